From an optimization exercise on the open Yosys and OpenROAD flow, aimed at small area, a short achievable clock period and few clock cycles; shortcuts taken in it are not production practice. Where RTL was checked, it was by simulation tests only, not by an equivalence proof against the original. The runs stand in the order in which they began. Some may have run side by side, so a run need not build on the results above it, and the first need not be the original design. Some runs may be left out. An edit can pass the tests and still lose a function that they never use. The RTL of runs 6, 7 and 12 was laid out without a check of its function.

$ cat flow/design.v
`timescale 1ns / 1ps
module alu(res, opra, oprb, cin, cout, zout, sout, parity, auxcar, sel);
   input  [7:0] opra;    
   input  [7:0] oprb;    
   input        cin;     
   output       cout;    
   output       zout;    
   output       sout;    
   output       parity;  
   output       auxcar;  
   input  [2:0] sel;     
   output [7:0] res;     
   reg       cout;    
   reg       zout;    
   reg       sout;    
   reg       parity;  
   reg       auxcar;  
   reg [7:0] resi;    
   reg [7:0] res;     
   always @(opra, oprb, cin, sel, res, resi) begin
      case (sel)
         3'b000: begin  
            { cout, resi } = opra+oprb;  
            auxcar = (((opra[3:0]+oprb[3:0]) >> 4) & 1'b1) ? 1'b1 : 1'b0 ;  
         end
         3'b001: begin  
            { cout, resi } = opra+oprb+cin;  
            auxcar = (((opra[3:0]+oprb[3:0]+cin) >> 4) & 1'b1) ? 1'b1 : 1'b0;  
         end
         3'b010, 3'b111: begin  
            { cout, resi } = opra-oprb;  
            auxcar = (((opra[3:0]-oprb[3:0]) >> 4) & 1'b1) ? 1'b1 : 1'b0;  
         end
         3'b011: begin  
            { cout, resi } = opra-oprb-cin;  
            auxcar = (((opra[3:0]-oprb[3:0]-cin >> 4)) & 1'b1) ? 1'b1 : 1'b0;  
         end
         3'b100: begin  
            { cout, resi } = {1'b0, opra&oprb};  
            auxcar = 1'b0;  
          end
         3'b101: begin  
            { cout, resi } = {1'b0, opra^oprb};  
            auxcar = 1'b0;  
         end
         3'b110:  begin  
            { cout, resi } = {1'b0, opra|oprb};  
            auxcar = 1'b0;  
         end
      endcase
      if (sel != 3'b111) res = resi; else res = opra;
      zout <= ~|resi;  
      sout <= resi[7];  
      parity <= ~^resi;  
   end
endmodule
`timescale 1ns / 1ps
module cpu8080(addr,      
               din,       
               dout,      
               readmem,   
               writemem,  
               readio,    
               writeio,   
               intr,      
               inta,      
               waitr,     
               reset,     
               clock);    
   output [15:0] addr;
   input  [7:0] din;
   output [7:0] dout;
   output readmem;
   output writemem;
   output readio;
   output writeio;
   input  intr;
   output inta;
   input  waitr;
   input  reset;
   input  clock;
   reg           readmem;
   reg           writemem;
   reg    [15:0] pc;
   reg    [15:0] addr;
   reg           readio;
   reg           writeio;
   reg           inta;
   reg    [15:0] sp;
   reg    [5:0]  state;        
   reg    [2:0]  regd;         
   reg    [7:0]  datao;        
   reg           dataeno;      
   reg    [15:0] waddrhold;    
   reg    [15:0] raddrhold;    
   reg    [7:0]  wdatahold;    
   reg    [7:0]  wdatahold2;   
   reg    [7:0]  rdatahold;    
   reg    [7:0]  rdatahold2;   
   reg    [1:0]  popdes;       
   reg    [5:0]  statesel;     
   reg    [5:0]  nextstate;    
   reg           eienb;        
   reg    [7:0]  opcode;       
   reg    [7:0]  regfil[0:7];
   reg           carry;  
   reg           auxcar;  
   reg           sign;  
   reg           zero;  
   reg           parity;  
   reg           ei;  
   reg           intcyc;  
   wire   [7:0]  alures;   
   reg    [7:0]  aluopra;  
   reg    [7:0]  aluoprb;  
   reg           alucin;   
   wire          alucout;  
   wire          alupar;   
   wire          aluaxc;   
   reg    [2:0]  alusel;   
   alu alu(alures, aluopra, aluoprb, alucin, alucout, aluzout, alusout, alupar,
           aluaxc, alusel);
   always @(posedge clock)
      if (reset) begin  
      state    <= 6'h01;  
      pc       <= 0;  
      dataeno  <= 0;  
      readmem  <= 0;  
      writemem <= 0;
      readio   <= 0;
      writeio  <= 0;
      inta     <= 0;
      intcyc   <= 0;
      ei       <= 1;  
      eienb    <= 0;
   end else case (state)
      6'h01: begin  
         if (intr&&ei) begin
            intcyc <= 1;  
            inta   <= 1;  
            ei     <= 0;  
         end else begin
            intcyc  <= 0;  
            readmem <= 1;  
         end
         addr <= pc;  
         if (eienb) ei <=1;  
         eienb <=0;  
         state <= 6'h02;  
      end
      6'h02: begin  
         state <= 6'h03;  
       end
      6'h03: begin  
         if (!waitr) 
            begin  
            opcode <= din;  
            readmem <= 0;  
            inta <= 0;  
            state <= 6'h04;  
         end
      end
      6'h04: begin  
         case (opcode[7:6])  
            2'b00: begin  
               case (opcode[5:0])  
                  6'b000000: begin  
                     state <= 6'h01;  
                     pc <= pc+16'h1;  
                  end
                  6'b110111: begin  
                     carry <= 1;  
                     state <= 6'h01;  
                     pc <= pc+16'h1;  
                  end
                  6'b111111: begin  
                     carry <= ~carry;  
                     state <= 6'h01;  
                     pc <= pc+16'h1;  
                  end
                  6'b101111: begin  
                     regfil[3'b111] <= ~regfil[3'b111];  
                     state <= 6'h01;  
                     pc <= pc+16'h1;  
                  end
                  6'b100111: begin  
                     if (regfil[3'b111][3:0] > 9 || auxcar)
                        { auxcar, regfil[3'b111] } <= regfil[3'b111]+8'h06;
                     state <= 6'h22;  
                     pc <= pc+16'h1;  
                  end
                  6'b000100, 6'b001100, 6'b010100, 6'b011100, 6'b100100, 
                  6'b101100, 6'b110100, 6'b111100, 6'b000101, 6'b001101, 
                  6'b010101, 6'b011101, 6'b100101, 6'b101101, 6'b110101, 
                  6'b111101: begin  
                     regd <= opcode[5:3];  
                     aluopra <= regfil[opcode[5:3]];  
                     aluoprb <= 1;  
                     if (opcode[0]) alusel <= 3'b010;  
                     else alusel <= 3'b000;  
                     if (opcode[5:3] == 3'b110) begin
                        raddrhold <= regfil[3'b100]<<8|regfil[3'b101];
                        statesel <= 60;  
                        state <= 6'h12;  
                     end else state <= 6'h07;  
                     pc <= pc+16'h1;  
                  end
                  6'b000010, 6'b010010: begin  
                     wdatahold <= regfil[3'b111];  
                     if (opcode[4])  
                        waddrhold <= regfil[3'b010]<<8|regfil[3'b011];
                     else  
                        waddrhold <= regfil[3'b000] << 8|regfil[3'b001];
                     statesel <= 1;  
                     state <= 6'h0e;
                     pc <= pc+16'h1;  
                  end
                  6'b001010, 6'b011010: begin  
                     regd <= 3'b111;  
                     if (opcode[4])  
                        raddrhold <= regfil[3'b010]<<8|regfil[3'b011];
                     else  
                        raddrhold <= regfil[3'b000]<<8|regfil[3'b001];
                     statesel <= 2;  
                     state <= 6'h12;
                     pc <= pc+16'h1;  
                  end
                  6'b000111: begin  
                     { carry, regfil[3'b111] } <= 
                        (regfil[3'b111] << 1)+regfil[3'b111][7];
                     state <= 6'h01;  
                     pc <= pc+16'h1;  
                  end
                  6'b010111: begin  
                     { carry, regfil[3'b111] } <= (regfil[3'b111] << 1)+carry;
                     state <= 6'h01;  
                     pc <= pc+16'h1;  
                  end
                  6'b001111: begin  
                     regfil[3'b111] <= 
                        (regfil[3'b111] >> 1)+(regfil[3'b111][0] << 7);
                     carry <= regfil[3'b111][0];
                     state <= 6'h01;  
                     pc <= pc+16'h1;  
                  end
                  6'b011111: begin  
                     regfil[3'b111] <= (regfil[3'b111] >> 1)+(carry << 7);
                     carry <= regfil[3'b111][0];
                     state <= 6'h01;  
                     pc <= pc+16'h1;  
                  end
                  6'b001001: begin  
                     { carry, regfil[3'b100], regfil[3'b101] } <= 
                        (regfil[3'b100] << 8)+regfil[3'b101]+
                        (regfil[3'b000] << 8)+regfil[3'b001];
                     state <= 6'h01;  
                     pc <= pc+16'h1;  
                  end
                  6'b011001: begin  
                     { carry, regfil[3'b100], regfil[3'b101] } <= 
                        (regfil[3'b100] << 8)+regfil[3'b101]+
                        (regfil[3'b010] << 8)+regfil[3'b011];
                     state <= 6'h01;  
                     pc <= pc+16'h1;  
                  end
                  6'b101001: begin  
                     { carry, regfil[3'b100], regfil[3'b101] } <= 
                        (regfil[3'b100] << 8)+regfil[3'b101]+
                        (regfil[3'b100] << 8)+regfil[3'b101];
                     state <= 6'h01;  
                     pc <= pc+16'h1;  
                  end
                  6'b111001: begin  
                     { carry, regfil[3'b100], regfil[3'b101] } <= 
                        (regfil[3'b100] << 8)+regfil[3'b101]+sp;
                     state <= 6'h01;  
                     pc <= pc+16'h1;  
                  end
                  6'b000011: begin  
                     regfil[3'b000] <= 
                        (((regfil[3'b000] << 8)+regfil[3'b001])+16'h1)>>8;
                     regfil[3'b001] <= 
                        ((regfil[3'b000] << 8)+regfil[3'b001])+16'h1;
                     state <= 6'h01;  
                     pc <= pc+16'h1;  
                  end
                  6'b010011: begin  
                     regfil[3'b010] <= 
                        (((regfil[3'b010] << 8)+regfil[3'b011])+16'h1)>>8;
                     regfil[3'b011] <= 
                        ((regfil[3'b010] << 8)+regfil[3'b011])+16'h1;
                     state <= 6'h01;  
                     pc <= pc+16'h1;  
                  end
                  6'b100011: begin  
                     regfil[3'b100] <= 
                        (((regfil[3'b100] << 8)+regfil[3'b101])+16'h1)>>8;
                     regfil[3'b101] <= 
                        ((regfil[3'b100] << 8)+regfil[3'b101])+16'h1;
                     state <= 6'h01;  
                     pc <= pc+16'h1;  
                  end
                  6'b110011: begin  
                     sp <= sp + 16'b1;
                     state <= 6'h01;  
                     pc <= pc+16'h1;  
                  end
                  6'b001011: begin  
                     regfil[3'b000] <= 
                        (((regfil[3'b000] << 8)+regfil[3'b001])-16'h1)>>8;
                     regfil[3'b001] <= 
                        ((regfil[3'b000] << 8)+regfil[3'b001])-16'h1;
                     state <= 6'h01;  
                     pc <= pc+16'h1;  
                  end
                  6'b011011: begin  
                     regfil[3'b010] <= 
                        (((regfil[3'b010] << 8)+regfil[3'b011])-16'h1)>>8;
                     regfil[3'b011] <= 
                        ((regfil[3'b010] << 8)+regfil[3'b011])-16'h1;
                     state <= 6'h01;  
                     pc <= pc+16'h1;  
                  end
                  6'b101011: begin  
                     regfil[3'b100] <= 
                        (((regfil[3'b100] << 8)+regfil[3'b101])-16'h1)>>8;
                     regfil[3'b101] <= 
                        ((regfil[3'b100] << 8)+regfil[3'b101])-16'h1;
                     state <= 6'h01;  
                     pc <= pc+1'h1;  
                  end
                  6'b111011: begin  
                     sp <= sp-16'b1;
                     state <= 6'h01;  
                     pc <= pc+16'h1;  
                  end
                  6'b000001: begin  
                     raddrhold <= pc+16'h1;  
                     statesel <= 4;  
                     state <= 6'h12;
                     pc <= pc+16'h3;  
                  end
                  6'b010001: begin  
                     raddrhold <= pc+16'h1;  
                     statesel <= 6;  
                     state <= 6'h12;
                     pc <= pc+16'h3;  
                  end
                  6'b100001: begin  
                     raddrhold <= pc+16'h1;  
                     statesel <= 8;  
                     state <= 6'h12;
                     pc <= pc+16'h3;  
                  end
                  6'b110001: begin  
                     raddrhold <= pc+16'h1;  
                     statesel <= 10;  
                     state <= 6'h12;
                     pc <= pc+16'h3;  
                  end
                  6'b000110, 6'b001110, 6'b010110, 6'b011110, 6'b100110, 
                  6'b101110, 6'b110110, 6'b111110: begin  
                     regd <= opcode[5:3];  
                     raddrhold <= pc+16'h1;  
                     if (opcode[5:3] == 3'b110) begin  
                        regd <= opcode[5:3];  
                        waddrhold <= { regfil[3'b100], regfil[3'b101] };
                        statesel <= 12;  
                     end else 
                        statesel <= 15;  
                     state <= 6'h12;
                     pc <= pc+16'h2;  
                  end
                  6'b110010: begin  
                     wdatahold <= regfil[3'b111];  
                     raddrhold <= pc+16'h1;  
                     statesel <= 17;  
                     state <= 6'h12;
                     pc <= pc + 16'h3;  
                  end
                  6'b111010: begin  
                     raddrhold <= pc+16'h1;  
                     regd <= 3'b111;  
                     statesel <= 21;  
                     state <= 6'h12;
                     pc <= pc+16'h3;  
                  end
                  6'b100010: begin  
                     wdatahold <= regfil[3'b101];  
                     wdatahold2 <= regfil[3'b100];
                     raddrhold <= pc+16'h1;  
                     statesel <= 26;  
                     state <= 6'h12;
                     pc <= pc+16'h3;  
                  end
                  6'b101010: begin  
                     raddrhold <= pc+16'h1;  
                     statesel <= 31;  
                     state <= 6'h12;
                     pc <= pc+16'h3;  
                  end
                  6'b001000, 6'b010000, 6'b011000, 6'b100000, 6'b101000, 
                  6'b110000, 6'b110000: begin 
                     state <= 6'h01;  
                     pc <= pc+16'h1;  
                  end
               endcase
            end
            2'b01: begin  
               if (opcode == 8'b01110110) state <= 6'h05;
               else begin
                  if (opcode[2:0] == 3'b110) begin
                     raddrhold <= regfil[3'b100]<<8|regfil[3'b101];
                     regd <= opcode[5:3];  
                     statesel <= 2;  
                     state <= 6'h12;
                  end else if (opcode[5:3] == 3'b110) begin
                     waddrhold <= regfil[3'b100]<<8|regfil[3'b101];
                     wdatahold <= regfil[opcode[2:0]];  
                     statesel <= 1;  
                     state <= 6'h0e;
                  end else begin
                     regfil[opcode[5:3]] <= regfil[opcode[2:0]];
                     state <= 6'h01;  
                  end
               end
               pc <= pc+16'h1;  
            end
            2'b10: begin  
               aluopra <= regfil[3'b111];  
               aluoprb <= regfil[opcode[2:0]];  
               alusel <= opcode[5:3];  
               alucin <= carry;  
               if (opcode[2:0] == 3'b110) begin
                  raddrhold <= regfil[3'b100]<<8|regfil[3'b101];
                  statesel <= 58;  
                  state <= 6'h12;  
               end else
                  state <= 6'h06;  
               pc <= pc+16'h1;  
            end
            2'b11: begin  
               case (opcode[5:0])  
                  6'b000101, 6'b010101, 6'b100101, 6'b110101: begin  
                     waddrhold <= sp-16'h2;  
                     sp <= sp-16'h2;  
                     case (opcode[5:4])  
                        2'b00: { wdatahold2, wdatahold } <= 
                                  { regfil[3'b000], regfil[3'b001] };
                        2'b01: { wdatahold2, wdatahold } <= 
                                  { regfil[3'b010], regfil[3'b011] };
                        2'b10: { wdatahold2, wdatahold } <= 
                                  { regfil[3'b100], regfil[3'b101] };
                        2'b11: { wdatahold2, wdatahold } <= 
                                  { regfil[3'b111], sign, zero, 1'b0, auxcar, 
                                    1'b0, parity, 1'b1, carry };
                     endcase
                     statesel <= 37;  
                     state <= 6'h0e;
                     pc <= pc+16'h1;  
                  end
                  6'b000001, 6'b010001, 6'b100001, 6'b110001: begin  
                     popdes <= opcode[5:4];  
                     raddrhold <= sp;  
                     sp <= sp+16'h2;  
                     statesel <= 39;  
                     state <= 6'h12;
                     pc <= pc+16'h1;  
                  end
                  6'b101011: begin  
                     regfil[3'b010] <= regfil[3'b100];
                     regfil[3'b011] <= regfil[3'b101];
                     regfil[3'b100] <= regfil[3'b010];
                     regfil[3'b101] <= regfil[3'b011];
                     state <= 6'h01;  
                     pc <= pc+16'h1;  
                  end
                  6'b100011: begin  
                     raddrhold <= sp;  
                     waddrhold <= sp;  
                     wdatahold <= regfil[3'b101];  
                     wdatahold2 <= regfil[3'b100];
                     statesel <= 41;  
                     state <= 6'h12;
                     pc <= pc+16'h1;  
                  end
                  6'b111001: begin  
                     sp <= { regfil[3'b100], regfil[3'b101] };
                     state <= 6'h01;  
                     pc <= pc+16'h1;  
                  end
                  6'b000110, 6'b001110, 6'b010110, 6'b011110, 6'b100110, 
                  6'b101110, 6'b110110, 
                  6'b111110: begin  
                     aluopra <= regfil[3'b111];  
                     alusel <= opcode[5:3];  
                     alucin <= carry;  
                     raddrhold <= pc+16'h1;  
                     statesel <= 45;  
                     state <= 6'h12;
                     pc <= pc+16'h2;  
                  end
                  6'b101001: begin  
                     state <= 6'h01;  
                     pc <= { regfil[3'b100], regfil[3'b101] };
                  end
                  6'b000011: begin  
                     raddrhold <= pc+16'h1;  
                     statesel <= 46;  
                     state <= 6'h12;
                  end
                  6'b000010, 6'b001010, 6'b010010, 6'b011010, 6'b100010, 
                  6'b101010, 6'b110010, 6'b111010: begin  
                     raddrhold <= pc+16'h1;  
                     statesel <= 46;  
                     case (opcode[5:3])  
                        3'b000: if (zero) state <= 6'h01;
                                else state <= 6'h12;
                        3'b001: if (!zero) state <= 6'h01;
                                else state <= 6'h12;
                        3'b010: if (carry) state <= 6'h01;
                                else state <= 6'h12;
                        3'b011: if (!carry) state <= 6'h01;
                                else state <= 6'h12;
                        3'b100: if (parity) state <= 6'h01;
                                else state <= 6'h12;
                        3'b101: if (!parity) state <= 6'h01;
                                else state <= 6'h12;
                        3'b110: if (sign) state <= 6'h01;
                                else state <= 6'h12;
                        3'b111: if (!sign) state <= 6'h01;
                                else state <= 6'h12;
                     endcase
                     pc <= pc+16'h3;  
                  end
                  6'b001101: begin  
                     raddrhold <= pc+16'h1;  
                     waddrhold <= sp-16'h2;  
                     if (intcyc) { wdatahold2, wdatahold } <= pc;
                     else { wdatahold2, wdatahold } <= pc+16'h3;
                     statesel <= 48;  
                     state <= 6'h12;
                  end
                  6'b000100, 6'b001100, 6'b010100, 6'b011100, 6'b100100, 
                  6'b101100, 6'b110100, 6'b111100: begin  
                     raddrhold <= pc+16'h1;  
                     waddrhold <= sp-16'h2;  
                     { wdatahold2, wdatahold } <= pc + 16'h3;
                     statesel <= 48;  
                     case (opcode[5:3])  
                        3'b000: if (zero) state <= 6'h01; 
                                else state <= 6'h12;
                        3'b001: if (!zero) state <= 6'h01;
                                else state <= 6'h12;
                        3'b010: if (carry) state <= 6'h01;
                                else state <= 6'h12;
                        3'b011: if (!carry) state <= 6'h01;
                                else state <= 6'h12;
                        3'b100: if (parity) state <= 6'h01;
                                else state <= 6'h12;
                        3'b101: if (!parity) state <= 6'h01;
                                else state <= 6'h12;
                        3'b110: if (sign) state <= 6'h01;
                                else state <= 6'h12;
                        3'b111: if (!sign) state <= 6'h01;
                                else state <= 6'h12;
                     endcase
                     pc <= pc+16'h3;  
                  end
                  6'b001001: begin  
                     raddrhold <= sp;  
                     statesel <= 56;  
                     state <= 6'h12;
                  end
                  6'b000000, 6'b001000, 6'b010000, 6'b011000, 6'b100000, 
                  6'b101000, 6'b110000, 6'b111000: begin  
                     raddrhold <= sp;  
                     statesel <= 56;  
                     case (opcode[5:3])  
                        3'b000: if (zero) state <= 6'h01; 
                                else state <= 6'h12;
                        3'b001: if (!zero) state <= 6'h01;
                                else state <= 6'h12;
                        3'b010: if (carry) state <= 6'h01;
                                else state <= 6'h12;
                        3'b011: if (!carry) state <= 6'h01;
                                else state <= 6'h12;
                        3'b100: if (parity) state <= 6'h01;
                                else state <= 6'h12;
                        3'b101: if (!parity) state <= 6'h01;
                                else state <= 6'h12;
                        3'b110: if (sign) state <= 6'h01;
                                else state <= 6'h12;
                        3'b111: if (!sign) state <= 6'h01;
                                else state <= 6'h12;
                     endcase
                     pc <= pc+16'h1;  
                  end
                  6'b000111, 6'b001111, 6'b010111, 6'b011111, 6'b100111, 
                  6'b101111, 6'b110111, 6'b111111: begin  
                     pc <= opcode & 8'b00111000;  
                     waddrhold <= sp-16'h2;  
                     if (intcyc) { wdatahold2, wdatahold } <= pc;
                     else { wdatahold2, wdatahold } <= pc+16'h1;  
                     sp <= sp-16'h2;  
                     statesel <= 37;  
                     state <= 6'h0e;  
                  end
                  6'b111011: begin  
                     eienb <= 1'b1;  
                     state <= 6'h01;  
                     pc <= pc+16'h1;  
                  end
                  6'b110011: begin  
                     ei <= 1'b0;
                     state <= 6'h01;  
                     pc <= pc+16'h1;  
                  end
                  6'b011011: begin  
                     raddrhold <= pc+1;  
                     statesel <= 52;  
                     state <= 6'h12;
                     pc <= pc+16'h2;  
                  end
                  6'b010011: begin  
                     raddrhold <= pc+1;  
                     statesel <= 53;  
                     state <= 6'h12;
                     pc <= pc+16'h2;  
                  end
                  6'b001011, 6'b011001, 6'b011101, 6'b101101, 
                  6'b111101: begin
                     state <= 6'h01;  
                     pc <= pc+16'h1;  
                  end
               endcase
            end
         endcase
      end
      6'h0e: begin
         addr <= waddrhold;  
         waddrhold <= waddrhold + 1'b1;  
         datao <= wdatahold;  
         wdatahold <= wdatahold2;  
         dataeno <= 1;  
         state <= 6'h0f;  
      end
      6'h0f: begin  
         writemem <= 1;  
         state <= 6'h10;  
      end
      6'h10: begin  
         if (!waitr) 
            begin  
            writemem <= 0;  
            state <= 6'h11;  
         end
      end
      6'h11: begin  
         dataeno <= 0;  
         state <= nextstate;  
         statesel <= statesel+6'b1;  
      end
      6'h12: begin
         addr <= raddrhold;  
         raddrhold <= raddrhold + 16'h1;  
         if (intcyc) inta <= 1;  
         else readmem <= 1;  
         state <= 6'h13;  
      end
      6'h13: begin  
         state <= 6'h14;  
      end
      6'h14: begin  
         if (!waitr) 
            begin  
            rdatahold2 <= rdatahold;  
            rdatahold <= din;  
            readmem <= 0;  
            inta <= 0;  
            state <= nextstate;  
            statesel <= statesel+6'b1;  
         end
      end
      6'h15: begin  
         case (popdes)  
            2'b00: { regfil[3'b000], regfil[3'b001] } <= 
                      { rdatahold, rdatahold2 };
            2'b01: { regfil[3'b010], regfil[3'b011] } <= 
                      { rdatahold, rdatahold2 };
            2'b10: { regfil[3'b100], regfil[3'b101] } <= 
                      { rdatahold, rdatahold2 };
            2'b11: begin
               regfil[3'b111] <= rdatahold;
               sign   <= ((rdatahold2 >> 7)& 1'b1) ? 1'b1:1'b0;
               zero   <= ((rdatahold2 >> 6)& 1'b1) ? 1'b1:1'b0;
               auxcar <= ((rdatahold2 >> 4)& 1'b1) ? 1'b1:1'b0;
               parity <= ((rdatahold2 >> 2)& 1'b1) ? 1'b1:1'b0;
               carry  <= ((rdatahold2 >> 0)& 1'b1) ? 1'b1:1'b0;
            end
         endcase
         state <= 6'h01;  
      end
      6'h0d: begin  
         state <= 6'h01;  
         pc <= { rdatahold, rdatahold2 };
      end
      6'h23: begin  
         sp <= sp-16'h2;  
         state <= 6'h01;  
         pc <= { rdatahold, rdatahold2 };
      end
      6'h24: begin  
         sp <= sp+16'h2;  
         state <= 6'h01;  
         pc <= { rdatahold, rdatahold2 };
      end
      6'h16: begin  
         addr <= rdatahold;  
         readio <= 1;  
         state <= 6'h17;  
      end
      6'h17: begin  
         state <= 6'h18;  
      end
      6'h18: begin  
         if (!waitr) 
            begin  
            regfil[3'b111] <= din;  
            readio <= 0;  
            state <= 6'h01;  
         end
      end
      6'h19: begin  
         addr <= rdatahold;  
         datao <= regfil[3'b111];  
         dataeno <= 1;  
         state <= 6'h1a;  
      end
      6'h1a: begin  
         writeio <= 1;  
         state <= 6'h1b;  
      end
      6'h1b: begin  
         if (!waitr) 
            begin  
            writeio <= 0;  
            state <= 6'h1c;  
         end
      end
      6'h1c: begin  
         dataeno <= 0;  
         state <= 6'h01;  
      end
      6'h05: begin  
         if (intr&&ei) state <= 6'h01;  
         else state <= 6'h05;
      end
      6'h1d: begin  
         regfil[regd] <= rdatahold;  
         state <= nextstate;  
         statesel <= statesel+6'b1;  
      end
      6'h25: begin  
         aluopra <= rdatahold;  
         state <= nextstate;  
         statesel <= statesel+6'b1;  
      end
      6'h26: begin  
         aluoprb <= rdatahold;  
         state <= nextstate;  
         statesel <= statesel+6'b1;  
      end
      6'h06: begin  
         regfil[3'b111] <= alures;  
         carry <= alucout;  
         sign <= alusout;  
         zero <= aluzout;  
         parity <= alupar;  
         auxcar <= aluaxc;  
         state <= 6'h01;  
      end
      6'h07: begin  
         regfil[regd] <= alures;  
         sign <= alures[7];  
         zero <= aluzout;  
         parity <= alupar;  
         auxcar <= aluaxc;  
         state <= 6'h01;  
      end
      6'h27: begin  
         waddrhold <= regfil[3'b100]<<8|regfil[3'b101];  
         wdatahold <= alures;  
         sign <= alures[7];  
         zero <= aluzout;  
         parity <= alupar;  
         auxcar <= aluaxc;  
         state <= nextstate;  
         statesel <= statesel+6'b1;  
      end
      6'h08: begin  
         regfil[3'b000] <= rdatahold;  
         regfil[3'b001] <= rdatahold2;  
         state <= 6'h01;  
      end
      6'h09: begin  
         regfil[3'b010] <= rdatahold;  
         regfil[3'b011] <= rdatahold2;  
         state <= 6'h01;  
      end
      6'h0a: begin  
         regfil[3'b100] <= rdatahold;  
         regfil[3'b101] <= rdatahold2;  
         state <= 6'h01;  
      end
      6'h0b: begin  
         sp <= { rdatahold, rdatahold2 };  
         state <= 6'h01;  
      end
      6'h1e: begin  
         wdatahold <= rdatahold;  
         state <= nextstate;  
         statesel <= statesel+6'b1;  
      end
      6'h1f: begin  
         waddrhold <= { rdatahold, rdatahold2 };
         state <= nextstate;  
         statesel <= statesel+6'b1;  
      end
      6'h20: begin  
         raddrhold <= { rdatahold, rdatahold2 };
         state <= nextstate;  
         statesel <= statesel+6'b1;  
      end
      6'h0c: begin  
         regfil[3'b101] <= rdatahold2;  
         regfil[3'b100] <= rdatahold;  
         state <= nextstate;  
         statesel <= statesel+6'b1;  
      end
      6'h21: begin
         aluoprb <= rdatahold;  
         state <= 6'h06;  
      end
      6'h22: begin
         if (regfil[3'b111][7:4] > 9 || carry)
            { carry, regfil[3'b111] } <= regfil[3'b111]+8'h60;
         state <= 6'h01;  
      end
      default: state <= 5'bx;
   endcase
   assign dout = datao;
   always @(statesel) case (statesel)
       1: nextstate = 6'h01;  
       2: nextstate = 6'h1d;  
       3: nextstate = 6'h01;  
       4: nextstate = 6'h12;  
       5: nextstate = 6'h08;  
       6: nextstate = 6'h12;  
       7: nextstate = 6'h09;  
       8: nextstate = 6'h12;  
       9: nextstate = 6'h0a;  
      10: nextstate = 6'h12;  
      11: nextstate = 6'h0b;  
      12: nextstate = 6'h1e;  
      13: nextstate = 6'h0e;  
      14: nextstate = 6'h01;  
      15: nextstate = 6'h1d;  
      16: nextstate = 6'h01;  
      17: nextstate = 6'h12;  
      18: nextstate = 6'h1f;  
      19: nextstate = 6'h0e;  
      20: nextstate = 6'h01;  
      21: nextstate = 6'h12;  
      22: nextstate = 6'h20;  
      23: nextstate = 6'h12;  
      24: nextstate = 6'h1d;  
      25: nextstate = 6'h01;  
      26: nextstate = 6'h12;  
      27: nextstate = 6'h1f;  
      28: nextstate = 6'h0e;  
      29: nextstate = 6'h0e;  
      30: nextstate = 6'h01;  
      31: nextstate = 6'h12;  
      32: nextstate = 6'h20;  
      33: nextstate = 6'h12;  
      34: nextstate = 6'h12;  
      35: nextstate = 6'h0c;  
      36: nextstate = 6'h01;  
      37: nextstate = 6'h0e;  
      38: nextstate = 6'h01;  
      39: nextstate = 6'h12;  
      40: nextstate = 6'h15;  
      41: nextstate = 6'h12;  
      42: nextstate = 6'h0e;  
      43: nextstate = 6'h0e;  
      44: nextstate = 6'h0a;  
      45: nextstate = 6'h21;  
      46: nextstate = 6'h12;  
      47: nextstate = 6'h0d;  
      48: nextstate = 6'h12;  
      49: nextstate = 6'h0e;  
      50: nextstate = 6'h0e;  
      51: nextstate = 6'h23;  
      52: nextstate = 6'h16;  
      53: nextstate = 6'h19;  
      54: nextstate = 6'h0e;  
      55: nextstate = 6'h0d;  
      56: nextstate = 6'h12;  
      57: nextstate = 6'h24;  
      58: nextstate = 6'h26;  
      59: nextstate = 6'h06;  
      60: nextstate = 6'h25;  
      61: nextstate = 6'h27;  
      62: nextstate = 6'h0e;  
      63: nextstate = 6'h01;  
      default nextstate = 6'bx;  
   endcase
endmodule
$ cat flow/run.sh
#!/bin/bash
# synth_recipe.tcl (not shown) runs the flow's synth.tcl, then flattens the netlist and writes it again
# the make line also repeats each setting of config.mk as NAME=value (left out here)
make -C /OpenROAD-flow-scripts/flow DESIGN_CONFIG=/design/flow/config.mk WORK_HOME=/design/flow/orfs CLKGATE_MAP_FILE= SYNTH_SCRIPT=/design/flow/synth_recipe.tcl finish
$ cat flow/config.mk
export PLATFORM = sky130hd
export DESIGN_NAME = cpu8080
export DESIGN_NICKNAME = cpu8080
export VERILOG_FILES = /design/flow/design.v
export SDC_FILE = /design/flow/constraint.sdc
export NUM_CORES = 4
export LEC_CHECK = 0
export CAP_MARGIN = 20
export CORE_MARGIN = 2
export CORE_UTILIZATION = 40
export SLEW_MARGIN = 20
$ cat flow/constraint.sdc
create_clock -name core_clock -period 7.0 [get_ports {clock}]
set_input_delay 1.4000 -clock core_clock [delete_from_list [all_inputs] [get_ports {clock}]]
set_output_delay 1.4000 -clock core_clock [all_outputs]
set_load 0.01 [all_outputs]
==> impl_results.md, run 1 <==
- Synth area leaders: edfxtp_1 22%, ha_1 5.2%, nand2_1 4.7%
- Filler Cell Count: 7,399
- EDFF count, synth: 212
- Critical Path RT: 7520 ps
- Clock Tree Buf Depth: 3
- Flops & latches, synth: 254
- Post-CTS Hold Buffers: 0
- Clock root cell: clkbuf_16
- Die height: 275 um
- Placer Congestion: 1.11
- Gr usage total: 38.0%
- # H-tree levels: 2
- Final cell count without fillers: 4,561
- Minimum clock period after layout: 5120 ps
- IO buf count: 40
- Final hold vios: 0
- Reg with most FFs: regfil
- Horizontal die dimension: 275 um
- Design area: 31,800 sq um
- Max-Cap Viols: 0
- Reg clk slew, reported paths: 70 ps
- Vias in the first global route: 29,400
- Setup bufs post-CTS: 0
- Post-place setup slack: 1930 ps
- DRT antenna net count: 0
- Clk Latency, worst-skew pair: 580 ps
- Status: no timing/DRC/antenna violations
- Layout area overhead: 8.24%
- Post-synth top area share: 21.7%
- Mux contribution to synthesized area: 7.75%
- Die area: 75,500 sq um
- Max Slew Vio Count: 0
- Residual DRC count: 0
- Drt total wl: 147,000 um
- Number of flip-flops in the largest register: 64
- Final setup vio count: 0
- Mapped Avg Cell Area: 7.89 sq um
- Via Count: 32,600
- Clock buffers created by TritonCTS: 36
- Rel. slew slack: 16.0%
- Post-synth design cell area: 29,300 sq um
- Num rows: 99
- Simple-Gate Fraction of Synth Area: 20.2%
- Element type at the critical path start: register
- CTS tree: done
- Main combinational cell family by area after synthesis: compound AO/OA/AOI/OAI gates
- Syn Nets: 3,857
- # resized after CTS: 0
- Most frequent cells in the layout: 371 x nand2_1, 340 x nor2_1, 269 x o21ai_0
- Fmax achieved: 195 MHz
- Crit Path Category: reg -> reg
- Wire length of the first global-routing pass: 211,000 um
- Via-to-Cell Ratio: 7.14
- Area after DPL: 30,600 sq um
- Main flop type after synthesis: edfxtp_1
- Crit end category: register
- Worst-Margin Slew: 1260 ps
- Layout cells sized above 1: 9.45%
- Starting density of the core: 40.3%
- Grt ovf: 0
- Async set-reset flop share out of synthesis: 0%
- Layout Skew: 13.3 ps
- Total negative setup slack: 0 ps
- Area leader, netlist: edfxtp_1
- Adder-Cell Fraction of Synth Area: 5.61%
- Detailed placement HPWL: 106,000 um
- Placed Cells: 4,490
- Violation count after the first detailed-route iteration: 5,704
- Core area: 72,800 sq um
- First-pass DRT Iterations: 10
- Sink Count: 254
- Nets@finish: 3,709
- Per-cell routed wire length: 32.3 um
- Num ports: 41
- Antenna violations before repair: 7
- Compound-Gate Fraction of Synth Area: 29.4%
- Post-Syn Instances: 3,717
- Synth cell types: 99
- Synth Area in XOR/XNOR: 6.30%
- Unrepaired setup endpoints after global routing: false
- CP arrival: 5650 ps
- Largest net degree at the start of global routing: 60
- Min-delay worst type: reg -> reg
- Most common cell after layout, fill and taps aside: nand2_1
- CP max FO: 22
- Final Cycle Share: 73.2%
- Seq/Total Area, Yosys: 24.6%
- Final worst setup slack: 1880 ps
- Synth warnings: 4
-- logic make-up after synthesis --
logic type | count (synthesis)
flops | 254
simple gates | 1248
buf+inv | 460
xor+xnor | 211
fa+ha+maj | 128
compound gates | 1253
mux | 163
-- per-layer routing --
layer  up-vias  track usage (%)  wire length [um]
li1      13900                -                 -
met1     15400             48.9             55100
met2      2641             54.6             60000
met3       592             13.0             21200
met4        11             23.2             11000
met5         -                0               129
-- area by class of cell --
class,instances,area [sq um],share of cell area (%)
clock buffers,47,942,2.97
clock inverters,19,204,0.642
flip-flops and latches,254,7210,22.7
repair buffers,159,1290,4.06
multi-input cells,3003,20500,64.4
well taps,959,1200,3.78
diodes,5,12.5,0.0394
inverters,115,439,1.38
-- synthesized netlist by cell type, drive strengths merged (11+ instances only) --
library cell  instances
nand4                37
clkbuf              276
o211ai               46
a32oi                11
nand2b               40
o22ai                33
mux2i                78
nor2                344
inv                 112
nand3b               14
o21a                 25
o31ai                29
a22oi                38
a21o                 32
and2                 15
xnor2               127
a221oi              120
a221o                40
mux4                 47
nor2b                40
and3                 38
dfxtp                42
nor3                111
nand2               372
a31oi                32
o221ai               27
or2                  25
xor2                 84
o311ai               11
ha                  122
a222oi               36
a21oi               248
nor3b                14
a22o                 13
nor4                 26
or4                  11
edfxtp              212
nand3               100
a2111oi              17
buf                  69
a211oi               80
o21ai               294
mux2                 38
or3                  31
-- per-stage QoR --
stage	hold WS, ps	utilization, %
finish	469	43.6
global route	497	43.6
CTS	478	43.6
detailed placement	464	42.0
global placement	454	42.0
floorplan	447	-
-- critical path, stage by stage, from the launching register on --
cell,delay [ps]
edfxtp_1,510
inv_1,160
ha_1,160
buf_4,310
or2_2,410
nor3_1,170
a311oi_1,280
o21ai_0,200
or3_1,630
inv_8,240
mux2i_1,700
inv_1,250
ha_1,300
nor2_1,190
o21ai_0,120
a32oi_1,250
o211a_1,160
-- worst paths after layout --
path,startpoint,endpoint,slack [ps],cells past startpoint
worst max-delay path,opcode[7],nextstate[4],1880,16
worst min-delay path,inta,inta,470,1
worst max register to register,opcode[7],nextstate[4],1880,16
worst min register to register,inta,inta,470,1
Power of run 1 is not shown: the default activity estimate is doubtful for this run.
==> run 2: changes to the inputs <==
==> flow/design.v (replaced) <==
`timescale 1ns / 1ps
module alu(x, y, cin, op, res, cout);
   input  [7:0] x;
   input  [7:0] y;
   input        cin;
   input  [2:0] op;
   output [7:0] res;
   output       cout;
   reg    [7:0] res;
   wire         sub = (op == 3'd1);
   wire   [8:0] sum = {1'b0, x} + {1'b0, y ^ {8{sub}}} + {8'b0, cin ^ sub};
   assign cout = sum[8] ^ sub;
   always @(*)
      case (op)
         3'd0, 3'd1: res = sum[7:0];
         3'd2:       res = x & y;
         3'd3:       res = x ^ y;
         3'd4:       res = x | y;
         default:    res = y;
      endcase
endmodule
`timescale 1ns / 1ps
module cpu8080(addr, din, dout, readmem, writemem, readio, writeio, intr, inta,
               waitr, reset, clock);
   output [15:0] addr;
   input  [7:0]  din;
   output [7:0]  dout;
   output        readmem;
   output        writemem;
   output        readio;
   output        writeio;
   input         intr;
   output        inta;
   input         waitr;
   input         reset;
   input         clock;
   localparam B_NONE = 3'd0, B_MR = 3'd1, B_MW = 3'd2, B_IOR = 3'd3,
              B_IOW = 3'd4, B_F = 3'd5;
   localparam A_PC = 3'd0, A_SP = 3'd1, A_BC = 3'd2, A_DE = 3'd3, A_HL = 3'd4,
              A_WZ = 3'd5;
   localparam Y_REG = 3'd0, Y_Z = 3'd1, Y_W = 3'd2, Y_SPL = 3'd3, Y_SPH = 3'd4,
              Y_K = 3'd5;
   localparam D_REG = 3'd0, D_Z = 3'd1, D_FLAGS = 3'd2, D_PCL = 3'd3,
              D_PCH = 3'd4;
   localparam OP_ADD = 3'd0, OP_SUB = 3'd1, OP_AND = 3'd2, OP_XOR = 3'd3,
              OP_OR = 3'd4, OP_PASS = 3'd5;
   reg    [7:0]  ir;
   reg    [2:0]  step;       
   reg           intcyc;     
   reg           gap;        
   reg           take_q;     
   reg           ei;
   reg           eienb;
   reg           xs;         
   reg    [15:0] pc;
   reg    [15:0] sp;
   reg    [7:0]  W, Z;
   reg    [7:0]  rB, rC, rD, rE, rH, rL, rA;
   reg           fS, fZ, fAC, fP, fCY;
   function [2:0] rmap;
      input [2:0] i;
      input       s;
      rmap = (s && (i[2] ^ i[1])) ? {~i[2], ~i[1], i[0]} : i;
   endfunction
   function [7:0] rsel;
      input [2:0] p;
      case (p)
         3'd0: rsel = rB;
         3'd1: rsel = rC;
         3'd2: rsel = rD;
         3'd3: rsel = rE;
         3'd4: rsel = rH;
         3'd5: rsel = rL;
         default: rsel = rA;
      endcase
   endfunction
   wire [2:0] ddd = ir[5:3];
   wire [2:0] sss = ir[2:0];
   wire [1:0] rp  = ir[5:4];
   wire [15:0] bc = {rB, rC};
   wire [15:0] de = xs ? {rH, rL} : {rD, rE};
   wire [15:0] hl = xs ? {rD, rE} : {rH, rL};
   wire [7:0] flagbyte = {fS, fZ, 1'b0, fAC, 1'b0, fP, 1'b1, fCY};
   reg cond;
   always @(*)
      case (ddd)
         3'd0: cond = !fZ;
         3'd1: cond = fZ;
         3'd2: cond = !fCY;
         3'd3: cond = fCY;
         3'd4: cond = !fP;
         3'd5: cond = fP;
         3'd6: cond = !fS;
         default: cond = fS;
      endcase
   reg    [2:0]  bus;
   reg    [2:0]  asel;
   reg           idec;       
   reg    [2:0]  dsrc;
   reg    [2:0]  didx;
   reg           xz;         
   reg    [2:0]  xidx;
   reg    [2:0]  ysrc;
   reg    [2:0]  yidx;
   reg    [7:0]  ykon;
   reg    [2:0]  aop;
   reg           acin;
   reg           last;
   reg    [15:0] pc_n, sp_n;
   reg    [7:0]  W_n, Z_n;
   reg    [2:0]  step_n;
   reg           xs_n;
   reg           fS_n, fZ_n, fAC_n, fP_n, fCY_n;
   reg           we;         
   reg    [2:0]  widx;
   reg    [1:0]  wsrc;       
   reg           pwe;        
   reg    [1:0]  pidx;
   reg    [15:0] abus;
   always @(*)
      case (asel)
         A_SP:    abus = sp;
         A_BC:    abus = bc;
         A_DE:    abus = de;
         A_HL:    abus = hl;
         A_WZ:    abus = {W, Z};
         default: abus = pc;
      endcase
   wire [15:0] idu  = abus + (idec ? 16'hffff : 16'h0001);
   wire [15:0] spm2 = {sp[15:1] - 15'd1, sp[0]};
   wire [7:0] rX = rsel(rmap(xidx, xs));
   wire [7:0] rY = rsel(rmap(yidx, xs));
   wire [7:0] rD_ = rsel(rmap(didx, xs));
   reg  [7:0] aY;
   always @(*)
      case (ysrc)
         Y_Z:     aY = Z;
         Y_W:     aY = W;
         Y_SPL:   aY = sp[7:0];
         Y_SPH:   aY = sp[15:8];
         Y_K:     aY = ykon;
         default: aY = rY;
      endcase
   wire [7:0] aX = xz ? Z : rX;
   wire [7:0] ares;
   wire       acout;
   alu alu(.x(aX), .y(aY), .cin(acin), .op(aop), .res(ares), .cout(acout));
   wire aS = ares[7];
   wire aZ = ~|ares;
   wire aP = ~^ares;
   reg  [7:0] dbus;
   always @(*)
      case (dsrc)
         D_Z:     dbus = Z;
         D_FLAGS: dbus = flagbyte;
         D_PCL:   dbus = pc[7:0];
         D_PCH:   dbus = pc[15:8];
         default: dbus = rD_;
      endcase
   wire ackwait = intcyc && (bus == B_MR) && !gap;
   wire rdop = (bus == B_MR) || (bus == B_F);
   assign readmem  = (rdop && !(bus == B_F ? take_q : intcyc));
   assign inta     = rdop && (bus == B_F ? take_q : intcyc) && !ackwait;
   assign writemem = (bus == B_MW);
   assign readio   = (bus == B_IOR);
   assign writeio  = (bus == B_IOW);
   assign addr     = abus;
   assign dout     = dbus;
   wire busy  = readmem || writemem || readio || writeio || inta;
   wire stall = waitr && busy;
   wire [2:0] grpop = ir[5:3];
   wire din_push = (din[7:6] == 2'b11) && (din[3:0] == 4'b0101);
   wire din_rst  = (din[7:6] == 2'b11) && (din[2:0] == 3'b111);
   wire din_di   = (din == 8'hf3);
   wire din_ei   = (din == 8'hfb);
   reg  [7:0] ir_n;
   reg        intcyc_n, ei_n, eienb_n;
   always @(*) begin
      bus = B_NONE; asel = A_PC; idec = 1'b0;
      dsrc = D_REG; didx = 3'd7;
      xz = 1'b0; xidx = 3'd7; ysrc = Y_REG; yidx = sss; ykon = 8'h00;
      aop = OP_PASS; acin = 1'b0;
      last = 1'b0;
      pc_n = pc; sp_n = sp; W_n = W; Z_n = Z;
      step_n = step + 3'd1;
      xs_n = xs;
      fS_n = fS; fZ_n = fZ; fAC_n = fAC; fP_n = fP; fCY_n = fCY;
      we = 1'b0; widx = ddd; wsrc = 2'd0;
      pwe = 1'b0; pidx = rp;
      ir_n = ir; intcyc_n = intcyc; ei_n = ei; eienb_n = eienb;
      if (step == 3'd0) begin
         step_n = 3'd1;
      end else case (ir[7:6])
      2'b00: case (sss)
         3'b000: last = 1'b1;  
         3'b001: if (!ir[3]) begin  
            case (step)
               3'd1, 3'd2: begin
                  bus = B_MR; asel = A_PC;
                  if (!intcyc) pc_n = idu;
                  if (rp == 2'b11) begin
                     if (step == 3'd1) sp_n[7:0] = din;
                     else sp_n[15:8] = din;
                  end else begin
                     we = 1'b1; wsrc = 2'd1;
                     widx = {rp, (step == 3'd1)};
                  end
               end
               default: last = 1'b1;
            endcase
         end else begin  
            xidx = (step == 3'd1) ? 3'd5 : 3'd4;
            aop = OP_ADD;
            acin = (step == 3'd1) ? 1'b0 : fCY;
            if (rp == 2'b11) ysrc = (step == 3'd1) ? Y_SPL : Y_SPH;
            else yidx = {rp, (step == 3'd1)};
            we = 1'b1; widx = xidx;
            fCY_n = acout;
            if (step != 3'd1) last = 1'b1;
         end
         3'b010: case (ddd)
            3'd0, 3'd2:  
               if (step == 3'd1) begin
                  bus = B_MW; asel = ddd[1] ? A_DE : A_BC;
                  dsrc = D_REG; didx = 3'd7;
               end else last = 1'b1;
            3'd1, 3'd3:  
               if (step == 3'd1) begin
                  bus = B_MR; asel = ddd[1] ? A_DE : A_BC;
                  we = 1'b1; widx = 3'd7; wsrc = 2'd1;
               end else last = 1'b1;
            default:  
               case (step)
                  3'd1: begin
                     bus = B_MR; asel = A_PC;
                     if (!intcyc) pc_n = idu;
                     Z_n = din;
                  end
                  3'd2: begin
                     bus = B_MR; asel = A_PC;
                     if (!intcyc) pc_n = idu;
                     W_n = din;
                  end
                  3'd3: begin
                     asel = A_WZ;
                     {W_n, Z_n} = idu;
                     if (ddd[0]) begin  
                        bus = B_MR;
                        we = 1'b1; wsrc = 2'd1;
                        widx = ddd[1] ? 3'd7 : 3'd5;
                     end else begin
                        bus = B_MW;
                        dsrc = D_REG; didx = ddd[1] ? 3'd7 : 3'd5;
                     end
                     if (ddd[1]) step_n = 3'd5;
                  end
                  3'd4: begin
                     asel = A_WZ;
                     if (ddd[0]) begin
                        bus = B_MR;
                        we = 1'b1; wsrc = 2'd1; widx = 3'd4;
                     end else begin
                        bus = B_MW;
                        dsrc = D_REG; didx = 3'd4;
                     end
                  end
                  default: last = 1'b1;
               endcase
         endcase
         3'b011:  
            if (step == 3'd1) begin
               idec = ir[3];
               case (rp)
                  2'd0: asel = A_BC;
                  2'd1: asel = A_DE;
                  2'd2: asel = A_HL;
                  default: asel = A_SP;
               endcase
               if (rp == 2'b11) sp_n = idu;
               else pwe = 1'b1;
            end else last = 1'b1;
         3'b100, 3'b101:  
            if (ddd != 3'd6) begin
               xidx = ddd; ysrc = Y_K; ykon = 8'h00; acin = 1'b1;
               aop = ir[0] ? OP_SUB : OP_ADD;
               we = 1'b1; widx = ddd;
               fS_n = aS; fZ_n = aZ; fP_n = aP; fAC_n = 1'b0;
               last = 1'b1;
            end else case (step)
               3'd1: begin
                  bus = B_MR; asel = A_HL;
                  Z_n = din;
               end
               3'd2: begin
                  xz = 1'b1; ysrc = Y_K; ykon = 8'h00; acin = 1'b1;
                  aop = ir[0] ? OP_SUB : OP_ADD;
                  Z_n = ares;
                  fS_n = aS; fZ_n = aZ; fP_n = aP; fAC_n = 1'b0;
               end
               3'd3: begin
                  bus = B_MW; asel = A_HL; dsrc = D_Z;
               end
               default: last = 1'b1;
            endcase
         3'b110:  
            if (ddd != 3'd6) begin
               if (step == 3'd1) begin
                  bus = B_MR; asel = A_PC;
                  if (!intcyc) pc_n = idu;
                  we = 1'b1; wsrc = 2'd1; widx = ddd;
               end else last = 1'b1;
            end else case (step)
               3'd1: begin
                  bus = B_MR; asel = A_PC;
                  if (!intcyc) pc_n = idu;
                  Z_n = din;
               end
               3'd2: begin
                  bus = B_MW; asel = A_HL; dsrc = D_Z;
               end
               default: last = 1'b1;
            endcase
         default: case (ddd)  
            3'd0: begin  
               fCY_n = rA[7]; xidx = 3'd7; ysrc = Y_K; ykon = {rA[6:0], rA[7]};
               we = 1'b1; widx = 3'd7; last = 1'b1;
            end
            3'd1: begin  
               fCY_n = rA[0]; ysrc = Y_K; ykon = {rA[0], rA[7:1]};
               we = 1'b1; widx = 3'd7; last = 1'b1;
            end
            3'd2: begin  
               fCY_n = rA[7]; ysrc = Y_K; ykon = {rA[6:0], fCY};
               we = 1'b1; widx = 3'd7; last = 1'b1;
            end
            3'd3: begin  
               fCY_n = rA[0]; ysrc = Y_K; ykon = {fCY, rA[7:1]};
               we = 1'b1; widx = 3'd7; last = 1'b1;
            end
            3'd4: begin  
               xidx = 3'd7; ysrc = Y_K; aop = OP_ADD; acin = 1'b0;
               widx = 3'd7;
               if (step == 3'd1) begin
                  ykon = 8'h06;
                  if (rA[3:0] > 4'd9 || fAC) begin
                     we = 1'b1; fAC_n = acout;
                  end
               end else begin
                  ykon = 8'h60;
                  if (rA[7:4] > 4'd9 || fCY) begin
                     we = 1'b1; fCY_n = acout;
                  end
                  last = 1'b1;
               end
            end
            3'd5: begin  
               ysrc = Y_K; ykon = ~rA;
               we = 1'b1; widx = 3'd7; last = 1'b1;
            end
            3'd6: begin  
               fCY_n = 1'b1; last = 1'b1;
            end
            default: begin  
               fCY_n = !fCY; last = 1'b1;
            end
         endcase
      endcase
      2'b01:
         if (ir[5:0] == 6'b110110) begin  
            if (step == 3'd1) begin
               if (!(intr && ei)) step_n = 3'd1;
            end else last = 1'b1;
         end else if (sss == 3'd6) begin  
            if (step == 3'd1) begin
               bus = B_MR; asel = A_HL;
               we = 1'b1; wsrc = 2'd1; widx = ddd;
            end else last = 1'b1;
         end else if (ddd == 3'd6) begin  
            if (step == 3'd1) begin
               bus = B_MW; asel = A_HL; dsrc = D_REG; didx = sss;
            end else last = 1'b1;
         end else begin  
            yidx = sss; aop = OP_PASS;
            we = 1'b1; widx = ddd;
            last = 1'b1;
         end
      2'b10:  
         if (sss == 3'd6 && step == 3'd1) begin
            bus = B_MR; asel = A_HL;
            Z_n = din;
         end else begin
            xidx = 3'd7;
            ysrc = (sss == 3'd6) ? Y_Z : Y_REG; yidx = sss;
            case (grpop)
               3'd0: begin aop = OP_ADD; acin = 1'b0; end
               3'd1: begin aop = OP_ADD; acin = fCY; end
               3'd2: begin aop = OP_SUB; acin = 1'b0; end
               3'd3: begin aop = OP_SUB; acin = fCY; end
               3'd4: aop = OP_AND;
               3'd5: aop = OP_XOR;
               3'd6: aop = OP_OR;
               default: begin aop = OP_SUB; acin = 1'b0; end
            endcase
            we = (grpop != 3'd7); widx = 3'd7;
            fS_n = aS; fZ_n = aZ; fP_n = aP; fAC_n = 1'b0;
            fCY_n = (grpop[2] && grpop != 3'd7) ? 1'b0 : acout;
            last = 1'b1;
         end
      default: case (sss)  
         3'b000, 3'b001:  
            if (sss == 3'b001 && ir[3] && rp[1]) begin  
               if (step == 3'd1) begin
                  if (rp[0]) sp_n = hl;
                  else pc_n = hl;
               end else last = 1'b1;
            end else if (sss == 3'b001 && !ir[3]) begin  
               case (step)
                  3'd1: begin
                     bus = B_MR; asel = A_SP; sp_n = idu;
                     if (rp == 2'b11) begin
                        fS_n = din[7]; fZ_n = din[6]; fAC_n = din[4];
                        fP_n = din[2]; fCY_n = din[0];
                     end else begin
                        we = 1'b1; wsrc = 2'd1; widx = {rp, 1'b1};
                     end
                  end
                  3'd2: begin
                     bus = B_MR; asel = A_SP; sp_n = idu;
                     we = 1'b1; wsrc = 2'd1;
                     widx = (rp == 2'b11) ? 3'd7 : {rp, 1'b0};
                  end
                  default: last = 1'b1;
               endcase
            end else begin  
               case (step)
                  3'd1: if (sss == 3'b001 || cond) begin
                     bus = B_MR; asel = A_SP; sp_n = idu;
                     Z_n = din;
                  end else last = 1'b1;
                  3'd2: begin
                     bus = B_MR; asel = A_SP; sp_n = idu;
                     pc_n = {din, Z};
                  end
                  default: last = 1'b1;
               endcase
            end
         3'b010:  
            case (step)
               3'd1: begin
                  bus = B_MR; asel = A_PC;
                  if (!intcyc) pc_n = idu;
                  Z_n = din;
               end
               3'd2: begin
                  bus = B_MR; asel = A_PC;
                  if (cond) pc_n = {din, Z};
                  else if (!intcyc) pc_n = idu;
               end
               default: last = 1'b1;
            endcase
         3'b011: case (ddd)
            3'd0, 3'd1:  
               case (step)
                  3'd1: begin
                     bus = B_MR; asel = A_PC;
                     if (!intcyc) pc_n = idu;
                     Z_n = din;
                  end
                  3'd2: begin
                     bus = B_MR; asel = A_PC;
                     pc_n = {din, Z};
                  end
                  default: last = 1'b1;
               endcase
            3'd2, 3'd3:  
               case (step)
                  3'd1: begin
                     bus = B_MR; asel = A_PC;
                     if (!intcyc) pc_n = idu;
                     Z_n = din;
                  end
                  3'd2: begin
                     asel = A_WZ;
                     if (ddd[0]) begin
                        bus = B_IOR;
                        we = 1'b1; wsrc = 2'd1; widx = 3'd7;
                     end else begin
                        bus = B_IOW; dsrc = D_REG; didx = 3'd7;
                     end
                  end
                  default: last = 1'b1;
               endcase
            3'd4:  
               case (step)
                  3'd1: begin
                     bus = B_MR; asel = A_SP; sp_n = idu;
                     Z_n = din;
                  end
                  3'd2: begin
                     bus = B_MR; asel = A_SP; idec = 1'b1; sp_n = idu;
                     W_n = din;
                  end
                  3'd3: begin
                     bus = B_MW; asel = A_SP; sp_n = idu;
                     dsrc = D_REG; didx = 3'd5;
                     ysrc = Y_Z; aop = OP_PASS;
                     we = 1'b1; widx = 3'd5;
                  end
                  3'd4: begin
                     bus = B_MW; asel = A_SP; idec = 1'b1; sp_n = idu;
                     dsrc = D_REG; didx = 3'd4;
                     ysrc = Y_W; aop = OP_PASS;
                     we = 1'b1; widx = 3'd4;
                  end
                  default: last = 1'b1;
               endcase
            3'd5: begin  
               xs_n = !xs; last = 1'b1;
            end
            default: last = 1'b1;  
         endcase
         3'b100, 3'b101:  
            if (sss == 3'b101 && !ir[3]) begin  
               case (step)
                  3'd1: begin
                     bus = B_MW; asel = A_SP; sp_n = idu;
                     if (rp == 2'b11) dsrc = D_FLAGS;
                     else begin dsrc = D_REG; didx = {rp, 1'b1}; end
                  end
                  3'd2: begin
                     bus = B_MW; asel = A_SP; idec = 1'b1; sp_n = idu;
                     dsrc = D_REG;
                     didx = (rp == 2'b11) ? 3'd7 : {rp, 1'b0};
                  end
                  default: last = 1'b1;
               endcase
            end else begin  
               case (step)
                  3'd1: begin
                     bus = B_MR; asel = A_PC;
                     if (!intcyc) pc_n = idu;
                     Z_n = din;
                  end
                  3'd2: begin
                     bus = B_MR; asel = A_PC;
                     if (!intcyc) pc_n = idu;
                     W_n = din;
                     if (sss == 3'b101 || cond) sp_n = spm2;
                     else step_n = 3'd5;
                  end
                  3'd3: begin
                     bus = B_MW; asel = A_SP; sp_n = idu;
                     dsrc = D_PCL;
                  end
                  3'd4: begin
                     bus = B_MW; asel = A_SP; idec = 1'b1; sp_n = idu;
                     dsrc = D_PCH;
                     pc_n = {W, Z};
                  end
                  default: last = 1'b1;
               endcase
            end
         3'b110:  
            if (step == 3'd1) begin
               bus = B_MR; asel = A_PC;
               if (!intcyc) pc_n = idu;
               Z_n = din;
            end else begin
               xidx = 3'd7; ysrc = Y_Z;
               case (grpop)
                  3'd0: begin aop = OP_ADD; acin = 1'b0; end
                  3'd1: begin aop = OP_ADD; acin = fCY; end
                  3'd2: begin aop = OP_SUB; acin = 1'b0; end
                  3'd3: begin aop = OP_SUB; acin = fCY; end
                  3'd4: aop = OP_AND;
                  3'd5: aop = OP_XOR;
                  3'd6: aop = OP_OR;
                  default: begin aop = OP_SUB; acin = 1'b0; end
               endcase
               we = (grpop != 3'd7); widx = 3'd7;
               fS_n = aS; fZ_n = aZ; fP_n = aP; fAC_n = 1'b0;
               fCY_n = (grpop[2] && grpop != 3'd7) ? 1'b0 : acout;
               last = 1'b1;
            end
         default:  
            case (step)
               3'd1: begin
                  bus = B_MW; asel = A_SP; sp_n = idu;
                  dsrc = D_PCL;
               end
               3'd2: begin
                  bus = B_MW; asel = A_SP; idec = 1'b1; sp_n = idu;
                  dsrc = D_PCH;
                  pc_n = {10'b0, ddd, 3'b000};
               end
               default: last = 1'b1;
            endcase
      endcase
      endcase
      if (last) begin
         bus = B_F; asel = A_PC; idec = 1'b0;
         ir_n = din; step_n = 3'd1; intcyc_n = take_q;
         if (!take_q) pc_n = idu;
         if (din_push || din_rst) sp_n = spm2;
         ei_n = (eienb || (ei && !take_q)) && !din_di;
         eienb_n = din_ei;
      end
   end
   wire [2:0] wphys = rmap(widx, xs);
   wire [7:0] wdata = wsrc[0] ? din : ares;
   wire [1:0] pphys = (xs && (pidx == 2'd1 || pidx == 2'd2)) ? ~pidx : pidx;
   always @(posedge clock) begin
      if (reset) begin
         step   <= 3'd0;
         ir     <= 8'h00;
         pc     <= 16'h0000;
         intcyc <= 1'b0;
         gap    <= 1'b0;
         take_q <= 1'b0;
         ei     <= 1'b1;
         eienb  <= 1'b0;
         xs     <= 1'b0;
      end else if (!stall) begin
         if (ackwait) gap <= 1'b1;
         else begin
            gap    <= 1'b0;
            take_q <= intr && ei_n;
            ir     <= ir_n;
            step   <= step_n;
            intcyc <= intcyc_n;
            ei     <= ei_n;
            eienb  <= eienb_n;
            xs     <= xs_n;
            pc     <= pc_n;
            sp     <= sp_n;
            W      <= W_n;
            Z      <= Z_n;
            fS     <= fS_n;
            fZ     <= fZ_n;
            fAC    <= fAC_n;
            fP     <= fP_n;
            fCY    <= fCY_n;
            if (we)
               case (wphys)
                  3'd0: rB <= wdata;
                  3'd1: rC <= wdata;
                  3'd2: rD <= wdata;
                  3'd3: rE <= wdata;
                  3'd4: rH <= wdata;
                  3'd5: rL <= wdata;
                  3'd7: rA <= wdata;
                  default: ;
               endcase
            if (pwe)
               case (pphys)
                  2'd0: {rB, rC} <= idu;
                  2'd1: {rD, rE} <= idu;
                  default: {rH, rL} <= idu;
               endcase
         end
      end
   end
endmodule
==> run 2 against run 1 <==
Net effect: still clean on timing, DRC and antenna; design area is 27% lower; die area is 31% lower; via count is 13% lower; fmax decreased by 25%; cell count is 20% lower; global-route usage up 14 points; critical path depth fell by 2; critical endpoint is now dout[5].
==> impl_results.md, run 2 <==
- Sink Count: 126 (was 254)
- Seq/Total Area, Yosys: 17.1% (was 24.6%)
- Synth Area in XOR/XNOR: 1.63% (was 6.30%)
- Min-delay worst type: reg -> reg (unchanged)
- Most instantiated library cell after synthesis: o21ai_0 (was nand2_1)
- R2r startpoint: ir[2] (was opcode[7])
- Most frequent cells in the layout: 325 x o21ai_0, 317 x nand2_1, 297 x nor2_1 (was 371 x nand2_1, 340 x nor2_1, 269 x o21ai_0)
- Core area: 50,000 sq um (was 72,800 sq um)
- Top flop regs: pc (16), sp (16)
- CP arrival: 5440 ps (was 5650 ps)
- Area leader, netlist: edfxtp_1 (unchanged)
- Reg-to-reg endpoint: pc[8] (was nextstate[4])
- Final Cycle Share: 97.7% (was 73.2%)
- CP Launch Point: ir[0] (was opcode[7])
- # H-tree levels: 4 (was 2)
- Status: no timing/DRC/antenna violations (unchanged)
- Clk Latency, worst-skew pair: 520 ps (was 580 ps)
- Most common cell after layout, fill and taps aside: o21ai_0 (was nand2_1)
- Per-cell routed wire length: 38.4 um (was 32.3 um)
- Crit end category: output port (was register)
- Slowest cell on crit path: clkdlybuf4s50_1 (was mux2i_1)
- CP max FO: 30 (was 22)
- Max-Cap Viols: 0 (unchanged)
- Synth warnings: 2 (was 4)
- Detailed placement HPWL: 103,000 um (was 106,000 um)
- Main combinational cell family by area after synthesis: compound AO/OA/AOI/OAI gates (unchanged)
- Via-to-Cell Ratio: 7.75 (was 7.14)
- Post-synth design cell area: 20,200 sq um (was 29,300 sq um)
- Minimum clock period after layout: 6840 ps (was 5120 ps)
- Vias in the first global route: 25,800 (was 29,400)
- Post-Syn Instances: 2,951 (was 3,717)
- Via Count: 28,400 (was 32,600)
- Clock buffers created by TritonCTS: 17 (was 36)
- Min-delay src: eienb (was inta)
- Adder-Cell Fraction of Synth Area: 3.52% (was 5.61%)
- Clock root cell: clkbuf_16 (unchanged)
- Layout area overhead: 14.1% (was 8.24%)
- Rel. slew slack: 15.6% (was 16.0%)
- Grt ovf: 0 (unchanged)
- Layout cells sized above 1: 12.9% (was 9.45%)
- Antenna violations before repair: 9 (was 7)
- Element type at the critical path start: register (unchanged)
- Design area: 23,100 sq um (was 31,800 sq um)
- Fmax achieved: 146 MHz (was 195 MHz)
- Endpoint, Worst Hold: eienb (was inta)
- Starting density of the core: 40.4% (was 40.3%)
- Mapped Avg Cell Area: 6.85 sq um (was 7.89 sq um)
- Critical Path RT: 5600 ps (was 7520 ps)
- Async set-reset flop share out of synthesis: 0% (unchanged)
- Syn Nets: 3,018 (was 3,857)
- Horizontal die dimension: 229 um (was 275 um)
- IO buf count: 40 (unchanged)
- Wire length of the first global-routing pass: 195,000 um (was 211,000 um)
- Slowest stage delay, CP: 660 ps (was 700 ps)
- Synth area leaders: edfxtp_1 14%, o21ai_0 8.1%, a21oi_1 7.1% (was edfxtp_1 22%, ha_1 5.2%, nand2_1 4.7%)
- Gr usage total: 51.8% (was 38.0%)
- Die height: 229 um (was 275 um)
- Die area: 52,300 sq um (was 75,500 sq um)
- Worst-Margin Slew: 1230 ps (was 1260 ps)
- Largest net degree at the start of global routing: 49 (was 60)
- R2R setup slack: 170 ps (was 1880 ps)
- Residual DRC count: 0 (unchanged)
- Simple-Gate Fraction of Synth Area: 21.1% (was 20.2%)
- Compound-Gate Fraction of Synth Area: 42.3% (was 29.4%)
- Critical Path, Cell by Cell: buf_4 -> and2b_1 -> nand3_1 -> buf_12 -> nor2_1 -> a32oi_1 -> o21ai_0 -> o21a_1 -> and2_1 -> a22oi_1 -> nor2_1 -> nor3_1 -> nor2_1 -> clkdlybuf4s50_1 (was inv_1 -> ha_1 -> buf_4 -> or2_2 -> nor3_1 -> a311oi_1 -> o21ai_0 -> or3_1 -> inv_8 -> mux2i_1 -> inv_1 -> ha_1 -> nor2_1 -> o21ai_0 -> a32oi_1 -> o211a_1)
- CTS tree: done (unchanged)
- DRT antenna net count: 0 (unchanged)
- Placer Congestion: 1.17 (was 1.11)
- Drt total wl: 141,000 um (was 147,000 um)
- Reg clk slew, reported paths: 70 ps (about the same)
- Main flop type after synthesis: edfxtp_1 (unchanged)
- Unrepaired setup endpoints after global routing: true (was false)
- Flops & latches, synth: 126 (was 254)
- Depth of the worst hold-timing path: 2 (was 1)
- Max Slew Vio Count: 0 (unchanged)
- Cells on worst reg2reg path: 24 (was 16)
- Area after DPL: 22,300 sq um (was 30,600 sq um)
- Num ports: 41 (unchanged)
- CP most frequent cell: nor2_1
- Violation count after the first detailed-route iteration: 6,017 (was 5,704)
- First-pass DRT Iterations: 10 (unchanged)
- Post-synth top area share: 13.8% (was 21.7%)
- Mux contribution to synthesized area: 7.20% (was 7.75%)
- Layout Skew: 16.8 ps (was 13.3 ps)
- Final hold vios: 0 (unchanged)
- Num rows: 82 (was 99)
- EDFF count, synth: 93 (was 212)
- Final setup vio count: 0 (unchanged)
- Synth top cells by count: 327 x o21ai_0, 317 x nand2_1, 298 x nor2_1 (was 371 x nand2_1, 344 x nor2_1, 275 x clkbuf_1)
- Nets@finish: 3,036 (was 3,709)
- Synth cell types: 99 (unchanged)
- Crit Path Category: reg -> out (was reg -> reg)
- Clock Tree Buf Depth: 2 (was 3)
-- run 2: cell types whose count changed in the layout (fill, tap and decap cells not counted), moves of 40 or more --
cell / delta
a21oi_1: +40
ha_1: -69
buf_4: +127
o21ai_0: +56
xor2_1: -75
mux2i_1: +40
xnor2_1: -103
edfxtp_1: -119
mux4_2: -46
nand2_1: -54
nor2_1: -43
-- run 2: layer usage --
layer / track usage [%] / share of wire (%) / vias up
met2: 70.9 / 39 / 2897
met3: 23.5 / 17 / 779
li1: - / - / 11300
met5: 0 / 0.023 / -
met4: 35.6 / 8.7 / 2
met1: 64.3 / 36 / 13400
-- run 2: per-stage QoR --
| stage | hold slack (ps) | instances | utilization (%) | setup slack [ps] | TNS (ps) |
|---|---|---|---|---|---|
| 2_1_floorplan | 448 | 2951 | - | 734 | 0 |
| 3_3_place_gp | 459 | 3617 | 44.6 | 258 | 0 |
| 3_5_place_dp | 466 | 3617 | 44.6 | 191 | 0 |
| 4_1_cts | 476 | 3649 | 45.8 | 143 | 0 |
| 5_1_grt | 534 | 3654 | 46.1 | -29.3 | -29.3 |
| 6_report | 479 | 3665 | 46.1 | 161 | 0 |
-- run 2: kinds of logic (layout without fill, tap and decap cells) --
logic type      Yosys count  in the layout
fa+ha+maj                55             55
other cells               0             11
buf+inv                 368            399
mux                     141            141
compound gates         1284           1284
xor+xnor                 36             36
simple gates            941            941
flops                   126            126
-- run 2: cell type report --
class / count / area [sq um]
fillers: 5219 / 26900
repair buffers: 291 / 2330
clock buffers: 17 / 425
flip-flops and latches: 126 / 3460
multi-input cells: 2457 / 15500
clock inverters: 15 / 189
well taps: 672 / 841
diodes: 11 / 27.5
inverters: 76 / 285
-- run 2: worst max path at each step --
| stage | to | slack, ps | cells past startpoint |
|---|---|---|---|
| 6_report | dout[5] | 160 | 14 |
| 5_1_grt | fP | -30 | 30 |
| 4_1_cts | sp[12] | 140 | 25 |
| 3_5_place_dp | sp[14] | 190 | 27 |
| 3_3_place_gp | sp[14] | 260 | 27 |
| 2_1_floorplan | sp[10] | 730 | 29 |
-- run 2: critical path, delay by kind of cell, from the launching register on --
family | cells | cell delay, ps
compound gates | 4 | 1390
buf+inv | 3 | 1270
flops | 1 | 390
simple gates | 7 | 1860
-- run 2: timing repair --
| action | in CTS | in global routing |
|---|---|---|
| buffers inserted | 0 | 2 |
| gates resized for setup | 0 | 16 |
| setup endpoints to repair | 0 | 45 |
| hold buffers | 0 | 0 |
Testbench counts for the RTL of run 2, summed over its fixed seeds: cycles 198,545.
Power of run 2 is not shown: the default activity estimate is doubtful for this run.
==> run 3: changes to the inputs <==
==> flow/design.v (replaced) <==
`timescale 1ns / 1ps
module alu(x, y, cin, op, res, cout);
   input  [7:0] x;
   input  [7:0] y;
   input        cin;
   input  [2:0] op;
   output [7:0] res;
   output       cout;
   reg    [7:0] res;
   wire         sub = (op == 3'd1);
   wire   [7:0] yy  = y ^ {8{sub}};
   wire   [7:0] g   = x & yy;
   wire   [7:0] p   = x ^ yy;
   wire         c0  = cin ^ sub;
   wire gl = g[3] | p[3] & g[2] | p[3] & p[2] & g[1] | p[3] & p[2] & p[1] & g[0];
   wire pl = &p[3:0];
   wire gh = g[7] | p[7] & g[6] | p[7] & p[6] & g[5] | p[7] & p[6] & p[5] & g[4];
   wire ph = &p[7:4];
   wire c4 = gl | pl & c0;
   wire [8:0] c;
   assign c[0] = c0;
   assign c[1] = g[0] | p[0] & c0;
   assign c[2] = g[1] | p[1] & g[0] | p[1] & p[0] & c0;
   assign c[3] = g[2] | p[2] & g[1] | p[2] & p[1] & g[0] | p[2] & p[1] & p[0] & c0;
   assign c[4] = c4;
   assign c[5] = g[4] | p[4] & c4;
   assign c[6] = g[5] | p[5] & g[4] | p[5] & p[4] & c4;
   assign c[7] = g[6] | p[6] & g[5] | p[6] & p[5] & g[4] | p[6] & p[5] & p[4] & c4;
   assign c[8] = gh | ph & gl | ph & pl & c0;
   assign cout = c[8] ^ sub;
   always @(*)
      case (op)
         3'd0, 3'd1: res = p ^ c[7:0];
         3'd2:       res = g;
         3'd3:       res = p;
         3'd4:       res = p | g;
         default:    res = y;
      endcase
endmodule
`timescale 1ns / 1ps
module cpu8080(addr, din, dout, readmem, writemem, readio, writeio, intr, inta,
               waitr, reset, clock);
   output [15:0] addr;
   input  [7:0]  din;
   output [7:0]  dout;
   output        readmem;
   output        writemem;
   output        readio;
   output        writeio;
   input         intr;
   output        inta;
   input         waitr;
   input         reset;
   input         clock;
   reg    [7:0]  ir;
   reg    [2:0]  step;       
   reg           intcyc;     
   reg           gap;        
   reg           take_q;     
   reg           ei;
   reg           eienb;
   reg           xs;         
   reg    [15:0] pc;
   reg    [15:0] sp;
   reg    [7:0]  W, Z;
   reg    [7:0]  rB, rC, rD, rE, rH, rL, rA;
   reg           fS, fAC, fCY;
   reg    [7:0]  fr;
   reg           fm, pZ, pP;
   wire          fZ = fm ? pZ : ~|fr;
   wire          fP = fm ? pP : ~^fr;
   reg           tc;         
   function [2:0] rmap;
      input [2:0] i;
      input       s;
      rmap = (s && (i[2] ^ i[1])) ? {~i[2], ~i[1], i[0]} : i;
   endfunction
   function [7:0] rsel;
      input [2:0] p;
      case (p)
         3'd0: rsel = rB;
         3'd1: rsel = rC;
         3'd2: rsel = rD;
         3'd3: rsel = rE;
         3'd4: rsel = rH;
         3'd5: rsel = rL;
         default: rsel = rA;
      endcase
   endfunction
   wire [2:0] ddd = ir[5:3];
   wire [7:0] flagbyte = {fS, fZ, 1'b0, fAC, 1'b0, fP, 1'b1, fCY};
   reg cond;
   always @(*)
      case (ddd)
         3'd0: cond = !fZ;
         3'd1: cond = fZ;
         3'd2: cond = !fCY;
         3'd3: cond = fCY;
         3'd4: cond = !fP;
         3'd5: cond = fP;
         3'd6: cond = !fS;
         default: cond = fS;
      endcase
   wire [2:0] nxt, alt;
   wire       usecond, hlt, pc_we, sp_we, sp_we_c, sp_m2, z_we, w_we, w_src;
   wire [1:0] z_src;
   wire       we, wdin, tc_we, daa, szp_alu, szp_din, xs_t;
   wire [2:0] widx, cy_sel;
   wire [1:0] ac_sel;
   cpu8080_ctl cur(.ir(ir), .step(step),
      .bus(), .asel(), .isel(), .dsrc(), .xz(), .xidx(), .ysrc(), .yidx(),
      .ksel(), .aop(), .acin(), .last(),
      .nxt(nxt), .alt(alt), .usecond(usecond), .hlt(hlt),
      .pc_we(pc_we), .sp_we(sp_we), .sp_we_c(sp_we_c), .sp_m2(sp_m2),
      .z_we(z_we), .w_we(w_we), .z_src(z_src), .w_src(w_src),
      .we(we), .widx(widx), .wdin(wdin), .tc_we(tc_we), .daa(daa),
      .szp_alu(szp_alu), .szp_din(szp_din), .ac_sel(ac_sel), .cy_sel(cy_sel),
      .xs_t(xs_t));
   reg    [2:0]  bus;
   reg    [2:0]  asel;       
   reg    [1:0]  isel;
   reg    [2:0]  dsrc;
   reg           xz;
   reg    [2:0]  xphys, yphys;
   reg    [2:0]  ysrc;
   reg    [2:0]  ksel;
   reg    [2:0]  aop;
   reg    [1:0]  acin;
   reg           last;
   wire ackwait = intcyc && (bus == 3'd1) && !gap;
   wire rdop = (bus == 3'd1) || (bus == 3'd5);
   wire ack  = (bus == 3'd5) ? take_q : intcyc;
   assign readmem  = rdop && !ack;
   assign inta     = rdop && ack && !ackwait;
   assign writemem = (bus == 3'd2);
   assign readio   = (bus == 3'd3);
   assign writeio  = (bus == 3'd4);
   wire busy  = readmem || writemem || readio || writeio || inta;
   wire stall = waitr && busy;
   wire hold  = stall || ackwait;
   wire [7:0] ir_n   = last ? din : ir;
   wire [2:0] step_n = last ? 3'd1 :
                       (hlt && !(intr && ei)) ? step :
                       (usecond && !cond) ? alt : nxt;
   wire       xs_n   = xs ^ xs_t;
   wire [7:0] nir   = reset ? 8'h00 : ir_n;
   wire [2:0] nstep = reset ? 3'd0 : step_n;
   wire       nxs   = reset ? 1'b0 : xs_n;
   wire [2:0] n_bus, n_asel, n_dsrc, n_xidx, n_ysrc, n_yidx, n_ksel, n_aop;
   wire [1:0] n_isel, n_acin;
   wire       n_xz, n_last;
   cpu8080_ctl nx(.ir(nir), .step(nstep),
      .bus(n_bus), .asel(n_asel), .isel(n_isel), .dsrc(n_dsrc), .xz(n_xz),
      .xidx(n_xidx), .ysrc(n_ysrc), .yidx(n_yidx), .ksel(n_ksel), .aop(n_aop),
      .acin(n_acin), .last(n_last),
      .nxt(), .alt(), .usecond(), .hlt(), .pc_we(), .sp_we(), .sp_we_c(),
      .sp_m2(), .z_we(), .w_we(), .z_src(), .w_src(), .we(), .widx(),
      .wdin(), .tc_we(), .daa(), .szp_alu(), .szp_din(), .ac_sel(),
      .cy_sel(), .xs_t());
   always @(posedge clock)
      if (reset || !hold) begin
         bus   <= n_bus;
         asel  <= (nxs && n_asel == 3'd3) ? 3'd4 :
                  (nxs && n_asel == 3'd4) ? 3'd3 : n_asel;
         isel  <= n_isel;
         dsrc  <= n_dsrc;
         xz    <= n_xz;
         xphys <= rmap(n_xidx, nxs);
         yphys <= rmap(n_yidx, nxs);
         ysrc  <= n_ysrc;
         ksel  <= n_ksel;
         aop   <= n_aop;
         acin  <= n_acin;
         last  <= n_last;
      end
   reg    [15:0] abus;
   always @(*)
      case (asel)
         3'd1:   abus = sp;
         3'd2:   abus = {rB, rC};
         3'd3:   abus = {rD, rE};
         3'd4:   abus = {rH, rL};
         3'd5:   abus = {W, Z};
         3'd6:  abus = {10'b0, ddd, 3'b000};
         default: abus = pc;
      endcase
   wire [1:0] iop = (last && take_q) ? 2'd2 : isel;
   reg  [15:0] idu;
   reg  [14:0] spd;
   integer k;
   always @(*) begin
      for (k = 0; k < 16; k = k + 1)
         idu[k] = abus[k] ^ ((iop == 2'd0) ? &(abus | ({16{1'b1}} << k)) :
                             (iop == 2'd1) ? ~|(abus & ~({16{1'b1}} << k)) :
                                               1'b0);
      for (k = 0; k < 15; k = k + 1)
         spd[k] = sp[k+1] ^ ~|(sp[15:1] & ~({15{1'b1}} << k));
   end
   wire [15:0] spm2 = {spd, sp[0]};
   wire [7:0] rX = rsel(xphys);
   wire [7:0] rY = rsel(yphys);
   reg  [7:0] kon;
   always @(*)
      case (ksel)
         3'd1:   kon = 8'h06;
         3'd2:   kon = 8'h60;
         3'd3:   kon = 8'hff;
         3'd4:   kon = {ddd[1] ? fCY : rA[0], rA[7:1]};
         default: kon = 8'h00;
      endcase
   reg  [7:0] aY;
   always @(*)
      case (ysrc)
         3'd1:    aY = Z;
         3'd2:    aY = W;
         3'd3:  aY = sp[7:0];
         3'd4:  aY = sp[15:8];
         3'd5:    aY = kon;
         default: aY = rY;
      endcase
   wire [7:0] aX = xz ? Z : rX;
   reg        aci;
   always @(*)
      case (acin)
         2'd1:   aci = 1'b1;
         2'd2:  aci = (ir[7:6] == 2'b00 && ir[2:0] == 3'b011) ? tc : fCY;
         2'd3:  aci = rA[7];
         default: aci = 1'b0;
      endcase
   wire [7:0] ares;
   wire       acout;
   alu alu(.x(aX), .y(aY), .cin(aci), .op(aop), .res(ares), .cout(acout));
   reg  [7:0] dbus;
   always @(*)
      case (dsrc)
         3'd1:     dbus = Z;
         3'd2: dbus = flagbyte;
         3'd3:   dbus = pc[7:0];
         3'd4:   dbus = pc[15:8];
         default:  dbus = rX;
      endcase
   assign addr = abus;
   assign dout = dbus;
   wire din_push = (din[7:6] == 2'b11) && (din[3:0] == 4'b0101);
   wire din_rst  = (din[7:6] == 2'b11) && (din[2:0] == 3'b111);
   wire din_di   = (din == 8'hf3);
   wire din_ei   = (din == 8'hfb);
   wire ei_n = last ? ((eienb || (ei && !take_q)) && !din_di) : ei;
   wire daa_ok = (step == 3'd1) ? (rA[3:0] > 4'd9 || fAC) :
                                  (rA[7:4] > 4'd9 || fCY);
   wire daa_en = !daa || daa_ok;
   reg        cy_n;
   always @(*)
      case (cy_sel)
         3'd1:  cy_n = acout;
         3'd2: cy_n = 1'b0;
         3'd3:  cy_n = 1'b1;
         3'd4:  cy_n = !fCY;
         3'd6:   cy_n = rA[0];
         3'd7:  cy_n = din[0];
         default: cy_n = fCY;
      endcase
   wire [2:0] wphys = rmap(widx, xs);
   wire [7:0] wdata = wdin ? din : ares;
   wire       pc_en = pc_we && (last || !intcyc);
   wire       sp_en = sp_we || (sp_we_c && cond);
   always @(posedge clock) begin
      if (reset) begin
         step   <= 3'd0;
         ir     <= 8'h00;
         pc     <= 16'h0000;
         intcyc <= 1'b0;
         gap    <= 1'b0;
         take_q <= 1'b0;
         ei     <= 1'b1;
         eienb  <= 1'b0;
         xs     <= 1'b0;
      end else if (!stall) begin
         if (ackwait) gap <= 1'b1;
         else begin
            gap    <= 1'b0;
            take_q <= intr && ei_n;
            step   <= step_n;
            ei     <= ei_n;
            xs     <= xs_n;
            if (last) begin
               ir     <= din;
               intcyc <= take_q;
               eienb  <= din_ei;
            end
            if (pc_en) pc <= idu;
            if (last && (din_push || din_rst)) sp <= spm2;
            else if (sp_en) sp <= sp_m2 ? spm2 : idu;
            if (z_we)
               Z <= (z_src == 2'd1) ? idu[7:0] : (z_src == 2'd2) ? ares : din;
            if (w_we) W <= w_src ? idu[15:8] : din;
            if (szp_alu) begin
               fS <= ares[7]; fr <= ares; fm <= 1'b0;
            end else if (szp_din) begin
               fS <= din[7]; pZ <= din[6]; pP <= din[2]; fm <= 1'b1;
            end
            if (daa_en)
               case (ac_sel)
                  2'd1: fAC <= 1'b0;
                  2'd2: fAC <= acout;
                  2'd3: fAC <= din[4];
                  default: ;
               endcase
            if (daa_en) fCY <= cy_n;
            if (we && daa_en)
               case (wphys)
                  3'd0: rB <= wdata;
                  3'd1: rC <= wdata;
                  3'd2: rD <= wdata;
                  3'd3: rE <= wdata;
                  3'd4: rH <= wdata;
                  3'd5: rL <= wdata;
                  3'd7: rA <= wdata;
                  default: ;
               endcase
            if (tc_we) tc <= acout;
         end
      end
   end
endmodule
module cpu8080_ctl(ir, step, bus, asel, isel, dsrc, xz, xidx, ysrc, yidx, ksel,
                   aop, acin, last, nxt, alt, usecond, hlt, pc_we, sp_we,
                   sp_we_c, sp_m2, z_we, w_we, z_src, w_src, we, widx, wdin,
                   tc_we, daa, szp_alu, szp_din, ac_sel, cy_sel, xs_t);
   input  [7:0]  ir;
   input  [2:0]  step;
   output [2:0]  bus;        
   output [2:0]  asel;       
   output [1:0]  isel;       
   output [2:0]  dsrc;       
   output        xz;         
   output [2:0]  xidx;       
   output [2:0]  ysrc;       
   output [2:0]  yidx;       
   output [2:0]  ksel;       
   output [2:0]  aop;
   output [1:0]  acin;
   output        last;       
   output [2:0]  nxt;        
   output [2:0]  alt;        
   output        usecond;
   output        hlt;        
   output        pc_we;
   output        sp_we;
   output        sp_we_c;    
   output        sp_m2;      
   output        z_we, w_we;
   output [1:0]  z_src;      
   output        w_src;      
   output        we;         
   output [2:0]  widx;
   output        wdin;       
   output        tc_we;
   output        daa;        
   output        szp_alu, szp_din;
   output [1:0]  ac_sel;     
   output [2:0]  cy_sel;
   output        xs_t;       
   reg    [2:0]  bus, asel, dsrc, xidx, ysrc, yidx, ksel, aop, nxt, alt, widx;
   reg    [2:0]  cy_sel;
   reg    [1:0]  isel, acin, z_src, ac_sel;
   reg           xz, last, usecond, hlt, pc_we, sp_we, sp_we_c, sp_m2;
   reg           z_we, w_we, w_src, we, wdin, tc_we, daa, szp_alu, szp_din;
   reg           xs_t;
   wire [2:0] ddd = ir[5:3];
   wire [2:0] sss = ir[2:0];
   wire [1:0] rp  = ir[5:4];
   task fetch;
      input [2:0] a;
      begin
         last = 1'b1; bus = 3'd5; asel = a; isel = 2'd0; pc_we = 1'b1;
         nxt = 3'd1;
      end
   endtask
   task rdpc;
      begin
         bus = 3'd1; asel = 3'd0; pc_we = 1'b1;
      end
   endtask
   task aluop;
      begin
         xidx = 3'd7;
         case (ddd)
            3'd0: begin aop = 3'd0; acin = 2'd0; end
            3'd1: begin aop = 3'd0; acin = 2'd2; end
            3'd2: begin aop = 3'd1; acin = 2'd0; end
            3'd3: begin aop = 3'd1; acin = 2'd2; end
            3'd4: aop = 3'd2;
            3'd5: aop = 3'd3;
            3'd6: aop = 3'd4;
            default: begin aop = 3'd1; acin = 2'd0; end
         endcase
         we = (ddd != 3'd7); widx = 3'd7;
         szp_alu = 1'b1; ac_sel = 2'd1;
         cy_sel = (ddd[2] && ddd != 3'd7) ? 3'd2 : 3'd1;
      end
   endtask
   always @(*) begin
      bus = 3'd0; asel = 3'd0; isel = 2'd0;
      dsrc = 3'd0;
      xz = 1'b0; xidx = 3'd7; ysrc = 3'd0; yidx = sss; ksel = 3'd0;
      aop = 3'd5; acin = 2'd0;
      last = 1'b0;
      nxt = step + 3'd1; alt = 3'd0; usecond = 1'b0; hlt = 1'b0;
      pc_we = 1'b0; sp_we = 1'b0; sp_we_c = 1'b0; sp_m2 = 1'b0;
      z_we = 1'b0; w_we = 1'b0; z_src = 2'd0; w_src = 1'b0;
      we = 1'b0; widx = ddd; wdin = 1'b0; tc_we = 1'b0; daa = 1'b0;
      szp_alu = 1'b0; szp_din = 1'b0; ac_sel = 2'd0; cy_sel = 3'd0;
      xs_t = 1'b0;
      if (step == 3'd0) begin
         nxt = 3'd1;
      end else case (ir[7:6])
      2'b00: case (sss)
         3'b000: fetch(3'd0);  
         3'b001: if (!ir[3]) begin  
            case (step)
               3'd1, 3'd2: begin
                  rdpc;
                  if (rp == 2'b11) begin
                     if (step == 3'd1) z_we = 1'b1;
                     else w_we = 1'b1;
                  end else begin
                     we = 1'b1; wdin = 1'b1;
                     widx = {rp, (step == 3'd1)};
                  end
                  if (step == 3'd2 && rp != 2'b11) nxt = 3'd4;
               end
               3'd3: begin  
                  asel = 3'd5; isel = 2'd2; sp_we = 1'b1;
               end
               default: fetch(3'd0);
            endcase
         end else begin  
            xidx = (step == 3'd1) ? 3'd5 : 3'd4;
            aop = 3'd0;
            acin = (step == 3'd1) ? 2'd0 : 2'd2;
            if (rp == 2'b11) ysrc = (step == 3'd1) ? 3'd3 : 3'd4;
            else yidx = {rp, (step == 3'd1)};
            we = 1'b1; widx = xidx;
            cy_sel = 3'd1;
            if (step != 3'd1) fetch(3'd0);
         end
         3'b010: case (ddd)
            3'd0, 3'd2:  
               if (step == 3'd1) begin
                  bus = 3'd2; asel = ddd[1] ? 3'd3 : 3'd2;
                  xidx = 3'd7; dsrc = 3'd0;
               end else fetch(3'd0);
            3'd1, 3'd3:  
               if (step == 3'd1) begin
                  bus = 3'd1; asel = ddd[1] ? 3'd3 : 3'd2;
                  we = 1'b1; widx = 3'd7; wdin = 1'b1;
               end else fetch(3'd0);
            default:  
               case (step)
                  3'd1: begin rdpc; z_we = 1'b1; end
                  3'd2: begin rdpc; w_we = 1'b1; end
                  3'd3: begin
                     asel = 3'd5;
                     z_we = 1'b1; w_we = 1'b1; z_src = 2'd1; w_src = 1'b1;
                     if (ddd[0]) begin  
                        bus = 3'd1;
                        we = 1'b1; wdin = 1'b1;
                        widx = ddd[1] ? 3'd7 : 3'd5;
                     end else begin
                        bus = 3'd2;
                        xidx = ddd[1] ? 3'd7 : 3'd5; dsrc = 3'd0;
                     end
                     if (ddd[1]) nxt = 3'd5;
                  end
                  3'd4: begin
                     asel = 3'd5;
                     if (ddd[0]) begin
                        bus = 3'd1;
                        we = 1'b1; wdin = 1'b1; widx = 3'd4;
                     end else begin
                        bus = 3'd2;
                        xidx = 3'd4; dsrc = 3'd0;
                     end
                  end
                  default: fetch(3'd0);
               endcase
         endcase
         3'b011:  
            if (rp == 2'b11) begin
               if (step == 3'd1) begin
                  isel = ir[3] ? 2'd1 : 2'd0;
                  asel = 3'd1; sp_we = 1'b1;
               end else fetch(3'd0);
            end else begin
               xidx = {rp, (step == 3'd1)}; widx = xidx; we = 1'b1;
               ysrc = 3'd5; ksel = ir[3] ? 3'd3 : 3'd0; aop = 3'd0;
               if (step == 3'd1) begin
                  acin = ir[3] ? 2'd0 : 2'd1; tc_we = 1'b1;
               end else begin
                  acin = 2'd2; fetch(3'd0);
               end
            end
         3'b100, 3'b101:  
            if (ddd != 3'd6) begin
               xidx = ddd; ysrc = 3'd5; ksel = 3'd0; acin = 2'd1;
               aop = ir[0] ? 3'd1 : 3'd0;
               we = 1'b1; widx = ddd;
               szp_alu = 1'b1; ac_sel = 2'd1;
               fetch(3'd0);
            end else case (step)
               3'd1: begin
                  bus = 3'd1; asel = 3'd4;
                  z_we = 1'b1;
               end
               3'd2: begin
                  xz = 1'b1; ysrc = 3'd5; ksel = 3'd0; acin = 2'd1;
                  aop = ir[0] ? 3'd1 : 3'd0;
                  z_we = 1'b1; z_src = 2'd2;
                  szp_alu = 1'b1; ac_sel = 2'd1;
               end
               3'd3: begin
                  bus = 3'd2; asel = 3'd4; dsrc = 3'd1;
               end
               default: fetch(3'd0);
            endcase
         3'b110:  
            if (ddd != 3'd6) begin
               if (step == 3'd1) begin
                  rdpc;
                  we = 1'b1; wdin = 1'b1; widx = ddd;
               end else fetch(3'd0);
            end else case (step)
               3'd1: begin rdpc; z_we = 1'b1; end
               3'd2: begin
                  bus = 3'd2; asel = 3'd4; dsrc = 3'd1;
               end
               default: fetch(3'd0);
            endcase
         default: case (ddd)  
            3'd0, 3'd2: begin  
               xidx = 3'd7; yidx = 3'd7; aop = 3'd0;
               acin = ddd[1] ? 2'd2 : 2'd3; cy_sel = 3'd1;
               we = 1'b1; widx = 3'd7; fetch(3'd0);
            end
            3'd1, 3'd3: begin  
               cy_sel = 3'd6; ysrc = 3'd5; ksel = 3'd4;
               we = 1'b1; widx = 3'd7; fetch(3'd0);
            end
            3'd4: begin  
               xidx = 3'd7; ysrc = 3'd5; aop = 3'd0; acin = 2'd0;
               widx = 3'd7; we = 1'b1; daa = 1'b1;
               if (step == 3'd1) begin
                  ksel = 3'd1; ac_sel = 2'd2;
               end else begin
                  ksel = 3'd2; cy_sel = 3'd1;
                  fetch(3'd0);
               end
            end
            3'd5: begin  
               xidx = 3'd7; ysrc = 3'd5; ksel = 3'd3; aop = 3'd3;
               we = 1'b1; widx = 3'd7; fetch(3'd0);
            end
            3'd6: begin  
               cy_sel = 3'd3; fetch(3'd0);
            end
            default: begin  
               cy_sel = 3'd4; fetch(3'd0);
            end
         endcase
      endcase
      2'b01:
         if (ir[5:0] == 6'b110110) begin  
            if (step == 3'd1) hlt = 1'b1;
            else fetch(3'd0);
         end else if (sss == 3'd6) begin  
            if (step == 3'd1) begin
               bus = 3'd1; asel = 3'd4;
               we = 1'b1; wdin = 1'b1; widx = ddd;
            end else fetch(3'd0);
         end else if (ddd == 3'd6) begin  
            if (step == 3'd1) begin
               bus = 3'd2; asel = 3'd4; xidx = sss; dsrc = 3'd0;
            end else fetch(3'd0);
         end else begin  
            yidx = sss; aop = 3'd5;
            we = 1'b1; widx = ddd;
            fetch(3'd0);
         end
      2'b10:  
         if (sss == 3'd6 && step == 3'd1) begin
            bus = 3'd1; asel = 3'd4;
            z_we = 1'b1;
         end else begin
            ysrc = (sss == 3'd6) ? 3'd1 : 3'd0; yidx = sss;
            aluop;
            fetch(3'd0);
         end
      default: case (sss)  
         3'b000, 3'b001:  
            if (sss == 3'b001 && ir[3] && rp[1]) begin  
               if (rp[0]) begin  
                  if (step == 3'd1) begin
                     asel = 3'd4; isel = 2'd2; sp_we = 1'b1;
                  end else fetch(3'd0);
               end else  
                  fetch(3'd4);
            end else if (sss == 3'b001 && !ir[3]) begin  
               case (step)
                  3'd1: begin
                     bus = 3'd1; asel = 3'd1; sp_we = 1'b1;
                     if (rp == 2'b11) begin
                        szp_din = 1'b1; ac_sel = 2'd3; cy_sel = 3'd7;
                     end else begin
                        we = 1'b1; wdin = 1'b1; widx = {rp, 1'b1};
                     end
                  end
                  3'd2: begin
                     bus = 3'd1; asel = 3'd1; sp_we = 1'b1;
                     we = 1'b1; wdin = 1'b1;
                     widx = (rp == 2'b11) ? 3'd7 : {rp, 1'b0};
                  end
                  default: fetch(3'd0);
               endcase
            end else begin  
               case (step)
                  3'd1: begin
                     bus = 3'd1; asel = 3'd1; z_we = 1'b1;
                     if (sss == 3'b001) sp_we = 1'b1;
                     else begin
                        sp_we_c = 1'b1; usecond = 1'b1; alt = 3'd4;
                     end
                  end
                  3'd2: begin
                     bus = 3'd1; asel = 3'd1; sp_we = 1'b1;
                     w_we = 1'b1;
                  end
                  3'd3: fetch(3'd5);
                  default: fetch(3'd0);
               endcase
            end
         3'b010:  
            case (step)
               3'd1: begin rdpc; z_we = 1'b1; end
               3'd2: begin
                  rdpc; w_we = 1'b1;
                  usecond = 1'b1; alt = 3'd4;
               end
               3'd3: fetch(3'd5);
               default: fetch(3'd0);
            endcase
         3'b011: case (ddd)
            3'd0, 3'd1:  
               case (step)
                  3'd1: begin rdpc; z_we = 1'b1; end
                  3'd2: begin rdpc; w_we = 1'b1; end
                  default: fetch(3'd5);
               endcase
            3'd2, 3'd3:  
               case (step)
                  3'd1: begin rdpc; z_we = 1'b1; end
                  3'd2: begin
                     asel = 3'd5;
                     if (ddd[0]) begin
                        bus = 3'd3;
                        we = 1'b1; wdin = 1'b1; widx = 3'd7;
                     end else begin
                        bus = 3'd4; xidx = 3'd7; dsrc = 3'd0;
                     end
                  end
                  default: fetch(3'd0);
               endcase
            3'd4:  
               case (step)
                  3'd1: begin
                     bus = 3'd1; asel = 3'd1; sp_we = 1'b1;
                     z_we = 1'b1;
                  end
                  3'd2: begin
                     bus = 3'd1; asel = 3'd1; isel = 2'd1; sp_we = 1'b1;
                     w_we = 1'b1;
                  end
                  3'd3: begin
                     bus = 3'd2; asel = 3'd1; sp_we = 1'b1;
                     xidx = 3'd5; dsrc = 3'd0;
                     ysrc = 3'd1; aop = 3'd5;
                     we = 1'b1; widx = 3'd5;
                  end
                  3'd4: begin
                     bus = 3'd2; asel = 3'd1; isel = 2'd1; sp_we = 1'b1;
                     xidx = 3'd4; dsrc = 3'd0;
                     ysrc = 3'd2; aop = 3'd5;
                     we = 1'b1; widx = 3'd4;
                  end
                  default: fetch(3'd0);
               endcase
            3'd5: begin  
               xs_t = 1'b1; fetch(3'd0);
            end
            default: fetch(3'd0);  
         endcase
         3'b100, 3'b101:  
            if (sss == 3'b101 && !ir[3]) begin  
               case (step)
                  3'd1: begin
                     bus = 3'd2; asel = 3'd1; sp_we = 1'b1;
                     if (rp == 2'b11) dsrc = 3'd2;
                     else begin dsrc = 3'd0; xidx = {rp, 1'b1}; end
                  end
                  3'd2: begin
                     bus = 3'd2; asel = 3'd1; isel = 2'd1; sp_we = 1'b1;
                     dsrc = 3'd0;
                     xidx = (rp == 2'b11) ? 3'd7 : {rp, 1'b0};
                  end
                  default: fetch(3'd0);
               endcase
            end else begin  
               case (step)
                  3'd1: begin rdpc; z_we = 1'b1; end
                  3'd2: begin
                     rdpc; w_we = 1'b1; sp_m2 = 1'b1;
                     if (sss == 3'b101) sp_we = 1'b1;
                     else begin
                        sp_we_c = 1'b1; usecond = 1'b1; alt = 3'd5;
                     end
                  end
                  3'd3: begin
                     bus = 3'd2; asel = 3'd1; sp_we = 1'b1;
                     dsrc = 3'd3;
                  end
                  3'd4: begin
                     bus = 3'd2; asel = 3'd1; isel = 2'd1; sp_we = 1'b1;
                     dsrc = 3'd4;
                     nxt = 3'd6;
                  end
                  3'd5: fetch(3'd0);           
                  default: fetch(3'd5);
               endcase
            end
         3'b110:  
            if (step == 3'd1) begin
               rdpc; z_we = 1'b1;
            end else begin
               ysrc = 3'd1;
               aluop;
               fetch(3'd0);
            end
         default:  
            case (step)
               3'd1: begin
                  bus = 3'd2; asel = 3'd1; sp_we = 1'b1;
                  dsrc = 3'd3;
               end
               3'd2: begin
                  bus = 3'd2; asel = 3'd1; isel = 2'd1; sp_we = 1'b1;
                  dsrc = 3'd4;
               end
               default: fetch(3'd6);
            endcase
      endcase
      endcase
   end
endmodule
--- a/flow/config.mk
+++ b/flow/config.mk
@@ -7,5 +7,6 @@
 export LEC_CHECK = 0
+export ABC_AREA = 1
 export CAP_MARGIN = 20
 export CORE_MARGIN = 2
-export CORE_UTILIZATION = 40
+export CORE_UTILIZATION = 50
 export SLEW_MARGIN = 20
==> run 3 against run 2 <==
Net effect: fmax increased by 32%; clock skew decreased by 3.5 ps; still clean; largest cell class unchanged; first-iteration DRC count decreased by 55%; sequential share of layout area increased by 15 points; via count decreased by 43%; area after synthesis decreased by 30%; critical path type is now in -> reg; register-to-register slack improved by 1700 ps; global-route usage decreased by 11 points; flip-flop and latch count increased by 40; wire length decreased by 58%; non-clock buffer count decreased by 237.
==> impl_results.md, run 3 <==
- # resized after CTS: 0 (unchanged)
- Crit end category: register (was output port)
- Nets@finish: 2,128 (was 3,036)
- Final Cycle Share: 74.0% (was 97.7%)
- Placer Congestion: 1.08 (was 1.17)
- Max Slew Vio Count: 0 (unchanged)
- Setup bufs post-CTS: 0 (unchanged)
- Core area: 27,900 sq um (was 50,000 sq um)
- Max-Cap Viols: 0 (unchanged)
- Critical path buffers and inverters: 6 (was 3)
- Final setup vio count: 0 (unchanged)
- Post-synth top area share: 28.2% (was 13.8%)
- Most common cell after layout, fill and taps aside: nand2_1 (was o21ai_0)
- Via-to-Cell Ratio: 6.49 (was 7.75)
- Die area: 29,700 sq um (was 52,300 sq um)
- Synth area leaders: edfxtp_1 28%, nand2_1 11%, inv_1 9.8% (was edfxtp_1 14%, o21ai_0 8.1%, a21oi_1 7.1%)
- Synth top cells by count: 397 x nand2_1, 368 x inv_1, 195 x nor2_1 (was 327 x o21ai_0, 317 x nand2_1, 298 x nor2_1)
- # H-tree levels: 4 (unchanged)
- Grt ovf: 0 (unchanged)
- Status: no timing/DRC/antenna violations (unchanged)
- Reg clk slew, reported paths: 70 ps (about the same)
- Minimum clock period after layout: 5180 ps (was 6840 ps)
- Violation count after the first detailed-route iteration: 2,700 (was 6,017)
- Layout cells sized above 1: 5.87% (was 12.9%)
- CP arrival: 5370 ps (was 5440 ps)
- Detailed placement HPWL: 46,800 um (was 103,000 um)
- CP most frequent cell: nor2_1 (unchanged)
- Min-delay worst type: reg -> reg (unchanged)
- Async set-reset flop share out of synthesis: 0% (unchanged)
- First-pass DRT Iterations: 9 (was 10)
- Synth warnings: 3 (was 2)
- EDFF count, synth: 133 (was 93)
- Layout area overhead: 9.01% (was 14.1%)
- Critical Path, Cell by Cell: clkdlybuf4s50_1 -> nand2_1 -> o21ai_1 -> inv_1 -> nor2_2 -> inv_1 -> nor2_1 -> buf_4 -> inv_1 -> nor2_1 -> inv_1 -> nor2_1 -> nor2_1 -> nand3_1 -> nor2_1 -> a21oi_1 -> nand3_1 -> nand3_1 -> nor2_1 -> nor2_1 -> nor2_1 (was buf_4 -> and2b_1 -> nand3_1 -> buf_12 -> nor2_1 -> a32oi_1 -> o21ai_0 -> o21a_1 -> and2_1 -> a22oi_1 -> nor2_1 -> nor3_1 -> nor2_1 -> clkdlybuf4s50_1)
- Area after DPL: 14,900 sq um (was 22,300 sq um)
- Largest net degree at the start of global routing: 46 (was 49)
- Clock root cell: clkbuf_16 (unchanged)
- IO buf count: 40 (unchanged)
- Slowest cell on crit path: clkdlybuf4s50_1 (unchanged)
- Flops & latches, synth: 166 (was 126)
- Critical Path RT: 7190 ps (was 5600 ps)
- Crit Path Category: in -> reg (was reg -> out)
- Design area: 15,400 sq um (was 23,100 sq um)
- Element type at the critical path start: input pin (was register)
- Post-Syn Instances: 2,063 (was 2,951)
- Synth cell types: 67 (was 99)
- Crit path depth: 21 (was 14)
- Wire length of the first global-routing pass: 89,600 um (was 195,000 um)
- Cells on worst reg2reg path: 24 (unchanged)
- Total negative setup slack: 0 ps (unchanged)
- Post-CTS Hold Buffers: 0 (unchanged)
- Worst-Margin Slew: 1100 ps (was 1230 ps)
- Depth of the worst hold-timing path: 2 (unchanged)
- Drt total wl: 59,600 um (was 141,000 um)
- CP max FO: 12 (was 30)
- Rel. slew slack: 26.2% (was 15.6%)
- DRT antenna net count: 0 (unchanged)
- Via Count: 16,100 (was 28,400)
- Clock buffers created by TritonCTS: 17 (unchanged)
- CP Launch Point: din[2] (was ir[0])
- Post-synth design cell area: 14,200 sq um (was 20,200 sq um)
- Final hold vios: 0 (unchanged)
- Mapped Avg Cell Area: 6.87 sq um (was 6.85 sq um)
- R2r startpoint: yphys[2] (was ir[2])
- Slowest stage delay, CP: 710 ps (was 660 ps)
- Most frequent cells in the layout: 396 x nand2_1, 368 x inv_1, 195 x nor2_1 (was 325 x o21ai_0, 317 x nand2_1, 297 x nor2_1)
- Clock Tree Buf Depth: 2 (unchanged)
- Reg-to-reg endpoint: rL[5] (was pc[8])
- CTS tree: done (unchanged)
- Die height: 172 um (was 229 um)
- Antenna violations before repair: 0 (was 9)
- Seq/Total Area, Yosys: 32.9% (was 17.1%)
- Horizontal die dimension: 172 um (was 229 um)
- CP delay by family, top: simple AND/OR/NAND/NOR gates (unchanged)
- Main flop type after synthesis: edfxtp_1 (unchanged)
- Num ports: 41 (unchanged)
- Clk Latency, worst-skew pair: 440 ps (was 520 ps)
- Area leader, netlist: edfxtp_1 (unchanged)
- Gr usage total: 40.6% (was 51.8%)
- Sink Count: 166 (was 126)
- Per-cell routed wire length: 24.1 um (was 38.4 um)
- Unrepaired setup endpoints after global routing: false (was true)
- CP endpoint: asel[1] (was dout[5])
- Layout Skew: 13.3 ps (was 16.8 ps)
- R2R setup slack: 1850 ps (was 170 ps)
- Most instantiated library cell after synthesis: nand2_1 (was o21ai_0)
- Num rows: 61 (was 82)
- Residual DRC count: 0 (unchanged)
- Syn Nets: 2,107 (was 3,018)
- Top flop regs: pc (16), sp (16) (unchanged)
- Vias in the first global route: 14,900 (was 25,800)
- Starting density of the core: 50.9% (was 40.4%)
- Antenna Cells: 0 (was 11)
- Fmax achieved: 193 MHz (was 146 MHz)
==> run 3: cell count changes after synthesis, moves of 103 or more <==
cell,before,now
a21oi_1,287,131
nor2_1,298,195
mux2i_1,116,0
clkbuf_1,217,24
inv_1,73,368
o21ai_0,327,168
==> run 3: how the worst min path moves through the flow <==
| stage | start | end | slack, ps |
|---|---|---|---|
| after floorplan | eienb | eienb | 430 |
| after global placement | eienb | eienb | 450 |
| after detailed placement | eienb | eienb | 450 |
| after CTS | eienb | eienb | 460 |
| after global routing | gap | gap | 490 |
| final | eienb | eienb | 470 |
==> run 3: cells by family (layout without fill, tap and decap cells) <==
logic type	count (synthesis)	after routing	share of synthesized area, %
AO/OA/AOI/OAI	564	564	24.1
XOR/XNOR	36	36	2.23
adder cells (fa/ha/maj)	32	32	2.93
buffers and inverters	443	477	12.5
flip-flops	166	166	32.9
AND/OR/NAND/NOR	822	822	25.4
==> run 3: through the flow <==
stage | instances | worst slack [ps] | util (%) | hold WS, ps
after floorplan | 2063 | 3050 | - | 431
after global placement | 2443 | 1570 | 53.3 | 446
after detailed placement | 2443 | 1550 | 53.3 | 453
after CTS | 2475 | 2000 | 55.4 | 465
after global routing | 2475 | 1500 | 55.4 | 494
final | 2475 | 1820 | 55.4 | 466
==> run 3: cell type report <==
class | count | area, sq um
fill | 2774 | 12400
multi-input combinational | 1454 | 7750
sequential | 166 | 4650
inverter | 391 | 1470
timing repair buffer | 54 | 505
tap | 378 | 473
clock buffer | 18 | 429
clock inverter | 14 | 158
==> run 3: worst register-to-register path: stages (launching register included) <==
cell and delay [ps]:
edfxtp_1 460, inv_1 110, nand2_1 90, nor2_1 50
inv_1 240, o22ai_1 110, o41ai_1 460, o2111ai_1 270
xnor2_1 340, inv_1 80, ha_1 280, inv_1 50
o31ai_1 340, nand2_1 150, nand2_1 80, nand2_1 60
nand2_1 80, inv_1 50, fa_1 370, or2_2 280
a21oi_1 130, a21oi_1 50, o2111ai_1 240, nand2_1 90
o21ai_0 360
==> run 3: per-layer routing <==
metal	global-route usage, %	routed length [um]	up-vias
met5	0	0	-
met4	26.1	4580	0
met3	9.38	6420	314
met2	63.9	26200	1233
met1	50.1	22400	7390
li1	-	-	7122
Testbench counts for the RTL of run 3, summed over its fixed seeds: cycles 198,606.
Power of run 3 is not shown: the default activity estimate is doubtful for this run.
==> run 4: changes to the inputs <==
--- a/flow/design.v
+++ b/flow/design.v
@@ -1,3 +1,3 @@
 `timescale 1ns / 1ps
-module alu(x, y, cin, op, res, cout);
+module alu(x, y, cin, sub, osum, oand, oxor, oor, opass, res, cout);
    input  [7:0] x;
@@ -5,7 +5,6 @@
    input        cin;
-   input  [2:0] op;
+   input        sub;
+   input        osum, oand, oxor, oor, opass;
    output [7:0] res;
    output       cout;
-   reg    [7:0] res;
-   wire         sub = (op == 3'd1);
    wire   [7:0] yy  = y ^ {8{sub}};
@@ -30,10 +29,7 @@
    assign cout = c[8] ^ sub;
-   always @(*)
-      case (op)
-         3'd0, 3'd1: res = p ^ c[7:0];
-         3'd2:       res = g;
-         3'd3:       res = p;
-         3'd4:       res = p | g;
-         default:    res = y;
-      endcase
+   assign res = ({8{osum}}  & (p ^ c[7:0])) |
+                ({8{oand}}  & g) |
+                ({8{oxor}}  & p) |
+                ({8{oor}}   & (p | g)) |
+                ({8{opass}} & y);
 endmodule
@@ -124,5 +120,5 @@
    reg    [2:0]  xphys, yphys;
-   reg    [2:0]  ysrc;
-   reg    [2:0]  ksel;
-   reg    [2:0]  aop;
+   reg           y_reg, y_z, y_w, y_k;             
+   reg           k_06, k_60, k_ff, k_rr;           
+   reg           a_sub, a_sum, a_and, a_xor, a_or, a_pass;
    reg    [1:0]  acin;
@@ -169,5 +165,16 @@
          yphys <= rmap(n_yidx, nxs);
-         ysrc  <= n_ysrc;
-         ksel  <= n_ksel;
-         aop   <= n_aop;
+         y_reg <= (n_ysrc == 3'd0);
+         y_z   <= (n_ysrc == 3'd1);
+         y_w   <= (n_ysrc == 3'd2);
+         y_k   <= (n_ysrc == 3'd5);
+         k_06  <= (n_ksel == 3'd1);
+         k_60  <= (n_ksel == 3'd2);
+         k_ff  <= (n_ksel == 3'd3);
+         k_rr  <= (n_ksel == 3'd4);
+         a_sub <= (n_aop == 3'd1);
+         a_sum <= (n_aop == 3'd0 || n_aop == 3'd1);
+         a_and <= (n_aop == 3'd2);
+         a_xor <= (n_aop == 3'd3);
+         a_or  <= (n_aop == 3'd4);
+         a_pass <= (n_aop == 3'd5);
          acin  <= n_acin;
@@ -201,21 +208,7 @@
    wire [7:0] rY = rsel(yphys);
-   reg  [7:0] kon;
-   always @(*)
-      case (ksel)
-         3'd1:   kon = 8'h06;
-         3'd2:   kon = 8'h60;
-         3'd3:   kon = 8'hff;
-         3'd4:   kon = {ddd[1] ? fCY : rA[0], rA[7:1]};
-         default: kon = 8'h00;
-      endcase
-   reg  [7:0] aY;
-   always @(*)
-      case (ysrc)
-         3'd1:    aY = Z;
-         3'd2:    aY = W;
-         3'd3:  aY = sp[7:0];
-         3'd4:  aY = sp[15:8];
-         3'd5:    aY = kon;
-         default: aY = rY;
-      endcase
+   wire [7:0] kon = ({8{k_06}} & 8'h06) | ({8{k_60}} & 8'h60) |
+                    ({8{k_ff}} & 8'hff) |
+                    ({8{k_rr}} & {ddd[1] ? fCY : rA[0], rA[7:1]});
+   wire [7:0] aY = ({8{y_reg}} & rY) | ({8{y_z}} & Z) | ({8{y_w}} & W) |
+                   ({8{y_k}} & kon);
    wire [7:0] aX = xz ? Z : rX;
@@ -231,3 +224,4 @@
    wire       acout;
-   alu alu(.x(aX), .y(aY), .cin(aci), .op(aop), .res(ares), .cout(acout));
+   alu alu(.x(aX), .y(aY), .cin(aci), .sub(a_sub), .osum(a_sum), .oand(a_and),
+           .oxor(a_xor), .oor(a_or), .opass(a_pass), .res(ares), .cout(acout));
    reg  [7:0] dbus;
@@ -437,7 +431,10 @@
             endcase
+         end else if (rp == 2'b11 && step == 3'd1) begin  
+            asel = 3'd1; isel = 2'd2;
+            z_we = 1'b1; w_we = 1'b1; z_src = 2'd1; w_src = 1'b1;
          end else begin  
-            xidx = (step == 3'd1) ? 3'd5 : 3'd4;
+            xidx = (step == 3'd1 || (rp == 2'b11 && step == 3'd2)) ? 3'd5 : 3'd4;
             aop = 3'd0;
-            acin = (step == 3'd1) ? 2'd0 : 2'd2;
-            if (rp == 2'b11) ysrc = (step == 3'd1) ? 3'd3 : 3'd4;
+            acin = (xidx == 3'd5) ? 2'd0 : 2'd2;
+            if (rp == 2'b11) ysrc = (step == 3'd2) ? 3'd1 : 3'd2;
             else yidx = {rp, (step == 3'd1)};
@@ -445,3 +442,3 @@
             cy_sel = 3'd1;
-            if (step != 3'd1) fetch(3'd0);
+            if (xidx == 3'd4) fetch(3'd0);
          end
==> run 4 against run 3 <==
Net effect: die area fell by 1.4%; critical path depth did not move; register-to-register slack got worse by 40 ps; non-clock buffer count fell by 1; first-iteration DRC count fell by 14%; cell count fell by 0.53%; flip-flop and latch count rose by 5; clock skew rose by 1.8 ps; synthesized cell count fell by 0.58%; highest routed layer is now met5; global-route usage rose by 1.0 points.
==> impl_results.md, run 4 <==
- Seq/Total Area, Yosys: 34.4% (was 32.9%)
- Post-Syn Instances: 2,051 (was 2,063)
- First-pass DRT Iterations: 14 (was 9)
- Setup bufs post-CTS: 0 (unchanged)
- Final setup vio count: 0 (unchanged)
- Final Core Density: 55.5% (was 55.4%)
- Most common cell after layout, fill and taps aside: nand2_1 (unchanged)
- Sink Count: 171 (was 166)
- Die area: 29,300 sq um (was 29,700 sq um)
- CTS tree: done (unchanged)
- Syn Nets: 2,095 (was 2,107)
- Top flop regs: pc (16), sp (16) (unchanged)
- Vias in the first global route: 14,700 (was 14,900)
- Fmax achieved: 193 MHz (about the same)
- Total negative setup slack: 0 ps (unchanged)
- Per-cell routed wire length: 24.9 um (was 24.1 um)
- Synth top cells by count: 448 x nand2_1, 328 x inv_1, 217 x nor2_1 (was 397 x nand2_1, 368 x inv_1, 195 x nor2_1)
- Num ports: 41 (unchanged)
- Violation count after the first detailed-route iteration: 2,322 (was 2,700)
- DRT antenna net count: 0 (unchanged)
- Clock Tree Buf Depth: 2 (unchanged)
- Drt total wl: 61,200 um (was 59,600 um)
- Area leader, netlist: edfxtp_1 (unchanged)
- Main flop type after synthesis: edfxtp_1 (unchanged)
- CP Launch Point: yphys[0] (was din[2])
- Most frequent cells in the layout: 447 x nand2_1, 328 x inv_1, 217 x nor2_1 (was 396 x nand2_1, 368 x inv_1, 195 x nor2_1)
- Die height: 171 um (was 172 um)
- Synth area leaders: edfxtp_1 30%, nand2_1 12%, inv_1 8.8% (was edfxtp_1 28%, nand2_1 11%, inv_1 9.8%)
- R2r startpoint: yphys[0] (was yphys[2])
- Detailed placement HPWL: 48,000 um (was 46,800 um)
- Post-CTS Hold Buffers: 0 (unchanged)
- Flops & latches, synth: 171 (was 166)
- Layout Skew: 15.1 ps (was 13.3 ps)
- Num rows: 61 (unchanged)
- Slowest stage delay, CP: 690 ps (was 710 ps)
- Element type at the critical path start: register (was input pin)
- Mapped Avg Cell Area: 6.81 sq um (was 6.87 sq um)
- Wire length of the first global-routing pass: 90,000 um (was 89,600 um)
- Crit end category: register (unchanged)
- # H-tree levels: 4 (unchanged)
- Gr usage total: 41.6% (was 40.6%)
- Synth cell types: 57 (was 67)
- Crit Path Category: reg -> reg (was in -> reg)
- Async set-reset flop share out of synthesis: 0% (unchanged)
- Clock root cell: clkbuf_16 (unchanged)
- Grt ovf: 0 (unchanged)
- Critical Path RT: 7080 ps (was 7190 ps)
- Final hold vios: 0 (unchanged)
- Clock buffers created by TritonCTS: 17 (unchanged)
- Minimum clock period after layout: 5190 ps (was 5180 ps)
- Via Count: 16,000 (was 16,100)
- Starting density of the core: 50.6% (was 50.9%)
- IO buf count: 40 (unchanged)
- Layout cells sized above 1: 4.99% (was 5.87%)
- Reg-to-reg endpoint: rE[4] (was rL[5])
- Most instantiated library cell after synthesis: nand2_1 (unchanged)
- Post-synth top area share: 29.7% (was 28.2%)
- Unrepaired setup endpoints after global routing: false (unchanged)
- Status: no timing/DRC/antenna violations (unchanged)
- Critical Path, Cell by Cell: inv_1 -> nor2_1 -> nand2_1 -> o221ai_1 -> o311ai_0 -> nand2_1 -> xor2_1 -> ha_1 -> nand2_1 -> o21ai_1 -> nand2_1 -> nand2_1 -> nand2_1 -> nand2_1 -> inv_1 -> fa_1 -> nor2_1 -> a221oi_1 -> o211ai_1 -> nand2_1 -> o21ai_0 (was clkdlybuf4s50_1 -> nand2_1 -> o21ai_1 -> inv_1 -> nor2_2 -> inv_1 -> nor2_1 -> buf_4 -> inv_1 -> nor2_1 -> inv_1 -> nor2_1 -> nor2_1 -> nand3_1 -> nor2_1 -> a21oi_1 -> nand3_1 -> nand3_1 -> nor2_1 -> nor2_1 -> nor2_1)
- Slowest cell on crit path: o311ai_0 (was clkdlybuf4s50_1)
- Antenna violations before repair: 1 (was 0)
- Filler Cell Count: 2,763 (was 2,774)
- Min-delay worst type: reg -> reg (unchanged)
- Max Slew Vio Count: 0 (unchanged)
- Core area: 27,600 sq um (was 27,900 sq um)
- Rel. slew slack: 28.8% (was 26.2%)
- Max-Cap Viols: 0 (unchanged)
- CP arrival: 5270 ps (was 5370 ps)
- Final Cycle Share: 74.1% (was 74.0%)
- CP max FO: 8 (was 12)
- Horizontal die dimension: 171 um (was 172 um)
- Worst-Margin Slew: 1060 ps (was 1100 ps)
- Post-synth design cell area: 14,000 sq um (was 14,200 sq um)
- CP endpoint: rE[4] (was asel[1])
- CP most frequent cell: nand2_1 (was nor2_1)
- EDFF count, synth: 138 (was 133)
- Layout area overhead: 9.74% (was 9.01%)
- Nets@finish: 2,114 (was 2,128)
- Clk Latency, worst-skew pair: 460 ps (was 440 ps)
- R2R setup slack: 1810 ps (was 1850 ps)
- Reg clk slew, reported paths: 80 ps (was 70 ps)
- Cells on worst reg2reg path: 21 (was 24)
- Placer Congestion: 1.07 (was 1.08)
- Synth warnings: 2 (was 3)
- Residual DRC count: 0 (unchanged)
- Largest net degree at the start of global routing: 50 (was 46)
- # resized after CTS: 0 (unchanged)
- Via-to-Cell Ratio: 6.48 (was 6.49)
[run 4: cell types whose count changed in the layout (fill, tap and decap cells not counted), sizes merged, moves of 6 or more]
cell,change
a211oi,-10
a21oi,-18
a221oi,+13
inv,-35
nand2,+46
nand3,-11
nand4,-6
nor2,+25
nor3,-8
o21ai,+18
o221ai,+6
o22ai,-36
xnor2,-7
[run 4: cells by family after synthesis]
kind of cell    share of synthesized area (%)
compound gates                           23.4
xor+xnor                                 2.01
fa+ha+maj                                2.97
buf+inv                                  11.1
flops                                    34.4
mux                                    0.0717
simple gates                             26.0
[run 4: worst min-delay path by stage]
stage	startpoint	to	slack [ps]	depth (start not counted)
3_3_place_gp	eienb	eienb	450	2
5_1_grt	gap	gap	500	2
4_1_cts	eienb	eienb	470	2
6_report	gap	gap	480	2
2_1_floorplan	eienb	eienb	430	2
3_5_place_dp	eienb	eienb	460	2
[run 4: per-stage QoR]
step,cells,setup WS (ps),hold slack [ps],instance area [sq um]
floorplan,2051,3270,431,14000
global placement,2427,1530,450,14700
detailed placement,2428,1640,459,14700
CTS,2460,1960,473,15300
global route,2461,1630,498,15300
finish,2462,1810,478,15300
[run 4: worst max-delay path, delay by kind of cell, from the launching register on]
family	cells	cell delay, ps
adders and majority gates	2	930
xor gates and xnor gates	1	250
and+or+nand+nor	10	1280
DFF	1	440
buffers and inverters	2	190
AOI/OAI and AO/OA	6	1750
[run 4: metal layers]
metal / part of all wire (%) / GRT usage [%] / vias up
met3: 11 / 7.68 / 314
met5: 0.026 / 0 / -
met4: 7.6 / 25.9 / 2
met2: 45 / 67.5 / 1217
met1: 37 / 51.3 / 7367
li1: - / - / 7066
[run 4: cell type report]
type	count	area [sq um]	area share (%)
Inverter	356	1340	8.72
Clock buffer	17	425	2.78
Antenna cell	1	2.50	0.0163
Clock inverter	15	153	0.996
Sequential cell	171	4800	31.3
Timing Repair Buffer	53	499	3.26
Tap cell	378	473	3.09
Multi-Input combinational cell	1471	7630	49.8
Testbench counts for the RTL of run 4, summed over its fixed seeds: cycles 198,819.
Power of run 4 is not shown: the default activity estimate is doubtful for this run.
==> run 5: changes to the inputs <==
--- a/flow/config.mk
+++ b/flow/config.mk
@@ -11,2 +11,3 @@
 export CORE_UTILIZATION = 50
+export SETUP_SLACK_MARGIN = 3
 export SLEW_MARGIN = 20
==> run 5 against run 4 <==
Net effect: critical path depth down 14; die area unchanged; design area is 16% higher; critical path type is now reg -> out.
==> impl_results.md, run 5 <==
- Status: no timing/DRC/antenna violations (unchanged)
- Layout Skew: 16.3 ps (was 15.1 ps)
- Clock Tree Buf Depth: 2 (unchanged)
- Nets@finish: 2,248 (was 2,114)
- Via-to-Cell Ratio: 6.68 (was 6.48)
- Layout area overhead: 27.1% (was 9.74%)
- Mapped Avg Cell Area: 6.81 sq um (unchanged)
- Post-synth top area share: 29.7% (unchanged)
- Post-place setup slack: 1640 ps (unchanged)
- Starting density of the core: 50.6% (unchanged)
- Async set-reset flop share out of synthesis: 0% (unchanged)
- Placed Cells: 2,428 (unchanged)
- # H-tree levels: 4 (unchanged)
- Detailed placement HPWL: 48,000 um (unchanged)
- Violation count after the first detailed-route iteration: 3,060 (was 2,322)
- Num rows: 61 (unchanged)
- Element type at the critical path start: register (unchanged)
- Main flop type after synthesis: edfxtp_1 (unchanged)
- Flops & latches, synth: 171 (unchanged)
- Minimum clock period after layout: 4350 ps (was 5190 ps)
- Sink Count: 171 (unchanged)
- Crit Path Category: reg -> out (was reg -> reg)
- Clock root cell: clkbuf_16 (unchanged)
- Residual DRC count: 0 (unchanged)
- Synth cell types: 57 (unchanged)
- Via Count: 17,400 (was 16,000)
- EDFF count, synth: 138 (unchanged)
- Total negative setup slack: 0 ps (unchanged)
- CP arrival: 2950 ps (was 5270 ps)
- Grt ovf: 0 (unchanged)
- Gr usage total: 44.4% (was 41.6%)
- Final hold vios: 0 (unchanged)
- R2r startpoint: yphys[2] (was yphys[0])
- Syn Nets: 2,095 (unchanged)
- Area after DPL: 14,700 sq um (unchanged)
- Drt total wl: 67,600 um (was 61,200 um)
- Placer Congestion: 1.07 (unchanged)
- Wire length of the first global-routing pass: 95,700 um (was 90,000 um)
- Synth warnings: 2 (unchanged)
- Reg clk slew, reported paths: 80 ps (about the same)
- Unrepaired setup endpoints after global routing: true (was false)
- Layout cells sized above 1: 21.2% (was 4.99%)
- Most instantiated library cell after synthesis: nand2_1 (unchanged)
- Clk Latency, worst-skew pair: 460 ps (about the same)
- Horizontal die dimension: 171 um (unchanged)
- Synth area leaders: edfxtp_1 30%, nand2_1 12%, inv_1 8.8% (unchanged)
- Die height: 171 um (unchanged)
- Filler Cell Count: 2,418 (was 2,763)
- Seq/Total Area, Yosys: 34.4% (unchanged)
- Max-Cap Viols: 0 (unchanged)
- CTS tree: done (unchanged)
- Largest net degree at the start of global routing: 50 (unchanged)
- Fmax achieved: 230 MHz (was 193 MHz)
- Antenna violations before repair: 3 (was 1)
- Post-synth design cell area: 14,000 sq um (unchanged)
- Num ports: 41 (unchanged)
- Max Slew Vio Count: 0 (unchanged)
- GR met3 Demand/Resource: 11.9% (was 7.68%)
- First-pass DRT Iterations: 11 (was 14)
- Min-delay worst type: reg -> reg (unchanged)
- GR peak layer: met2 (unchanged)
- Final cell count without fillers: 2,598 (was 2,462)
- Min-delay src: eienb (was gap)
- Post-CTS Hold Buffers: 0 (unchanged)
- CP max FO: 15 (was 8)
- Endpoint, Worst Hold: eienb (was gap)
- Design area: 17,800 sq um (was 15,300 sq um)
- IO buf count: 40 (unchanged)
- Clock buffers created by TritonCTS: 17 (unchanged)
- Reg-to-reg endpoint: rD[2] (was rE[4])
- Vias in the first global route: 15,600 (was 14,700)
- DRT antenna net count: 0 (unchanged)
- GR met1 Demand/Resource: 52.8% (was 51.3%)
- Final worst setup slack: 2650 ps (was 1810 ps)
- Most common cell after layout, fill and taps aside: nand2_1 (unchanged)
- Top flop regs: pc (16), sp (16) (unchanged)
- Met2 Use GR: 69.3% (was 67.5%)
- Synth top cells by count: 448 x nand2_1, 328 x inv_1, 217 x nor2_1 (unchanged)
- Final Cycle Share: 62.1% (was 74.1%)
- Critical Path RT: 5600 ps (was 7080 ps)
- Cells on worst reg2reg path: 23 (was 21)
- Final setup vio count: 0 (unchanged)
- Post-Syn Instances: 2,051 (unchanged)
- Die area: 29,300 sq um (unchanged)
- R2R setup slack: 2700 ps (was 1810 ps)
- Worst-Margin Slew: 1230 ps (was 1060 ps)
- Most frequent cells in the layout: 413 x nand2_1, 289 x inv_1, 180 x nor2_1 (was 447 x nand2_1, 328 x inv_1, 217 x nor2_1)
- Area leader, netlist: edfxtp_1 (unchanged)
- Per-cell routed wire length: 26.0 um (was 24.9 um)
- Depth of the worst hold-timing path: 2 (unchanged)
- Core area: 27,600 sq um (unchanged)
- Rel. slew slack: 16.8% (was 28.8%)
- Crit end category: output port (was register)
-- run 5: worst max path at each step --
stage | end | from | slack (ps)
floorplan | rA[4] | yphys[1] | 3270
global placement | xphys[0] | reset | 1530
global route | addr[15] | asel[0] | 2620
finish | addr[15] | asel[0] | 2650
detailed placement | rH[1] | waitr | 1640
CTS | dout[1] | dsrc[2] | 2770
-- run 5: layer usage --
metal | part of all wire (%) | routed length [um] | vias up
met2 | 43 | 29000 | 1598
met4 | 9.9 | 6690 | 2
li1 | - | - | 7369
met1 | 34 | 23300 | 7888
met3 | 13 | 8650 | 509
met5 | 0.013 | 9 | -
-- run 5: repair_timing --
action	CTS	global route
gates resized for setup	207	192
setup endpoints to repair	238	222
buffers inserted	70	62
cloned	3	0
pin swaps	43	49
-- run 5: layout make-up --
| cell class | instances | area, sq um | share of cell area, % |
|---|---|---|---|
| inverters | 356 | 1410 | 7.93 |
| clock inverters | 15 | 153 | 0.860 |
| clock buffers | 17 | 425 | 2.40 |
| diodes | 3 | 7.51 | 0.0423 |
| repair buffers | 184 | 1540 | 8.68 |
| repair inverters | 2 | 12.5 | 0.0705 |
| flip-flops and latches | 171 | 4820 | 27.1 |
| multi-input cells | 1472 | 8910 | 50.2 |
| well taps | 378 | 473 | 2.66 |
-- run 5: logic make-up (layout without fill, tap and decap cells) --
| kind of cell | after synthesis | count (layout) | share of synthesized area [%] |
|---|---|---|---|
| flip-flops | 171 | 171 | 34.4 |
| AO/OA/AOI/OAI | 542 | 542 | 23.4 |
| adder cells (fa/ha/maj) | 32 | 32 | 2.97 |
| other | 0 | 3 | 0 |
| buffers and inverters | 409 | 574 | 11.1 |
| AND/OR/NAND/NOR | 864 | 865 | 26.0 |
| multiplexers | 1 | 1 | 0.0717 |
| XOR/XNOR | 32 | 32 | 2.01 |
-- run 5: per-stage QoR --
| stage | util, % | hold slack [ps] |
|---|---|---|
| after floorplan | - | 431 |
| after global placement | 53.3 | 450 |
| after global routing | 64.2 | 520 |
| after detailed placement | 53.3 | 459 |
| after CTS | 59.9 | 472 |
| final | 64.3 | 474 |
-- run 5: worst max-delay path: stages, from the launching register on --
cell	delay, ps
edfxtp_1	450
buf_4	190
nor2_4	180
nand2_8	180
o22ai_2	550
a21oi_1	130
o2111ai_1	190
clkdlybuf4s50_1	610
Power of run 5 is not shown: the default activity estimate is doubtful for this run.
==> run 6: changes to the inputs <==
--- a/flow/design.v
+++ b/flow/design.v
@@ -115,5 +115,5 @@
    reg    [2:0]  bus;
-   reg    [2:0]  asel;       
+   reg           s_pc, s_sp, s_bc, s_de, s_hl, s_wz, s_rst;
    reg    [1:0]  isel;
-   reg    [2:0]  dsrc;
+   reg           d_x, d_z, d_flags, d_pcl, d_pch;
    reg           xz;
@@ -158,6 +158,15 @@
          bus   <= n_bus;
-         asel  <= (nxs && n_asel == 3'd3) ? 3'd4 :
-                  (nxs && n_asel == 3'd4) ? 3'd3 : n_asel;
+         s_pc  <= (n_asel == 3'd0);
+         s_sp  <= (n_asel == 3'd1);
+         s_bc  <= (n_asel == 3'd2);
+         s_de  <= (n_asel == (nxs ? 3'd4 : 3'd3));
+         s_hl  <= (n_asel == (nxs ? 3'd3 : 3'd4));
+         s_wz  <= (n_asel == 3'd5);
+         s_rst <= (n_asel == 3'd6);
          isel  <= n_isel;
-         dsrc  <= n_dsrc;
+         d_x     <= (n_dsrc == 3'd0);
+         d_z     <= (n_dsrc == 3'd1);
+         d_flags <= (n_dsrc == 3'd2);
+         d_pcl   <= (n_dsrc == 3'd3);
+         d_pch   <= (n_dsrc == 3'd4);
          xz    <= n_xz;
@@ -182,13 +191,6 @@
       end
-   reg    [15:0] abus;
-   always @(*)
-      case (asel)
-         3'd1:   abus = sp;
-         3'd2:   abus = {rB, rC};
-         3'd3:   abus = {rD, rE};
-         3'd4:   abus = {rH, rL};
-         3'd5:   abus = {W, Z};
-         3'd6:  abus = {10'b0, ddd, 3'b000};
-         default: abus = pc;
-      endcase
+   wire [15:0] abus = ({16{s_pc}} & pc) | ({16{s_sp}} & sp) |
+                      ({16{s_bc}} & {rB, rC}) | ({16{s_de}} & {rD, rE}) |
+                      ({16{s_hl}} & {rH, rL}) | ({16{s_wz}} & {W, Z}) |
+                      ({16{s_rst}} & {10'b0, ddd, 3'b000});
    wire [1:0] iop = (last && take_q) ? 2'd2 : isel;
@@ -226,11 +228,5 @@
            .oxor(a_xor), .oor(a_or), .opass(a_pass), .res(ares), .cout(acout));
-   reg  [7:0] dbus;
-   always @(*)
-      case (dsrc)
-         3'd1:     dbus = Z;
-         3'd2: dbus = flagbyte;
-         3'd3:   dbus = pc[7:0];
-         3'd4:   dbus = pc[15:8];
-         default:  dbus = rX;
-      endcase
+   wire [7:0] dbus = ({8{d_x}} & rX) | ({8{d_z}} & Z) |
+                     ({8{d_flags}} & flagbyte) | ({8{d_pcl}} & pc[7:0]) |
+                     ({8{d_pch}} & pc[15:8]);
    assign addr = abus;
--- a/flow/config.mk
+++ b/flow/config.mk
@@ -11,3 +11,3 @@
 export CORE_UTILIZATION = 50
-export SETUP_SLACK_MARGIN = 3
+export SETUP_SLACK_MARGIN = 2
 export SLEW_MARGIN = 20
==> run 6 against run 5 <==
Net effect: area after synthesis up 2.4%; synthesized cell count up 1.2%; critical path type unchanged; flip-flop and latch count up 6; worst hold slack better by 3.2 ps; setup slack worse by 560 ps; still clean on timing, DRC and antenna; largest cell class unchanged; register-to-register slack worse by 560 ps; die area up 2.4%; wire length down 9.2%.
==> impl_results.md, run 6 <==
- Status: no timing/DRC/antenna violations (unchanged)
- Clock root cell: clkbuf_16 (unchanged)
- Nets@finish: 2,141 (was 2,248)
- Main flop type after synthesis: edfxtp_1 (unchanged)
- Most common cell after layout, fill and taps aside: nand2_1 (unchanged)
- Grt ovf: 0 (unchanged)
- Post-synth design cell area: 14,300 sq um (was 14,000 sq um)
- Horizontal die dimension: 173 um (was 171 um)
- Area leader, netlist: edfxtp_1 (unchanged)
- Post-synth top area share: 30.2% (was 29.7%)
- Die area: 30,000 sq um (was 29,300 sq um)
- Crit end category: output port (unchanged)
- Post-Syn Instances: 2,075 (was 2,051)
- Clk Latency, worst-skew pair: 440 ps (was 460 ps)
- Simple-Gate Fraction of Synth Area: 28.6% (was 26.0%)
- Num rows: 61 (unchanged)
- IO buf count: 40 (unchanged)
- Reg clk slew, reported paths: 70 ps (was 80 ps)
- Most frequent cells in the layout: 505 x nand2_1, 301 x inv_1, 190 x nor2_1 (was 413 x nand2_1, 289 x inv_1, 180 x nor2_1)
- Num ports: 41 (unchanged)
- Top flop regs: pc (16), sp (16) (unchanged)
- CP arrival: 3510 ps (was 2950 ps)
- Vias in the first global route: 14,600 (was 15,600)
- Slowest cell on crit path: clkdlybuf4s50_1 (unchanged)
- Area of the multi-input gates: 7870 sq um (was 8910 sq um)
- Element type at the critical path start: register (unchanged)
- Core area: 28,000 sq um (was 27,600 sq um)
- Critical path buffers and inverters: 2 (unchanged)
- CTS tree: done (unchanged)
- Critical Path, Cell by Cell: nor2_1 -> inv_1 -> nor2_1 -> a21oi_1 -> o2111ai_1 -> o21ai_0 -> o21ai_0 -> clkdlybuf4s50_1 (was buf_4 -> nor2_4 -> nand2_8 -> o22ai_2 -> a21oi_1 -> o2111ai_1 -> clkdlybuf4s50_1)
- Synth warnings: 2 (unchanged)
- Hold WS: 477 ps (was 474 ps)
- Filler Cell Count: 2,743 (was 2,418)
- Residual DRC count: 0 (unchanged)
- CP max FO: 8 (was 15)
- Synth top cells by count: 509 x nand2_1, 301 x inv_1, 194 x nor2_1 (was 448 x nand2_1, 328 x inv_1, 217 x nor2_1)
- Gr usage total: 39.7% (was 44.4%)
- Max-Cap Viols: 0 (unchanged)
- Worst-Margin Slew: 1240 ps (was 1230 ps)
- Synth Area in XOR/XNOR: 2.32% (was 2.01%)
- Compound-Gate Fraction of Synth Area: 20.7% (was 23.4%)
- Crit Path Category: reg -> out (unchanged)
- Seq/Total Area, Yosys: 34.8% (was 34.4%)
- Synth cell types: 69 (was 57)
- Slowest stage delay, CP: 680 ps (was 610 ps)
- Async set-reset flop share out of synthesis: 0% (unchanged)
- Layout Skew: 11.3 ps (was 16.3 ps)
- Final hold vios: 0 (unchanged)
- Mux contribution to synthesized area: 0% (was 0.0717%)
- Layout area overhead: 10.4% (was 27.1%)
- Drt total wl: 61,300 um (was 67,600 um)
- Violation count after the first detailed-route iteration: 2,738 (was 3,060)
- DRT antenna net count: 0 (unchanged)
- EDFF count, synth: 144 (was 138)
- Unrepaired setup endpoints after global routing: false (was true)
- Per-cell routed wire length: 24.6 um (was 26.0 um)
- Main combinational cell family by area after synthesis: simple AND/OR/NAND/NOR gates (unchanged)
- Wire length of the first global-routing pass: 90,600 um (was 95,700 um)
- Min-delay worst type: reg -> reg (unchanged)
- Adder-Cell Fraction of Synth Area: 2.90% (was 2.97%)
- Antenna violations before repair: 1 (was 3)
- Starting density of the core: 51.1% (was 50.6%)
- Post-CTS Hold Buffers: 0 (unchanged)
- CP delay by family, top: compound AO/OA/AOI/OAI gates (unchanged)
- Rel. slew slack: 16.7% (was 16.8%)
- Total negative setup slack: 0 ps (unchanged)
- Clock Tree Buf Depth: 2 (unchanged)
- Die height: 173 um (was 171 um)
- Final Cycle Share: 70.2% (was 62.1%)
- Detailed placement HPWL: 47,400 um (was 48,000 um)
- Storage element area: 4980 sq um (was 4820 sq um)
- Layout cells sized above 1: 6.78% (was 21.2%)
- # H-tree levels: 4 (unchanged)
- Via-to-Cell Ratio: 6.46 (was 6.68)
- Minimum clock period after layout: 4910 ps (was 4350 ps)
- Syn Nets: 2,119 (was 2,095)
- Max Slew Vio Count: 0 (unchanged)
- Clock buffers created by TritonCTS: 17 (unchanged)
- Most instantiated library cell after synthesis: nand2_1 (unchanged)
- Synth area leaders: edfxtp_1 30%, nand2_1 13%, inv_1 7.9% (was edfxtp_1 30%, nand2_1 12%, inv_1 8.8%)
- Critical Path RT: 5600 ps (about the same)
- Largest net degree at the start of global routing: 57 (was 50)
- Fmax achieved: 204 MHz (was 230 MHz)
- Via Count: 16,100 (was 17,400)
- Placer Congestion: 1.03 (was 1.07)
- Sink Count: 177 (was 171)
- First-pass DRT Iterations: 10 (was 11)
- Final setup vio count: 0 (unchanged)
- Mapped Avg Cell Area: 6.90 sq um (was 6.81 sq um)
- Flops & latches, synth: 177 (was 171)
run 6: cell count changes in the layout (fill, tap and decap cells not counted), moves of 10 or more:
cell             delta
inv_2              -23
clkdlybuf4s50_1    +20
nand2_1            +92
o22ai_2            -13
inv_1              +12
o21ai_2            -17
o22ai_1            -19
nor2_1             +10
nor2_4             -34
clkinvlp_4         -13
a21oi_2            -12
nand3_1            +27
buf_4             -112
run 6: per-layer routing:
metal / wire [um] / part of all wire [%] / track usage, %
met3: 7320 / 12 / 6.53
met1: 23100 / 38 / 52.2
met4: 3920 / 6.4 / 21.0
met2: 27000 / 44 / 62.8
met5: 0 / 0 / 0
run 6: final timing paths:
path	startpoint	end	slack, ps	depth (start not counted)
min reg2reg	pc[0]	pc[0]	480	2
min	pc[0]	pc[0]	480	2
max reg2reg	step[0]	rH[2]	2140	14
max	xphys[0]	dout[0]	2090	8
run 6: timing repair:
| item | in CTS | in global routing |
|---|---|---|
| buffers inserted | 0 | 6 |
| pin swaps | 0 | 2 |
| setup endpoints to repair | 7 | 94 |
| resized for setup | 1 | 18 |
run 6: cells by family after synthesis:
family                   Yosys count
AND/OR/NAND/NOR                  946
AO/OA/AOI/OAI                    487
XOR/XNOR                          37
flip-flops                       177
buffers and inverters            396
adder cells (fa/ha/maj)           32
run 6: area by class of cell:
type,count,area share [%]
clock buffers,18,2.72
diodes,1,0.0158
flip-flops and latches,177,31.6
well taps,378,2.99
multi-input cells,1502,49.8
inverters,334,7.99
clock inverters,14,1.13
repair buffers,65,3.82
run 6: through the flow:
| step | instance area [sq um] | cells | utilization [%] | setup slack [ps] |
|---|---|---|---|---|
| after global routing | 15800 | 2488 | 56.4 | 2000 |
| after CTS | 15700 | 2482 | 56.0 | 2020 |
| final | 15800 | 2489 | 56.4 | 2090 |
| after global placement | 15100 | 2450 | 53.8 | 1460 |
| after floorplan | 14300 | 2075 | - | 2910 |
| after detailed placement | 15100 | 2450 | 53.8 | 1760 |
run 6: tightest hold or removal path: stages, from the launching register on:
cell,delay [ps]
dfxtp_1,310
inv_1,70
a21oi_1,60
Power of run 6 is not shown: the default activity estimate is doubtful for this run.
==> run 7: changes to the inputs <==
--- a/flow/design.v
+++ b/flow/design.v
@@ -82,2 +82,3 @@
          3'd5: rsel = rL;
+         3'd6: rsel = Z;
          default: rsel = rA;
@@ -117,4 +118,3 @@
    reg    [1:0]  isel;
-   reg           d_x, d_z, d_flags, d_pcl, d_pch;
-   reg           xz;
+   reg           d_x, d_flags, d_pcl, d_pch;
    reg    [2:0]  xphys, yphys;
@@ -167,3 +167,2 @@
          d_x     <= (n_dsrc == 3'd0);
-         d_z     <= (n_dsrc == 3'd1);
          d_flags <= (n_dsrc == 3'd2);
@@ -171,3 +170,2 @@
          d_pch   <= (n_dsrc == 3'd4);
-         xz    <= n_xz;
          xphys <= rmap(n_xidx, nxs);
@@ -215,3 +213,3 @@
                    ({8{y_k}} & kon);
-   wire [7:0] aX = xz ? Z : rX;
+   wire [7:0] aX = rX;
    reg        aci;
@@ -228,3 +226,3 @@
            .oxor(a_xor), .oor(a_or), .opass(a_pass), .res(ares), .cout(acout));
-   wire [7:0] dbus = ({8{d_x}} & rX) | ({8{d_z}} & Z) |
+   wire [7:0] dbus = ({8{d_x}} & rX) |
                      ({8{d_flags}} & flagbyte) | ({8{d_pcl}} & pc[7:0]) |
@@ -509,3 +507,3 @@
                3'd2: begin
-                  xz = 1'b1; ysrc = 3'd5; ksel = 3'd0; acin = 2'd1;
+                  xidx = 3'd6; ysrc = 3'd5; ksel = 3'd0; acin = 2'd1;
                   aop = ir[0] ? 3'd1 : 3'd0;
@@ -515,3 +513,3 @@
                3'd3: begin
-                  bus = 3'd2; asel = 3'd4; dsrc = 3'd1;
+                  bus = 3'd2; asel = 3'd4; xidx = 3'd6; dsrc = 3'd0;
                end
@@ -528,3 +526,3 @@
                3'd2: begin
-                  bus = 3'd2; asel = 3'd4; dsrc = 3'd1;
+                  bus = 3'd2; asel = 3'd4; xidx = 3'd6; dsrc = 3'd0;
                end
==> run 7 against run 6 <==
Net effect: utilization down 0.91 points; non-clock buffer count is 4 lower; worst hold slack got worse by 0.76 ps; cell count increased by 0.52%; die area is 0.45% higher; design area is the same; sequential share of layout area down 0.37 points; fmax increased by 1.6%; still clean; via count decreased by 0.60%.
==> impl_results.md, run 7 <==
- IO buf count: 40 (unchanged)
- Setup bufs post-CTS: 0 (unchanged)
- Filler Cell Count: 2,867 (was 2,743)
- Min-delay worst type: reg -> reg (unchanged)
- Async set-reset flop share out of synthesis: 0% (unchanged)
- Sink Count: 175 (was 177)
- Clock Tree Buf Depth: 2 (unchanged)
- Synth cell types: 68 (was 69)
- Num ports: 41 (unchanged)
- Final Cycle Share: 69.0% (was 70.2%)
- Status: no timing/DRC/antenna violations (unchanged)
- Horizontal die dimension: 174 um (was 173 um)
- Post-Syn Instances: 2,087 (was 2,075)
- Clock buffers created by TritonCTS: 17 (unchanged)
- Post-CTS Hold Buffers: 0 (unchanged)
- First-pass DRT Iterations: 9 (was 10)
- Flops & latches, synth: 175 (was 177)
- CTS tree: done (unchanged)
- Antenna Cells: 0 (was 1)
- Core area: 28,500 sq um (was 28,000 sq um)
- Via Count: 16,000 (was 16,100)
- Violation count after the first detailed-route iteration: 2,443 (was 2,738)
- Per-cell routed wire length: 24.3 um (was 24.6 um)
- Unrepaired setup endpoints after global routing: true (was false)
- Crit Path Category: reg -> out (unchanged)
- Layout area overhead: 9.91% (was 10.4%)
- Total negative setup slack: 0 ps (unchanged)
- Critical Path RT: 5600 ps (about the same)
- Detailed placement HPWL: 47,000 um (was 47,400 um)
- Most frequent cells in the layout: 506 x nand2_1, 291 x inv_1, 207 x nor2_1 (was 505 x nand2_1, 301 x inv_1, 190 x nor2_1)
- Synth area leaders: edfxtp_1 30%, nand2_1 13%, inv_1 7.7% (was edfxtp_1 30%, nand2_1 13%, inv_1 7.9%)
- EDFF count, synth: 142 (was 144)
- Max Slew Vio Count: 0 (unchanged)
- Nets@finish: 2,149 (was 2,141)
- Main flop type after synthesis: edfxtp_1 (unchanged)
- Wire length of the first global-routing pass: 90,700 um (was 90,600 um)
- Layout Skew: 16.4 ps (was 11.3 ps)
- DRT antenna net count: 0 (unchanged)
- Worst-Margin Slew: 1330 ps (was 1240 ps)
- Clock root cell: clkbuf_16 (unchanged)
- Max-Cap Viols: 0 (unchanged)
- Top flop regs: pc (16), sp (16) (unchanged)
- Area leader, netlist: edfxtp_1 (unchanged)
- Placer Congestion: 1.05 (was 1.03)
- Synth top cells by count: 507 x nand2_1, 293 x inv_1, 208 x nor2_1 (was 509 x nand2_1, 301 x inv_1, 194 x nor2_1)
- Die height: 174 um (was 173 um)
- Post-synth top area share: 29.7% (was 30.2%)
- Crit end category: output port (unchanged)
- Via-to-Cell Ratio: 6.39 (was 6.46)
- Num rows: 62 (was 61)
- Rel. slew slack: 10.4% (was 16.7%)
- Residual DRC count: 0 (unchanged)
- Seq/Total Area, Yosys: 34.3% (was 34.8%)
- Syn Nets: 2,131 (was 2,119)
- Area of the multi-input gates: 8020 sq um (was 7870 sq um)
- Fmax achieved: 207 MHz (was 204 MHz)
- Storage element area: 4930 sq um (was 4980 sq um)
- Most common cell after layout, fill and taps aside: nand2_1 (unchanged)
- Mapped Avg Cell Area: 6.89 sq um (was 6.90 sq um)
- CP max FO: 6 (was 8)
- Element type at the critical path start: register (unchanged)
- Drt total wl: 60,700 um (was 61,300 um)
- Synth warnings: 2 (unchanged)
- Antenna violations before repair: 0 (was 1)
- Final hold vios: 0 (unchanged)
- Grt ovf: 0 (unchanged)
- CP arrival: 3430 ps (was 3510 ps)
- Layout cells sized above 1: 6.70% (was 6.78%)
- Final setup vio count: 0 (unchanged)
- Vias in the first global route: 14,800 (was 14,600)
- Die area: 30,100 sq um (was 30,000 sq um)
- Most instantiated library cell after synthesis: nand2_1 (unchanged)
- Largest net degree at the start of global routing: 54 (was 57)
- Minimum clock period after layout: 4830 ps (was 4910 ps)
- Reg clk slew, reported paths: 80 ps (was 70 ps)
- Gr usage total: 39.7% (about the same)
- Clk Latency, worst-skew pair: 460 ps (was 440 ps)
- Starting density of the core: 50.5% (was 51.1%)
- # H-tree levels: 4 (unchanged)
- Post-synth design cell area: 14,400 sq um (was 14,300 sq um)
- # resized after CTS: 0 (was 1)
[run 7: per-layer routing]
layer	part of all wire, %	up-vias	GRT usage [%]
met5	0	-	0
met4	7.3	0	24.0
met1	38	7335	50.3
met2	45	1204	64.2
li1	-	7153	-
met3	9.7	292	5.86
[run 7: cells by family (layout without fill, tap and decap cells)]
family / count (synthesis) / count (layout) / synth area share (%)
muxes: 1 / 1 / 0.0696
DFF: 175 / 175 / 34.3
and+or+nand+nor: 990 / 990 / 30.4
adders and majority gates: 32 / 32 / 2.89
xor gates and xnor gates: 35 / 35 / 2.13
AOI/OAI and AO/OA: 475 / 475 / 19.9
buffers and inverters: 379 / 410 / 10.3
[run 7: cell type report]
type / instances / area share (%)
Multi-Input combinational cell: 1533 / 50.7
Sequential cell: 175 / 31.2
Inverter: 317 / 7.58
Timing Repair Buffer: 61 / 3.53
Tap cell: 384 / 3.04
Clock buffer: 17 / 2.69
Clock inverter: 15 / 1.23
[run 7: final timing paths]
check / startpoint / to / slack [ps] / depth (start not counted)
min: eienb / eienb / 480 / 2
max reg2reg: xphys[0] / rE[5] / 2170 / 21
min reg2reg: eienb / eienb / 480 / 2
max: xphys[0] / dout[4] / 2170 / 9
[run 7: worst max-delay path, stage by stage (launching register included)]
cell and delay [ps]:
edfxtp_1 530, inv_1 130, nor3_1 770, a221oi_1 170, nand3_1 150, o21ai_0 280, inv_1 170, nand2_1 90
nand4_1 130, clkdlybuf4s50_1 560
[run 7: stage by stage]
step	setup WS [ps]	std cells	cell area, sq um	hold slack [ps]	util (%)
2_1_floorplan	3120	2087	14400	431	-
3_3_place_gp	1810	2470	15100	445	53.2
3_5_place_dp	1820	2470	15100	450	53.2
4_1_cts	2090	2502	15800	463	55.4
5_1_grt	1850	2502	15800	485	55.5
6_report	2170	2502	15800	477	55.5
Power of run 7 is not shown: the default activity estimate is doubtful for this run.
==> run 8: changes to the inputs <==
==> flow/design.v: back to that of run 4 <==
==> run 8 against run 7 <==
Net effect: worst hold slack barely moved; setup slack worse by 160 ps; non-clock buffer count down 8; cell count is 1.6% lower; via count is 0.41% lower; critical path depth shrank 2; first-iteration DRC count hardly changed; area after synthesis down 2.8%; synthesized cell count shrank 1.7%; highest routed layer unchanged.
==> impl_results.md, run 8 <==
- Total negative setup slack: 0 ps (unchanged)
- Layout area overhead: 10.2% (was 9.91%)
- Worst-Margin Slew: 1120 ps (was 1330 ps)
- Seq/Total Area, Yosys: 34.4% (was 34.3%)
- Synth area leaders: edfxtp_1 30%, nand2_1 12%, inv_1 8.8% (was edfxtp_1 30%, nand2_1 13%, inv_1 7.7%)
- Starting density of the core: 50.6% (was 50.5%)
- Top flop regs: pc (16), sp (16) (unchanged)
- Vias in the first global route: 14,800 (about the same)
- First-pass DRT Iterations: 8 (was 9)
- Via Count: 15,900 (was 16,000)
- Status: no timing/DRC/antenna violations (unchanged)
- Area leader, netlist: edfxtp_1 (unchanged)
- Antenna violations before repair: 0 (unchanged)
- Critical Path RT: 5600 ps (about the same)
- Synth warnings: 2 (unchanged)
- Cells on worst reg2reg path: 20 (was 21)
- Per-cell routed wire length: 24.9 um (was 24.3 um)
- Synth top cells by count: 448 x nand2_1, 328 x inv_1, 217 x nor2_1 (was 507 x nand2_1, 293 x inv_1, 208 x nor2_1)
- Clock Tree Buf Depth: 2 (unchanged)
- Crit Path Category: reg -> out (unchanged)
- Via-to-Cell Ratio: 6.46 (was 6.39)
- Reg clk slew, reported paths: 80 ps (about the same)
- Clock buffers created by TritonCTS: 17 (unchanged)
- Final cell count without fillers: 2,463 (was 2,502)
- Violation count after the first detailed-route iteration: 2,444 (was 2,443)
- Min-delay src: gap (was eienb)
- Detailed placement HPWL: 48,000 um (was 47,000 um)
- R2r startpoint: yphys[0] (was xphys[0])
- Clock root cell: clkbuf_16 (unchanged)
- CP arrival: 3600 ps (was 3430 ps)
- Core area: 27,600 sq um (was 28,500 sq um)
- Most common cell after layout, fill and taps aside: nand2_1 (unchanged)
- Most instantiated library cell after synthesis: nand2_1 (unchanged)
- IO buf count: 40 (unchanged)
- Placer Congestion: 1.07 (was 1.05)
- Clk Latency, worst-skew pair: 450 ps (was 460 ps)
- # H-tree levels: 4 (unchanged)
- Placed Cells: 2,428 (was 2,470)
- Synth cell types: 57 (was 68)
- R2R setup slack: 2280 ps (was 2170 ps)
- Main flop type after synthesis: edfxtp_1 (unchanged)
- Max Slew Vio Count: 0 (unchanged)
- Gr usage total: 41.7% (was 39.7%)
- Num ports: 41 (unchanged)
- Post-Syn Instances: 2,051 (was 2,087)
- Mapped Avg Cell Area: 6.81 sq um (was 6.89 sq um)
- Min-delay worst type: reg -> reg (unchanged)
- Final setup vio count: 0 (unchanged)
- Fmax achieved: 200 MHz (was 207 MHz)
- Layout cells sized above 1: 5.66% (was 6.70%)
- CP max FO: 9 (was 6)
- Reg-to-reg endpoint: rC[5] (was rE[5])
- Post-synth design cell area: 14,000 sq um (was 14,400 sq um)
- Most frequent cells in the layout: 447 x nand2_1, 328 x inv_1, 211 x nor2_1 (was 506 x nand2_1, 291 x inv_1, 207 x nor2_1)
- Largest net degree at the start of global routing: 50 (was 54)
- Drt total wl: 61,200 um (was 60,700 um)
- Rel. slew slack: 24.8% (was 10.4%)
- Flops & latches, synth: 171 (was 175)
- Nets@finish: 2,114 (was 2,149)
- CTS tree: done (unchanged)
- Hold WS: 477 ps (about the same)
- Grt ovf: 0 (unchanged)
- Max-Cap Viols: 0 (unchanged)
- Minimum clock period after layout: 5000 ps (was 4830 ps)
- Die height: 171 um (was 174 um)
- Layout Skew: 17.2 ps (was 16.4 ps)
- Async set-reset flop share out of synthesis: 0% (unchanged)
- Num rows: 61 (was 62)
- Die area: 29,300 sq um (was 30,100 sq um)
- Final Cycle Share: 71.4% (was 69.0%)
- Wire length of the first global-routing pass: 90,200 um (was 90,700 um)
- DRT antenna net count: 0 (unchanged)
- Element type at the critical path start: register (unchanged)
- Unrepaired setup endpoints after global routing: true (unchanged)
- Residual DRC count: 0 (unchanged)
- Syn Nets: 2,095 (was 2,131)
- Depth of the worst hold-timing path: 2 (unchanged)
- Post-synth top area share: 29.7% (about the same)
- Endpoint, Worst Hold: gap (was eienb)
- Horizontal die dimension: 171 um (was 174 um)
- Final hold vios: 0 (unchanged)
- EDFF count, synth: 138 (was 142)
- Sink Count: 171 (was 175)
- Crit end category: output port (unchanged)
run 8: cell count changes in the layout (fill, tap and decap cells not counted), moves of 13 or more:
cell,delta
a21oi_1,+24
inv_1,+37
nand2_1,-59
nand3_1,-38
o221ai_1,+13
o22ai_1,+19
run 8: worst max-delay path, stage by stage, from the launching register on:
cell	delay [ps]
edfxtp_1	450
nor3_2	390
inv_1	270
nand3_1	270
clkinv_1	330
a2111oi_0	620
a21oi_1	270
clkdlybuf4s50_1	550
run 8: kinds of logic after synthesis:
group | count (synthesis) | synth area share [%]
muxes | 1 | 0.0717
and+or+nand+nor | 864 | 26.0
buffers and inverters | 409 | 11.1
adders and majority gates | 32 | 2.97
xor gates and xnor gates | 32 | 2.01
DFF | 171 | 34.4
AOI/OAI and AO/OA | 542 | 23.4
run 8: layout make-up:
| type | count | area, sq um |
|---|---|---|
| Inverter | 356 | 1340 |
| Fill cell | 2759 | 12200 |
| Multi-Input combinational cell | 1471 | 7690 |
| Timing Repair Buffer | 53 | 499 |
| Antenna cell | 2 | 5.00 |
| Clock buffer | 17 | 425 |
| Tap cell | 378 | 473 |
| Clock inverter | 15 | 153 |
| Sequential cell | 171 | 4810 |
run 8: worst max path at each step:
stage              from       end  slack (ps)  depth (start not counted)
2_1_floorplan  yphys[1]     rA[4]        3270                         20
3_3_place_gp      reset  xphys[0]        1530                         13
3_5_place_dp      waitr     rH[1]        1640                          9
4_1_cts         dsrc[0]   dout[1]        2050                          7
5_1_grt          bus[1]     rE[4]        1990                         15
6_report        dsrc[0]   dout[1]        2000                          7
run 8: routing by layer:
layer | wire length [um] | up-vias | global-route usage [%]
li1 | - | 7081 | -
met1 | 22400 | 7322 | 51.3
met2 | 27700 | 1224 | 67.5
met3 | 6630 | 291 | 7.82
met4 | 4460 | 0 | 26.2
met5 | 0 | - | 0
run 8: stage by stage:
stage                     utilization, %  setup WS, ps  area [sq um]
after floorplan                        -          3270         14000
after global placement              53.3          1530         14700
after detailed placement            53.3          1640         14700
after CTS                           55.4          2050         15300
after global routing                55.7          1990         15400
final                               55.7          2000         15400
run 8: timing repair:
action	in CTS	in global routing
hold buffers	0	0
setup endpoints to repair	1	59
setup buffers	0	0
gates resized for setup	1	17
Testbench counts for the RTL of run 8, summed over its fixed seeds: cycles 198,819.
Power of run 8 is not shown: the default activity estimate is doubtful for this run.
==> run 9: changes to the inputs <==
--- a/flow/config.mk
+++ b/flow/config.mk
@@ -11,3 +11,3 @@
 export CORE_UTILIZATION = 50
-export SETUP_SLACK_MARGIN = 2
+export SETUP_SLACK_MARGIN = 2.25
 export SLEW_MARGIN = 20
==> run 9 against run 8 <==
Net effect: clock-buffer cell count unchanged; flip-flop and latch count is the same; fmax is 3.2% higher; design area grew 0.99%; sequential share of layout area down 0.31 points; still clean; synthesized cell count stayed put; clock skew is 1.4 ps lower; first-iteration DRC count decreased by 1.1%; die area stayed put.
==> impl_results.md, run 9 <==
- Final Core Density: 56.2% (was 55.7%)
- Via-to-Cell Ratio: 6.55 (was 6.46)
- Clock Tree Buf Depth: 2 (unchanged)
- DRT antenna net count: 0 (unchanged)
- Nets@finish: 2,118 (was 2,114)
- Core area: 27,600 sq um (unchanged)
- CP arrival: 3440 ps (was 3600 ps)
- Fmax achieved: 207 MHz (was 200 MHz)
- Status: no timing/DRC/antenna violations (unchanged)
- Final Cycle Share: 69.1% (was 71.4%)
- R2R setup slack: 2310 ps (was 2280 ps)
- Final hold vios: 0 (unchanged)
- Area leader, netlist: edfxtp_1 (unchanged)
- Critical Path RT: 5600 ps (about the same)
- Starting density of the core: 50.6% (unchanged)
- First-pass DRT Iterations: 10 (was 8)
- Gr usage total: 41.7% (about the same)
- Detailed placement HPWL: 48,000 um (unchanged)
- Residual DRC count: 0 (unchanged)
- Die height: 171 um (unchanged)
- Mapped Avg Cell Area: 6.81 sq um (unchanged)
- Synth cell types: 57 (unchanged)
- Top flop regs: pc (16), sp (16) (unchanged)
- Drt total wl: 61,500 um (was 61,200 um)
- Via Count: 16,100 (was 15,900)
- Max-Cap Viols: 0 (unchanged)
- # H-tree levels: 4 (unchanged)
- Grt ovf: 0 (unchanged)
- Clock buffers created by TritonCTS: 17 (unchanged)
- Post-Syn Instances: 2,051 (unchanged)
- GR met3 Demand/Resource: 8.12% (was 7.82%)
- Vias in the first global route: 14,800 (about the same)
- Hold WS: 474 ps (was 477 ps)
- Num rows: 61 (unchanged)
- Min-delay worst type: reg -> reg (unchanged)
- Per-cell routed wire length: 24.9 um (about the same)
- Critical Path, Cell by Cell: nor3_1 -> inv_1 -> o22ai_1 -> a21oi_1 -> o2111ai_1 -> o21ai_0 -> a21oi_1 -> clkdlybuf4s50_1 (was nor3_2 -> inv_1 -> nand3_1 -> clkinv_1 -> a2111oi_0 -> a21oi_1 -> clkdlybuf4s50_1)
- Seq/Total Area, Yosys: 34.4% (unchanged)
- Flops & latches, synth: 171 (unchanged)
- Layout cells sized above 1: 7.14% (was 5.66%)
- CP most frequent cell: a21oi_1
- Most common cell after layout, fill and taps aside: nand2_1 (unchanged)
- Synth area leaders: edfxtp_1 30%, nand2_1 12%, inv_1 8.8% (unchanged)
- Num ports: 41 (unchanged)
- Sink Count: 171 (unchanged)
- Main flop type after synthesis: edfxtp_1 (unchanged)
- Post-synth design cell area: 14,000 sq um (unchanged)
- CP max FO: 7 (was 9)
- CTS tree: done (unchanged)
- Slowest stage delay, CP: 630 ps (was 620 ps)
- Antenna Cells: 0 (was 2)
- Violation count after the first detailed-route iteration: 2,418 (was 2,444)
- Met2 Use GR: 67.5% (about the same)
- Rel. slew slack: 31.6% (was 24.8%)
- EDFF count, synth: 138 (unchanged)
- Worst-Margin Slew: 1020 ps (was 1120 ps)
- Element type at the critical path start: register (unchanged)
- Most instantiated library cell after synthesis: nand2_1 (unchanged)
- Syn Nets: 2,095 (unchanged)
- IO buf count: 40 (unchanged)
- Crit Path Category: reg -> out (unchanged)
- Final setup vio count: 0 (unchanged)
- Post-synth top area share: 29.7% (unchanged)
- Placer Congestion: 1.07 (unchanged)
- GR met1 Demand/Resource: 51.2% (was 51.3%)
- Synth top cells by count: 448 x nand2_1, 328 x inv_1, 217 x nor2_1 (unchanged)
- Async set-reset flop share out of synthesis: 0% (unchanged)
- GR peak layer: met2 (unchanged)
- Unrepaired setup endpoints after global routing: true (unchanged)
- Crit end category: output port (unchanged)
- Clk Latency, worst-skew pair: 450 ps (about the same)
- Horizontal die dimension: 171 um (unchanged)
- Slowest cell on crit path: nor3_1 (was a2111oi_0)
- Clock root cell: clkbuf_16 (unchanged)
- Largest net degree at the start of global routing: 50 (unchanged)
- Most frequent cells in the layout: 445 x nand2_1, 323 x inv_1, 202 x nor2_1 (was 447 x nand2_1, 328 x inv_1, 211 x nor2_1)
- Max Slew Vio Count: 0 (unchanged)
- Total negative setup slack: 0 ps (unchanged)
- Minimum clock period after layout: 4840 ps (was 5000 ps)
- Antenna violations before repair: 1 (was 0)
- Layout Skew: 15.7 ps (was 17.2 ps)
- Wire length of the first global-routing pass: 90,400 um (was 90,200 um)
- Reg clk slew, reported paths: 70 ps (was 80 ps)
- Die area: 29,300 sq um (unchanged)
- Synth warnings: 2 (unchanged)
- Layout area overhead: 11.3% (was 10.2%)
-- run 9: cell counts after synthesis --
Identical to the previous run, type by type.
-- run 9: repair_timing --
action                                  CTS  global route
endpoints found under the setup margin   44           137
cloned                                    0             1
pin swaps                                 1             0
buffers inserted                          0             3
gates resized for setup                  10            49
hold buffers                              0             0
-- run 9: final timing paths --
| kind | startpoint | end | cells after the start |
|---|---|---|---|
| worst min register to register | gap | gap | 2 |
| worst min-delay path | gap | gap | 2 |
| worst max register to register | yphys[1] | rC[5] | 21 |
| worst max-delay path | xphys[2] | dout[7] | 8 |
-- run 9: layout make-up --
cell class	count	area (sq um)
inverters	356	1360
repair inverters	1	5.00
flip-flops and latches	171	4810
well taps	378	473
clock buffers	17	425
clock inverters	15	153
fillers	2763	12100
multi-input cells	1471	7790
repair buffers	56	527
-- run 9: cells by family (layout without fill, tap and decap cells) --
| group | count (synthesis) | count (layout) | share of synthesized area, % |
|---|---|---|---|
| DFF | 171 | 171 | 34.4 |
| buffers and inverters | 409 | 445 | 11.1 |
| adders and majority gates | 32 | 32 | 2.97 |
| muxes | 1 | 1 | 0.0717 |
| AOI/OAI and AO/OA | 542 | 542 | 23.4 |
| xor gates and xnor gates | 32 | 32 | 2.01 |
| and+or+nand+nor | 864 | 864 | 26.0 |
-- run 9: routing by layer --
metal	up-vias	wire length, um
li1	7071	-
met1	7444	22300
met2	1304	27700
met3	325	6860
met4	2	4610
met5	-	12
-- run 9: metrics by stage --
stage          setup slack (ps)  area, sq um  std cells
3_5_place_dp               1640        14700       2428
5_1_grt                    2120        15500       2465
6_report                   2160        15500       2465
4_1_cts                    2160        15300       2460
3_3_place_gp               1530        14700       2427
2_1_floorplan              3270        14000       2051
-- run 9: critical path, delay by kind of cell, from the launching register on --
kind	cells	cell delay, ps
AOI/OAI and AO/OA	5	1020
and+or+nand+nor	1	630
DFF	1	510
buffers and inverters	2	830
Power of run 9 is not shown: the default activity estimate is doubtful for this run.
==> run 10: changes to the inputs <==
--- a/flow/config.mk
+++ b/flow/config.mk
@@ -11,3 +11,3 @@
 export CORE_UTILIZATION = 50
-export SETUP_SLACK_MARGIN = 2.25
+export SETUP_SLACK_MARGIN = 2.75
 export SLEW_MARGIN = 20
==> run 10 against run 9 <==
Net effect: clock skew down 0.50 ps; highest routed layer unchanged; still clean on timing, DRC and antenna; die area unchanged; utilization grew 4.0 points; worst hold slack improved by 2.2 ps; via count is 1.9% higher; non-clock buffer count is 54 higher; setup slack improved by 440 ps; global-route usage grew 0.84 points; first-iteration DRC count grew 8.4%; wire length rose by 3.6%.
==> impl_results.md, run 10 <==
- Syn Nets: 2,095 (unchanged)
- CP arrival: 4560 ps (was 3440 ps)
- Endpoint, Worst Hold: gap (unchanged)
- Num ports: 41 (unchanged)
- Total negative setup slack: 0 ps (unchanged)
- Residual DRC count: 0 (unchanged)
- Clock root cell: clkbuf_16 (unchanged)
- Synth warnings: 2 (unchanged)
- Slowest cell on crit path: edfxtp_1 (was nor3_1)
- Final worst setup slack: 2610 ps (was 2160 ps)
- Largest net degree at the start of global routing: 50 (unchanged)
- Slowest stage delay, CP: 580 ps (was 630 ps)
- Top flop regs: pc (16), sp (16) (unchanged)
- CP most frequent cell: nand2_2 (was a21oi_1)
- Sink Count: 171 (unchanged)
- Final Cycle Share: 62.8% (was 69.1%)
- Cells on worst reg2reg path: 21 (unchanged)
- Layout Skew: 15.2 ps (was 15.7 ps)
- Clock Tree Buf Depth: 2 (unchanged)
- Final setup vio count: 0 (unchanged)
- Most frequent cells in the layout: 428 x nand2_1, 303 x inv_1, 185 x nor2_1 (was 445 x nand2_1, 323 x inv_1, 202 x nor2_1)
- Final hold vios: 0 (unchanged)
- Flops & latches, synth: 171 (unchanged)
- Synth cell types: 57 (unchanged)
- Post-CTS Hold Buffers: 0 (unchanged)
- Status: no timing/DRC/antenna violations (unchanged)
- Reg clk slew, reported paths: 70 ps (about the same)
- Mapped Avg Cell Area: 6.81 sq um (unchanged)
- Num rows: 61 (unchanged)
- Nets@finish: 2,175 (was 2,118)
- R2R setup slack: 2610 ps (was 2310 ps)
- EDFF count, synth: 138 (unchanged)
- Wire length of the first global-routing pass: 92,100 um (was 90,400 um)
- Critical Path RT: 7170 ps (was 5600 ps)
- Violation count after the first detailed-route iteration: 2,621 (was 2,418)
- Filler Cell Count: 2,625 (was 2,763)
- Via-to-Cell Ratio: 6.52 (was 6.55)
- CTS tree: done (unchanged)
- Most instantiated library cell after synthesis: nand2_1 (unchanged)
- First-pass DRT Iterations: 10 (unchanged)
- Crit path depth: 21 (was 8)
- Detailed placement HPWL: 48,000 um (unchanged)
- Vias in the first global route: 15,000 (was 14,800)
- Critical Path, Cell by Cell: nor2_2 -> inv_2 -> nor2_4 -> inv_2 -> o22ai_1 -> o311ai_2 -> nand2_2 -> xor2_2 -> ha_4 -> nand2_1 -> o21ai_2 -> nand2_2 -> nand2_2 -> nand2_2 -> nand2_2 -> inv_2 -> fa_1 -> xor2_1 -> o21ai_1 -> a22oi_2 -> o21ai_0 (was nor3_1 -> inv_1 -> o22ai_1 -> a21oi_1 -> o2111ai_1 -> o21ai_0 -> a21oi_1 -> clkdlybuf4s50_1)
- Die area: 29,300 sq um (unchanged)
- # H-tree levels: 4 (unchanged)
- Layout cells sized above 1: 14.9% (was 7.14%)
- Unrepaired setup endpoints after global routing: true (unchanged)
- Post-synth top area share: 29.7% (unchanged)
- Per-cell routed wire length: 25.2 um (was 24.9 um)
- Minimum clock period after layout: 4390 ps (was 4840 ps)
- CP max FO: 6 (was 7)
- Crit Path Category: reg -> reg (was reg -> out)
- Clock buffers created by TritonCTS: 17 (unchanged)
- CP delay by family, top: compound AO/OA/AOI/OAI gates (unchanged)
- Fmax achieved: 228 MHz (was 207 MHz)
- Max-Cap Viols: 0 (unchanged)
- Depth of the worst hold-timing path: 2 (unchanged)
- Grt ovf: 0 (unchanged)
- Post-synth design cell area: 14,000 sq um (unchanged)
- Post-Syn Instances: 2,051 (unchanged)
- Most common cell after layout, fill and taps aside: nand2_1 (unchanged)
- Layout area overhead: 19.3% (was 11.3%)
- Min-delay worst type: reg -> reg (unchanged)
- Element type at the critical path start: register (unchanged)
- Clk Latency, worst-skew pair: 450 ps (about the same)
- Synth area leaders: edfxtp_1 30%, nand2_1 12%, inv_1 8.8% (unchanged)
- Synth top cells by count: 448 x nand2_1, 328 x inv_1, 217 x nor2_1 (unchanged)
- Core area: 27,600 sq um (unchanged)
- Seq/Total Area, Yosys: 34.4% (unchanged)
- Die height: 171 um (unchanged)
- DRT antenna net count: 0 (unchanged)
- Main flop type after synthesis: edfxtp_1 (unchanged)
- Reg-to-reg endpoint: Z[5] (was rC[5])
- Max Slew Vio Count: 0 (unchanged)
- Critical path buffers and inverters: 3 (was 2)
- Via Count: 16,400 (was 16,100)
- Starting density of the core: 50.6% (unchanged)
- Crit end category: register (was output port)
- Post-place setup slack: 1640 ps (unchanged)
- Horizontal die dimension: 171 um (unchanged)
- Async set-reset flop share out of synthesis: 0% (unchanged)
- IO buf count: 40 (unchanged)
- Min-delay src: gap (unchanged)
- Final Core Density: 60.3% (was 56.2%)
- Gr usage total: 42.6% (was 41.7%)
- Antenna violations before repair: 2 (was 1)
- Rel. slew slack: 25.1% (was 31.6%)
- Placer Congestion: 1.07 (unchanged)
- Worst-Margin Slew: 1110 ps (was 1020 ps)
- Area leader, netlist: edfxtp_1 (unchanged)
- R2r startpoint: yphys[1] (unchanged)
- Drt total wl: 63,700 um (was 61,500 um)
==> run 10: through the flow <==
step	area, sq um	cells	hold WS, ps
6_report	16700	2523	476
5_1_grt	16700	2522	498
4_1_cts	15800	2482	472
3_5_place_dp	14700	2428	459
3_3_place_gp	14700	2427	450
2_1_floorplan	14000	2051	431
==> run 10: what timing repair did <==
action	CTS	global route
buffers inserted	20	38
endpoints found under the setup margin	208	201
resized for setup	110	139
cloned	2	2
pin swaps	14	33
==> run 10: worst register-to-register path, cell delays in order (launching register included) <==
cell,delay (ps)
edfxtp_1,580
nor2_2,60
inv_2,110
nor2_4,70
inv_2,110
o22ai_1,90
o311ai_2,420
nand2_2,260
xor2_2,240
ha_4,330
nand2_1,70
o21ai_2,170
nand2_2,90
nand2_2,90
nand2_2,60
nand2_2,90
inv_2,40
fa_1,370
xor2_1,170
o21ai_1,160
a22oi_2,360
o21ai_0,190
==> run 10: kinds of logic after synthesis <==
| family | synth area share, % |
|---|---|
| mux | 0.0717 |
| compound gates | 23.4 |
| fa+ha+maj | 2.97 |
| xor+xnor | 2.01 |
| buf+inv | 11.1 |
| flops | 34.4 |
| simple gates | 26.0 |
==> run 10: worst max-delay path by stage <==
stage	startpoint	to
3_5_place_dp	waitr	rH[1]
2_1_floorplan	yphys[1]	rA[4]
6_report	yphys[1]	Z[5]
3_3_place_gp	reset	xphys[0]
4_1_cts	dsrc[2]	dout[1]
5_1_grt	yphys[1]	Z[5]
==> run 10: layout make-up <==
type / instances / area [sq um] / share of cell area (%)
multi-input cells: 1473 / 8470 / 50.8
flip-flops and latches: 171 / 4810 / 28.9
inverters: 356 / 1380 / 8.26
repair buffers: 110 / 936 / 5.62
well taps: 378 / 473 / 2.84
clock buffers: 17 / 425 / 2.55
clock inverters: 15 / 153 / 0.916
repair inverters: 2 / 10.0 / 0.0601
diodes: 1 / 2.50 / 0.0150
==> run 10: layer usage <==
layer	part of all wire [%]	vias to the layer above	GRT usage (%)
met3	11	389	8.61
met2	44	1334	67.9
li1	-	7202	-
met5	0.024	-	0
met4	8.7	2	29.3
met1	36	7521	51.8
Power of run 10 is not shown: the default activity estimate is doubtful for this run.
==> run 11: changes to the inputs <==
--- a/flow/config.mk
+++ b/flow/config.mk
@@ -11,3 +11,3 @@
 export CORE_UTILIZATION = 50
-export SETUP_SLACK_MARGIN = 2.75
+export SETUP_SLACK_MARGIN = 2.5
 export SLEW_MARGIN = 20
==> run 11 against run 10 <==
Net effect: still clean; cell count fell by 1.1%; global-route usage decreased by 0.26 points; clock-buffer cell count unchanged; via count is 1.3% lower; flip-flop and latch count did not move.
==> impl_results.md, run 11 <==
- Die area: 29,300 sq um (unchanged)
- Die height: 171 um (unchanged)
- Violation count after the first detailed-route iteration: 2,465 (was 2,621)
- Sink Count: 171 (unchanged)
- Wire length of the first global-routing pass: 91,500 um (was 92,100 um)
- Reg clk slew, reported paths: 70 ps (about the same)
- Rel. slew slack: 25.8% (was 25.1%)
- Max-Cap Viols: 0 (unchanged)
- Clk Latency, worst-skew pair: 450 ps (about the same)
- Total negative setup slack: 0 ps (unchanged)
- Filler Cell Count: 2,700 (was 2,625)
- Final worst setup slack: 2430 ps (was 2610 ps)
- Synth warnings: 2 (unchanged)
- Starting density of the core: 50.6% (unchanged)
- Placer Congestion: 1.07 (unchanged)
- WL met1: 22,500 um (was 22,900 um)
- Post-synth top area share: 29.7% (unchanged)
- Slowest cell on crit path: edfxtp_1 (unchanged)
- Layout Skew: 15.6 ps (was 15.2 ps)
- Nets@finish: 2,146 (was 2,175)
- Crit end category: output port (was register)
- Most common cell after layout, fill and taps aside: nand2_1 (unchanged)
- Per-cell routed wire length: 25.1 um (was 25.2 um)
- Post-CTS Hold Buffers: 0 (unchanged)
- First-pass DRT Iterations: 9 (was 10)
- Grt ovf: 0 (unchanged)
- Slowest stage delay, CP: 540 ps (was 580 ps)
- Top flop regs: pc (16), sp (16) (unchanged)
- Async set-reset flop share out of synthesis: 0% (unchanged)
- Minimum clock period after layout: 4570 ps (was 4390 ps)
- DRT antenna net count: 0 (unchanged)
- Met2 wire length: 27,900 um (was 28,200 um)
- Detailed placement HPWL: 48,000 um (unchanged)
- Clock Tree Buf Depth: 2 (unchanged)
- Unrepaired setup endpoints after global routing: true (unchanged)
- Largest net degree at the start of global routing: 50 (unchanged)
- CP arrival: 3170 ps (was 4560 ps)
- CP max FO: 9 (was 6)
- Synth area leaders: edfxtp_1 30%, nand2_1 12%, inv_1 8.8% (unchanged)
- Clock buffers created by TritonCTS: 17 (unchanged)
- Crit Path Category: reg -> out (was reg -> reg)
- Max Slew Vio Count: 0 (unchanged)
- Antenna violations before repair: 2 (unchanged)
- Element type at the critical path start: register (unchanged)
- Post-synth design cell area: 14,000 sq um (unchanged)
- Most instantiated library cell after synthesis: nand2_1 (unchanged)
- Clock root cell: clkbuf_16 (unchanged)
- Depth of the worst hold-timing path: 2 (unchanged)
- IO buf count: 40 (unchanged)
- Gr usage total: 42.3% (was 42.6%)
- Main flop type after synthesis: edfxtp_1 (unchanged)
- Post-Syn Instances: 2,051 (unchanged)
- Syn Nets: 2,095 (unchanged)
- Most frequent cells in the layout: 440 x nand2_1, 318 x inv_1, 192 x nor2_1 (was 428 x nand2_1, 303 x inv_1, 185 x nor2_1)
- Fmax achieved: 219 MHz (was 228 MHz)
- Flops & latches, synth: 171 (unchanged)
- Cells on worst reg2reg path: 20 (was 21)
- Min-delay worst type: reg -> reg (unchanged)
- Max Used Layer: met5 (unchanged)
- Drt total wl: 62,500 um (was 63,700 um)
- Seq/Total Area, Yosys: 34.4% (unchanged)
- Worst-Margin Slew: 1100 ps (was 1110 ps)
- Vias in the first global route: 14,900 (was 15,000)
- CTS tree: done (unchanged)
- Horizontal die dimension: 171 um (unchanged)
- Num rows: 61 (unchanged)
- EDFF count, synth: 138 (unchanged)
- Via Count: 16,200 (was 16,400)
- Synth cell types: 57 (unchanged)
- Final hold vios: 0 (unchanged)
- Layout area overhead: 14.7% (was 19.3%)
- Layout cells sized above 1: 10.4% (was 14.9%)
- Num ports: 41 (unchanged)
- Critical Path RT: 5600 ps (was 7170 ps)
- Core area: 27,600 sq um (unchanged)
- Synth top cells by count: 448 x nand2_1, 328 x inv_1, 217 x nor2_1 (unchanged)
- Post-place setup slack: 1640 ps (unchanged)
- # H-tree levels: 4 (unchanged)
- Final Cycle Share: 65.2% (was 62.8%)
- Final setup vio count: 0 (unchanged)
- Mapped Avg Cell Area: 6.81 sq um (unchanged)
- Met3 wire len: 7070 um (was 7090 um)
- Via-to-Cell Ratio: 6.50 (was 6.52)
- Area leader, netlist: edfxtp_1 (unchanged)
- Critical Path, Cell by Cell: inv_1 -> nand3_1 -> o22ai_1 -> nor2_1 -> o221ai_1 -> o21ai_0 -> inv_2 -> clkdlybuf4s50_1 (was nor2_2 -> inv_2 -> nor2_4 -> inv_2 -> o22ai_1 -> o311ai_2 -> nand2_2 -> xor2_2 -> ha_4 -> nand2_1 -> o21ai_2 -> nand2_2 -> nand2_2 -> nand2_2 -> nand2_2 -> inv_2 -> fa_1 -> xor2_1 -> o21ai_1 -> a22oi_2 -> o21ai_0)
- Residual DRC count: 0 (unchanged)
- Status: no timing/DRC/antenna violations (unchanged)
## run 11: changes by cell type in the layout (fill, tap and decap cells not counted), sizes merged, moves of 2 or more
cell / change
clkdlybuf4s50: +2
buf: -27
dlygate4sd2: -2
clkinvlp: -3
inv: +3
## run 11: layout make-up
type | count | area (sq um) | share of cell area [%]
Multi-Input combinational cell | 1472 | 8070 | 50.3
Sequential cell | 171 | 4810 | 30.0
Inverter | 356 | 1360 | 8.48
Timing Repair Buffer | 83 | 726 | 4.53
Tap cell | 378 | 473 | 2.95
Clock buffer | 17 | 425 | 2.66
Clock inverter | 15 | 153 | 0.953
Timing Repair inverter | 1 | 5.00 | 0.0312
Antenna cell | 2 | 5.00 | 0.0312
## run 11: final timing paths
kind / start / to / slack [ps]
setup reg to reg: asel[2] / sp[11] / 2560
setup / recovery: asel[2] / addr[0] / 2430
hold / removal: gap / gap / 470
hold reg to reg: gap / gap / 470
## run 11: through the flow
step	hold WS [ps]	utilization [%]	area [sq um]	std cells
2_1_floorplan	431	-	14000	2051
4_1_cts	473	55.8	15400	2462
6_report	472	58.0	16000	2495
3_5_place_dp	459	53.3	14700	2428
5_1_grt	498	58.0	16000	2493
3_3_place_gp	450	53.3	14700	2427
## run 11: timing repair
| item | CTS | global route |
|---|---|---|
| setup buffers | 0 | 31 |
| setup endpoints to repair | 144 | 143 |
| resized for setup | 39 | 93 |
| pin swaps | 1 | 16 |
| cloned | 2 | 0 |
## run 11: per-layer routing
metal / up-vias / global-route usage, %
li1: 7136 / -
met1: 7420 / 51.4
met2: 1321 / 67.6
met3: 348 / 9.00
met4: 2 / 28.4
met5: - / 0
## run 11: critical path: cells and delay by family, from the launching register on
| family | cells | cell delay, ps |
|---|---|---|
| AO/OA/AOI/OAI | 3 | 810 |
| flip-flops | 1 | 540 |
| buffers and inverters | 3 | 880 |
| AND/OR/NAND/NOR | 2 | 480 |
## run 11: cell families (layout without fill, tap and decap cells)
group,count (synthesis),in the layout,synth area share [%]
and+or+nand+nor,864,865,26.0
AOI/OAI and AO/OA,542,542,23.4
buffers and inverters,409,472,11.1
DFF,171,171,34.4
adders and majority gates,32,32,2.97
xor gates and xnor gates,32,32,2.01
muxes,1,1,0.0717
other,0,2,0
Power of run 11 is not shown: the default activity estimate is doubtful for this run.
==> run 12: changes to the inputs <==
--- a/flow/design.v
+++ b/flow/design.v
@@ -62,7 +62,3 @@
    reg    [7:0]  rB, rC, rD, rE, rH, rL, rA;
-   reg           fS, fAC, fCY;
-   reg    [7:0]  fr;
-   reg           fm, pZ, pP;
-   wire          fZ = fm ? pZ : ~|fr;
-   wire          fP = fm ? pP : ~^fr;
+   reg           fS, fZ, fAC, fP, fCY;
    reg           tc;         
@@ -291,5 +287,5 @@
             if (szp_alu) begin
-               fS <= ares[7]; fr <= ares; fm <= 1'b0;
+               fS <= ares[7]; fZ <= ~|ares; fP <= ~^ares;
             end else if (szp_din) begin
-               fS <= din[7]; pZ <= din[6]; pP <= din[2]; fm <= 1'b1;
+               fS <= din[7]; fZ <= din[6]; fP <= din[2];
             end
==> run 12 against run 11 <==
Net effect: cell count down 0.72%; flip-flop and latch count decreased by 9; non-clock buffer count grew 13; die area shrank 0.72%; design area fell by 1.5%.
==> impl_results.md, run 12 <==
- Post-Syn Instances: 2,036 (was 2,051)
- Synth warnings: 2 (unchanged)
- Worst-Margin Slew: 1080 ps (was 1100 ps)
- Min-delay worst type: reg -> reg (unchanged)
- Total negative setup slack: 0 ps (unchanged)
- Most frequent cells in the layout: 375 x nand2_1, 321 x inv_1, 194 x nor2_1 (was 440 x nand2_1, 318 x inv_1, 192 x nor2_1)
- Post-synth top area share: 27.9% (was 29.7%)
- Clk Latency, worst-skew pair: 450 ps (about the same)
- GR met3 Demand/Resource: 6.50% (was 9.00%)
- EDFF count, synth: 129 (was 138)
- Synth area leaders: edfxtp_1 28%, nand2_1 10%, inv_1 9.2% (was edfxtp_1 30%, nand2_1 12%, inv_1 8.8%)
- Max Slew Vio Count: 0 (unchanged)
- Top flop regs: pc (16), sp (16) (unchanged)
- Rel. slew slack: 27.6% (was 25.8%)
- R2R setup slack: 2340 ps (was 2560 ps)
- Layout area overhead: 13.8% (was 14.7%)
- Starting density of the core: 51.2% (was 50.6%)
- Reg clk slew, reported paths: 70 ps (about the same)
- Num ports: 41 (unchanged)
- Synth top cells by count: 387 x nand2_1, 340 x inv_1, 214 x nor2_1 (was 448 x nand2_1, 328 x inv_1, 217 x nor2_1)
- # H-tree levels: 4 (unchanged)
- Final worst setup slack: 2340 ps (was 2430 ps)
- Most instantiated library cell after synthesis: nand2_1 (unchanged)
- CP arrival: 4830 ps (was 3170 ps)
- Final hold vios: 0 (unchanged)
- IO buf count: 40 (unchanged)
- Layout cells sized above 1: 11.4% (was 10.4%)
- GR peak layer: met2 (unchanged)
- CTS tree: done (unchanged)
- Minimum clock period after layout: 4660 ps (was 4570 ps)
- Die area: 29,100 sq um (was 29,300 sq um)
- Gr usage total: 38.7% (was 42.3%)
- Clock root cell: clkbuf_16 (unchanged)
- Max-Cap Viols: 0 (unchanged)
- Antenna violations before repair: 0 (was 2)
- Nets@finish: 2,135 (was 2,146)
- Synth cell types: 61 (was 57)
- Final setup vio count: 0 (unchanged)
- Mapped Avg Cell Area: 6.81 sq um (about the same)
- Post-synth design cell area: 13,900 sq um (was 14,000 sq um)
- Area of the multi-input gates: 7960 sq um (was 8070 sq um)
- Sink Count: 162 (was 171)
- Detailed placement HPWL: 43,800 um (was 48,000 um)
- Num rows: 60 (was 61)
- Seq/Total Area, Yosys: 32.7% (was 34.4%)
- Storage element area: 4540 sq um (was 4810 sq um)
- Unrepaired setup endpoints after global routing: true (unchanged)
- Drt total wl: 57,200 um (was 62,500 um)
- Die height: 171 um (about the same)
- Post-CTS Hold Buffers: 0 (unchanged)
- Via Count: 16,000 (was 16,200)
- Crit path depth: 26 (was 8)
- Vias in the first global route: 14,600 (was 14,900)
- Grt ovf: 0 (unchanged)
- Critical path buffers and inverters: 4 (was 3)
- Horizontal die dimension: 171 um (about the same)
- Slowest stage delay, CP: 520 ps (was 540 ps)
- Violation count after the first detailed-route iteration: 2,474 (was 2,465)
- Hold WS: 465 ps (was 472 ps)
- Core area: 27,100 sq um (was 27,600 sq um)
- R2r startpoint: yphys[0] (was asel[2])
- Flops & latches, synth: 162 (was 171)
- CP endpoint: fP (was addr[0])
- DRT antenna net count: 0 (unchanged)
- Critical Path RT: 7180 ps (was 5600 ps)
- CP most frequent cell: nand2_1
- GR met1 Demand/Resource: 49.3% (was 51.4%)
- Main flop type after synthesis: edfxtp_1 (unchanged)
- CP max FO: 4 (was 9)
- Element type at the critical path start: register (unchanged)
- Largest net degree at the start of global routing: 50 (unchanged)
- Placer Congestion: 1.11 (was 1.07)
- Async set-reset flop share out of synthesis: 0% (unchanged)
- Layout Skew: 21.3 ps (was 15.6 ps)
- Wire length of the first global-routing pass: 84,800 um (was 91,500 um)
- Clock buffers created by TritonCTS: 17 (unchanged)
- Crit Path Category: reg -> reg (was reg -> out)
- Slowest cell on crit path: fa_2 (was edfxtp_1)
- Met2 Use GR: 61.3% (was 67.6%)
- CP Launch Point: yphys[0] (was asel[2])
- Reg-to-reg endpoint: fP (was sp[11])
- Cells on worst reg2reg path: 26 (was 20)
- Filler Cell Count: 2,566 (was 2,700)
- Area leader, netlist: edfxtp_1 (unchanged)
- Fmax achieved: 215 MHz (was 219 MHz)
- Syn Nets: 2,080 (was 2,095)
- Via-to-Cell Ratio: 6.45 (was 6.50)
- First-pass DRT Iterations: 8 (was 9)
- Status: no timing/DRC/antenna violations (unchanged)
- Per-cell routed wire length: 23.1 um (was 25.1 um)
- Residual DRC count: 0 (unchanged)
- CP delay by family, top: compound AO/OA/AOI/OAI gates (was buffers and inverters)
- Crit end category: register (was output port)
- Final Cycle Share: 66.5% (was 65.2%)
- Most common cell after layout, fill and taps aside: nand2_1 (unchanged)
- Clock Tree Buf Depth: 2 (unchanged)
- Post-place setup slack: 1600 ps (was 1640 ps)
==> run 12: per-layer routing <==
layer  vias to the layer above  wire length, um
met2                      1328            25200
met5                         -                0
met3                       295             6330
met1                      7265            21600
li1                       7101                -
met4                         0             4130
==> run 12: worst min path at each step <==
stage	start	endpoint	slack [ps]	cells past startpoint
5_1_grt	gap	gap	490	2
3_5_place_dp	gap	gap	460	2
2_1_floorplan	gap	gap	440	2
4_1_cts	gap	gap	470	2
3_3_place_gp	gap	gap	450	2
6_report	gap	gap	460	2
==> run 12: what timing repair did <==
item                                    in CTS  in global routing
buffers inserted                            18                 20
pin swaps                                   15                 15
gates resized for setup                     44                 61
cloned                                       0                  0
endpoints found under the setup margin      91                109
==> run 12: cell families after synthesis <==
group | Yosys count | share of synthesized area [%]
adder cells (fa/ha/maj) | 32 | 3.00
flip-flops | 162 | 32.7
AO/OA/AOI/OAI | 546 | 23.9
AND/OR/NAND/NOR | 836 | 26.3
buffers and inverters | 425 | 11.9
XOR/XNOR | 35 | 2.21
==> run 12: worst reg2reg max path, cell delays in order, from the launching register on <==
cell,delay [ps]
edfxtp_1,500
buf_6,170
buf_6,110
nand3_4,90
o22ai_2,80
a221oi_2,270
o2111ai_2,180
o211ai_1,130
nand2_1,130
xor2_1,170
ha_1,370
nand2_1,80
o21ai_2,160
nand2_1,80
nand2_2,80
nand2_2,50
nand2_2,70
inv_2,40
fa_2,520
o21ai_1,70
a2111o_1,350
inv_2,100
ha_4,200
xnor2_2,140
xnor2_1,130
nand2_1,70
o21ai_1,60
==> run 12: layout make-up <==
class                   instances  share of cell area [%]
multi-input cells            1449                    50.5
repair buffers                 96                    5.30
clock buffers                  17                    2.70
diodes                          1                  0.0159
well taps                     372                    2.95
flip-flops and latches        162                    28.7
inverters                     365                    8.81
clock inverters                15                    1.03
==> run 12: stage by stage <==
stage / area (sq um) / instances / util, %
after CTS: 15400 / 2456 / 57.0
after global placement: 14600 / 2406 / 53.8
after detailed placement: 14600 / 2406 / 53.8
final: 15800 / 2477 / 58.2
after floorplan: 13900 / 2036 / -
after global routing: 15800 / 2476 / 58.2
Power of run 12 is not shown: the default activity estimate is doubtful for this run.
==> run 13: changes to the inputs <==
--- a/flow/design.v
+++ b/flow/design.v
@@ -62,3 +62,7 @@
    reg    [7:0]  rB, rC, rD, rE, rH, rL, rA;
-   reg           fS, fZ, fAC, fP, fCY;
+   reg           fS, fAC, fCY;
+   reg    [7:0]  fr;
+   reg           fm, pZ, pP;
+   wire          fZ = fm ? pZ : ~|fr;
+   wire          fP = fm ? pP : ~^fr;
    reg           tc;         
@@ -229,2 +233,3 @@
          3'd4:   dbus = pc[15:8];
+         3'd5:   dbus = ir[0] ? Z - 8'd1 : Z + 8'd1;
          default:  dbus = rX;
@@ -287,5 +292,5 @@
             if (szp_alu) begin
-               fS <= ares[7]; fZ <= ~|ares; fP <= ~^ares;
+               fS <= ares[7]; fr <= ares; fm <= 1'b0;
             end else if (szp_din) begin
-               fS <= din[7]; fZ <= din[6]; fP <= din[2];
+               fS <= din[7]; pZ <= din[6]; pP <= din[2]; fm <= 1'b1;
             end
@@ -509,10 +514,7 @@
                3'd2: begin
+                  bus = 3'd2; asel = 3'd4; dsrc = 3'd5;
                   xz = 1'b1; ysrc = 3'd5; ksel = 3'd0; acin = 2'd1;
                   aop = ir[0] ? 3'd1 : 3'd0;
-                  z_we = 1'b1; z_src = 2'd2;
                   szp_alu = 1'b1; ac_sel = 2'd1;
                end
-               3'd3: begin
-                  bus = 3'd2; asel = 3'd4; dsrc = 3'd1;
-               end
                default: fetch(3'd0);
==> run 13 against run 12 <==
Net effect: critical endpoint is now dout[7]; via count grew 2.7%; critical path depth down 18; area after synthesis up 4.6%; register-to-register slack better by 290 ps; utilization is 1.3 points lower; sequential share of layout area up 0.73 points; design area increased by 3.3%; first-iteration DRC count is 16% lower; clock skew down 10 ps; wire length increased by 8.2%.
==> impl_results.md, run 13 <==
- IO buf count: 40 (unchanged)
- Synth top cells by count: 449 x nand2_1, 346 x inv_1, 220 x nor2_1 (was 387 x nand2_1, 340 x inv_1, 214 x nor2_1)
- Clock buffers created by TritonCTS: 17 (unchanged)
- Synth area leaders: edfxtp_1 29%, nand2_1 12%, inv_1 9.0% (was edfxtp_1 28%, nand2_1 10%, inv_1 9.2%)
- Final hold vios: 0 (unchanged)
- Critical Path, Cell by Cell: buf_4 -> nand2_1 -> inv_1 -> o41ai_1 -> nor2_1 -> a2111oi_2 -> inv_1 -> clkbuf_2
- Total negative setup slack: 0 ps (unchanged)
- Worst-Margin Slew: 1280 ps (was 1080 ps)
- Num ports: 41 (unchanged)
- Sink Count: 171 (was 162)
- CTS tree: done (unchanged)
- Vias in the first global route: 15,300 (was 14,600)
- Die area: 30,400 sq um (was 29,100 sq um)
- Placer Congestion: 1.04 (was 1.11)
- Crit end category: output port (was register)
- First-pass DRT Iterations: 8 (unchanged)
- Min-delay worst type: reg -> reg (unchanged)
- Largest net degree at the start of global routing: 51 (was 50)
- Filler Cell Count: 2,778 (was 2,566)
- # H-tree levels: 4 (unchanged)
- Synth cell types: 65 (was 61)
- Nets@finish: 2,218 (was 2,135)
- Seq/Total Area, Yosys: 33.1% (was 32.7%)
- Detailed placement HPWL: 48,500 um (was 43,800 um)
- Num rows: 62 (was 60)
- GR met1 Demand/Resource: 49.4% (was 49.3%)
- Final setup vio count: 0 (unchanged)
- Placed Cells: 2,516 (was 2,406)
- Post-Syn Instances: 2,129 (was 2,036)
- Violation count after the first detailed-route iteration: 2,076 (was 2,474)
- Layout Skew: 11.1 ps (was 21.3 ps)
- Starting density of the core: 50.7% (was 51.2%)
- Met2 Use GR: 63.9% (was 61.3%)
- Element type at the critical path start: register (unchanged)
- Post-synth design cell area: 14,500 sq um (was 13,900 sq um)
- Syn Nets: 2,180 (was 2,080)
- GR met3 Demand/Resource: 7.06% (was 6.50%)
- Layout area overhead: 12.4% (was 13.8%)
- Most common cell after layout, fill and taps aside: nand2_1 (unchanged)
- Slowest cell on crit path: o41ai_1 (was fa_2)
- Per-cell routed wire length: 24.1 um (was 23.1 um)
- DRT antenna net count: 0 (unchanged)
- Crit Path Category: reg -> out (was reg -> reg)
- Wire length of the first global-routing pass: 91,900 um (was 84,800 um)
- Max Slew Vio Count: 0 (unchanged)
- Final cell count without fillers: 2,565 (was 2,477)
- Residual DRC count: 0 (unchanged)
- EDFF count, synth: 138 (was 129)
- Core area: 28,600 sq um (was 27,100 sq um)
- Slowest stage delay, CP: 880 ps (was 520 ps)
- CP most frequent cell: inv_1 (was nand2_1)
- Drt total wl: 61,900 um (was 57,200 um)
- Grt ovf: 0 (unchanged)
- Top flop regs: pc (16), sp (16) (unchanged)
- Minimum clock period after layout: 4500 ps (was 4660 ps)
- CP max FO: 6 (was 4)
- Most instantiated library cell after synthesis: nand2_1 (unchanged)
- Synth warnings: 2 (unchanged)
- Post-synth top area share: 28.6% (was 27.9%)
- Max-Cap Viols: 0 (unchanged)
- Layout cells sized above 1: 9.27% (was 11.4%)
- Final Cycle Share: 64.3% (was 66.5%)
- Critical Path RT: 5600 ps (was 7180 ps)
- Critical path buffers and inverters: 4 (unchanged)
- Gr usage total: 40.0% (was 38.7%)
- Fmax achieved: 222 MHz (was 215 MHz)
- Flops & latches, synth: 171 (was 162)
- Post-CTS Hold Buffers: 0 (unchanged)
- Clock root cell: clkbuf_16 (unchanged)
- CP delay by family, top: compound AO/OA/AOI/OAI gates (unchanged)
- Via Count: 16,400 (was 16,000)
- Horizontal die dimension: 174 um (was 171 um)
- GR peak layer: met2 (unchanged)
- Via-to-Cell Ratio: 6.40 (was 6.45)
- CP arrival: 3100 ps (was 4830 ps)
- Most frequent cells in the layout: 442 x nand2_1, 339 x inv_1, 202 x nor2_1 (was 375 x nand2_1, 321 x inv_1, 194 x nor2_1)
- Status: no timing/DRC/antenna violations (unchanged)
- Mapped Avg Cell Area: 6.81 sq um (about the same)
- Main flop type after synthesis: edfxtp_1 (unchanged)
- Clock Tree Buf Depth: 2 (unchanged)
- Reg clk slew, reported paths: 70 ps (about the same)
- Async set-reset flop share out of synthesis: 0% (unchanged)
- Unrepaired setup endpoints after global routing: true (unchanged)
- Die height: 174 um (was 171 um)
- Antenna violations before repair: 3 (was 0)
- Area leader, netlist: edfxtp_1 (unchanged)
- Rel. slew slack: 14.0% (was 27.6%)
- Clk Latency, worst-skew pair: 450 ps (about the same)
-- run 13: what timing repair did --
item / in CTS / in global routing
setup endpoints to repair: 72 / 119
gates resized for setup: 33 / 61
setup buffers: 3 / 12
pin swaps: 3 / 8
-- run 13: logic make-up (layout without fill, tap and decap cells) --
group | after synthesis | after routing | synth area share (%)
and+or+nand+nor | 921 | 921 | 27.5
AOI/OAI and AO/OA | 537 | 537 | 22.1
buffers and inverters | 424 | 475 | 11.5
DFF | 171 | 171 | 33.1
adders and majority gates | 39 | 39 | 3.52
xor gates and xnor gates | 36 | 36 | 2.17
muxes | 1 | 1 | 0.0776
other | 0 | 1 | 0
-- run 13: worst paths after layout --
check | endpoint | cells after the start | from | slack (ps)
worst max-delay path | dout[7] | 8 | xphys[2] | 2500
worst min-delay path | gap | 2 | gap | 480
worst max register to register | rA[5] | 19 | yphys[2] | 2630
worst min register to register | gap | 2 | gap | 480
-- run 13: worst min-delay path, cell delays in order (launching register included) --
cell,delay [ps]
dfxtp_1,310
inv_1,50
a31oi_1,60
-- run 13: stage by stage --
stage / setup WS (ps) / area [sq um] / hold slack, ps / utilization (%)
floorplan: 3030 / 14500 / 440 / -
global placement: 1660 / 15300 / 451 / 53.4
detailed placement: 1760 / 15300 / 469 / 53.4
CTS: 2410 / 16000 / 477 / 55.8
global route: 2370 / 16300 / 502 / 57.0
finish: 2500 / 16300 / 476 / 57.0
-- run 13: layout make-up --
| type | instances | area (sq um) | area share, % |
|---|---|---|---|
| multi-input cells | 1534 | 8360 | 51.3 |
| clock buffers | 17 | 425 | 2.61 |
| well taps | 384 | 480 | 2.95 |
| diodes | 1 | 2.50 | 0.0153 |
| flip-flops and latches | 171 | 4810 | 29.5 |
| clock inverters | 15 | 154 | 0.944 |
| inverters | 367 | 1390 | 8.55 |
| repair buffers | 76 | 686 | 4.20 |
-- run 13: layer usage --
| metal | vias to the layer above | part of all wire [%] |
|---|---|---|
| met5 | - | 0.050 |
| met4 | 4 | 7.9 |
| met3 | 282 | 9.8 |
| met2 | 1171 | 45 |
| met1 | 7616 | 37 |
| li1 | 7348 | - |
Testbench counts for the RTL of run 13, summed over its fixed seeds: cycles 196,450.
Power of run 13 is not shown: the default activity estimate is doubtful for this run.

## what the ideal ports hide
Ports are ideal in the flow. The routed layouts listed here were re-timed in OpenROAD.
Step 1 assumes that a clkbuf_16 drives the clock port and a buf_2 every other input.
Step 2 times the ports against the registers' clock, not the clock port: input delays grow and output delays shrink by t, the midpoint of the rising clock arrivals with the driver on.
a / b / c = ideal / step 1 / step 2; a / b = the first two.
run | shift t [ns] | slack for setup (ns) | slew at the worst register clock pin (ns)
run 1 | 0.643 | 1.877 / 1.877 / 1.764 | 0.07 / 0.07
run 2 | 0.577 | 0.161 / 0.094 / 0.167 | 0.08 / 0.08
run 3 | 0.483 | 1.821 / 1.848 / 1.364 | 0.08 / 0.08
run 4 | 0.499 | 1.811 / 1.776 / 1.528 | 0.08 / 0.08
run 5 | 0.506 | 2.652 / 2.600 / 2.588 | 0.08 / 0.08
run 6 | 0.491 | 2.088 / 2.033 / 1.746 | 0.08 / 0.08
run 7 | 0.504 | 2.167 / 2.113 / 1.762 | 0.08 / 0.08
run 8 | 0.497 | 2.005 / 1.952 / 1.675 | 0.08 / 0.08
run 9 | 0.498 | 2.162 / 2.109 / 1.905 | 0.08 / 0.08
run 10 | 0.499 | 2.606 / 2.606 / 2.332 | 0.08 / 0.08
run 11 | 0.499 | 2.433 / 2.380 / 2.050 | 0.08 / 0.08
run 12 | 0.484 | 2.345 / 2.345 / 2.129 | 0.08 / 0.08
run 13 | 0.496 | 2.501 / 2.448 / 2.147 | 0.08 / 0.08
After both steps setup and hold are still met in every run listed. The setup slack of run 3, which loses most, moves by +0.027 ns with the drivers and by -0.457 ns with both steps.
